This design comes from an exercise in tuning for small area, a short achievable clock period and few clock cycles per item on the open sky130 flow, not from production work. RTL that was checked went through simulation tests only; none was proved equivalent to the original. The runs stand in the order in which they began. Some may have run side by side, so a run need not build on the results above it, and the first need not be the original design. The series may have gaps, and a smaller design here may also do less where the tests do not look. The RTL of runs 1 to 4, 6, 9, 17 and 28 was laid out without a check of its function. Power figures rest on the tool's default switching activity, not on a simulated workload.

**flow/config.mk**
```make
export PLATFORM = sky130hd
export DESIGN_NAME = tea_interface
export DESIGN_NICKNAME = tea_interface
export VERILOG_FILES = /design/flow/design.v
export SDC_FILE = /design/flow/constraint.sdc
export NUM_CORES = 4
export LEC_CHECK = 0
export CAP_MARGIN = 20
export CORE_MARGIN = 2
export CORE_UTILIZATION = 40
export SLEW_MARGIN = 20
```
**flow/constraint.sdc**
```tcl
create_clock -name core_clock -period 12.0 [get_ports {clk}]
set_input_delay 2.4000 -clock core_clock [delete_from_list [all_inputs] [get_ports {clk}]]
set_output_delay 2.4000 -clock core_clock [all_outputs]
set_load 0.01 [all_outputs]
```
**flow/design.v**
```verilog
module tea_enc_dec (
    input [63:0] in,
    input [127:0] key,
    input mode,
    input write,
    input clk,
    output reg [63:0] out,
    output reg out_ready
);
    parameter rounds = 32;
    reg[31:0] sum;
    reg[5:0] round_counter;
    localparam DELTA = 32'h9E3779B9;
    function [31:0] tea_round_func (input[31:0] vhalf, input[63:0] khalf, input[31:0] sum);
        begin
            tea_round_func = ((vhalf << 4) + khalf[63:32]) ^
                             (vhalf + sum) ^
                             ((vhalf >> 5) + khalf[31:0]);
        end
    endfunction
    function [63:0] encrypt_cycle(input[63:0] v, input[127:0] k, input[63:0] sum);
        begin
            encrypt_cycle = v;
            encrypt_cycle[63:32] += tea_round_func(encrypt_cycle[31:0] , k[127:64], sum);
            encrypt_cycle[31:0]  += tea_round_func(encrypt_cycle[63:32], k[63:0],   sum);
        end
    endfunction
    function [63:0] decrypt_cycle(input[63:0] v, input[127:0] k, input [63:0] sum);
        begin
            decrypt_cycle = v;
            decrypt_cycle[31:0]  -= tea_round_func(decrypt_cycle[63:32], k[63:0],   sum);
            decrypt_cycle[63:32] -= tea_round_func(decrypt_cycle[31:0],  k[127:64], sum);
        end
    endfunction
    always@(posedge clk) begin
        if (write) begin
            round_counter <= 0;
            out <= in;
            sum <= mode ? (rounds)*DELTA : DELTA;
            out_ready <= 0;
        end else if (round_counter < rounds) begin
            round_counter <= round_counter + 1;
            if(mode == 0) begin
                out <= encrypt_cycle(out, key, sum);
                sum <= sum + DELTA;
            end else begin
                out <= decrypt_cycle(out, key, sum);
                sum <= sum - DELTA;
            end
        end else  
            out_ready <= 1;
    end
endmodule
module tea_interface(
    input [63:0] in,
    input mode,
    input reset,
    input write,
    input clk,
    output [63:0] out,
    output out_ready
);
    parameter swapbytes = 1;
    wire [63:0] encdec_out;
    wire [63:0] unswapped_in;
    reg[127:0] key;
    reg waiting_key;
    assign unswapped_in = swapbytes ? byteswap32_64(in) : in;
    assign out = swapbytes ? byteswap32_64(encdec_out) : encdec_out;
    reg enable_output;
    wire out_ready_unmasked;
    assign out_ready = enable_output && out_ready_unmasked;
    tea_enc_dec encdec(unswapped_in, key, mode, write, clk, encdec_out, out_ready_unmasked);
    function [31:0] byteswap32(input[31:0] x);
        byteswap32 = {x[7:0], x[15:8], x[23:16], x[31:24]};
    endfunction
    function [63:0] byteswap32_64(input[63:0] x);
        byteswap32_64 = {
            byteswap32(x[63:32]),
            byteswap32(x[31:0])
        };
    endfunction
    always@(posedge clk) begin
        if (reset) begin
            key[127:64] <= unswapped_in;
            waiting_key <= 1;
            enable_output <= 0;
        end else if (waiting_key) begin
            key[63:0] <= unswapped_in;
            waiting_key <= 0;
        end else if (write) begin
            enable_output <= 1;
        end
    end
endmodule
```
**flow/run.sh**
```bash
#!/bin/bash
# synth_recipe.tcl (not shown) runs the flow's synth.tcl, then flattens the netlist and writes it again
# the make line also repeats each setting of config.mk as NAME=value (left out here)
make -C /OpenROAD-flow-scripts/flow DESIGN_CONFIG=/design/flow/config.mk WORK_HOME=/design/flow/orfs CLKGATE_MAP_FILE= SYNTH_SCRIPT=/design/flow/synth_recipe.tcl finish
```
==> impl_metrics.env, run 1 <==
export IMPL_cp_required_ns=12.36
export IMPL_syn_num_nets=4394
export IMPL_ys_warn_count=2
export IMPL_outcome="timing/DRC/antenna clean"
export IMPL_fin_tns_setup_ns=0
export IMPL_regToRegSetupSlack_ns=0.81
export IMPL_drc=0
export IMPL_die_area_mm2=0.08543
export IMPL_drtIter0Drc=3398
export IMPL_wl_per_cell_um=25.91
export IMPL_synth_top_flop_cell="edfxtp_1"
export IMPL_cts_setup_buffers=0
export IMPL_max_freq_mhz=89.39
export IMPL_drive_above_1_share_pct=3.337
export IMPL_grt_total_usage_pct=29.78
export IMPL_clock_skew_ns=0.01678
export IMPL_start_util_pct=40.42
export IMPL_worstSetupEndpoint="encdec.out[31]"
export IMPL_crit_type="flip-flop to flip-flop"
export IMPL_r2r_end="encdec.out[31]"
export IMPL_critical_path_endpoint_type="flip-flop"
export IMPL_grtUsageMet1_pct=43.23
export IMPL_ys_ff_latch=233
export IMPL_die_w_um=292.3
export IMPL_grt_util_met2_pct=45.37
export IMPL_chipHeight_um=292.3
export IMPL_tightestPinTransition_ns=1.049
export IMPL_finalCritPeriodShare_pct=93.23
export IMPL_synth_edf_count=224
export IMPL_finalHoldViolCount=0
export IMPL_area_growth_pct=11.69
export IMPL_io_buffers=132
export IMPL_path_clk_slew_ns=0.06
export IMPL_fin_area_mm2=0.03713
export IMPL_hpwl_um=107000
export IMPL_cts_buffer_depth=3
export IMPL_core_mm2=0.08224
export IMPL_hp_class="flip-flop to flip-flop"
export IMPL_timing_rr_start="encdec.out[1]"
export IMPL_nets=4569
export IMPL_cts_buffers=30
export IMPL_ys_seq_area_share_pct=20.78
export IMPL_critPathLaunch="encdec.out[1]"
export IMPL_multi_input_area_mm2=0.02569
export IMPL_rows=105
export IMPL_rsz0062_at_grt="false"
export IMPL_startpoint_type="flip-flop"
export IMPL_vias=31070
export IMPL_cts_root_buffer_cell="clkbuf_16"
export IMPL_syn_area_per_cell_um2=8.769
export IMPL_met3_usage_pct=5.349
export IMPL_grt_max_degree=65
export IMPL_maxSlewViolCount=0
export IMPL_ant_nets=0
export IMPL_grt_pass1_vias=29510
export IMPL_drt_first_pass_iters=6
export IMPL_cts_tree="built"
export IMPL_viasPerCell=6.137
export IMPL_syn_instance_count=3791
export IMPL_cts_hold_buf=0
export IMPL_antenna_found_initial=5
export IMPL_slew_headroom_pct=30.09
export IMPL_fillCellCount=8033
export IMPL_reg2reg_depth=42
export IMPL_cpMostUsedCell="a21oi_1"
export IMPL_clock_latency_ns=0.61
export IMPL_crit_fanout=9
export IMPL_cts_resized_gates=0
export IMPL_postPlaceCellArea_mm2=0.03614
export IMPL_grt_pass1_wl_um=188800
export IMPL_min_period_ns=11.19
export IMPL_seqCellArea_mm2=0.006907
export IMPL_worstPathArrival_ns=11.54
export IMPL_cp_slowest_stage_delay_ns=0.72
export IMPL_cap_viol_max_count=0
export IMPL_crit_slowest_cell="a2111oi_1"
export IMPL_routabilityCongestion=0.9832
export IMPL_cts_sink_count=233
export IMPL_htreeDepth=1
export IMPL_async_flop_share_pct=0
export IMPL_syn_area_mm2=0.03324
export IMPL_drt_total_wl_um=131200
export IMPL_setup_viol_count_final=0
export IMPL_grt_overflow=0
export IMPL_synth_cell_type_count=81
export IMPL_io_pins=133
export IMPL_top_usage_layer="met2"
[kinds of logic (layout without fill, tap and decap cells)]
logic type / count (synthesis) / in the layout / synth area share [%]
AND/OR/NAND/NOR: 775 / 775 / 11.21
XOR/XNOR: 740 / 740 / 19.71
other: 0 / 6 / 0
multiplexers: 21 / 21 / 0.6474
adder cells (fa/ha/maj): 535 / 535 / 20.52
flip-flops: 233 / 233 / 20.78
buffers and inverters: 178 / 373 / 2.014
AO/OA/AOI/OAI: 1309 / 1309 / 25.13
[Yosys cell counts, drive strengths merged (13+ instances only)]
cell	number	area (µm²)
nor2	172	645.6
o31ai	21	162.6
clkbuf	31	116.4
fa	17	340.3
a211o	14	122.6
edfxtp	224	6726
o21bai	68	510.5
and2	17	106.4
o21a	52	390.4
or3	22	137.6
and3	25	156.4
a211oi	49	367.9
a31oi	40	250.2
nor3	45	225.2
nand2b	59	369.1
mux2i	17	170.2
nand2	243	912.1
xnor2	613	5369
inv	138	518.0
a21o	261	1959
a41oi	13	113.9
a21oi	420	2110
o211ai	21	157.7
nand3	68	340.3
xor2	122	1069
nand4	32	200.2
ha	518	6481
nor2b	48	300.3
o21ai	233	1170
[per-layer routing]
layer	vias up	part of all wire [%]	routed length (µm)
met1	14990	45	58570
li1	14440	-	-
met5	-	0	0
met3	186	11	13960
met4	0	2.6	3349
met2	1455	42	55270
[per-stage QoR]
stage | hold slack, ns | worst slack, ns | cells | util, %
6_report | 0.4587 | 0.8127 | 5062 | 45.15
5_1_grt | 0.4863 | 0.05286 | 5056 | 45.13
4_1_cts | 0.4671 | 0.6548 | 5056 | 45.12
3_5_place_dp | 0.4532 | 0.7117 | 5004 | 43.94
3_3_place_gp | 0.4444 | 0.7219 | 5004 | 43.94
2_1_floorplan | 0.4292 | 2.944 | 3791 | -
[cell usage in the layout, fill, tap and decap left out, drive strengths merged, types with 21 or more instances in the layout]
cell           netlist  routed
a211oi              49      49
xnor2              613     613
nor2b               48      48
ha                 518     518
o21ai              233     233
edfxtp             224     224
clkdlybuf4s50        0     129
o211ai              21      21
a31oi               40      40
and3                25      25
o21a                52      52
inv                138     139
nand2              243     243
o31ai               21      21
buf                  8      53
o21bai              68      68
nand4               32      32
nor2               172     172
nand3               68      68
a21o               261     261
xor2               122     122
clkbuf              31      38
or3                 22      22
a21oi              420     420
nand2b              59      59
nor3                45      45
[registers in the layout, summed over array words and instances (netlist names)]
name and flops:
waiting_key 1, encdec.round_counter 6, encdec.out 64, encdec.sum 32
key 128, encdec.out_ready 1, enable_output 1
[final cells by class]
cell class,instances,area share [%]
diodes,6,0.04044
clock buffers,38,2.160
flip-flops and latches,233,18.60
repair buffers,182,4.549
clock inverters,14,0.4515
inverters,139,1.405
well taps,1070,3.606
multi-input cells,3380,69.19
[how the worst min path moves through the flow]
stage | slack [ns] | endpoint | cells past startpoint | from
2_1_floorplan | 0.43 | enable_output | 2 | enable_output
3_3_place_gp | 0.44 | encdec.out_ready | 2 | encdec.out_ready
3_5_place_dp | 0.45 | encdec.out_ready | 2 | encdec.out_ready
4_1_cts | 0.47 | encdec.out_ready | 2 | encdec.out_ready
5_1_grt | 0.49 | encdec.out_ready | 2 | encdec.out_ready
6_report | 0.46 | encdec.out_ready | 2 | encdec.out_ready
[worst max-delay path: cells and delay by family, from the launching register on]
kind                       cells  cell delay (ns)
and+or+nand+nor               10             1.57
adders and majority gates      4             1.48
xor gates and xnor gates       5             1.33
DFF                            1             0.60
AOI/OAI and AO/OA             23             5.93
Power of run 1 is left out: the tool's default activity adds up to more than one toggle a clock period on the data nets, which glitch-free logic cannot reach.
==> run 2: changes to the inputs <==
==> flow/design.v (replaced) <==
module tea_interface(
    input [63:0] in,
    input mode,
    input reset,
    input write,
    input clk,
    output [63:0] out,
    output out_ready
);
    localparam [31:0] DELTA = 32'h9E3779B9;
    localparam [31:0] SUM_DEC = 32'hC6EF3720;  
    function [31:0] bs(input [31:0] x);
        bs = {x[7:0], x[15:8], x[23:16], x[31:24]};
    endfunction
    wire [31:0] in_y = bs(in[63:32]);
    wire [31:0] in_z = bs(in[31:0]);
    reg [63:0] kp, kq;
    reg        qhi;       
    reg        wk;        
    reg [31:0] y, z, s;
    reg        m;         
    reg        t;         
    reg        ph;        
    reg        busy, rdy;
    always @(posedge clk) begin
        kq <= kp;
        kp <= (reset | wk) ? {in_y, in_z} : kq;
        qhi <= wk ? 1'b1 : ~qhi;
    end
    wire [31:0] x  = t ? y : z;
    wire [31:0] w  = t ? z : y;
    wire [31:0] f  = ((x << 4) + kq[63:32]) ^ (x + s) ^ ((x >> 5) + kq[31:0]);
    wire [32:0] r  = {w, m} + {f ^ {32{m}}, m};
    wire [31:0] nw = r[32:1];
    wire go   = busy & (qhi == ~t);
    wire last = ph & (s == (m ? DELTA : SUM_DEC));
    always @(posedge clk) begin
        if (reset) begin
            wk   <= 1'b1;
            busy <= 1'b0;
            rdy  <= 1'b0;
        end else begin
            wk <= 1'b0;
            if (write) begin
                busy <= 1'b1;
                rdy  <= 1'b0;
            end else if (go & last) begin
                busy <= 1'b0;
                rdy  <= 1'b1;
            end
        end
    end
    always @(posedge clk) begin
        if (write) begin
            y  <= in_y;
            z  <= in_z;
            s  <= mode ? SUM_DEC : DELTA;
            m  <= mode;
            t  <= mode;
            ph <= 1'b0;
        end else if (go) begin
            if (t) z <= nw; else y <= nw;
            t  <= ~t;
            ph <= ~ph;
            if (ph) s <= m ? s - DELTA : s + DELTA;
        end
    end
    assign out = {bs(y), bs(z)};
    assign out_ready = rdy;
endmodule
==> impl_metrics.env, run 2 <==
export IMPL_ys_ff_latch=231
export IMPL_cts_buffers=27
export IMPL_diodes=0
export IMPL_cts_root_buffer_cell="clkbuf_16"
export IMPL_place_ws_ns=5.406
export IMPL_start_util_pct=40.71
export IMPL_synth_cell_type_count=78
export IMPL_viasPerCell=5.615
export IMPL_dp_cells=2315
export IMPL_fin_tns_setup_ns=0
export IMPL_hp_start="kp[54]"
export IMPL_cp_slowest_stage_delay_ns=0.48
export IMPL_cts_setup_buffers=0
export IMPL_chipHeight_um=205.5
export IMPL_cts_hold_buf=0
export IMPL_slew_headroom_pct=27.13
export IMPL_synth_top_cells_by_count="nand2_1, xnor2_1, ha_1"
export IMPL_syn_instance_count=1692
export IMPL_ys_seq_area_share_pct=34.50
export IMPL_setup_viol_count_final=0
export IMPL_grt_pass1_wl_um=75590
export IMPL_critical_path_endpoint_type="flip-flop"
export IMPL_tightestPinTransition_ns=1.093
export IMPL_crit_family="compound AO/OA/AOI/OAI gates"
export IMPL_drive_above_1_share_pct=11.03
export IMPL_synth_edf_count=98
export IMPL_timing_rr_start="t"
export IMPL_grt_max_degree=79
export IMPL_clock_skew_ns=0.02006
export IMPL_outcome="timing/DRC/antenna clean"
export IMPL_cpMostUsedCell="a21o_1"
export IMPL_grt_overflow=0
export IMPL_hp_class="flip-flop to flip-flop"
export IMPL_cp_required_ns=12.36
export IMPL_grt_pass1_vias=12890
export IMPL_worstPathArrival_ns=7.05
export IMPL_fin_area_mm2=0.01899
export IMPL_finalCritPeriodShare_pct=55.79
export IMPL_path_buf_inv=1
export IMPL_async_flop_share_pct=0
export IMPL_htreeDepth=1
export IMPL_io_buffers=132
export IMPL_wl_per_cell_um=20.99
export IMPL_worst_slack_ns=5.306
export IMPL_fillCellCount=3750
export IMPL_reg2reg_depth=25
export IMPL_max_freq_mhz=149.4
export IMPL_yosysMostFrequentCell="nand2_1"
export IMPL_startpoint_type="flip-flop"
export IMPL_path_clk_slew_ns=0.06
export IMPL_drtIter0Drc=956
export IMPL_maxSlewViolCount=0
export IMPL_worstSetupEndpoint="y[31]"
export IMPL_routabilityCongestion=0.8947
export IMPL_grt_total_usage_pct=23.26
export IMPL_instances_no_fill=2365
export IMPL_ant_nets=0
export IMPL_largestRegisters="kp: 64 flops, kq: 64 flops"
export IMPL_regToRegSetupSlack_ns=5.31
export IMPL_r2r_end="y[31]"
export IMPL_cts_tree="built"
export IMPL_syn_num_nets=1913
export IMPL_finalHoldViolCount=0
export IMPL_postPlaceCellArea_mm2=0.01813
export IMPL_cap_viol_max_count=0
export IMPL_min_period_ns=6.694
export IMPL_area_growth_pct=16.86
export IMPL_final_common_cell="nand2_1"
export IMPL_die_w_um=205.5
export IMPL_hpwl_um=38670
export IMPL_syn_area_per_cell_um2=9.603
export IMPL_cts_resized_gates=0
export IMPL_crit_fanout=46
export IMPL_crit_slowest_cell="buf_4"
export IMPL_drc=0
export IMPL_cts_buffer_depth=3
export IMPL_cts_sink_count=231
export IMPL_critPathLaunch="t"
export IMPL_core_mm2=0.03991
export IMPL_rows=73
export IMPL_yosys_area_top_type="edfxtp_1"
export IMPL_synthTopCellsByArea="edfxtp_1, dfxtp_1, ha_1, xnor2_1, mux2_2"
export IMPL_synth_top_area_share_pct=18.11
export IMPL_final_cell_mix="nand2_1, xnor2_1, ha_1"
export IMPL_rsz0062_at_grt="false"
export IMPL_synth_top_flop_cell="dfxtp_1"
export IMPL_vias=13280
export IMPL_antenna_found_initial=0
export IMPL_crit_type="flip-flop to flip-flop"
export IMPL_ys_warn_count=1
export IMPL_die_area_mm2=0.04225
export IMPL_nets=2040
export IMPL_syn_area_mm2=0.01625
export IMPL_io_pins=133
export IMPL_drt_first_pass_iters=7
export IMPL_crit_cells=25
export IMPL_drt_total_wl_um=49650
export IMPL_clock_latency_ns=0.56
run 2: cell types whose count changed in the layout (fill, tap and decap cells not counted), moves of 75 or more:
cell | before | now
mux2_2 | 4 | 115
xor2_1 | 122 | 47
xnor2_1 | 613 | 174
dfxtp_1 | 9 | 133
ha_1 | 518 | 149
o21ai_0 | 227 | 88
nor2_1 | 171 | 63
edfxtp_1 | 224 | 98
inv_1 | 137 | 43
a21o_1 | 261 | 94
a21oi_1 | 418 | 128
run 2: worst min path at each step:
| stage | endpoint | slack, ns | cells past startpoint |
|---|---|---|---|
| CTS | kq[3] | 0.32 | 0 |
| global route | kq[14] | 0.33 | 0 |
| floorplan | kq[0] | 0.31 | 0 |
| detailed placement | kq[3] | 0.31 | 0 |
| global placement | kq[31] | 0.31 | 0 |
| finish | kq[54] | 0.32 | 0 |
run 2: per-layer routing:
| layer | vias up | wire [µm] | track usage, % |
|---|---|---|---|
| met5 | - | 0 | 0 |
| met4 | 0 | 1006 | 5.781 |
| met3 | 59 | 3009 | 2.978 |
| met2 | 398 | 21590 | 36.18 |
| met1 | 6389 | 24050 | 33.97 |
| li1 | 6434 | - | - |
run 2: area by class of cell:
cell class / count / area (µm²) / share of cell area [%]
Clock buffer: 34 / 721.9 / 3.802
Clock inverter: 16 / 132.6 / 0.6985
Inverter: 44 / 165.2 / 0.8698
Multi-Input combinational cell: 1371 / 10300 / 54.23
Sequential cell: 231 / 5605 / 29.52
Tap cell: 525 / 656.9 / 3.460
Timing Repair Buffer: 144 / 1409 / 7.420
run 2: through the flow:
step	hold WS, ns	util (%)
2_1_floorplan	0.3096	-
3_3_place_gp	0.3101	45.43
3_5_place_dp	0.3121	45.43
4_1_cts	0.3243	47.57
5_1_grt	0.3267	47.57
6_report	0.3222	47.57
run 2: cells by family (layout without fill, tap and decap cells):
group,count (synthesis),in the layout,share of synthesized area [%]
flip-flops,231,231,34.50
XOR/XNOR,226,226,12.63
AO/OA/AOI/OAI,456,456,18.24
AND/OR/NAND/NOR,414,414,11.95
multiplexers,122,122,8.455
adder cells (fa/ha/maj),153,153,11.97
buffers and inverters,90,238,2.256
Power of run 2 is left out for the same reason.
==> run 3: changes to the inputs <==
==> flow/design.v (replaced) <==
module tea_interface(
    input [63:0] in,
    input mode,
    input reset,
    input write,
    input clk,
    output [63:0] out,
    output out_ready
);
    parameter KS = 0;  
    localparam [31:0] DELTA   = 32'h9E3779B9;
    localparam [31:0] NDELTA  = 32'h61C88647;  
    localparam [31:0] SUM_DEC = 32'hC6EF3720;  
    function [31:0] bs(input [31:0] x);
        bs = {x[7:0], x[15:8], x[23:16], x[31:24]};
    endfunction
    wire [31:0] in_y = bs(in[63:32]);
    wire [31:0] in_z = bs(in[31:0]);
    reg [63:0] kp, kq;
    reg        qhi;        
    reg        wk;         
    reg [31:0] a, c, d, s;
    reg        m;          
    reg        ph;         
    reg        pre;        
    reg [1:0]  post;       
    reg        busy, rdy;
    always @(posedge clk) begin
        kp <= kq;
        kq <= (reset | wk) ? {in_y, in_z} : kp;
        qhi <= wk ? 1'b0 : ~qhi;
    end
    wire [31:0] mm = {32{m}};
    wire [31:0] bres;
    wire        ov;
    padd #(32, 0) add_b (c, d, m, bres, ov);
    wire [27:0] s1 = c[27:0] ^ d[27:0] ^ kq[63:36];
    wire [27:0] c1 = {(c[26:0] & d[26:0]) | (c[26:0] & kq[62:36]) | (d[26:0] & kq[62:36]), m};
    wire [27:0] t1h;
    padd #(28, KS) add_t1 (s1, c1, 1'b0, t1h, );
    wire [31:0] t1 = {t1h, kq[35:32]};
    wire [31:0] s2 = c ^ d ^ s;
    wire [31:0] c2 = {(c[30:0] & d[30:0]) | (c[30:0] & s[30:0]) | (d[30:0] & s[30:0]), m};
    wire [31:0] t2;
    padd #(32, KS) add_t2 (s2, c2, 1'b0, t2, );
    wire [4:0]  lo5;
    wire        cy5;
    padd #(5, 1) add_lo5 (c[4:0], d[4:0], m, lo5, cy5);
    wire [31:0] cs  = {{5{ov}}, c[31:5]};
    wire [31:0] ds  = {5'd0, d[31:5]};
    wire [31:0] s3  = cs ^ ds ^ kq[31:0];
    wire [31:0] c3  = {(cs[30:0] & ds[30:0]) | (cs[30:0] & kq[30:0]) | (ds[30:0] & kq[30:0]), cy5};
    wire [31:0] t3;
    padd #(32, KS) add_t3 (s3, c3, 1'b0, t3, );
    wire        swp = pre | (post != 2'd0);
    wire [31:0] f   = (t1 ^ t2 ^ t3) & {32{~swp}};
    wire go  = busy & (swp | (qhi == (m ~^ ph)));
    wire fin = ph & (s == (m ? DELTA : SUM_DEC));
    always @(posedge clk) begin
        if (reset) begin
            wk   <= 1'b1;
            busy <= 1'b0;
            rdy  <= 1'b0;
        end else begin
            wk <= 1'b0;
            if (write) begin
                busy <= 1'b1;
                rdy  <= 1'b0;
            end else if (go & (post == 2'd1)) begin
                busy <= 1'b0;
                rdy  <= 1'b1;
            end
        end
    end
    always @(posedge clk) begin
        if (write) begin
            a    <= in_y;
            c    <= in_z;
            d    <= {32{mode}};
            s    <= mode ? SUM_DEC : DELTA;
            m    <= mode;
            ph   <= 1'b0;
            pre  <= mode;
            post <= 2'd0;
        end else if (go) begin
            a <= bres;
            c <= a;
            d <= f ^ mm;
            if (pre) begin
                pre <= 1'b0;
            end else if (post != 2'd0) begin
                post <= post - 2'd1;
            end else begin
                ph <= ~ph;
                if (ph) s <= s + (m ? NDELTA : DELTA);
                if (fin) post <= m ? 2'd1 : 2'd2;
            end
        end
    end
    assign out = {bs(a), bs(c)};
    assign out_ready = rdy;
endmodule
module padd #(parameter W = 32, parameter KS = 0) (
    input  [W-1:0] a,
    input  [W-1:0] b,
    input          ci,
    output [W-1:0] s,
    output         co
);
    reg [W-1:0] p, g, gp, pp;
    integer l, i, j;
    always @* begin
        p = a ^ b;
        g = a & b;
        g[0] = g[0] | (p[0] & ci);
        gp = g;
        pp = p;
        for (l = 0; (1 << l) < W; l = l + 1) begin
            for (i = W - 1; i >= 0; i = i - 1) begin
                if (KS) j = i - (1 << l);
                else    j = ((i >> l) & 1) ? ((i >> l) << l) - 1 : -1;
                if (j >= 0) begin
                    gp[i] = gp[i] | (pp[i] & gp[j]);
                    pp[i] = pp[i] & pp[j];
                end
            end
        end
    end
    assign s  = p ^ {gp[W-2:0], ci};
    assign co = gp[W-1];
endmodule
==> impl_metrics.env, run 3 <==
export IMPL_synth_top_cells_by_count="xnor2_1, ha_1, dfxtp_1"
export IMPL_die_area_mm2=0.04564
export IMPL_yosys_area_top_type="edfxtp_1"
export IMPL_die_w_um=213.6
export IMPL_ys_ff_latch=265
export IMPL_ys_warn_count=4
export IMPL_grt_pass1_vias=12290
export IMPL_syn_instance_count=1535
export IMPL_async_flop_share_pct=0
export IMPL_rows=76
export IMPL_yosysMostFrequentCell="xnor2_1"
export IMPL_finalCritPeriodShare_pct=51.45
export IMPL_tightestPinTransition_ns=0.9740
export IMPL_fillCellCount=3971
export IMPL_routabilityCongestion=0.8562
export IMPL_syn_area_per_cell_um2=11.45
export IMPL_cp_required_ns=12.29
export IMPL_hp_class="flip-flop to flip-flop"
export IMPL_outcome="timing/DRC/antenna clean"
export IMPL_startpoint_type="flip-flop"
export IMPL_synth_edf_count=130
export IMPL_finalHoldViolCount=0
export IMPL_min_period_ns=6.173
export IMPL_grt_total_usage_pct=20.81
export IMPL_wl_per_cell_um=20.33
export IMPL_chipHeight_um=213.6
export IMPL_grt_max_degree=65
export IMPL_path_clk_slew_ns=0.07
export IMPL_drt_first_pass_iters=5
export IMPL_critical_path_endpoint_type="flip-flop"
export IMPL_clock_skew_ns=0.01895
export IMPL_drtIter0Drc=733
export IMPL_syn_area_mm2=0.01758
export IMPL_slew_headroom_pct=35.06
export IMPL_fin_tns_setup_ns=0
export IMPL_maxSlewViolCount=0
export IMPL_cts_buffers=30
export IMPL_crit_fanout=26
export IMPL_hpwl_um=34150
export IMPL_cts_tree="built"
export IMPL_final_cell_mix="xnor2_1, ha_1, dfxtp_1"
export IMPL_core_mm2=0.04327
export IMPL_synth_top_area_share_pct=22.21
export IMPL_htreeDepth=1
export IMPL_ant_nets=0
export IMPL_rsz0062_at_grt="false"
export IMPL_diodes=0
export IMPL_synth_top_flop_cell="dfxtp_1"
export IMPL_cts_root_buffer_cell="clkbuf_16"
export IMPL_cts_sink_count=265
export IMPL_ys_seq_area_share_pct=37.58
export IMPL_drive_above_1_share_pct=11.33
export IMPL_cts_buffer_depth=3
export IMPL_drc=0
export IMPL_final_common_cell="xnor2_1"
export IMPL_grt_overflow=0
export IMPL_cts_resized_gates=0
export IMPL_crit_type="flip-flop to flip-flop"
export IMPL_start_util_pct=40.63
export IMPL_largestRegisters="kp: 64 flops, kq: 64 flops"
export IMPL_io_buffers=132
export IMPL_syn_num_nets=1861
export IMPL_cts_setup_buffers=0
export IMPL_worstPathArrival_ns=6.46
export IMPL_antenna_found_initial=0
export IMPL_finish_utilization_pct=47.82
export IMPL_max_freq_mhz=162.0
export IMPL_setup_viol_count_final=0
export IMPL_grt_pass1_wl_um=72190
export IMPL_io_pins=133
export IMPL_cts_hold_buf=0
export IMPL_viasPerCell=5.311
export IMPL_synth_cell_type_count=69
export IMPL_nets=1996
export IMPL_area_growth_pct=17.70
export IMPL_drt_total_wl_um=46330
export IMPL_vias=12100
export IMPL_cap_viol_max_count=0
export IMPL_clock_latency_ns=0.58
export IMPL_synthTopCellsByArea="edfxtp_1, dfxtp_1, fa_1, ha_1, xnor2_1"
## run 3: changes by cell type in the layout (fill, tap and decap cells not counted), moves of 29 or more
| cell | change |
|---|---|
| a21oi_1 | -29 |
| o21ai_0 | -29 |
| fa_1 | +103 |
| edfxtp_1 | +32 |
| nand2_1 | -116 |
| a21o_1 | -33 |
## run 3: final cells by class
cell class	instances	area [µm²]	share of cell area, %
Multi-Input combinational cell	1180	10660	51.51
Sequential cell	265	6606	31.93
Timing Repair Buffer	139	1371	6.628
Clock buffer	41	915.9	4.426
Tap cell	585	732.0	3.538
Clock inverter	15	205.2	0.9917
Inverter	54	202.7	0.9796
## run 3: logic make-up (layout without fill, tap and decap cells)
kind of cell | after synthesis | count (layout) | share of synthesized area, %
buf+inv | 90 | 249 | 1.922
fa+ha+maj | 258 | 258 | 22.93
flops | 265 | 265 | 37.58
simple gates | 274 | 274 | 7.552
mux | 101 | 101 | 6.463
compound gates | 344 | 344 | 13.05
xor+xnor | 203 | 203 | 10.51
## run 3: worst paths after layout
kind,end,cells past startpoint,from,slack (ns)
setup / recovery,d[31],23,m,5.83
hold / removal,kp[32],0,kq[32],0.37
setup reg to reg,d[31],23,m,5.83
hold reg to reg,kp[32],0,kq[32],0.37
## run 3: per-layer routing
metal  wire length, µm  global-route usage (%)  part of all wire, %  vias to the layer above
li1                  -                       -                    -                     5824
met1             22480                   30.38                   49                     6036
met2             21340                   33.55                   46                      197
met3              1799                   2.124                  3.9                       46
met4               716                   4.310                  1.5                        0
met5                 0                       0                    0                        -
## run 3: through the flow
step / setup slack, ns / cell area (µm²) / instances / hold WS, ns
3_3_place_gp: 5.949 / 19570 / 2223 / 0.3563
2_1_floorplan: 6.194 / 17580 / 1535 / 0.3368
3_5_place_dp: 5.867 / 19570 / 2223 / 0.3564
6_report: 5.827 / 20690 / 2279 / 0.3687
4_1_cts: 5.831 / 20690 / 2279 / 0.3692
5_1_grt: 5.499 / 20690 / 2279 / 0.3794
## run 3: worst max-delay path, stage by stage (launching register included)
cell and delay, ns:
edfxtp_1 0.40, inv_2 0.48, fa_1 0.29, inv_1 0.07, fa_1 0.45, a211oi_2 0.35
o21ai_2 0.17, a41oi_4 0.31, a211oi_2 0.17, o2111a_2 0.35, o21a_4 0.24, a21oi_4 0.13
inv_1 0.10, ha_1 0.20, xnor2_1 0.17, xnor2_1 0.11, xnor2_1 0.34, nor4_1 0.09
a2111oi_0 0.37, o211ai_1 0.16, xnor3_1 0.27, or4_1 0.50, o2111ai_1 0.12, nor2_1 0.05
Power of run 3 is left out for the same reason.
==> run 4: changes to the inputs <==
--- a/flow/design.v
+++ b/flow/design.v
@@ -9,3 +9,3 @@
 );
-    parameter KS = 0;  
+    parameter KS = 1;  
     localparam [31:0] DELTA   = 32'h9E3779B9;
==> impl_metrics.env, run 4 <==
export IMPL_finalCritPeriodShare_pct=59.29
export IMPL_drive_above_1_share_pct=10.44
export IMPL_postPlaceCellArea_mm2=0.02038
export IMPL_hp_class="flip-flop to flip-flop"
export IMPL_outcome="timing/DRC/antenna clean"
export IMPL_die_area_mm2=0.04771
export IMPL_chipHeight_um=218.4
export IMPL_grt_pass1_wl_um=79810
export IMPL_crit_slowest_cell="a211oi_1"
export IMPL_ys_ff_latch=265
export IMPL_io_pins=133
export IMPL_synth_top_area_share_pct=21.23
export IMPL_crit_type="flip-flop to flip-flop"
export IMPL_synth_edf_count=130
export IMPL_cts_hold_buf=0
export IMPL_synthTopCellsByArea="edfxtp_1, dfxtp_1, ha_1, fa_1, xnor2_1"
export IMPL_syn_area_per_cell_um2=10.79
export IMPL_grtUsageMet1_pct=31.64
export IMPL_maxSlewViolCount=0
export IMPL_cap_viol_max_count=0
export IMPL_drt_first_pass_iters=5
export IMPL_tightestPinTransition_ns=1.065
export IMPL_min_period_ns=7.115
export IMPL_cp_slowest_stage_delay_ns=0.75
export IMPL_startpoint_type="flip-flop"
export IMPL_hpwl_um=39290
export IMPL_worstPathArrival_ns=7.39
export IMPL_crit_fanout=39
export IMPL_whs_ns=0.3659
export IMPL_synth_cell_type_count=79
export IMPL_diodes=0
export IMPL_drt_total_wl_um=51910
export IMPL_routabilityCongestion=0.8873
export IMPL_viasPerCell=5.528
export IMPL_area_growth_pct=16.23
export IMPL_wl_per_cell_um=21.12
export IMPL_cts_sink_count=265
export IMPL_clock_latency_ns=0.58
export IMPL_grt_overflow=0
export IMPL_grt_util_met2_pct=34.46
export IMPL_ant_nets=0
export IMPL_setup_viol_count_final=0
export IMPL_max_freq_mhz=140.5
export IMPL_top_usage_layer="met2"
export IMPL_cts_root_buffer_cell="clkbuf_16"
export IMPL_ys_warn_count=5
export IMPL_final_cell_mix="xnor2_1, ha_1, dfxtp_1"
export IMPL_grt_total_usage_pct=21.74
export IMPL_die_w_um=218.4
export IMPL_finalHoldViolCount=0
export IMPL_antenna_found_initial=0
export IMPL_syn_area_mm2=0.01839
export IMPL_cpMostUsedCell="a21oi_1"
export IMPL_clock_skew_ns=0.02959
export IMPL_core_mm2=0.04538
export IMPL_cp_required_ns=12.27
export IMPL_synth_top_cells_by_count="xnor2_1, ha_1, dfxtp_1"
export IMPL_final_common_cell="xnor2_1"
export IMPL_syn_instance_count=1704
export IMPL_drtIter0Drc=922
export IMPL_cts_resized_gates=0
export IMPL_synth_top_flop_cell="dfxtp_1"
export IMPL_cts_tree="built"
export IMPL_grt_max_degree=70
export IMPL_path_clk_slew_ns=0.06
export IMPL_vias=13590
export IMPL_fin_tns_setup_ns=0
export IMPL_rsz0062_at_grt="false"
export IMPL_cts_buffer_depth=3
export IMPL_grt_pass1_vias=13480
export IMPL_drc=0
export IMPL_cts_setup_buffers=0
export IMPL_cts_buffers=30
export IMPL_ys_seq_area_share_pct=35.92
export IMPL_htreeDepth=1
export IMPL_fillCellCount=4228
export IMPL_async_flop_share_pct=0
export IMPL_yosys_area_top_type="edfxtp_1"
export IMPL_regToRegSetupSlack_ns=4.89
export IMPL_largestRegisters="kp: 64 flops, kq: 64 flops"
export IMPL_nets=2151
export IMPL_syn_num_nets=2021
export IMPL_cp_cell_sequence="buf_4 > inv_2 > fa_1 > inv_1 > fa_1 > a211oi_1 > o21ai_0 > o311ai_1 > a211oi_1 > o21ai_0 > a31oi_1 > ha_1 > ha_1 > a21oi_1 > inv_1 > a21oi_1 > o31ai_1 > a21oi_1 > xor3_1 > mux2i_1"
export IMPL_met3_usage_pct=2.422
export IMPL_rows=78
export IMPL_yosysMostFrequentCell="xnor2_1"
export IMPL_fin_area_mm2=0.02138
export IMPL_start_util_pct=40.53
export IMPL_critical_path_endpoint_type="flip-flop"
export IMPL_slew_headroom_pct=28.98
export IMPL_io_buffers=132
-- run 4: per-stage QoR --
stage,std cells,utilization [%],worst slack (ns)
floorplan,1704,-,6.365
global placement,2402,44.91,5.064
detailed placement,2402,44.91,4.919
CTS,2458,47.11,4.877
global route,2458,47.11,4.414
finish,2458,47.11,4.885
-- run 4: cell type report --
class / count / area (µm²) / share of cell area (%)
Clock buffer: 40 / 869.6 / 4.068
Clock inverter: 16 / 126.4 / 0.5912
Inverter: 39 / 146.4 / 0.6848
Multi-Input combinational cell: 1356 / 11480 / 53.72
Sequential cell: 265 / 6606 / 30.90
Tap cell: 600 / 750.7 / 3.512
Timing Repair Buffer: 142 / 1394 / 6.520
-- run 4: kinds of logic after synthesis --
kind of cell	count (synthesis)	share of synthesized area [%]
flops	265	35.92
buf+inv	83	1.735
xor+xnor	208	10.29
fa+ha+maj	249	20.82
mux	105	6.388
simple gates	353	9.171
compound gates	441	15.68
-- run 4: critical path: cells and delay by family (launching register included) --
kind | cells | cell delay (ns)
buffers and inverters | 4 | 1.10
DFF | 1 | 0.32
muxes | 1 | 0.13
xor gates and xnor gates | 1 | 0.45
adders and majority gates | 4 | 1.47
AOI/OAI and AO/OA | 10 | 3.33
-- run 4: layer usage --
| metal | wire [µm] | vias to the layer above |
|---|---|---|
| li1 | - | 6501 |
| met1 | 24900 | 6704 |
| met2 | 23520 | 321 |
| met3 | 2437 | 62 |
| met4 | 1046 | 0 |
| met5 | 0 | - |
-- run 4: final timing paths --
check,startpoint,end,cells after the start
max reg2reg,m,d[31],20
min reg2reg,kq[33],kp[33],0
max,m,d[31],20
min,kq[33],kp[33],0
Power of run 4 is left out for the same reason.
==> run 5: changes to the inputs <==
==> flow/design.v (replaced) <==
module tea_interface(
    input [63:0] in,
    input mode,
    input reset,
    input write,
    input clk,
    output [63:0] out,
    output out_ready
);
    localparam [31:0] DELTA   = 32'h9E3779B9;
    localparam [31:0] NDELTA  = 32'h61C88647;  
    localparam [31:0] SUM_DEC = 32'hC6EF3720;  
    function [31:0] bs(input [31:0] x);
        bs = {x[7:0], x[15:8], x[23:16], x[31:24]};
    endfunction
    wire [31:0] in_y = bs(in[63:32]);
    wire [31:0] in_z = bs(in[31:0]);
    reg [63:0] kp, kq;
    reg        qhi;       
    reg        wk;        
    reg [31:0] a, b, s;
    reg        m;         
    reg        ph;        
    reg        pre, post;  
    reg        busy, rdy;
    always @(posedge clk) begin
        kq <= kp;
        kp <= (reset | wk) ? {in_y, in_z} : kq;
        qhi <= wk ? 1'b1 : ~qhi;
    end
    wire        swp = pre | post;
    wire [31:0] f   = ((b << 4) + kq[63:32]) ^ (b + s) ^ ((b >> 5) + kq[31:0]);
    wire [31:0] fe  = f & {32{~swp}};
    wire [31:0] mm  = {32{m}};
    wire [31:0] nb  = mm ^ ((mm ^ a) + fe);
    wire go   = busy & (swp | (qhi == (m ~^ ph)));
    wire fin  = ph & (s == (m ? DELTA : SUM_DEC));
    always @(posedge clk) begin
        if (reset) begin
            wk   <= 1'b1;
            busy <= 1'b0;
            rdy  <= 1'b0;
        end else begin
            wk <= 1'b0;
            if (write) begin
                busy <= 1'b1;
                rdy  <= 1'b0;
            end else if (go & (post | (~m & ~swp & fin))) begin
                busy <= 1'b0;
                rdy  <= 1'b1;
            end
        end
    end
    always @(posedge clk) begin
        if (write) begin
            a    <= in_y;
            b    <= in_z;
            s    <= mode ? SUM_DEC : DELTA;
            m    <= mode;
            ph   <= 1'b0;
            pre  <= mode;
            post <= 1'b0;
        end else if (go) begin
            a <= b;
            b <= nb;
            if (swp) begin
                pre  <= 1'b0;
                post <= 1'b0;
            end else begin
                ph <= ~ph;
                if (ph) s <= s + (m ? NDELTA : DELTA);
                if (m & fin) post <= 1'b1;
            end
        end
    end
    assign out = {bs(a), bs(b)};
    assign out_ready = rdy;
endmodule
==> impl_metrics.env, run 5 <==
export IMPL_outcome="timing/DRC/antenna clean"
export IMPL_top_usage_layer="met2"
export IMPL_reg2reg_depth=25
export IMPL_hold_path_depth=0
export IMPL_routabilityCongestion=0.8925
export IMPL_grtUsageMet1_pct=32.08
export IMPL_drtIter0Drc=763
export IMPL_drt_first_pass_iters=7
export IMPL_chipHeight_um=202.9
export IMPL_rows=72
export IMPL_nets=1926
export IMPL_synth_top_area_share_pct=18.60
export IMPL_finalCritPeriodShare_pct=52.70
export IMPL_area_growth_pct=17.32
export IMPL_io_pins=133
export IMPL_min_to="kq[6]"
export IMPL_final_common_cell="xnor2_1"
export IMPL_setup_viol_count_final=0
export IMPL_syn_area_per_cell_um2=10.01
export IMPL_min_period_ns=6.325
export IMPL_die_area_mm2=0.04116
export IMPL_slew_headroom_pct=27.91
export IMPL_regToRegSetupSlack_ns=5.68
export IMPL_maxSlewViolCount=0
export IMPL_viasPerCell=5.459
export IMPL_synth_top_flop_cell="dfxtp_1"
export IMPL_path_buf_inv=0
export IMPL_wl_per_cell_um=20.43
export IMPL_synth_edf_count=98
export IMPL_ys_seq_area_share_pct=35.56
export IMPL_cts_setup_buffers=0
export IMPL_synthTopCellsByArea="edfxtp_1, dfxtp_1, ha_1, xnor2_1, mux2_2"
export IMPL_rsz0062_at_grt="false"
export IMPL_hp_start="kp[6]"
export IMPL_hp_class="flip-flop to flip-flop"
export IMPL_final_cell_mix="xnor2_1, ha_1, dfxtp_1"
export IMPL_yosys_area_top_type="edfxtp_1"
export IMPL_ys_warn_count=1
export IMPL_vias=12260
export IMPL_critical_path_endpoint_type="flip-flop"
export IMPL_diodes=0
export IMPL_fillCellCount=3598
export IMPL_timing_rr_start="b[5]"
export IMPL_hpwl_um=34620
export IMPL_grt_max_degree=66
export IMPL_fin_tns_setup_ns=0
export IMPL_cts_root_buffer_cell="clkbuf_16"
export IMPL_cts_buffer_depth=3
export IMPL_cts_buffers=27
export IMPL_seqCellArea_mm2=0.005625
export IMPL_grt_pass1_wl_um=71040
export IMPL_crit_slowest_cell="edfxtp_1"
export IMPL_max_freq_mhz=158.1
export IMPL_critPathLaunch="b[5]"
export IMPL_drt_total_wl_um=45880
export IMPL_ys_ff_latch=232
export IMPL_htreeDepth=1
export IMPL_startpoint_type="flip-flop"
export IMPL_die_w_um=202.9
export IMPL_r2r_end="b[31]"
export IMPL_io_buffers=132
export IMPL_yosysMostFrequentCell="xnor2_1"
export IMPL_antenna_found_initial=0
export IMPL_core_mm2=0.03883
export IMPL_tightestPinTransition_ns=1.081
export IMPL_met3_usage_pct=2.327
export IMPL_cts_sink_count=232
export IMPL_crit_family="compound AO/OA/AOI/OAI gates"
export IMPL_async_flop_share_pct=0
export IMPL_syn_instance_count=1581
export IMPL_worstPathArrival_ns=6.64
export IMPL_drive_above_1_share_pct=11.23
export IMPL_grt_pass1_vias=12120
export IMPL_cap_viol_max_count=0
export IMPL_grt_util_met2_pct=35.13
export IMPL_start_util_pct=40.75
export IMPL_synth_cell_type_count=73
export IMPL_synth_top_cells_by_count="xnor2_1, ha_1, dfxtp_1"
export IMPL_syn_num_nets=1800
export IMPL_multi_input_area_mm2=0.009926
export IMPL_ant_nets=0
export IMPL_crit_fanout=5
export IMPL_clock_skew_ns=0.01061
export IMPL_grt_overflow=0
export IMPL_cts_tree="built"
export IMPL_largestRegisters="kp: 64 flops, kq: 64 flops"
export IMPL_drc=0
export IMPL_grt_total_usage_pct=22.16
export IMPL_cts_resized_gates=0
export IMPL_crit_type="flip-flop to flip-flop"
export IMPL_cpMostUsedCell="a21o_1"
export IMPL_clock_latency_ns=0.56
export IMPL_cp_slowest_stage_delay_ns=0.51
export IMPL_cts_hold_buf=0
export IMPL_syn_area_mm2=0.01582
export IMPL_cp_required_ns=12.31
export IMPL_finalHoldViolCount=0
export IMPL_path_clk_slew_ns=0.06
[run 5: cell types whose count changed after synthesis, sizes merged, moves of 8 or more]
cell,delta
a21o,+18
a21oi,+8
and3,-8
edfxtp,-32
fa,-90
ha,-8
mux2,+18
nand2,-35
nor2,+18
nor3,-14
o21a,-13
xor2,+47
[run 5: kinds of logic (layout without fill, tap and decap cells)]
logic type | Yosys count | in the layout | synth area share, %
compound gates | 422 | 422 | 17.46
simple gates | 322 | 322 | 9.696
xor+xnor | 260 | 260 | 14.83
flops | 232 | 232 | 35.56
fa+ha+maj | 151 | 151 | 12.18
mux | 120 | 120 | 8.518
buf+inv | 74 | 221 | 1.764
[run 5: worst max-delay path by stage]
stage,to,slack (ns),depth (start not counted)
finish,b[31],5.68,25
global route,b[31],5.34,25
CTS,b[31],5.68,25
detailed placement,b[31],5.74,25
global placement,b[31],5.78,25
floorplan,b[31],6.49,25
[run 5: area by class of cell]
cell class	count	share of cell area, %
clock buffers	37	4.058
clock inverters	13	0.6472
well taps	518	3.492
repair buffers	138	7.348
inverters	33	0.6674
flip-flops and latches	232	30.31
multi-input cells	1275	53.48
[run 5: layer usage]
| metal | part of all wire [%] | wire length [µm] |
|---|---|---|
| met2 | 44 | 20250 |
| met3 | 3.9 | 1808 |
| met5 | 0 | 0 |
| met4 | 2.1 | 962 |
| met1 | 50 | 22860 |
[run 5: stage by stage]
stage / util (%) / std cells / hold WS (ns) / area, µm² / setup slack, ns
floorplan: - / 1581 / 0.3096 / 15820 / 6.492
global placement: 45.55 / 2196 / 0.3103 / 17690 / 5.780
detailed placement: 45.55 / 2196 / 0.3121 / 17690 / 5.738
CTS: 47.80 / 2246 / 0.3224 / 18560 / 5.684
global route: 47.80 / 2246 / 0.3273 / 18560 / 5.337
finish: 47.80 / 2246 / 0.3195 / 18560 / 5.675
Testbench counts for the RTL of run 5, summed over its fixed seeds: cycles 68,736, items 1,024.
Power of run 5 is left out for the same reason.
==> run 6: changes to the inputs <==
==> flow/design.v (replaced) <==
module tea_interface(
    input [63:0] in,
    input mode,
    input reset,
    input write,
    input clk,
    output [63:0] out,
    output out_ready
);
    localparam [31:0] DELTA   = 32'h9E3779B9;
    localparam [31:0] NDELTA  = 32'h61C88647;  
    localparam [31:0] SUM_DEC = 32'hC6EF3720;  
    function [31:0] bs(input [31:0] x);
        bs = {x[7:0], x[15:8], x[23:16], x[31:24]};
    endfunction
    wire [31:0] in_y = bs(in[63:32]);
    wire [31:0] in_z = bs(in[31:0]);
    reg [63:0] kp, kq;
    reg        qhi;        
    reg        wk;         
    reg [31:0] a, c, d, s;
    reg        m;          
    reg        mi;         
    reg        ph;         
    reg        pre;        
    reg [1:0]  post;       
    reg        busy, rdy;
    always @(posedge clk) begin
        kp <= kq;
        kq <= (reset | wk) ? {in_y, in_z} : kp;
        qhi <= wk ? 1'b0 : ~qhi;
    end
    wire [32:0] bfull = {1'b0, c} + {1'b0, d} + {32'd0, mi};
    wire [31:0] bres  = bfull[31:0];
    wire        ov    = bfull[32];
    wire [27:0] s1 = c[27:0] ^ d[27:0] ^ kq[63:36];
    wire [27:0] c1 = {(c[26:0] & d[26:0]) | (c[26:0] & kq[62:36]) | (d[26:0] & kq[62:36]), mi};
    wire [27:0] t1h = s1 + c1;
    wire [31:0] t1 = {t1h, kq[35:32]};
    wire [31:0] s2 = c ^ d ^ s;
    wire [31:0] c2 = {(c[30:0] & d[30:0]) | (c[30:0] & s[30:0]) | (d[30:0] & s[30:0]), mi};
    wire [31:0] t2 = s2 + c2;
    wire [31:0] k5  = {kq[26:0], 5'd0};
    wire [31:0] s3  = c ^ d ^ k5;
    wire [31:0] mj3 = (c & d) | (c & k5) | (d & k5);
    wire [32:0] x3  = {1'b0, s3} + {mj3[30:0], mi};
    wire        c3p = x3[32];
    wire        c3c = mj3[31];
    wire        up3 = (c3c & c3p) | ((c3c ^ c3p) & ~ov);
    wire [4:0]  k1h = kq[31:27];
    wire [31:0] t3  = {up3 ? k1h + 5'd1 : k1h, x3[31:5]};
    wire        swp = pre | (post != 2'd0);
    wire        kok = qhi == (m ~^ ph);
    wire        go  = busy & (swp | kok);
    wire        rnd = busy & ~swp & kok;
    wire        fin = ph & (s == (m ? DELTA : SUM_DEC));
    wire [31:0] f  = (t1 ^ t2 ^ t3) & {32{rnd}};
    wire        mn = write ? mode : m;
    always @(posedge clk) begin
        if (reset) begin
            wk   <= 1'b1;
            busy <= 1'b0;
            rdy  <= 1'b0;
        end else begin
            wk <= 1'b0;
            if (write) begin
                busy <= 1'b1;
                rdy  <= 1'b0;
            end else if (go & (post == 2'd1)) begin
                busy <= 1'b0;
                rdy  <= 1'b1;
            end
        end
    end
    always @(posedge clk) begin
        d <= f ^ {32{mn}};
        if (write) begin
            a    <= in_y;
            c    <= in_z;
            s    <= mode ? SUM_DEC : DELTA;
            m    <= mode;
            mi   <= mode;
            ph   <= 1'b0;
            pre  <= mode;
            post <= 2'd0;
        end else if (go) begin
            a <= bres;
            c <= a;
            if (pre) begin
                pre <= 1'b0;
            end else if (post != 2'd0) begin
                post <= post - 2'd1;
            end else begin
                ph <= ~ph;
                if (ph) s <= s + (m ? NDELTA : DELTA);
                if (fin) post <= m ? 2'd1 : 2'd2;
            end
        end
    end
    assign out = {bs(a), bs(c)};
    assign out_ready = rdy;
endmodule
==> impl_metrics.env, run 6 <==
export IMPL_outcome="timing/DRC/antenna clean"
export IMPL_synth_cell_type_count=74
export IMPL_drc=0
export IMPL_area_growth_pct=16.84
export IMPL_final_cell_mix="xnor2_1, dfxtp_1, ha_1"
export IMPL_chipHeight_um=216.8
export IMPL_viasPerCell=5.454
export IMPL_drt_first_pass_iters=5
export IMPL_cts_setup_buffers=0
export IMPL_synth_top_flop_cell="dfxtp_1"
export IMPL_cts_buffers=31
export IMPL_drive_above_1_share_pct=9.807
export IMPL_start_util_pct=40.71
export IMPL_grt_max_degree=66
export IMPL_cts_sink_count=266
export IMPL_drt_total_wl_um=52110
export IMPL_nets=2158
export IMPL_die_w_um=216.8
export IMPL_postPlaceCellArea_mm2=0.02012
export IMPL_diodes=0
export IMPL_yosysMostFrequentCell="xnor2_1"
export IMPL_cts_tree="built"
export IMPL_htreeDepth=1
export IMPL_cts_root_buffer_cell="clkbuf_16"
export IMPL_synth_edf_count=98
export IMPL_crit_type="flip-flop to flip-flop"
export IMPL_final_common_cell="xnor2_1"
export IMPL_cap_viol_max_count=0
export IMPL_yosys_area_top_type="dfxtp_1"
export IMPL_clock_skew_ns=0.01250
export IMPL_async_flop_share_pct=0
export IMPL_synth_top_cells_by_count="xnor2_1, dfxtp_1, ha_1"
export IMPL_wl_per_cell_um=21.20
export IMPL_clock_latency_ns=0.58
export IMPL_ys_warn_count=1
export IMPL_crit_fanout=5
export IMPL_slew_headroom_pct=25.33
export IMPL_syn_area_mm2=0.01812
export IMPL_cts_hold_buf=0
export IMPL_cts_resized_gates=0
export IMPL_ys_ff_latch=266
export IMPL_min_period_ns=6.024
export IMPL_syn_instance_count=1710
export IMPL_grt_pass1_vias=13600
export IMPL_tightestPinTransition_ns=1.118
export IMPL_finalHoldViolCount=0
export IMPL_grt_total_usage_pct=22.30
export IMPL_syn_num_nets=2025
export IMPL_hpwl_um=40680
export IMPL_path_clk_slew_ns=0.06
export IMPL_worstPathArrival_ns=6.45
export IMPL_grt_overflow=0
export IMPL_max_freq_mhz=166.0
export IMPL_hp_class="flip-flop to flip-flop"
export IMPL_rsz0062_at_grt="false"
export IMPL_ant_nets=0
export IMPL_fin_tns_setup_ns=0
export IMPL_die_area_mm2=0.04702
export IMPL_setup_viol_count_final=0
export IMPL_io_buffers=132
export IMPL_cts_buffer_depth=3
export IMPL_critical_path_endpoint_type="flip-flop"
export IMPL_cp_required_ns=12.43
export IMPL_startpoint_type="flip-flop"
export IMPL_ys_seq_area_share_pct=34.80
export IMPL_maxSlewViolCount=0
export IMPL_synthTopCellsByArea="dfxtp_1, edfxtp_1, ha_1, fa_1, xnor2_1"
export IMPL_core_mm2=0.04451
export IMPL_rows=77
export IMPL_drtIter0Drc=844
export IMPL_synth_top_area_share_pct=18.56
export IMPL_grt_pass1_wl_um=80790
export IMPL_routabilityCongestion=0.9196
export IMPL_io_pins=133
export IMPL_largestRegisters="kp: 64 flops, kq: 64 flops"
export IMPL_finalCritPeriodShare_pct=50.20
export IMPL_vias=13410
export IMPL_antenna_found_initial=0
export IMPL_syn_area_per_cell_um2=10.60
export IMPL_fin_area_mm2=0.02117
-- run 6: cell count changes after synthesis, sizes merged, moves of 18 or more --
cell,previous run,this run
nand2,83,129
mux2,117,97
dfxtp,134,168
xor2,91,47
fa,5,93
a21oi,134,110
nor2,99,75
xnor2,164,182
-- run 6: per-layer routing --
layer / share of wire (%) / vias to the layer above / routed length (µm) / track usage [%]
li1: - / 6447 / - / -
met2: 46 / 336 / 24080 / 36.36
met1: 47 / 6554 / 24520 / 31.53
met3: 4.5 / 68 / 2368 / 2.879
met4: 2.2 / 0 / 1140 / 5.205
met5: 0 / - / 0 / 0
-- run 6: stage by stage --
step / cells / hold slack [ns] / setup slack [ns] / util, %
after floorplan: 1710 / 0.3487 / 6.984 / -
after global placement: 2401 / 0.3553 / 5.835 / 45.17
after detailed placement: 2402 / 0.3560 / 5.996 / 45.19
after CTS: 2458 / 0.3626 / 5.962 / 47.56
after global routing: 2458 / 0.3754 / 5.537 / 47.56
final: 2458 / 0.3647 / 5.976 / 47.56
-- run 6: critical path, cell delays in order, from the launching register on --
cell and delay (ns):
edfxtp_1 0.53, fa_1 0.55, ha_1 0.35, and3_1 0.21, and2_1 0.17, a221oi_1 0.45
a2111oi_1 0.16, clkdlybuf4s18_2 0.29, o21ai_0 0.20, o211ai_1 0.17, a21oi_1 0.26, o21bai_1 0.14
a21o_1 0.20, ha_1 0.18, nand3b_1 0.17, nor4_1 0.37, nand3_1 0.13, a211oi_1 0.32
nor3_2 0.14, mux2i_1 0.24, xnor2_1 0.17, xnor3_1 0.34, nand2_1 0.09, xnor2_1 0.06
-- run 6: final cells by class --
| type | count | area [µm²] |
|---|---|---|
| clock buffer | 35 | 832.0 |
| timing repair buffer | 139 | 1374 |
| inverter | 50 | 187.7 |
| clock inverter | 21 | 221.5 |
| tap | 592 | 740.7 |
| sequential | 266 | 6306 |
| fill | 4158 | 23340 |
| multi-input combinational | 1355 | 11510 |
-- run 6: worst paths after layout --
check	startpoint	to	slack, ns	depth (start not counted)
max	c[9]	d[28]	5.98	23
min	kq[3]	kp[3]	0.36	0
max reg2reg	c[9]	d[28]	5.98	23
min reg2reg	kq[3]	kp[3]	0.36	0
-- run 6: kinds of logic after synthesis --
family | after synthesis | share of synthesized area [%]
compound gates | 427 | 15.68
fa+ha+maj | 247 | 20.91
simple gates | 349 | 9.122
xor+xnor | 232 | 11.45
flops | 266 | 34.80
mux | 100 | 6.194
buf+inv | 89 | 1.844
Power of run 6 is not shown: the default activity estimate is doubtful for this run.
==> run 7: changes to the inputs <==
==> flow/design.v (replaced) <==
module tea_interface(
    input [63:0] in,
    input mode,
    input reset,
    input write,
    input clk,
    output [63:0] out,
    output out_ready
);
    localparam [31:0] DELTA   = 32'h9E3779B9;
    localparam [31:0] NDELTA  = 32'h61C88647;  
    localparam [31:0] SUM_DEC = 32'hC6EF3720;  
    function [31:0] bs(input [31:0] x);
        bs = {x[7:0], x[15:8], x[23:16], x[31:24]};
    endfunction
    wire [31:0] in_y = bs(in[63:32]);
    wire [31:0] in_z = bs(in[31:0]);
    reg [63:0] kp, kq;
    reg        qhi;       
    reg        wk;        
    reg [31:0] a, b, s;
    reg        m;         
    reg        ph;        
    reg        pre, post;  
    reg        busy, rdy;
    always @(posedge clk) begin
        kq <= kp;
        kp <= (reset | wk) ? {in_y, in_z} : kq;
        qhi <= wk ? 1'b1 : ~qhi;
    end
    wire        swp = pre | post;
    wire [31:0] f   = ((b << 4) + kq[63:32]) ^ (b + s) ^ ((b >> 5) + kq[31:0]);
    wire [31:0] fe  = f & {32{~swp}};
    wire [31:0] mm  = {32{m}};
    wire [31:0] nb  = mm ^ ((mm ^ a) + fe);
    wire go   = busy & (swp | (qhi == (m ~^ ph)));
    wire fin  = ph & (s == (m ? DELTA : SUM_DEC));
    always @(posedge clk) begin
        if (reset) begin
            wk   <= 1'b1;
            busy <= 1'b0;
            rdy  <= 1'b0;
        end else begin
            wk <= 1'b0;
            if (write) begin
                busy <= 1'b1;
                rdy  <= 1'b0;
            end else if (go & (post | (~m & ~swp & fin))) begin
                busy <= 1'b0;
                rdy  <= 1'b1;
            end
        end
    end
    always @(posedge clk) begin
        if (write) begin
            a    <= in_y;
            b    <= in_z;
            s    <= mode ? SUM_DEC : DELTA;
            m    <= mode;
            ph   <= 1'b0;
            pre  <= mode;
            post <= 1'b0;
        end else if (go) begin
            a <= b;
            b <= nb;
            if (swp) begin
                pre  <= 1'b0;
                post <= 1'b0;
            end else begin
                ph <= ~ph;
                if (ph) s <= s + (m ? NDELTA : DELTA);
                if (m & fin) post <= 1'b1;
            end
        end
    end
    assign out = {bs(a), bs(b)};
    assign out_ready = rdy;
endmodule
==> flow/flow/run.sh (new file) <==
#!/bin/bash
# The standard layout, with timing repair aiming below the clock period:
# repair_timing treats paths with less than MARGIN ns of slack as failing.
set -euo pipefail
MARGIN=7
bash standard.sh SETUP_SLACK_MARGIN=$MARGIN finish > standard_finish.log 2>&1
==> flow/standard.sh (new file) <==
#!/bin/bash
# synth_recipe.tcl (not shown) runs the flow's synth.tcl, then flattens the netlist and writes it again
# the make line also repeats each setting of config.mk as NAME=value (left out here)
make -C /OpenROAD-flow-scripts/flow DESIGN_CONFIG=/design/flow/config.mk WORK_HOME=/design/flow/orfs CLKGATE_MAP_FILE= SYNTH_SCRIPT=/design/flow/synth_recipe.tcl "${@:-finish}"
removed: flow/run.sh
==> impl_metrics.env, run 7 <==
export IMPL_syn_area_per_cell_um2=10.01
export IMPL_synth_top_cells_by_count="xnor2_1, ha_1, dfxtp_1"
export IMPL_viasPerCell=5.467
export IMPL_ys_ff_latch=232
export IMPL_crit_type="flip-flop to flip-flop"
export IMPL_cp_cell_sequence="buf_6 > ha_4 > fa_2 > a21o_1 > a21o_1 > a211oi_4 > o31ai_4 > a2111oi_4 > buf_4 > buf_6 > o31ai_4 > a21oi_2 > nor2b_1 > xnor3_1 > xor2_1 > nor2_1 > ha_1 > nand2_2 > o41ai_4 > a21o_1 > a21oi_2 > xnor2_1 > xnor2_1 > mux2_2"
export IMPL_syn_num_nets=1800
export IMPL_drtIter0Drc=822
export IMPL_path_clk_slew_ns=0.06
export IMPL_min_period_ns=5.460
export IMPL_wl_per_cell_um=20.62
export IMPL_grt_total_usage_pct=23.12
export IMPL_hpwl_um=35110
export IMPL_grt_pass1_wl_um=74210
export IMPL_synthTopCellsByArea="edfxtp_1, dfxtp_1, ha_1, xnor2_1, mux2_2"
export IMPL_final_common_cell="xnor2_1"
export IMPL_max_freq_mhz=183.1
export IMPL_maxSlewViolCount=0
export IMPL_drt_total_wl_um=48300
export IMPL_cts_buffers=26
export IMPL_worstPathArrival_ns=5.76
export IMPL_vias=12800
export IMPL_rsz0062_at_grt="true"
export IMPL_cts_buffer_depth=3
export IMPL_yosys_area_top_type="edfxtp_1"
export IMPL_io_buffers=132
export IMPL_hp_class="flip-flop to flip-flop"
export IMPL_synth_edf_count=98
export IMPL_final_cell_mix="xnor2_1, dfxtp_1, clkdlybuf4s50_1"
export IMPL_grt_max_degree=66
export IMPL_cpMostUsedCell="a21o_1"
export IMPL_antenna_found_initial=0
export IMPL_cp_required_ns=12.30
export IMPL_core_mm2=0.03883
export IMPL_routabilityCongestion=0.8823
export IMPL_slew_headroom_pct=28.82
export IMPL_drive_above_1_share_pct=22.26
export IMPL_drt_first_pass_iters=5
export IMPL_cts_sink_count=232
export IMPL_ys_warn_count=1
export IMPL_grt_pass1_vias=12530
export IMPL_cap_viol_max_count=0
export IMPL_htreeDepth=1
export IMPL_outcome="timing/DRC/antenna clean"
export IMPL_diodes=0
export IMPL_chipHeight_um=202.9
export IMPL_cts_tree="built"
export IMPL_start_util_pct=40.75
export IMPL_nets=2025
export IMPL_fin_tns_setup_ns=0
export IMPL_die_w_um=202.9
export IMPL_synth_top_area_share_pct=18.60
export IMPL_die_area_mm2=0.04116
export IMPL_area_growth_pct=27.19
export IMPL_setup_viol_count_final=0
export IMPL_clock_skew_ns=0.008705
export IMPL_async_flop_share_pct=0
export IMPL_crit_fanout=4
export IMPL_syn_area_mm2=0.01582
export IMPL_startpoint_type="flip-flop"
export IMPL_finalCritPeriodShare_pct=45.50
export IMPL_whs_ns=0.3194
export IMPL_finalHoldViolCount=0
export IMPL_ys_seq_area_share_pct=35.56
export IMPL_syn_instance_count=1581
export IMPL_cp_slowest_stage_delay_ns=0.46
export IMPL_drc=0
export IMPL_synth_cell_type_count=73
export IMPL_synth_top_flop_cell="dfxtp_1"
export IMPL_place_ws_ns=6.090
export IMPL_crit_slowest_cell="a2111oi_4"
export IMPL_worst_slack_ns=6.540
export IMPL_cts_root_buffer_cell="clkbuf_16"
export IMPL_clock_latency_ns=0.55
export IMPL_yosysMostFrequentCell="xnor2_1"
export IMPL_critical_path_endpoint_type="flip-flop"
export IMPL_largestRegisters="kp: 64 flops, kq: 64 flops"
export IMPL_cts_hold_buf=0
export IMPL_tightestPinTransition_ns=1.068
export IMPL_io_pins=133
export IMPL_rows=72
export IMPL_grt_overflow=0
export IMPL_ant_nets=0
==> run 7: cell count changes after synthesis, moves of 18 or more <==
| cell | delta |
|---|---|
| nand2_1 | -46 |
| xnor2_1 | -18 |
| xor2_1 | +44 |
| a21oi_1 | +21 |
| o21ai_0 | -27 |
| nor2_1 | +24 |
| fa_1 | -88 |
| dfxtp_1 | -34 |
| mux2_2 | +20 |
==> run 7: per-stage QoR <==
stage | cells | area [µm²] | util, %
2_1_floorplan | 1581 | 15920 | -
3_3_place_gp | 2197 | 17780 | 45.80
3_5_place_dp | 2197 | 17780 | 45.80
4_1_cts | 2297 | 19360 | 49.87
5_1_grt | 2342 | 20120 | 51.82
6_report | 2342 | 20120 | 51.82
==> run 7: path summary, 6_finish.rpt <==
kind              endpoint  slack [ns]    from  depth (start not counted)
setup / recovery     b[31]        6.54    b[5]                         24
hold / removal      kq[44]        0.32  kp[44]                          0
setup reg to reg     b[31]        6.54    b[5]                         24
hold reg to reg     kq[44]        0.32  kp[44]                          0
==> run 7: what timing repair did <==
| item | 4_1_cts | 5_1_grt |
|---|---|---|
| cloned | 0 | 1 |
| setup endpoints to repair | 14 | 18 |
| pin swaps | 47 | 86 |
| resized for setup | 60 | 94 |
| buffers inserted | 54 | 44 |
==> run 7: metal layers <==
| metal | track usage (%) | vias to the layer above | wire, µm |
|---|---|---|---|
| met5 | 0 | - | 0 |
| li1 | - | 6237 | - |
| met4 | 6.074 | 0 | 1107 |
| met3 | 1.878 | 71 | 1841 |
| met1 | 33.68 | 6234 | 23660 |
| met2 | 36.86 | 261 | 21690 |
==> run 7: logic make-up (layout without fill, tap and decap cells) <==
kind of cell | count (synthesis) | after routing | share of synthesized area (%)
and+or+nand+nor | 322 | 322 | 9.696
buffers and inverters | 74 | 317 | 1.764
AOI/OAI and AO/OA | 422 | 422 | 17.46
adders and majority gates | 151 | 151 | 12.18
DFF | 232 | 232 | 35.56
muxes | 120 | 120 | 8.518
xor gates and xnor gates | 260 | 260 | 14.83
==> run 7: layout make-up <==
class	instances	area (µm²)
clock buffer	37	765.7
clock inverter	9	105.1
fill	3432	18710
inverter	33	127.6
multi-input combinational	1275	10700
sequential	232	5625
tap	518	648.1
timing repair buffer	237	2145
timing repair inverter	1	5.005
==> run 7: critical path, delay by kind of cell, from the launching register on <==
family	cells	cell delay, ns
AO/OA/AOI/OAI	10	2.19
XOR/XNOR	4	0.77
adder cells (fa/ha/maj)	3	0.90
buffers and inverters	3	0.43
flip-flops	1	0.40
multiplexers	1	0.26
AND/OR/NAND/NOR	3	0.24
Testbench counts for the RTL of run 7, summed over its fixed seeds: cycles 68,736, items 1,024.
Power of run 7 is not shown: default switching activity piles up to over one toggle a cycle in this logic, so the estimate is an artifact.
==> run 8: changes to the inputs <==
==> flow/flow/run.sh (replaced) <==
#!/bin/bash
# The standard layout, with timing repair aiming below the clock period:
# repair_timing treats paths with less than MARGIN ns of slack as failing,
# and may resize cells to any footprint.
set -euo pipefail
MARGIN=8
bash standard.sh SETUP_SLACK_MARGIN=$MARGIN MATCH_CELL_FOOTPRINT=0 finish > standard_finish.log 2>&1
==> impl_metrics.env, run 8 <==
export IMPL_cp_required_ns=12.31
export IMPL_clock_skew_ns=0.01484
export IMPL_largestRegisters="kp: 64 flops, kq: 64 flops"
export IMPL_cts_buffers=26
export IMPL_hold_path_depth=0
export IMPL_drt_total_wl_um=51970
export IMPL_async_flop_share_pct=0
export IMPL_hp_class="flip-flop to flip-flop"
export IMPL_regToRegSetupSlack_ns=6.52
export IMPL_yosysMostFrequentCell="xnor2_1"
export IMPL_drt_first_pass_iters=5
export IMPL_tightestPinTransition_ns=1.103
export IMPL_drtIter0Drc=817
export IMPL_grt_overflow=0
export IMPL_syn_num_nets=1800
export IMPL_slew_headroom_pct=26.49
export IMPL_grt_pass1_wl_um=76970
export IMPL_die_area_mm2=0.04116
export IMPL_crit_slowest_cell="edfxtp_1"
export IMPL_crit_type="flip-flop to flip-flop"
export IMPL_final_cell_mix="xnor2_1, dfxtp_1, ha_1"
export IMPL_core_mm2=0.03883
export IMPL_syn_area_mm2=0.01582
export IMPL_rows=72
export IMPL_syn_area_per_cell_um2=10.01
export IMPL_yosys_area_top_type="edfxtp_1"
export IMPL_seqCellArea_mm2=0.005625
export IMPL_startpoint_type="flip-flop"
export IMPL_maxSlewViolCount=0
export IMPL_io_buffers=132
export IMPL_ys_seq_area_share_pct=35.56
export IMPL_cts_root_buffer_cell="clkbuf_16"
export IMPL_ys_warn_count=1
export IMPL_rsz0062_at_grt="true"
export IMPL_grt_total_usage_pct=24.39
export IMPL_fin_tns_setup_ns=0
export IMPL_grt_max_degree=66
export IMPL_nets=2048
export IMPL_r2r_end="b[31]"
export IMPL_cp_cell_sequence="ha_1 > a21o_1 > nand4_1 > nand3_2 > a31o_4 > a2111oi_4 > buf_4 > o41a_1 > buf_4 > xnor2_1 > xnor2_1 > nor2_1 > ha_1 > and3_4 > and4_1 > a221o_1 > nor3_4 > o41ai_4 > a21o_1 > a21oi_2 > xnor2_1 > xnor2_1 > mux2_2"
export IMPL_max_freq_mhz=182.5
export IMPL_diodes=0
export IMPL_hpwl_um=35270
export IMPL_path_clk_slew_ns=0.06
export IMPL_timing_rr_start="b[1]"
export IMPL_fillCellCount=3458
export IMPL_routabilityCongestion=0.9261
export IMPL_hp_start="kp[35]"
export IMPL_synth_top_flop_cell="dfxtp_1"
export IMPL_cts_sink_count=232
export IMPL_reg2reg_depth=23
export IMPL_multi_input_area_mm2=0.01076
export IMPL_drive_above_1_share_pct=23.55
export IMPL_synth_edf_count=98
export IMPL_setup_viol_count_final=0
export IMPL_drc=0
export IMPL_start_util_pct=40.75
export IMPL_synth_top_area_share_pct=18.60
export IMPL_worstPathArrival_ns=5.79
export IMPL_chipHeight_um=202.9
export IMPL_critical_path_endpoint_type="flip-flop"
export IMPL_area_growth_pct=29.17
export IMPL_final_common_cell="xnor2_1"
export IMPL_ys_ff_latch=232
export IMPL_cts_tree="built"
export IMPL_wl_per_cell_um=21.97
export IMPL_synth_top_cells_by_count="xnor2_1, ha_1, dfxtp_1"
export IMPL_finalCritPeriodShare_pct=45.67
export IMPL_synthTopCellsByArea="edfxtp_1, dfxtp_1, ha_1, xnor2_1, mux2_2"
export IMPL_cap_viol_max_count=0
export IMPL_crit_fanout=7
export IMPL_min_to="kq[35]"
export IMPL_outcome="timing/DRC/antenna clean"
export IMPL_grt_pass1_vias=12820
export IMPL_cts_buffer_depth=3
export IMPL_cpMostUsedCell="xnor2_1"
export IMPL_antenna_found_initial=2
export IMPL_min_period_ns=5.481
export IMPL_ant_nets=0
export IMPL_io_pins=133
export IMPL_cts_hold_buf=0
export IMPL_syn_instance_count=1581
export IMPL_die_w_um=202.9
export IMPL_clock_latency_ns=0.57
export IMPL_vias=13150
export IMPL_finalHoldViolCount=0
export IMPL_viasPerCell=5.562
export IMPL_cp_slowest_stage_delay_ns=0.51
export IMPL_htreeDepth=1
export IMPL_synth_cell_type_count=73
[run 8: cell types whose count changed in the layout (fill, tap and decap cells not counted), moves of 3 or more]
cell / before / now
clkdlybuf4s50_1: 131 / 100
dlymetal6s2s_1: 0 / 31
buf_6: 10 / 25
ha_1: 120 / 128
ha_2: 15 / 7
buf_4: 96 / 103
nor2_1: 90 / 86
nor2_2: 7 / 11
inv_4: 0 / 3
[run 8: worst max-delay path by stage]
stage	slack [ns]	start	to
2_1_floorplan	6.99	b[5]	b[31]
3_3_place_gp	6.33	b[11]	b[31]
3_5_place_dp	6.25	b[11]	b[31]
4_1_cts	6.48	b[1]	b[31]
5_1_grt	6.30	b[5]	b[31]
6_report	6.52	b[1]	b[31]
[run 8: through the flow]
step / instances / instance area [µm²] / setup WS, ns / utilization (%) / hold WS, ns
final: 2365 / 20430 / 6.519 / 52.63 / 0.3172
after global routing: 2365 / 20430 / 6.302 / 52.63 / 0.3304
after CTS: 2329 / 19750 / 6.481 / 50.87 / 0.3183
after detailed placement: 2196 / 17880 / 6.247 / 46.06 / 0.3121
after global placement: 2196 / 17870 / 6.328 / 46.04 / 0.3104
after floorplan: 1581 / 16020 / 6.989 / - / 0.3096
[run 8: metal layers]
layer,vias to the layer above,GRT usage [%],wire length (µm),part of all wire [%]
met5,-,0,0,0
met4,0,7.143,1454,2.8
met3,70,2.135,2336,4.5
met2,360,38.93,23160,45
met1,6437,35.15,25020,48
li1,6287,-,-,-
[run 8: worst max-delay path, delay by kind of cell (launching register included)]
family                     cells  cell delay (ns)
muxes                          1             0.26
AOI/OAI and AO/OA              8             1.77
buffers and inverters          2             0.34
DFF                            1             0.51
adders and majority gates      2             0.76
xor gates and xnor gates       4             0.59
and+or+nand+nor                6             0.96
[run 8: layout make-up]
cell class,count,share of cell area (%)
Multi-Input combinational cell,1275,52.65
Sequential cell,232,27.53
Timing Repair Buffer,260,12.08
Clock buffer,34,3.533
Tap cell,518,3.172
Inverter,33,0.6368
Clock inverter,12,0.3796
Timing Repair inverter,1,0.02449
[run 8: timing repair]
action | 4_1_cts | 5_1_grt
pin swaps | 27 | 68
cloned | 3 | 1
endpoints found under the setup margin | 71 | 32
buffers inserted | 84 | 35
gates resized for setup | 100 | 87
[run 8: cells by family (layout without fill, tap and decap cells)]
group | after synthesis | after routing | share of synthesized area (%)
xor+xnor | 260 | 260 | 14.83
compound gates | 422 | 422 | 17.46
buf+inv | 74 | 340 | 1.764
mux | 120 | 120 | 8.518
simple gates | 322 | 322 | 9.696
fa+ha+maj | 151 | 151 | 12.18
flops | 232 | 232 | 35.56
Power of run 8 is left out for the same reason.
==> run 9: changes to the inputs <==
==> flow/design.v: back to that of run 6 <==
==> impl_metrics.env, run 9 <==
export IMPL_syn_area_per_cell_um2=10.60
export IMPL_nets=2236
export IMPL_finalHoldViolCount=0
export IMPL_slew_headroom_pct=19.63
export IMPL_min_period_ns=4.943
export IMPL_rsz0062_at_grt="true"
export IMPL_synth_edf_count=98
export IMPL_area_growth_pct=24.05
export IMPL_worstSetupEndpoint="d[28]"
export IMPL_diodes=0
export IMPL_clock_latency_ns=0.55
export IMPL_place_ws_ns=6.651
export IMPL_crit_type="flip-flop to flip-flop"
export IMPL_syn_instance_count=1710
export IMPL_largestRegisters="kp: 64 flops, kq: 64 flops"
export IMPL_drt_total_wl_um=56080
export IMPL_cp_slowest_stage_delay_ns=0.56
export IMPL_ant_nets=0
export IMPL_setup_viol_count_final=0
export IMPL_critical_path_endpoint_type="flip-flop"
export IMPL_dp_cells=2401
export IMPL_die_w_um=216.8
export IMPL_hp_class="flip-flop to flip-flop"
export IMPL_reg2reg_depth=23
export IMPL_die_area_mm2=0.04702
export IMPL_synth_top_flop_cell="dfxtp_1"
export IMPL_htreeDepth=2
export IMPL_routabilityCongestion=0.9075
export IMPL_final_common_cell="xnor2_1"
export IMPL_yosysMostFrequentCell="xnor2_1"
export IMPL_drc=0
export IMPL_hpwl_um=42010
export IMPL_synthTopCellsByArea="dfxtp_1, edfxtp_1, ha_1, fa_1, xnor2_1"
export IMPL_rows=77
export IMPL_grt_pass1_wl_um=84950
export IMPL_worst_slack_ns=7.057
export IMPL_fin_tns_setup_ns=0
export IMPL_ys_seq_area_share_pct=34.80
export IMPL_cp_required_ns=12.40
export IMPL_chipHeight_um=216.8
export IMPL_finalCritPeriodShare_pct=41.20
export IMPL_core_mm2=0.04451
export IMPL_synth_cell_type_count=74
export IMPL_clock_skew_ns=0.03195
export IMPL_finish_utilization_pct=50.49
export IMPL_vias=13940
export IMPL_cts_buffers=34
export IMPL_grt_total_usage_pct=23.80
export IMPL_cp_cell_sequence="fa_1 > ha_4 > and3_4 > and2_4 > a221oi_4 > a2111oi_4 > o21ai_1 > o211ai_1 > a21oi_2 > o21bai_1 > a21o_1 > ha_2 > nand3b_1 > nor4_2 > nand3_1 > a211oi_2 > nor3_4 > buf_6 > mux2i_1 > xnor2_1 > xnor3_1 > nand2_1 > xnor2_1"
export IMPL_drive_above_1_share_pct=17.83
export IMPL_drtIter0Drc=1009
export IMPL_syn_area_mm2=0.01812
export IMPL_start_util_pct=40.71
export IMPL_startpoint_type="flip-flop"
export IMPL_final_cell_mix="xnor2_1, dfxtp_1, ha_1"
export IMPL_drt_first_pass_iters=5
export IMPL_outcome="timing/DRC/antenna clean"
export IMPL_fillCellCount=4107
export IMPL_antenna_found_initial=0
export IMPL_wl_per_cell_um=22.10
export IMPL_timing_rr_start="c[10]"
export IMPL_grt_max_degree=69
export IMPL_synth_top_cells_by_count="xnor2_1, dfxtp_1, ha_1"
export IMPL_cap_viol_max_count=0
export IMPL_tightestPinTransition_ns=1.203
export IMPL_cpMostUsedCell="xnor2_1"
export IMPL_crit_fanout=4
export IMPL_ys_warn_count=1
export IMPL_grt_pass1_vias=14100
export IMPL_worstPathArrival_ns=5.34
export IMPL_instances_no_fill=2538
export IMPL_syn_num_nets=2025
export IMPL_max_freq_mhz=202.3
export IMPL_ys_ff_latch=266
export IMPL_io_pins=133
export IMPL_async_flop_share_pct=0
export IMPL_viasPerCell=5.494
export IMPL_critPathLaunch="c[10]"
export IMPL_io_buffers=132
export IMPL_cts_sink_count=266
export IMPL_yosys_area_top_type="dfxtp_1"
export IMPL_maxSlewViolCount=0
export IMPL_r2r_end="d[28]"
export IMPL_path_clk_slew_ns=0.06
export IMPL_regToRegSetupSlack_ns=7.06
export IMPL_cts_root_buffer_cell="clkbuf_16"
export IMPL_cts_tree="built"
export IMPL_grt_overflow=0
export IMPL_crit_slowest_cell="fa_1"
export IMPL_synth_top_area_share_pct=18.56
export IMPL_cts_buffer_depth=3
## run 9: changes by cell type in the layout (fill, tap and decap cells not counted), sizes merged, moves of 18 or more
| cell | delta |
|---|---|
| fa | +88 |
| buf | -47 |
| nand2 | +46 |
| xor2 | -44 |
| dfxtp | +34 |
| a21oi | -24 |
| nor2 | -23 |
| mux2 | -20 |
| xnor2 | +18 |
## run 9: how the worst min path moves through the flow
stage,startpoint,to,slack (ns),cells past startpoint
after global placement,kq[63],kp[63],0.36,0
after CTS,kq[62],kp[62],0.36,0
after detailed placement,kq[31],kp[31],0.36,0
after global routing,kq[32],kp[32],0.37,0
after floorplan,kq[31],kp[31],0.35,0
final,kq[62],kp[62],0.36,0
## run 9: metrics by stage
| step | hold WS [ns] | instance area, µm² |
|---|---|---|
| after floorplan | 0.3487 | 18240 |
| after global placement | 0.3562 | 20220 |
| after detailed placement | 0.3556 | 20220 |
| after CTS | 0.3607 | 22050 |
| after global routing | 0.3721 | 22480 |
| final | 0.3589 | 22480 |
## run 9: logic make-up after synthesis
group	count (synthesis)	share of synthesized area, %
xor+xnor	232	11.45
mux	100	6.194
flops	266	34.80
simple gates	349	9.122
compound gates	427	15.68
fa+ha+maj	247	20.91
buf+inv	89	1.844
## run 9: cell type report
| cell class | count | area, µm² | area share (%) |
|---|---|---|---|
| inverters | 50 | 200.2 | 0.8907 |
| multi-input cells | 1356 | 12090 | 53.79 |
| clock buffers | 46 | 967.2 | 4.303 |
| clock inverters | 15 | 115.1 | 0.5122 |
| flip-flops and latches | 266 | 6320 | 28.12 |
| repair buffers | 212 | 2037 | 9.063 |
| repair inverters | 1 | 5.005 | 0.02227 |
| well taps | 592 | 740.7 | 3.296 |
## run 9: layer usage
layer	part of all wire [%]	wire length, µm	vias up	global-route usage [%]
met5	0	0	-	0
met4	2.5	1430	0	6.530
met3	6.0	3366	92	4.864
met2	46	25900	416	38.38
met1	45	25390	6824	32.52
li1	-	-	6612	-
## run 9: what timing repair did
item	4_1_cts	5_1_grt
cloned	2	0
endpoints found under the setup margin	185	44
pin swaps	29	40
gates resized for setup	84	59
endpoints found under the hold margin	0	0
hold buffers	0	0
setup buffers	54	20
## run 9: worst max-delay path, delay by kind of cell (launching register included)
family | cells | cell delay (ns)
and+or+nand+nor | 7 | 1.09
xor gates and xnor gates | 3 | 0.44
DFF | 1 | 0.41
AOI/OAI and AO/OA | 8 | 1.60
buffers and inverters | 1 | 0.14
adders and majority gates | 3 | 0.96
muxes | 1 | 0.16
Power of run 9 is not shown: the default activity estimate is doubtful for this run.
==> run 10: changes to the inputs <==
==> flow/design.v (replaced) <==
module tea_interface(
    input [63:0] in,
    input mode,
    input reset,
    input write,
    input clk,
    output [63:0] out,
    output out_ready
);
    localparam [31:0] DELTA   = 32'h9E3779B9;
    localparam [31:0] NDELTA  = 32'h61C88647;  
    localparam [31:0] SUM_DEC = 32'hC6EF3720;  
    function [31:0] bs(input [31:0] x);
        bs = {x[7:0], x[15:8], x[23:16], x[31:24]};
    endfunction
    wire [31:0] in_y = bs(in[63:32]);
    wire [31:0] in_z = bs(in[31:0]);
    reg [63:0] kp, kq;
    reg        qhi;       
    reg        wk;        
    reg [31:0] a, b, s;
    reg        m;         
    reg        ph;        
    reg        pre, post;  
    reg        busy, rdy;
    always @(posedge clk) begin
        kq <= kp;
        kp <= (reset | wk) ? {in_y, in_z} : kq;
        qhi <= wk ? 1'b1 : ~qhi;
    end
    wire        swp = pre | post;
    wire [31:0] f   = ((b << 4) + kq[63:32]) ^ (b + s) ^ ((b >> 5) + kq[31:0]);
    wire [31:0] fe  = f & {32{~swp}};
    wire [31:0] mm  = {32{m}};
    wire [31:0] nb  = mm ^ ((mm ^ a) + fe);
    wire go   = busy & (swp | (qhi == (m ~^ ph)));
    wire fin  = ph & (s == (m ? DELTA : SUM_DEC));
    always @(posedge clk) begin
        if (reset) begin
            wk   <= 1'b1;
            busy <= 1'b0;
            rdy  <= 1'b0;
        end else begin
            wk <= 1'b0;
            if (write) begin
                busy <= 1'b1;
                rdy  <= 1'b0;
            end else if (go & (post | (~m & ~swp & fin))) begin
                busy <= 1'b0;
                rdy  <= 1'b1;
            end
        end
    end
    always @(posedge clk) begin
        if (write) begin
            a    <= in_y;
            b    <= in_z;
            s    <= mode ? SUM_DEC : DELTA;
            m    <= mode;
            ph   <= 1'b0;
            pre  <= mode;
            post <= 1'b0;
        end else if (go) begin
            a <= b;
            b <= nb;
            if (swp) begin
                pre  <= 1'b0;
                post <= 1'b0;
            end else begin
                ph <= ~ph;
                if (ph) s <= s + (m ? NDELTA : DELTA);
                if (m & fin) post <= 1'b1;
            end
        end
    end
    assign out = {bs(a), bs(b)};
    assign out_ready = rdy;
endmodule
==> flow/flow/run.sh (replaced) <==
#!/bin/bash
set -euo pipefail
bash standard.sh SETUP_SLACK_MARGIN=7 ADDER_MAP_FILE= finish > standard_finish.log 2>&1
==> impl_metrics.env, run 10 <==
export IMPL_grt_max_degree=80
export IMPL_synth_top_cells_by_count="xnor2_1, nand2_1, nor2_1"
export IMPL_grt_pass1_wl_um=90210
export IMPL_finalCritPeriodShare_pct=45.05
export IMPL_finish_utilization_pct=51.91
export IMPL_crit_fanout=7
export IMPL_syn_area_per_cell_um2=8.674
export IMPL_drt_first_pass_iters=8
export IMPL_finalHoldViolCount=0
export IMPL_ys_seq_area_share_pct=31.84
export IMPL_synth_cell_type_count=91
export IMPL_slew_headroom_pct=43.65
export IMPL_outcome="timing/DRC/antenna clean"
export IMPL_critical_path_endpoint_type="flip-flop"
export IMPL_wl_per_cell_um=20.88
export IMPL_clock_latency_ns=0.56
export IMPL_viasPerCell=5.820
export IMPL_tightestPinTransition_ns=0.8432
export IMPL_worstPathArrival_ns=5.72
export IMPL_crit_type="flip-flop to flip-flop"
export IMPL_yosysMostFrequentCell="xnor2_1"
export IMPL_syn_area_mm2=0.01767
export IMPL_nets=2282
export IMPL_chipHeight_um=214.2
export IMPL_grt_pass1_vias=15730
export IMPL_startpoint_type="flip-flop"
export IMPL_top_usage_layer="met2"
export IMPL_cap_viol_max_count=0
export IMPL_drtIter0Drc=1326
export IMPL_cts_tree="built"
export IMPL_drt_total_wl_um=59010
export IMPL_io_buffers=132
export IMPL_clock_skew_ns=0.01532
export IMPL_htreeDepth=1
export IMPL_synth_edf_count=98
export IMPL_grt_overflow=0
export IMPL_synth_top_area_share_pct=16.65
export IMPL_hpwl_um=37910
export IMPL_die_w_um=214.2
export IMPL_met3_usage_pct=2.596
export IMPL_min_period_ns=5.406
export IMPL_die_area_mm2=0.04587
export IMPL_cts_sink_count=232
export IMPL_synth_top_flop_cell="dfxtp_1"
export IMPL_max_freq_mhz=185.0
export IMPL_cts_root_buffer_cell="clkbuf_16"
export IMPL_ys_ff_latch=232
export IMPL_maxSlewViolCount=0
export IMPL_final_common_cell="xnor2_1"
export IMPL_path_clk_slew_ns=0.06
export IMPL_final_cell_mix="xnor2_1, nand2_1, nor2_1"
export IMPL_grt_util_met2_pct=43.35
export IMPL_io_pins=133
export IMPL_setup_viol_count_final=0
export IMPL_fin_tns_setup_ns=0
export IMPL_drc=0
export IMPL_antenna_found_initial=0
export IMPL_grt_total_usage_pct=24.63
export IMPL_ys_warn_count=1
export IMPL_cts_buffer_depth=3
export IMPL_yosys_area_top_type="edfxtp_1"
export IMPL_cts_buffers=27
export IMPL_area_growth_pct=29.08
export IMPL_largestRegisters="kp: 64 flops, kq: 64 flops"
export IMPL_routabilityCongestion=0.8958
export IMPL_syn_instance_count=2037
export IMPL_regToRegSetupSlack_ns=6.59
export IMPL_syn_num_nets=2105
export IMPL_synthTopCellsByArea="edfxtp_1, dfxtp_1, xnor2_1, mux2_2, xor2_1"
export IMPL_ant_nets=0
export IMPL_rsz0062_at_grt="true"
export IMPL_async_flop_share_pct=0
export IMPL_cts_hold_buf=0
export IMPL_drive_above_1_share_pct=24.75
export IMPL_grtUsageMet1_pct=32.21
export IMPL_start_util_pct=40.22
export IMPL_hp_class="flip-flop to flip-flop"
export IMPL_vias=16450
export IMPL_core_mm2=0.04393
export IMPL_rows=77
export IMPL_cp_required_ns=12.31
[run 10: cell types whose count changed in the layout (fill, tap and decap cells not counted), moves of 33 or more]
cell	before	now
xnor2_1	179	219
ha_1	137	0
nand2_1	126	160
a21o_1	74	17
maj3_1	0	36
fa_1	87	0
nor2_1	73	145
buf_4	69	140
dfxtp_1	159	126
[run 10: cell type report]
class | instances | area, µm²
well taps | 592 | 740.7
inverters | 41 | 158.9
clock buffers | 37 | 763.2
diodes | 1 | 2.502
fillers | 4063 | 21130
repair buffers | 301 | 2779
multi-input cells | 1611 | 12620
clock inverters | 12 | 103.9
flip-flops and latches | 232 | 5635
[run 10: kinds of logic (layout without fill, tap and decap cells)]
group	count (synthesis)	after routing	synth area share [%]
flops	232	232	31.84
compound gates	549	549	20.39
xor+xnor	345	345	18.44
simple gates	552	552	14.79
mux	122	122	7.697
buf+inv	194	391	4.397
fa+ha+maj	43	43	2.457
other cells	0	1	0
[run 10: worst paths after layout]
check               from      to  cells after the start
setup / recovery    b[5]   b[28]                     21
hold / removal    kp[42]  kq[42]                      0
hold reg to reg   kp[42]  kq[42]                      0
setup reg to reg    b[5]   b[28]                     21
[run 10: per-layer routing]
layer / vias up / routed length, µm
met5: - / 0
met4: 0 / 1243
met3: 71 / 3510
met2: 542 / 28980
met1: 8119 / 25280
li1: 7720 / -
[run 10: worst max-delay path, stage by stage, from the launching register on]
cell	delay (ns)
edfxtp_1	0.46
buf_4	0.20
buf_4	0.17
xor2_2	0.20
o2111a_2	0.27
buf_6	0.15
o31ai_4	0.33
nand2_1	0.10
maj3_2	0.33
xnor3_2	0.28
mux2i_4	0.37
buf_6	0.16
o21ai_2	0.05
a32o_2	0.30
o22ai_1	0.17
o211ai_1	0.24
a31oi_4	0.31
a22oi_2	0.14
a2111oi_4	0.38
nor2_1	0.12
xnor2_1	0.15
mux2_4	0.26
[run 10: repair_timing]
| action | CTS | global route |
|---|---|---|
| setup endpoints to repair | 18 | 16 |
| cloned | 2 | 0 |
| gates resized for setup | 171 | 66 |
| pin swaps | 88 | 33 |
| buffers inserted | 138 | 17 |
[run 10: stage by stage]
stage / instance area (µm²) / setup WS (ns) / instances / hold WS [ns]
finish: 22810 / 6.594 / 2827 / 0.3226
global route: 22800 / 6.391 / 2826 / 0.3311
CTS: 22300 / 6.616 / 2807 / 0.3255
detailed placement: 19430 / 5.364 / 2618 / 0.3121
global placement: 19430 / 5.543 / 2618 / 0.3101
floorplan: 17910 / 6.997 / 2037 / 0.3096
Testbench counts for the RTL of run 10, summed over its fixed seeds: cycles 68,736, items 1,024.
Power of run 10 is not shown: the default activity estimate is doubtful for this run.
==> run 11: changes to the inputs <==
==> flow/flow/run.sh (replaced) <==
#!/bin/bash
set -euo pipefail
bash standard.sh SETUP_SLACK_MARGIN=7 finish > standard_finish.log 2>&1
--- a/flow/config.mk
+++ b/flow/config.mk
@@ -9,3 +9,4 @@
 export CORE_MARGIN = 2
-export CORE_UTILIZATION = 40
+export CORE_UTILIZATION = 65
+export PLACE_DENSITY = 0.8
 export SLEW_MARGIN = 20
==> impl_metrics.env, run 11 <==
export IMPL_area_growth_pct=23.99
export IMPL_synth_top_cells_by_count="xnor2_1, ha_1, dfxtp_1"
export IMPL_crit_fanout=3
export IMPL_die_w_um=160.0
export IMPL_fin_tns_setup_ns=0
export IMPL_drc=0
export IMPL_clock_skew_ns=0.01176
export IMPL_grt_pass1_wl_um=73550
export IMPL_critPathLaunch="b[5]"
export IMPL_chipHeight_um=160.0
export IMPL_dp_cells=2002
export IMPL_fillCellCount=1546
export IMPL_cts_sink_count=232
export IMPL_worstSetupEndpoint="b[31]"
export IMPL_yosysMostFrequentCell="xnor2_1"
export IMPL_place_ws_ns=6.061
export IMPL_drt_first_pass_iters=5
export IMPL_cap_viol_max_count=0
export IMPL_diodes=0
export IMPL_final_cell_mix="xnor2_1, dfxtp_1, clkdlybuf4s50_1"
export IMPL_synth_compound_area_share_pct=17.45
export IMPL_vias=13420
export IMPL_grt_total_usage_pct=36.47
export IMPL_antenna_found_initial=0
export IMPL_htreeDepth=1
export IMPL_syn_num_nets=1800
export IMPL_viasPerCell=6.288
export IMPL_synthTopCellsByArea="edfxtp_1, dfxtp_1, ha_1, xnor2_1, mux2_2"
export IMPL_crit_type="flip-flop to flip-flop"
export IMPL_critical_path_endpoint_type="flip-flop"
export IMPL_path_clk_slew_ns=0.06
export IMPL_hp_class="flip-flop to flip-flop"
export IMPL_io_pins=133
export IMPL_wl_per_cell_um=22.85
export IMPL_max_freq_mhz=178.4
export IMPL_ys_warn_count=1
export IMPL_rows=57
export IMPL_cts_tree="built"
export IMPL_synth_edf_count=98
export IMPL_cts_buffers=25
export IMPL_worstPathArrival_ns=5.89
export IMPL_cp_required_ns=12.29
export IMPL_instances_no_fill=2134
export IMPL_largestRegisters="kp: 64 flops, kq: 64 flops"
export IMPL_cts_hold_buf=0
export IMPL_finalCritPeriodShare_pct=46.71
export IMPL_outcome="timing/DRC/antenna clean"
export IMPL_grt_pass1_vias=13160
export IMPL_ant_nets=0
export IMPL_min_period_ns=5.606
export IMPL_drtIter0Drc=1368
export IMPL_cts_root_buffer_cell="clkbuf_16"
export IMPL_ys_seq_area_share_pct=35.56
export IMPL_async_flop_share_pct=0
export IMPL_worst_slack_ns=6.394
export IMPL_final_common_cell="xnor2_1"
export IMPL_regToRegSetupSlack_ns=6.39
export IMPL_io_buffers=132
export IMPL_synth_top_flop_cell="dfxtp_1"
export IMPL_syn_instance_count=1581
export IMPL_routabilityCongestion=0.9294
export IMPL_ys_ff_latch=232
export IMPL_muxShareOfSynthArea_pct=8.518
export IMPL_cts_buffer_depth=3
export IMPL_yosys_area_top_type="edfxtp_1"
export IMPL_drt_total_wl_um=48770
export IMPL_synth_fa_ha_area_share_pct=12.18
export IMPL_core_mm2=0.02411
export IMPL_rsz0062_at_grt="true"
export IMPL_grt_max_degree=73
export IMPL_grt_overflow=0
export IMPL_synth_top_area_share_pct=18.60
export IMPL_synth_xor_area_share_pct=14.83
export IMPL_finalHoldViolCount=0
export IMPL_slew_headroom_pct=27.11
export IMPL_tightestPinTransition_ns=1.093
export IMPL_die_area_mm2=0.02560
export IMPL_nets=2011
export IMPL_start_util_pct=65.63
export IMPL_timing_rr_start="b[5]"
export IMPL_synth_cell_type_count=73
export IMPL_syn_area_mm2=0.01582
export IMPL_startpoint_type="flip-flop"
export IMPL_hpwl_um=33280
export IMPL_synth_top_family_by_area="compound AO/OA/AOI/OAI gates"
export IMPL_syn_area_per_cell_um2=10.01
export IMPL_clock_latency_ns=0.54
export IMPL_maxSlewViolCount=0
export IMPL_drive_above_1_share_pct=20.50
export IMPL_synth_simple_area_share_pct=9.696
export IMPL_r2r_end="b[31]"
export IMPL_reg2reg_depth=23
export IMPL_setup_viol_count_final=0
run 11: cell count changes in the layout (fill, tap and decap cells not counted), moves of 36 or more:
cell / change
ha_1: +127
a21o_1: +75
maj3_1: -36
buf_4: -57
nor2_1: -54
xnor2_1: -62
nand2_1: -78
o21ai_0: -53
run 11: critical path, cell delays in order (launching register included):
cell and delay, ns:
edfxtp_1 0.44, buf_6 0.16, ha_4 0.17, fa_2 0.34
a21o_1 0.20, a21o_1 0.20, a211oi_4 0.30, o31ai_4 0.12
a2111oi_4 0.48, buf_4 0.19, o31ai_2 0.11, a21oi_2 0.20
nor2b_1 0.09, xnor3_1 0.35, xor2_1 0.16, nor2_1 0.07
ha_1 0.38, nand2_1 0.13, o41ai_4 0.47, a21o_1 0.19
a21oi_2 0.06, xnor2_1 0.18, xnor2_1 0.08, mux2_2 0.26
run 11: cell families (layout without fill, tap and decap cells):
logic type / after synthesis / after routing
adder cells (fa/ha/maj): 151 / 151
buffers and inverters: 74 / 303
multiplexers: 120 / 120
AO/OA/AOI/OAI: 422 / 422
AND/OR/NAND/NOR: 322 / 322
flip-flops: 232 / 232
XOR/XNOR: 260 / 260
run 11: repair_timing:
| item | in CTS | in global routing |
|---|---|---|
| gates cloned | 1 | 0 |
| setup buffers | 35 | 51 |
| endpoints found under the setup margin | 15 | 20 |
| pin swaps | 35 | 60 |
| resized for setup | 47 | 73 |
run 11: layout make-up:
| class | count | area, µm² | area share, % |
|---|---|---|---|
| clock buffers | 31 | 710.7 | 3.623 |
| clock inverters | 14 | 151.4 | 0.7718 |
| inverters | 33 | 127.6 | 0.6506 |
| multi-input cells | 1275 | 10540 | 53.75 |
| flip-flops and latches | 232 | 5625 | 28.68 |
| well taps | 324 | 405.4 | 2.067 |
| repair buffers | 224 | 2047 | 10.44 |
| repair inverters | 1 | 5.005 | 0.02552 |
run 11: worst min-delay path by stage:
stage            from  slack [ns]  endpoint  depth (start not counted)
3_3_place_gp   kp[14]        0.31    kq[14]                          0
5_1_grt        kp[23]        0.33    kq[23]                          0
2_1_floorplan   kp[0]        0.31     kq[0]                          0
4_1_cts        kp[28]        0.32    kq[28]                          0
6_report       kp[28]        0.32    kq[28]                          0
3_5_place_dp   kp[50]        0.31    kq[50]                          0
run 11: per-stage QoR:
step / area [µm²] / util [%] / hold WS, ns
final: 19620 / 81.37 / 0.3202
after detailed placement: 17530 / 72.72 / 0.3121
after CTS: 18920 / 78.48 / 0.3224
after global routing: 19620 / 81.37 / 0.3276
after global placement: 17530 / 72.72 / 0.3097
after floorplan: 15920 / - / 0.3096
run 11: per-layer routing:
| metal | vias up | GRT usage [%] | wire [µm] |
|---|---|---|---|
| met4 | 0 | 11.79 | 1637 |
| met3 | 125 | 6.468 | 4183 |
| met2 | 626 | 57.91 | 22330 |
| met1 | 6457 | 50.93 | 20620 |
| met5 | - | 0 | 0 |
| li1 | 6210 | - | - |
Power of run 11 is not shown: default switching activity piles up to over one toggle a cycle in this logic, so the estimate is an artifact.
==> run 12: changes to the inputs <==
==> flow/flow/run.sh (replaced) <==
#!/bin/bash
set -euo pipefail
bash standard.sh SETUP_SLACK_MARGIN=7.5 finish > standard_finish.log 2>&1
--- a/flow/config.mk
+++ b/flow/config.mk
@@ -7,6 +7,6 @@
 export LEC_CHECK = 0
+export ABC_AREA = 1
 export CAP_MARGIN = 20
 export CORE_MARGIN = 2
-export CORE_UTILIZATION = 65
-export PLACE_DENSITY = 0.8
+export CORE_UTILIZATION = 40
 export SLEW_MARGIN = 20
==> impl_metrics.env, run 12 <==
export IMPL_start_util_pct=40.55
export IMPL_fin_tns_setup_ns=0
export IMPL_htreeDepth=1
export IMPL_grt_max_degree=111
export IMPL_crit_fanout=5
export IMPL_io_pins=133
export IMPL_cpMostUsedCell="nand2_1"
export IMPL_synth_top_area_share_pct=17.26
export IMPL_cp_slowest_stage_delay_ns=0.41
export IMPL_cap_viol_max_count=0
export IMPL_drtIter0Drc=1069
export IMPL_wl_per_cell_um=20.24
export IMPL_crit_family="simple AND/OR/NAND/NOR gates"
export IMPL_antenna_found_initial=1
export IMPL_yosys_area_top_type="edfxtp_1"
export IMPL_drc=0
export IMPL_synth_edf_count=98
export IMPL_nets=2665
export IMPL_fillCellCount=4173
export IMPL_ant_nets=0
export IMPL_die_w_um=210.4
export IMPL_syn_area_mm2=0.01705
export IMPL_cp_required_ns=12.29
export IMPL_cts_sink_count=232
export IMPL_grt_pass1_wl_um=89980
export IMPL_synth_top_flop_cell="dfxtp_1"
export IMPL_yosysMostFrequentCell="nand2_1"
export IMPL_ys_seq_area_share_pct=33.00
export IMPL_crit_type="flip-flop to flip-flop"
export IMPL_vias=16230
export IMPL_finalCritPeriodShare_pct=37.26
export IMPL_largestRegisters="kp: 64 flops, kq: 64 flops"
export IMPL_ys_ff_latch=232
export IMPL_drt_total_wl_um=60850
export IMPL_synth_cell_type_count=56
export IMPL_crit_slowest_cell="edfxtp_1"
export IMPL_diodes=0
export IMPL_syn_instance_count=2235
export IMPL_cts_root_buffer_cell="clkbuf_16"
export IMPL_grt_overflow=0
export IMPL_grt_total_usage_pct=26.72
export IMPL_ys_warn_count=1
export IMPL_cts_buffer_depth=3
export IMPL_syn_num_nets=2454
export IMPL_cts_tree="built"
export IMPL_io_buffers=132
export IMPL_path_clk_slew_ns=0.06
export IMPL_tightestPinTransition_ns=0.9179
export IMPL_outcome="timing/DRC/antenna clean"
export IMPL_fin_area_mm2=0.02149
export IMPL_area_growth_pct=26.07
export IMPL_hpwl_um=47020
export IMPL_critical_path_endpoint_type="flip-flop"
export IMPL_async_flop_share_pct=0
export IMPL_slew_headroom_pct=38.80
export IMPL_drt_first_pass_iters=6
export IMPL_seqCellArea_mm2=0.005625
export IMPL_setup_viol_count_final=0
export IMPL_drive_above_1_share_pct=15.97
export IMPL_finalHoldViolCount=0
export IMPL_worstPathArrival_ns=4.77
export IMPL_die_area_mm2=0.04429
export IMPL_multi_input_area_mm2=0.01132
export IMPL_final_common_cell="nand2_1"
export IMPL_rows=75
export IMPL_path_buf_inv=2
export IMPL_clock_skew_ns=0.01812
export IMPL_final_cell_mix="nand2_1, inv_1, o21ai_0"
export IMPL_max_freq_mhz=223.7
export IMPL_synthTopCellsByArea="edfxtp_1, dfxtp_1, nand2_1, ha_1, xor2_1"
export IMPL_hp_class="flip-flop to flip-flop"
export IMPL_syn_area_per_cell_um2=7.628
export IMPL_grt_pass1_vias=15570
export IMPL_min_period_ns=4.471
export IMPL_clock_latency_ns=0.59
export IMPL_routabilityCongestion=0.9326
export IMPL_core_mm2=0.04204
export IMPL_maxSlewViolCount=0
export IMPL_synth_top_cells_by_count="nand2_1, inv_1, a21oi_1"
export IMPL_cp_cell_sequence="buf_6 > ha_4 > fa_2 > nand2_2 > nand2_2 > o21ai_4 > o21ai_4 > a21oi_4 > buf_4 > o21ai_2 > nand2_1 > nand2_1 > or2_1 > nand2_1 > nand2_1 > a21oi_1 > nor2_2 > ha_4 > nand4_1 > nor3_1 > nand4_1 > nand2_1 > xnor2_2 > o21ai_0"
export IMPL_cts_buffers=27
export IMPL_startpoint_type="flip-flop"
export IMPL_viasPerCell=5.399
export IMPL_chipHeight_um=210.4
export IMPL_rsz0062_at_grt="true"
export IMPL_postPlaceCellArea_mm2=0.01895
==> run 12: cell types whose count changed after synthesis, moves of 60 or more <==
cell,previous run,this run
nand2_1,83,492
inv_1,32,238
o21ai_0,64,180
xnor2_1,164,59
mux2_2,117,17
a21o_1,92,18
nor2_1,99,165
nand3_1,27,88
a21oi_1,131,191
==> run 12: worst paths after layout <==
kind | startpoint | to | slack, ns | cells after the start
max | b[0] | b[28] | 7.53 | 24
max reg2reg | b[0] | b[28] | 7.53 | 24
min reg2reg | kp[16] | kq[16] | 0.31 | 0
min | kp[16] | kq[16] | 0.31 | 0
==> run 12: cells by family after synthesis <==
logic type	Yosys count	share of synthesized area (%)
flops	232	33.00
fa+ha+maj	151	11.30
buf+inv	281	6.261
xor+xnor	195	10.02
simple gates	850	20.95
compound gates	509	17.34
mux	17	1.123
==> run 12: layer usage <==
| metal | track usage, % | vias up | wire (µm) |
|---|---|---|---|
| met4 | 5.901 | 2 | 1299 |
| met2 | 44.87 | 456 | 28060 |
| met3 | 3.561 | 81 | 3545 |
| met1 | 36.64 | 7743 | 27930 |
| met5 | 0 | - | 13 |
| li1 | - | 7947 | - |
==> run 12: stage by stage <==
step | worst slack [ns] | hold slack (ns) | utilization (%) | std cells
2_1_floorplan | 7.579 | 0.3096 | - | 2235
3_3_place_gp | 6.400 | 0.3099 | 45.08 | 2872
3_5_place_dp | 6.321 | 0.3121 | 45.08 | 2872
4_1_cts | 7.458 | 0.3172 | 48.50 | 2960
5_1_grt | 7.353 | 0.3190 | 51.12 | 3006
6_report | 7.529 | 0.3123 | 51.12 | 3006
==> run 12: final cells by class <==
class                   count  share of cell area [%]
repair buffers            224                   9.466
inverters                 239                   4.197
clock inverters             7                  0.3901
well taps                 539                   3.138
flip-flops and latches    232                   26.17
multi-input cells        1722                   52.69
clock buffers              43                   3.947
==> run 12: what timing repair did <==
item                                    4_1_cts  5_1_grt
hold buffers                                  0        0
buffers inserted                             38       46
resized for setup                            48      164
endpoints found under the setup margin       93       82
pin swaps                                    19       46
==> run 12: worst register-to-register path: cells and delay by family, from the launching register on <==
kind | cells | cell delay, ns
XOR/XNOR | 1 | 0.18
AO/OA/AOI/OAI | 6 | 0.77
adder cells (fa/ha/maj) | 3 | 0.87
buffers and inverters | 2 | 0.32
flip-flops | 1 | 0.41
AND/OR/NAND/NOR | 12 | 1.63
Power of run 12 is not shown: the default activity estimate is doubtful for this run.
==> run 13: changes to the inputs <==
==> flow/run.sh (new file) <==
#!/bin/bash
# synth_recipe.tcl (not shown) runs the flow's synth.tcl, then flattens the netlist and writes it again
# the make line also repeats each setting of config.mk as NAME=value (left out here)
make -C /OpenROAD-flow-scripts/flow DESIGN_CONFIG=/design/flow/config.mk WORK_HOME=/design/flow/orfs CLKGATE_MAP_FILE= SYNTH_SCRIPT=/design/flow/synth_recipe.tcl finish
removed: flow/flow/run.sh
removed: flow/standard.sh
==> impl_metrics.env, run 13 <==
export IMPL_max_freq_mhz=197.7
export IMPL_diodes=0
export IMPL_synthTopCellsByArea="edfxtp_1, dfxtp_1, nand2_1, ha_1, xor2_1"
export IMPL_worstPathArrival_ns=5.37
export IMPL_hp_class="flip-flop to flip-flop"
export IMPL_vias=15680
export IMPL_final_cell_mix="nand2_1, inv_1, a21oi_1"
export IMPL_rows=75
export IMPL_synth_top_cells_by_count="nand2_1, inv_1, a21oi_1"
export IMPL_syn_instance_count=2235
export IMPL_outcome="timing/DRC/antenna clean"
export IMPL_grt_overflow=0
export IMPL_area_growth_pct=17.15
export IMPL_hpwl_um=46600
export IMPL_cts_hold_buf=0
export IMPL_ys_warn_count=1
export IMPL_finalHoldViolCount=0
export IMPL_ant_nets=0
export IMPL_routabilityCongestion=0.9674
export IMPL_drive_above_1_share_pct=6.494
export IMPL_cts_sink_count=232
export IMPL_crit_fanout=5
export IMPL_synth_edf_count=98
export IMPL_htreeDepth=1
export IMPL_synth_cell_type_count=56
export IMPL_grt_pass1_vias=15520
export IMPL_cts_resized_gates=0
export IMPL_critical_path_endpoint_type="flip-flop"
export IMPL_antenna_found_initial=0
export IMPL_grt_pass1_wl_um=89700
export IMPL_drt_total_wl_um=59310
export IMPL_fin_area_mm2=0.01997
export IMPL_maxSlewViolCount=0
export IMPL_cap_viol_max_count=0
export IMPL_yosysMostFrequentCell="nand2_1"
export IMPL_drtIter0Drc=1115
export IMPL_tightestPinTransition_ns=1.114
export IMPL_setup_viol_count_final=0
export IMPL_startpoint_type="flip-flop"
export IMPL_synth_top_flop_cell="dfxtp_1"
export IMPL_cts_buffer_depth=3
export IMPL_path_clk_slew_ns=0.06
export IMPL_ys_seq_area_share_pct=33.00
export IMPL_crit_type="flip-flop to flip-flop"
export IMPL_rsz0062_at_grt="false"
export IMPL_io_pins=133
export IMPL_ys_ff_latch=232
export IMPL_drt_first_pass_iters=5
export IMPL_drc=0
export IMPL_syn_area_per_cell_um2=7.628
export IMPL_cts_buffers=29
export IMPL_grt_total_usage_pct=26.64
export IMPL_postPlaceCellArea_mm2=0.01896
export IMPL_die_w_um=210.4
export IMPL_die_area_mm2=0.04429
export IMPL_syn_num_nets=2454
export IMPL_async_flop_share_pct=0
export IMPL_clock_skew_ns=0.01310
export IMPL_final_common_cell="nand2_1"
export IMPL_core_mm2=0.04204
export IMPL_yosys_area_top_type="edfxtp_1"
export IMPL_start_util_pct=40.55
export IMPL_finalCritPeriodShare_pct=42.14
export IMPL_cts_root_buffer_cell="clkbuf_16"
export IMPL_largestRegisters="kp: 64 flops, kq: 64 flops"
export IMPL_syn_area_mm2=0.01705
export IMPL_min_period_ns=5.057
export IMPL_cp_required_ns=12.32
export IMPL_clock_latency_ns=0.59
export IMPL_nets=2583
export IMPL_regToRegSetupSlack_ns=6.94
export IMPL_chipHeight_um=210.4
export IMPL_slew_headroom_pct=25.26
export IMPL_synth_top_area_share_pct=17.26
export IMPL_fin_tns_setup_ns=0
export IMPL_viasPerCell=5.357
export IMPL_cts_tree="built"
export IMPL_io_buffers=132
export IMPL_cts_setup_buffers=0
export IMPL_grt_max_degree=66
export IMPL_wl_per_cell_um=20.27
==> run 13: cell types whose count changed in the layout (fill, tap and decap cells not counted), moves of 21 or more <==
| cell | delta |
|---|---|
| nand2_1 | +27 |
| a21oi_2 | -26 |
| buf_4 | -80 |
| a21oi_1 | +35 |
| ha_1 | +24 |
| xor2_1 | +22 |
| nand2_2 | -21 |
==> run 13: final timing paths <==
check,start,endpoint,cells after the start
max reg2reg,b[5],b[29],24
max,b[5],b[29],24
min reg2reg,kp[10],kq[10],0
min,kp[10],kq[10],0
==> run 13: critical path, cell delays in order (launching register included) <==
cell and delay (ns):
edfxtp_1 0.56, ha_1 0.31, fa_1 0.41, nand3_1 0.09
nand2_1 0.12, a21oi_2 0.26, o21ai_2 0.16, nand2_1 0.08
nand2_1 0.10, a21oi_1 0.19, xor2_1 0.34, o21ai_1 0.12
a21oi_1 0.14, ha_1 0.30, a21oi_1 0.32, o21ai_0 0.15
a21oi_1 0.15, nand3_1 0.22, nand2_1 0.14, nand2_1 0.09
nand3_1 0.08, nand3_1 0.08, or2_1 0.21, nand3_1 0.06
o21ai_0 0.08
==> run 13: cell families (layout without fill, tap and decap cells) <==
group | Yosys count | count (layout) | synth area share (%)
xor+xnor | 195 | 195 | 10.02
simple gates | 850 | 850 | 20.95
buf+inv | 281 | 433 | 6.261
fa+ha+maj | 151 | 151 | 11.30
mux | 17 | 17 | 1.123
flops | 232 | 232 | 33.00
compound gates | 509 | 509 | 17.34
==> run 13: per-layer routing <==
layer / vias to the layer above / share of wire, % / global-route usage [%]
met4: 0 / 2.4 / 6.727
met1: 7388 / 47 / 37.46
met3: 77 / 5.7 / 2.831
met2: 426 / 45 / 43.79
li1: 7785 / - / -
met5: - / 0 / 0
==> run 13: cell type report <==
| class | count | area (µm²) |
|---|---|---|
| fill | 4177 | 22070 |
| multi-input combinational | 1722 | 10380 |
| clock inverter | 15 | 182.7 |
| sequential | 232 | 5625 |
| tap | 539 | 674.4 |
| timing repair buffer | 140 | 1389 |
| clock buffer | 39 | 825.8 |
| inverter | 239 | 898.4 |
==> run 13: through the flow <==
step | util, % | worst slack, ns | instances | hold WS, ns
after floorplan | - | 6.950 | 2235 | 0.3096
after global placement | 45.06 | 6.608 | 2871 | 0.3102
after detailed placement | 45.11 | 6.535 | 2872 | 0.3121
after CTS | 47.51 | 6.984 | 2926 | 0.3224
after global routing | 47.51 | 6.554 | 2926 | 0.3299
final | 47.51 | 6.943 | 2926 | 0.3181
Power of run 13 is not shown: the default activity estimate is doubtful for this run.
==> run 14: changes to the inputs <==
==> flow/flow/run.sh (new file) <==
#!/bin/bash
# The standard layout, with two changes:
# - timing repair treats paths with less than MARGIN ns of slack as failing,
#   so it speeds up the design below the clock period;
# - the buffer on each input and output port is the smallest buffer.
set -euo pipefail
MARGIN=7.5
bash standard.sh SETUP_SLACK_MARGIN=$MARGIN \
  "BUFFER_PORTS_ARGS=-buffer_cell sky130_fd_sc_hd__buf_1" \
  finish > standard_finish.log 2>&1
==> flow/standard.sh (new file) <==
#!/bin/bash
# synth_recipe.tcl (not shown) runs the flow's synth.tcl, then flattens the netlist and writes it again
# the make line also repeats each setting of config.mk as NAME=value (left out here)
make -C /OpenROAD-flow-scripts/flow DESIGN_CONFIG=/design/flow/config.mk WORK_HOME=/design/flow/orfs CLKGATE_MAP_FILE= SYNTH_SCRIPT=/design/flow/synth_recipe.tcl "${@:-finish}"
--- a/flow/config.mk
+++ b/flow/config.mk
@@ -11,2 +11,3 @@
 export CORE_UTILIZATION = 40
+export CTS_BUF_LIST = sky130_fd_sc_hd__clkbuf_4
 export SLEW_MARGIN = 20
removed: flow/run.sh
==> impl_metrics.env, run 14 <==
export IMPL_cp_slowest_stage_delay_ns=0.55
export IMPL_crit_type="flip-flop to flip-flop"
export IMPL_io_pins=133
export IMPL_crit_slowest_cell="edfxtp_1"
export IMPL_drive_above_1_share_pct=14.97
export IMPL_critical_path_endpoint_type="flip-flop"
export IMPL_grt_max_degree=65
export IMPL_crit_fanout=5
export IMPL_syn_instance_count=2235
export IMPL_rows=75
export IMPL_hpwl_um=45960
export IMPL_synth_edf_count=98
export IMPL_ant_nets=0
export IMPL_final_common_cell="nand2_1"
export IMPL_nets=2681
export IMPL_cap_viol_max_count=0
export IMPL_viasPerCell=5.336
export IMPL_cts_buffer_depth=3
export IMPL_wl_per_cell_um=19.37
export IMPL_hold_path_depth=0
export IMPL_syn_area_mm2=0.01705
export IMPL_ys_ff_latch=232
export IMPL_largestRegisters="kp: 64 flops, kq: 64 flops"
export IMPL_slew_headroom_pct=47.33
export IMPL_clock_skew_ns=0.08814
export IMPL_startpoint_type="flip-flop"
export IMPL_synth_top_flop_cell="dfxtp_1"
export IMPL_hp_class="flip-flop to flip-flop"
export IMPL_grt_pass1_vias=15910
export IMPL_syn_area_per_cell_um2=7.628
export IMPL_yosys_area_top_type="edfxtp_1"
export IMPL_finalHoldViolCount=0
export IMPL_vias=16340
export IMPL_ys_warn_count=1
export IMPL_cp_required_ns=12.55
export IMPL_drt_total_wl_um=59310
export IMPL_synth_top_area_share_pct=17.26
export IMPL_drtIter0Drc=1207
export IMPL_drt_first_pass_iters=5
export IMPL_maxSlewViolCount=0
export IMPL_tightestPinTransition_ns=0.7900
export IMPL_antenna_found_initial=2
export IMPL_area_growth_pct=17.97
export IMPL_fin_tns_setup_ns=0
export IMPL_cts_tree="built"
export IMPL_max_freq_mhz=218.1
export IMPL_grt_total_usage_pct=26.53
export IMPL_reg2reg_depth=22
export IMPL_io_buffers=132
export IMPL_cts_root_buffer_cell="clkbuf_4"
export IMPL_synthTopCellsByArea="edfxtp_1, dfxtp_1, nand2_1, ha_1, xor2_1"
export IMPL_htreeDepth=3
export IMPL_start_util_pct=40.55
export IMPL_die_area_mm2=0.04429
export IMPL_cts_hold_buf=0
export IMPL_synth_top_cells_by_count="nand2_1, inv_1, a21oi_1"
export IMPL_ys_seq_area_share_pct=33.00
export IMPL_worstPathArrival_ns=5.14
export IMPL_rsz0062_at_grt="true"
export IMPL_cpMostUsedCell="a21oi_1"
export IMPL_yosysMostFrequentCell="nand2_1"
export IMPL_chipHeight_um=210.4
export IMPL_synth_cell_type_count=56
export IMPL_cts_buffers=69
export IMPL_final_cell_mix="nand2_1, inv_1, o21ai_0"
export IMPL_cp_cell_sequence="ha_1 > a21o_1 > a31oi_1 > o21ai_0 > a21oi_2 > o21ai_2 > xor2_2 > inv_1 > nand2_1 > a21oi_1 > nor2_1 > ha_1 > a21oi_1 > inv_1 > a21oi_1 > o21ai_0 > a21oi_1 > nand2_1 > xor2_1 > nand3_1 > nand3_1 > nand2_1"
export IMPL_finalCritPeriodShare_pct=38.21
export IMPL_min_period_ns=4.586
export IMPL_syn_num_nets=2454
export IMPL_outcome="timing/DRC/antenna clean"
export IMPL_grt_overflow=0
export IMPL_grt_pass1_wl_um=88600
export IMPL_async_flop_share_pct=0
export IMPL_routabilityCongestion=1.009
export IMPL_die_w_um=210.4
export IMPL_setup_viol_count_final=0
export IMPL_cts_sink_count=232
export IMPL_path_clk_slew_ns=0.07
export IMPL_clock_latency_ns=0.83
export IMPL_core_mm2=0.04204
export IMPL_drc=0
==> run 14: cell counts after synthesis <==
Identical to the previous run, type by type.
==> run 14: final timing paths <==
| kind | startpoint | to | slack (ns) |
|---|---|---|---|
| max reg2reg | b[15] | b[31] | 7.41 |
| min | kp[9] | kq[9] | 0.29 |
| max | b[15] | b[31] | 7.41 |
| min reg2reg | kp[9] | kq[9] | 0.29 |
==> run 14: critical path, delay by kind of cell, from the launching register on <==
kind	cells	cell delay, ns
AND/OR/NAND/NOR	6	0.51
flip-flops	1	0.55
adder cells (fa/ha/maj)	2	0.85
AO/OA/AOI/OAI	10	1.89
buffers and inverters	2	0.14
XOR/XNOR	2	0.37
==> run 14: area by class of cell <==
class | instances | area, µm²
tap | 539 | 674.4
fill | 4266 | 21930
clock inverter | 27 | 231.5
clock buffer | 100 | 750.7
sequential | 232 | 5625
timing repair buffer | 198 | 1012
inverter | 239 | 903.4
antenna | 5 | 12.51
multi-input combinational | 1722 | 10900
==> run 14: repair_timing <==
action / in CTS / in global routing
resized for setup: 42 / 85
pin swaps: 15 / 31
buffers inserted: 27 / 31
endpoints found under the setup margin: 53 / 40
==> run 14: through the flow <==
| step | instance area, µm² | std cells | hold WS, ns | util [%] | setup slack [ns] |
|---|---|---|---|---|---|
| final | 20110 | 3062 | 0.2920 | 47.84 | 7.414 |
| after detailed placement | 18130 | 2872 | 0.3121 | 43.13 | 6.604 |
| after global placement | 18130 | 2872 | 0.3098 | 43.13 | 6.681 |
| after global routing | 20110 | 3062 | 0.3004 | 47.84 | 7.174 |
| after floorplan | 17050 | 2235 | 0.3096 | - | 7.579 |
| after CTS | 19520 | 3026 | 0.2931 | 46.43 | 7.430 |
==> run 14: logic make-up (layout without fill, tap and decap cells) <==
logic type | after synthesis | count (layout) | share of synthesized area [%]
XOR/XNOR | 195 | 195 | 10.02
buffers and inverters | 281 | 564 | 6.261
flip-flops | 232 | 232 | 33.00
AND/OR/NAND/NOR | 850 | 850 | 20.95
other | 0 | 5 | 0
adder cells (fa/ha/maj) | 151 | 151 | 11.30
AO/OA/AOI/OAI | 509 | 509 | 17.34
multiplexers | 17 | 17 | 1.123
==> run 14: metal layers <==
layer	vias to the layer above	share of wire (%)	GRT usage, %
met5	-	0	0
met1	7664	46	35.65
li1	8023	-	-
met2	530	45	43.17
met3	123	6.2	4.172
met4	0	3.1	9.713
Power of run 14 is not shown: the default activity estimate is doubtful for this run.
==> run 15: changes to the inputs <==
--- a/flow/config.mk
+++ b/flow/config.mk
@@ -11,3 +11,4 @@
 export CORE_UTILIZATION = 40
-export CTS_BUF_LIST = sky130_fd_sc_hd__clkbuf_4
+export CTS_CLUSTER_DIAMETER = 100
+export CTS_CLUSTER_SIZE = 30
 export SLEW_MARGIN = 20
==> impl_metrics.env, run 15 <==
export IMPL_outcome="timing/DRC/antenna clean"
export IMPL_worstPathArrival_ns=4.76
export IMPL_yosysMostFrequentCell="nand2_1"
export IMPL_synth_edf_count=98
export IMPL_rsz0062_at_grt="true"
export IMPL_cpMostUsedCell="nand3_1"
export IMPL_whs_ns=0.3278
export IMPL_syn_area_mm2=0.01705
export IMPL_regToRegSetupSlack_ns=7.50
export IMPL_critical_path_endpoint_type="flip-flop"
export IMPL_grt_overflow=0
export IMPL_final_common_cell="nand2_1"
export IMPL_clock_skew_ns=0.03156
export IMPL_final_cell_mix="nand2_1, inv_1, o21ai_0"
export IMPL_hpwl_um=45960
export IMPL_htreeDepth=1
export IMPL_drive_above_1_share_pct=14.62
export IMPL_start_util_pct=40.55
export IMPL_finalHoldViolCount=0
export IMPL_postPlaceCellArea_mm2=0.01813
export IMPL_place_ws_ns=6.604
export IMPL_viasPerCell=5.438
export IMPL_drt_total_wl_um=59180
export IMPL_reg2reg_depth=25
export IMPL_crit_family="compound AO/OA/AOI/OAI gates"
export IMPL_drt_first_pass_iters=5
export IMPL_fillCellCount=4201
export IMPL_syn_instance_count=2235
export IMPL_path_buf_inv=1
export IMPL_cts_tree="built"
export IMPL_finalCritPeriodShare_pct=37.49
export IMPL_max_freq_mhz=222.3
export IMPL_hp_start="kp[35]"
export IMPL_rows=75
export IMPL_largestRegisters="kp: 64 flops, kq: 64 flops"
export IMPL_cp_required_ns=12.26
export IMPL_die_area_mm2=0.04429
export IMPL_chipHeight_um=210.4
export IMPL_fin_tns_setup_ns=0
export IMPL_grt_total_usage_pct=25.93
export IMPL_fin_area_mm2=0.02006
export IMPL_syn_num_nets=2454
export IMPL_vias=16140
export IMPL_syn_area_per_cell_um2=7.628
export IMPL_die_w_um=210.4
export IMPL_antenna_found_initial=0
export IMPL_setup_viol_count_final=0
export IMPL_grt_max_degree=65
export IMPL_ys_seq_area_share_pct=33.00
export IMPL_clock_latency_ns=0.53
export IMPL_wl_per_cell_um=19.95
export IMPL_slew_headroom_pct=47.87
export IMPL_crit_fanout=4
export IMPL_synth_top_area_share_pct=17.26
export IMPL_grt_pass1_wl_um=87500
export IMPL_yosys_area_top_type="edfxtp_1"
export IMPL_core_mm2=0.04204
export IMPL_cts_buffers=14
export IMPL_ys_ff_latch=232
export IMPL_crit_slowest_cell="edfxtp_1"
export IMPL_cp_slowest_stage_delay_ns=0.51
export IMPL_cap_viol_max_count=0
export IMPL_startpoint_type="flip-flop"
export IMPL_path_clk_slew_ns=0.11
export IMPL_cts_hold_buf=0
export IMPL_io_pins=133
export IMPL_io_buffers=132
export IMPL_synth_top_flop_cell="dfxtp_1"
export IMPL_area_growth_pct=17.68
export IMPL_tightestPinTransition_ns=0.7818
export IMPL_diodes=0
export IMPL_nets=2639
export IMPL_synth_cell_type_count=56
export IMPL_drtIter0Drc=1148
export IMPL_cts_sink_count=232
export IMPL_cts_root_buffer_cell="clkbuf_16"
export IMPL_worst_slack_ns=7.501
export IMPL_timing_rr_start="b[0]"
export IMPL_synthTopCellsByArea="edfxtp_1, dfxtp_1, nand2_1, ha_1, xor2_1"
export IMPL_async_flop_share_pct=0
export IMPL_ys_warn_count=1
export IMPL_hp_class="flip-flop to flip-flop"
export IMPL_min_to="kq[35]"
export IMPL_crit_type="flip-flop to flip-flop"
export IMPL_ant_nets=0
export IMPL_cts_buffer_depth=3
export IMPL_min_period_ns=4.499
export IMPL_r2r_end="b[29]"
export IMPL_maxSlewViolCount=0
export IMPL_synth_top_cells_by_count="nand2_1, inv_1, a21oi_1"
export IMPL_hold_path_depth=0
export IMPL_routabilityCongestion=1.009
export IMPL_grt_pass1_vias=15340
export IMPL_drc=0
run 15: cell counts after synthesis:
No cell type changed its count.
run 15: final cells by class:
cell class                      instances  area (µm²)  area share, %
Multi-Input combinational cell       1722       11260          56.12
Sequential cell                       232        5625          28.04
Timing Repair Buffer                  211        1106          5.513
Inverter                              239       905.9          4.515
Clock buffer                           16       389.1          1.940
Clock inverter                          8       102.6         0.5114
Tap cell                              539       674.4          3.362
run 15: cells by family after synthesis:
| kind of cell | after synthesis | synth area share [%] |
|---|---|---|
| adder cells (fa/ha/maj) | 151 | 11.30 |
| buffers and inverters | 281 | 6.261 |
| multiplexers | 17 | 1.123 |
| XOR/XNOR | 195 | 10.02 |
| AO/OA/AOI/OAI | 509 | 17.34 |
| AND/OR/NAND/NOR | 850 | 20.95 |
| flip-flops | 232 | 33.00 |
run 15: worst register-to-register path, delay by kind of cell, from the launching register on:
kind / cells / cell delay (ns)
buffers and inverters: 1 / 0.15
DFF: 1 / 0.51
xor gates and xnor gates: 1 / 0.22
adders and majority gates: 3 / 0.92
and+or+nand+nor: 11 / 1.16
AOI/OAI and AO/OA: 9 / 1.27
run 15: routing by layer:
layer	vias up	GRT usage, %	share of wire (%)
met3	78	2.622	5.6
met2	524	43.57	46
met1	7658	35.97	46
met5	-	0	0
met4	0	5.949	2.4
li1	7876	-	-
run 15: worst max-delay path by stage:
stage,startpoint,end,cells past startpoint
CTS,b[0],b[29],25
global placement,write,a[23],4
floorplan,write,a[0],5
global route,b[7],b[29],22
finish,b[0],b[29],25
detailed placement,write,a[24],4
run 15: repair_timing:
item                       4_1_cts  5_1_grt
gates cloned                     0        0
setup endpoints to repair      103       18
pin swaps                       12       47
hold endpoints to repair         0        0
resized for setup               24      173
setup buffers                   30       41
run 15: metrics by stage:
| step | utilization [%] | cells |
|---|---|---|
| 2_1_floorplan | - | 2235 |
| 3_3_place_gp | 43.13 | 2872 |
| 3_5_place_dp | 43.13 | 2872 |
| 4_1_cts | 45.12 | 2926 |
| 5_1_grt | 47.72 | 2967 |
| 6_report | 47.72 | 2967 |
Power of run 15 is not shown: the default activity estimate is doubtful for this run.
==> run 16: changes to the inputs <==
--- a/flow/flow/run.sh
+++ b/flow/flow/run.sh
@@ -6,3 +6,3 @@
 set -euo pipefail
-MARGIN=7.5
+MARGIN=8
 bash standard.sh SETUP_SLACK_MARGIN=$MARGIN \
--- a/flow/config.mk
+++ b/flow/config.mk
@@ -11,4 +11,3 @@
 export CORE_UTILIZATION = 40
-export CTS_CLUSTER_DIAMETER = 100
-export CTS_CLUSTER_SIZE = 30
+export CTS_BUF_LIST = sky130_fd_sc_hd__clkbuf_8
 export SLEW_MARGIN = 20
==> impl_metrics.env, run 16 <==
export IMPL_outcome="timing/DRC/antenna clean"
export IMPL_crit_fanout=4
export IMPL_cts_sink_count=232
export IMPL_tightestPinTransition_ns=0.6773
export IMPL_diodes=0
export IMPL_clock_latency_ns=0.64
export IMPL_ys_ff_latch=232
export IMPL_synth_top_flop_cell="dfxtp_1"
export IMPL_final_cell_mix="nand2_1, inv_1, o21ai_0"
export IMPL_die_w_um=210.4
export IMPL_io_buffers=132
export IMPL_synth_edf_count=98
export IMPL_synthTopCellsByArea="edfxtp_1, dfxtp_1, nand2_1, ha_1, xor2_1"
export IMPL_hpwl_um=47910
export IMPL_hp_class="flip-flop to flip-flop"
export IMPL_drt_first_pass_iters=6
export IMPL_worst_slack_ns=7.436
export IMPL_wl_per_cell_um=20.56
export IMPL_place_ws_ns=6.595
export IMPL_routabilityCongestion=0.9873
export IMPL_synth_top_area_share_pct=17.26
export IMPL_crit_slowest_cell="edfxtp_1"
export IMPL_io_pins=133
export IMPL_die_area_mm2=0.04429
export IMPL_antenna_found_initial=0
export IMPL_synth_cell_type_count=56
export IMPL_drc=0
export IMPL_cpMostUsedCell="a21oi_4"
export IMPL_async_flop_share_pct=0
export IMPL_nets=2709
export IMPL_cts_buffers=43
export IMPL_cts_hold_buf=0
export IMPL_vias=16600
export IMPL_synth_top_cells_by_count="nand2_1, inv_1, a21oi_1"
export IMPL_path_buf_inv=5
export IMPL_cp_required_ns=12.33
export IMPL_syn_area_per_cell_um2=7.628
export IMPL_crit_type="flip-flop to flip-flop"
export IMPL_cp_slowest_stage_delay_ns=0.43
export IMPL_min_period_ns=4.564
export IMPL_core_mm2=0.04204
export IMPL_setup_viol_count_final=0
export IMPL_clock_skew_ns=0.03560
export IMPL_cts_buffer_depth=3
export IMPL_ys_seq_area_share_pct=33.00
export IMPL_startpoint_type="flip-flop"
export IMPL_yosysMostFrequentCell="nand2_1"
export IMPL_grt_max_degree=65
export IMPL_cts_tree="built"
export IMPL_grt_overflow=0
export IMPL_start_util_pct=40.55
export IMPL_htreeDepth=2
export IMPL_drtIter0Drc=1268
export IMPL_drt_total_wl_um=63000
export IMPL_ys_warn_count=1
export IMPL_yosys_area_top_type="edfxtp_1"
export IMPL_grt_pass1_vias=15860
export IMPL_rsz0062_at_grt="true"
export IMPL_viasPerCell=5.416
export IMPL_area_growth_pct=24.73
export IMPL_syn_instance_count=2235
export IMPL_cap_viol_max_count=0
export IMPL_cts_root_buffer_cell="clkbuf_8"
export IMPL_finalCritPeriodShare_pct=38.04
export IMPL_maxSlewViolCount=0
export IMPL_grt_pass1_wl_um=92360
export IMPL_syn_num_nets=2454
export IMPL_path_clk_slew_ns=0.06
export IMPL_crit_family="compound AO/OA/AOI/OAI gates"
export IMPL_slew_headroom_pct=54.52
export IMPL_critical_path_endpoint_type="flip-flop"
export IMPL_grt_total_usage_pct=27.73
export IMPL_max_freq_mhz=219.1
export IMPL_final_common_cell="nand2_1"
export IMPL_ant_nets=0
export IMPL_worstPathArrival_ns=4.90
export IMPL_rows=75
export IMPL_finalHoldViolCount=0
export IMPL_chipHeight_um=210.4
export IMPL_drive_above_1_share_pct=19.25
export IMPL_largestRegisters="kp: 64 flops, kq: 64 flops"
export IMPL_fin_tns_setup_ns=0
export IMPL_syn_area_mm2=0.01705
[run 16: changes by cell type in the layout (fill, tap and decap cells not counted), moves of 15 or more]
cell       before  now
inv_1         234  249
clkbuf_16      15    0
ha_4           11   33
buf_4          77  109
clkbuf_8        1   51
ha_1          119  103
[run 16: per-layer routing]
layer	GRT usage (%)	vias up	part of all wire [%]
li1	-	8029	-
met1	37.80	7871	44
met2	45.55	565	46
met3	3.829	130	7.0
met4	8.694	0	3.1
met5	0	-	0
[run 16: timing repair]
action | 4_1_cts | 5_1_grt
buffers inserted | 71 | 41
resized for setup | 131 | 159
endpoints found under the setup margin | 148 | 20
pin swaps | 35 | 68
[run 16: layout make-up]
class | count | area (µm²)
Fill cell | 4092 | 20780
Multi-Input combinational cell | 1722 | 11720
Sequential cell | 232 | 5625
Timing Repair Buffer | 252 | 1451
Inverter | 239 | 913.4
Clock buffer | 51 | 701.9
Tap cell | 539 | 674.4
Clock inverter | 29 | 178.9
[run 16: worst paths after layout]
check | end | depth (start not counted) | startpoint | slack (ns)
worst max register to register | b[21] | 25 | b[0] | 7.44
worst min register to register | kq[13] | 0 | kp[13] | 0.31
worst min-delay path | kq[13] | 0 | kp[13] | 0.31
worst max-delay path | b[21] | 25 | b[0] | 7.44
[run 16: metrics by stage]
| step | area [µm²] | utilization, % | hold WS (ns) | instances |
|---|---|---|---|---|
| final | 21260 | 50.58 | 0.3079 | 3064 |
| after global placement | 18140 | 43.15 | 0.3098 | 2872 |
| after global routing | 21260 | 50.58 | 0.3240 | 3064 |
| after detailed placement | 18140 | 43.15 | 0.3121 | 2872 |
| after CTS | 20190 | 48.03 | 0.3041 | 3023 |
| after floorplan | 17070 | - | 0.3096 | 2235 |
[run 16: cell families after synthesis]
family	after synthesis	synth area share, %
DFF	232	33.00
adders and majority gates	151	11.30
AOI/OAI and AO/OA	509	17.34
muxes	17	1.123
buffers and inverters	281	6.261
xor gates and xnor gates	195	10.02
and+or+nand+nor	850	20.95
[run 16: worst register-to-register path, stage by stage (launching register included)]
cell and delay [ns]:
edfxtp_1 0.43, buf_6 0.15, ha_4 0.17, fa_2 0.41
nand2_2 0.08, nand2_2 0.06, o21ai_4 0.08, o21ai_4 0.09
a21oi_4 0.30, inv_2 0.12, a21oi_4 0.15, xor2_2 0.23
xnor2_2 0.16, o21ai_1 0.10, a21oi_2 0.18, ha_4 0.25
a21oi_4 0.15, o21ai_2 0.08, a21oi_2 0.12, nand3_2 0.17
buf_4 0.18, buf_4 0.13, buf_6 0.11, or2_4 0.22
nand3_2 0.05, o21ai_1 0.07
Power of run 16 is not shown: default switching activity piles up to over one toggle a cycle in this logic, so the estimate is an artifact.
==> run 17: changes to the inputs <==
--- a/flow/design.v
+++ b/flow/design.v
@@ -31,6 +31,12 @@
     wire        swp = pre | post;
-    wire [31:0] f   = ((b << 4) + kq[63:32]) ^ (b + s) ^ ((b >> 5) + kq[31:0]);
+    wire [31:0] t1, t2, t3;
+    padd #(32) u1 (b << 4, kq[63:32], 1'b0, t1, );
+    padd #(32) u2 (b, s, 1'b0, t2, );
+    padd #(32) u3 (b >> 5, kq[31:0], 1'b0, t3, );
+    wire [31:0] f   = t1 ^ t2 ^ t3;
     wire [31:0] fe  = f & {32{~swp}};
     wire [31:0] mm  = {32{m}};
-    wire [31:0] nb  = mm ^ ((mm ^ a) + fe);
+    wire [31:0] nbr;
+    padd #(32) u4 (mm ^ a, fe, 1'b0, nbr, );
+    wire [31:0] nb  = mm ^ nbr;
     wire go   = busy & (swp | (qhi == (m ~^ ph)));
@@ -78 +84,29 @@
 endmodule
+module padd #(parameter W = 32) (
+    input  [W-1:0] a,
+    input  [W-1:0] b,
+    input          ci,
+    output [W-1:0] s,
+    output         co
+);
+    reg [W-1:0] p, g, gp, pp;
+    integer l, i, j;
+    always @* begin
+        p = a ^ b;
+        g = a & b;
+        g[0] = g[0] | (p[0] & ci);
+        gp = g;
+        pp = p;
+        for (l = 0; (1 << l) < W; l = l + 1) begin
+            for (i = W - 1; i >= 0; i = i - 1) begin
+                j = i - (1 << l);
+                if (j >= 0) begin
+                    gp[i] = gp[i] | (pp[i] & gp[j]);
+                    pp[i] = pp[i] & pp[j];
+                end
+            end
+        end
+    end
+    assign s  = p ^ {gp[W-2:0], ci};
+    assign co = gp[W-1];
+endmodule
--- a/flow/flow/run.sh
+++ b/flow/flow/run.sh
@@ -6,3 +6,3 @@
 set -euo pipefail
-MARGIN=8
+MARGIN=7.5
 bash standard.sh SETUP_SLACK_MARGIN=$MARGIN \
--- a/flow/config.mk
+++ b/flow/config.mk
@@ -11,3 +11,4 @@
 export CORE_UTILIZATION = 40
-export CTS_BUF_LIST = sky130_fd_sc_hd__clkbuf_8
+export CTS_CLUSTER_DIAMETER = 60
+export CTS_CLUSTER_SIZE = 20
 export SLEW_MARGIN = 20
==> impl_metrics.env, run 17 <==
export IMPL_syn_area_per_cell_um2=7.462
export IMPL_fin_area_mm2=0.02049
export IMPL_hpwl_um=49150
export IMPL_slew_headroom_pct=44.60
export IMPL_crit_fanout=5
export IMPL_min_period_ns=4.411
export IMPL_antenna_found_initial=2
export IMPL_routabilityCongestion=0.9803
export IMPL_crit_family="simple AND/OR/NAND/NOR gates"
export IMPL_cts_buffer_depth=3
export IMPL_die_area_mm2=0.04484
export IMPL_largestRegisters="kp: 64 flops, kq: 64 flops"
export IMPL_startpoint_type="flip-flop"
export IMPL_cap_viol_max_count=0
export IMPL_synth_top_cells_by_count="nand2_1, inv_1, a21oi_1"
export IMPL_grt_total_usage_pct=26.96
export IMPL_nets=2711
export IMPL_clock_latency_ns=0.60
export IMPL_outcome="timing/DRC/antenna clean"
export IMPL_final_cell_mix="nand2_1, inv_1, a21oi_1"
export IMPL_yosys_area_top_type="edfxtp_1"
export IMPL_drtIter0Drc=1269
export IMPL_finalHoldViolCount=0
export IMPL_maxSlewViolCount=0
export IMPL_ys_ff_latch=232
export IMPL_async_flop_share_pct=0
export IMPL_ant_nets=0
export IMPL_final_common_cell="nand2_1"
export IMPL_r2r_end="b[28]"
export IMPL_regToRegSetupSlack_ns=7.59
export IMPL_timing_rr_start="b[20]"
export IMPL_grt_max_degree=66
export IMPL_area_growth_pct=18.68
export IMPL_viasPerCell=5.328
export IMPL_hp_start="kp[11]"
export IMPL_yosysMostFrequentCell="nand2_1"
export IMPL_rows=76
export IMPL_drive_above_1_share_pct=13.42
export IMPL_fin_tns_setup_ns=0
export IMPL_start_util_pct=40.26
export IMPL_rsz0062_at_grt="true"
export IMPL_cts_sink_count=232
export IMPL_die_w_um=211.8
export IMPL_syn_num_nets=2533
export IMPL_io_pins=133
export IMPL_syn_area_mm2=0.01727
export IMPL_grt_pass1_vias=15400
export IMPL_max_freq_mhz=226.7
export IMPL_cts_tree="built"
export IMPL_reg2reg_depth=21
export IMPL_wl_per_cell_um=19.88
export IMPL_ys_seq_area_share_pct=32.58
export IMPL_cpMostUsedCell="nand2_1"
export IMPL_finalCritPeriodShare_pct=36.76
export IMPL_io_buffers=132
export IMPL_syn_instance_count=2314
export IMPL_cts_hold_buf=0
export IMPL_cp_slowest_stage_delay_ns=0.57
export IMPL_crit_type="flip-flop to flip-flop"
export IMPL_cts_buffers=25
export IMPL_instances_no_fill=3098
export IMPL_drc=0
export IMPL_whs_ns=0.3147
export IMPL_hp_class="flip-flop to flip-flop"
export IMPL_drt_total_wl_um=61580
export IMPL_chipHeight_um=211.8
export IMPL_tightestPinTransition_ns=0.8310
export IMPL_hold_path_depth=0
export IMPL_synth_top_area_share_pct=17.04
export IMPL_worstPathArrival_ns=4.75
export IMPL_grt_pass1_wl_um=90210
export IMPL_core_mm2=0.04289
export IMPL_crit_slowest_cell="edfxtp_1"
export IMPL_postPlaceCellArea_mm2=0.01841
export IMPL_synth_edf_count=98
export IMPL_dp_cells=2999
export IMPL_critical_path_endpoint_type="flip-flop"
export IMPL_setup_viol_count_final=0
export IMPL_cp_required_ns=12.34
export IMPL_path_clk_slew_ns=0.08
export IMPL_ys_warn_count=2
export IMPL_drt_first_pass_iters=5
export IMPL_htreeDepth=1
export IMPL_cts_root_buffer_cell="clkbuf_16"
export IMPL_cp_cell_sequence="ha_1 > nand2_1 > nor2_1 > inv_1 > o21ai_0 > nand2_1 > nand3_1 > a21boi_1 > xor2_1 > nand3_1 > nand2_1 > nor2_4 > ha_2 > nand2_2 > o21ai_0 > a21oi_1 > o21ai_0 > o21bai_2 > or2_2 > nand3_1 > nand2_1"
export IMPL_min_to="kq[11]"
export IMPL_path_buf_inv=1
export IMPL_clock_skew_ns=0.02720
export IMPL_synthTopCellsByArea="edfxtp_1, dfxtp_1, nand2_1, ha_1, xor2_1"
export IMPL_grt_overflow=0
export IMPL_synth_cell_type_count=55
export IMPL_vias=16510
export IMPL_synth_top_flop_cell="dfxtp_1"
[run 17: changes by cell type after synthesis, moves of 11 or more]
| cell | previous run | this run |
|---|---|---|
| nand2_1 | 492 | 527 |
| a21oi_1 | 191 | 203 |
| nand3_1 | 88 | 115 |
| o21ai_1 | 10 | 23 |
| inv_1 | 238 | 227 |
| nor2_1 | 165 | 184 |
| xor2_1 | 136 | 122 |
[run 17: final cells by class]
class	count	area (µm²)
multi-input cells	1804	11370
flip-flops and latches	232	5625
fillers	4332	22390
clock inverters	19	264.0
inverters	237	897.1
clock buffers	27	643.1
well taps	585	732.0
diodes	2	5.005
repair buffers	192	954.7
[run 17: logic make-up (layout without fill, tap and decap cells)]
| group | count (synthesis) | count (layout) | share of synthesized area [%] |
|---|---|---|---|
| AOI/OAI and AO/OA | 512 | 512 | 16.72 |
| xor gates and xnor gates | 182 | 182 | 9.232 |
| adders and majority gates | 151 | 151 | 11.16 |
| buffers and inverters | 278 | 475 | 6.152 |
| DFF | 232 | 232 | 32.58 |
| muxes | 18 | 18 | 1.174 |
| other | 0 | 2 | 0 |
| and+or+nand+nor | 941 | 941 | 22.99 |
[run 17: through the flow]
step,utilization [%],worst slack [ns]
2_1_floorplan,-,7.597
3_3_place_gp,42.93,6.443
3_5_place_dp,42.93,6.383
4_1_cts,45.45,7.502
5_1_grt,47.77,7.325
6_report,47.78,7.589
[run 17: how the worst max path moves through the flow]
stage	from	end	slack, ns	cells after the start
floorplan	write	a[0]	7.60	5
global placement	write	s[26]	6.44	6
detailed placement	write	s[25]	6.38	6
CTS	b[5]	b[28]	7.50	26
global route	b[5]	b[27]	7.33	22
finish	b[20]	b[28]	7.59	21
[run 17: worst register-to-register path, delay by kind of cell (launching register included)]
kind / cells / cell delay, ns
xor+xnor: 1 / 0.17
simple gates: 11 / 1.51
buf+inv: 1 / 0.08
flops: 1 / 0.57
compound gates: 6 / 1.04
fa+ha+maj: 2 / 0.80
[run 17: what timing repair did]
action                                  in CTS  in global routing
pin swaps                                    0                 22
gates resized for setup                     22                156
setup buffers                               12                 39
hold endpoints to repair                     0                  0
endpoints found under the setup margin     135                 51
[run 17: metal layers]
layer	track usage (%)	share of wire [%]
met1	36.72	46
met2	43.49	45
met3	4.851	6.3
met4	8.111	3.3
met5	0	0.045
Power of run 17 is not shown: the default activity estimate is doubtful for this run.
==> run 18: changes to the inputs <==
--- a/flow/design.v
+++ b/flow/design.v
@@ -101,3 +101,3 @@
             for (i = W - 1; i >= 0; i = i - 1) begin
-                j = i - (1 << l);
+                j = ((i >> l) & 1) ? ((i >> l) << l) - 1 : -1;
                 if (j >= 0) begin
==> impl_metrics.env, run 18 <==
export IMPL_final_cell_mix="nand2_1, inv_1, dfxtp_1"
export IMPL_synth_top_flop_cell="dfxtp_1"
export IMPL_ys_warn_count=2
export IMPL_vias=13690
export IMPL_routabilityCongestion=0.9092
export IMPL_r2r_end="b[16]"
export IMPL_max_freq_mhz=222.7
export IMPL_yosysMostFrequentCell="nand2_1"
export IMPL_ys_ff_latch=232
export IMPL_drc=0
export IMPL_grt_max_degree=74
export IMPL_finalHoldViolCount=0
export IMPL_cts_buffer_depth=3
export IMPL_synth_top_cells_by_count="nand2_1, inv_1, ha_1"
export IMPL_synth_edf_count=98
export IMPL_cts_buffers=26
export IMPL_critPathLaunch="write"
export IMPL_wl_per_cell_um=16.99
export IMPL_regToRegSetupSlack_ns=7.53
export IMPL_io_buffers=132
export IMPL_cpMostUsedCell="buf_4"
export IMPL_start_util_pct=40.71
export IMPL_io_pins=133
export IMPL_diodes=0
export IMPL_grt_total_usage_pct=21.68
export IMPL_cts_hold_buf=0
export IMPL_htreeDepth=1
export IMPL_final_common_cell="nand2_1"
export IMPL_cp_cell_sequence="clkbuf_2 > buf_4 > buf_4 > nor2_1 > clkinvlp_4 > buf_4"
export IMPL_die_w_um=202.8
export IMPL_setup_viol_count_final=0
export IMPL_cp_slowest_stage_delay_ns=0.60
export IMPL_hpwl_um=33470
export IMPL_slew_headroom_pct=43.74
export IMPL_rows=72
export IMPL_cap_viol_max_count=0
export IMPL_drive_above_1_share_pct=12.89
export IMPL_synthTopCellsByArea="edfxtp_1, dfxtp_1, ha_1, nand2_1, inv_1"
export IMPL_whs_ns=0.3267
export IMPL_timing_rr_start="b[5]"
export IMPL_largestRegisters="kp: 64 flops, kq: 64 flops"
export IMPL_finish_utilization_pct=48.08
export IMPL_hp_class="flip-flop to flip-flop"
export IMPL_grt_pass1_vias=13080
export IMPL_die_area_mm2=0.04112
export IMPL_outcome="timing/DRC/antenna clean"
export IMPL_drt_total_wl_um=45580
export IMPL_viasPerCell=5.101
export IMPL_syn_num_nets=2191
export IMPL_fin_tns_setup_ns=0
export IMPL_synth_top_area_share_pct=18.62
export IMPL_ant_nets=0
export IMPL_path_clk_slew_ns=0.07
export IMPL_rsz0062_at_grt="true"
export IMPL_core_mm2=0.03883
export IMPL_syn_area_mm2=0.01581
export IMPL_syn_area_per_cell_um2=8.060
export IMPL_crit_type="primary input to flip-flop"
export IMPL_nets=2375
export IMPL_tightestPinTransition_ns=0.8422
export IMPL_cts_sink_count=232
export IMPL_cts_tree="built"
export IMPL_crit_slowest_cell="clkinvlp_4"
export IMPL_drt_first_pass_iters=5
export IMPL_clock_skew_ns=0.01436
export IMPL_synth_cell_type_count=54
export IMPL_ys_seq_area_share_pct=35.59
export IMPL_finalCritPeriodShare_pct=37.42
export IMPL_startpoint_type="primary input"
export IMPL_worstPathArrival_ns=4.69
export IMPL_async_flop_share_pct=0
export IMPL_worstSetupEndpoint="b[1]"
export IMPL_drtIter0Drc=1014
export IMPL_area_growth_pct=18.11
export IMPL_chipHeight_um=202.8
export IMPL_syn_instance_count=1961
export IMPL_maxSlewViolCount=0
export IMPL_clock_latency_ns=0.57
export IMPL_yosys_area_top_type="edfxtp_1"
export IMPL_crit_fanout=37
export IMPL_critical_path_endpoint_type="flip-flop"
export IMPL_reg2reg_depth=24
export IMPL_cts_root_buffer_cell="clkbuf_16"
export IMPL_cp_required_ns=12.20
export IMPL_grt_pass1_wl_um=70190
export IMPL_grt_overflow=0
export IMPL_antenna_found_initial=0
export IMPL_min_period_ns=4.491
## run 18: worst min-delay path by stage
stage,from,to,slack [ns],cells after the start
after floorplan,kp[0],kq[0],0.31,0
after global placement,kp[60],kq[60],0.31,0
after detailed placement,kp[63],kq[63],0.31,0
after CTS,kp[10],kq[10],0.33,0
after global routing,kp[51],kq[51],0.33,0
final,kp[20],kq[20],0.33,0
## run 18: repair_timing
item	CTS	global route
gates resized for setup	16	92
pin swaps	9	45
setup buffers	19	33
setup endpoints to repair	45	54
## run 18: final cells by class
| type | count | area [µm²] |
|---|---|---|
| tap | 518 | 648.1 |
| clock buffer | 29 | 704.4 |
| clock inverter | 19 | 249.0 |
| multi-input combinational | 1440 | 9477 |
| timing repair buffer | 196 | 1020 |
| fill | 3784 | 20160 |
| sequential | 232 | 5625 |
| inverter | 249 | 943.4 |
## run 18: logic make-up (layout without fill, tap and decap cells)
| group | Yosys count | count (layout) | share of synthesized area, % |
|---|---|---|---|
| buf+inv | 289 | 493 | 6.943 |
| flops | 232 | 232 | 35.59 |
| xor+xnor | 148 | 148 | 8.249 |
| compound gates | 377 | 377 | 14.23 |
| fa+ha+maj | 162 | 162 | 13.77 |
| mux | 19 | 19 | 1.354 |
| simple gates | 734 | 734 | 19.86 |
## run 18: metal layers
layer | vias to the layer above | share of wire, % | global-route usage, %
met1 | 6387 | 46 | 29.40
met5 | - | 0 | 0
met3 | 60 | 5.4 | 2.697
met2 | 341 | 46 | 36.47
met4 | 0 | 2.4 | 5.787
li1 | 6898 | - | -
## run 18: critical path, delay by kind of cell
kind,cells,cell delay [ns]
buf+inv,5,2.05
simple gates,1,0.17
## run 18: stage by stage
step	worst slack [ns]	instances	instance area, µm²
after floorplan	7.636	1961	15810
after global placement	6.909	2583	16900
after detailed placement	6.887	2583	16900
after CTS	7.491	2650	18050
after global routing	7.310	2683	18670
final	7.509	2683	18670
Testbench counts for the RTL of run 18, summed over its fixed seeds: cycles 68,736, items 1,024.
Power of run 18 is not shown: the default activity estimate is doubtful for this run.
==> run 19: changes to the inputs <==
--- a/flow/flow/run.sh
+++ b/flow/flow/run.sh
@@ -6,3 +6,3 @@
 set -euo pipefail
-MARGIN=7.5
+MARGIN=8
 bash standard.sh SETUP_SLACK_MARGIN=$MARGIN \
==> impl_metrics.env, run 19 <==
export IMPL_io_buffers=132
export IMPL_drc=0
export IMPL_syn_instance_count=1961
export IMPL_cts_buffer_depth=3
export IMPL_vias=13870
export IMPL_synth_top_flop_cell="dfxtp_1"
export IMPL_ys_seq_area_share_pct=35.59
export IMPL_async_flop_share_pct=0
export IMPL_fin_tns_setup_ns=0
export IMPL_slew_headroom_pct=27.44
export IMPL_chipHeight_um=202.8
export IMPL_die_w_um=202.8
export IMPL_grt_pass1_vias=13330
export IMPL_cts_buffers=26
export IMPL_grt_overflow=0
export IMPL_critical_path_endpoint_type="flip-flop"
export IMPL_drt_total_wl_um=46890
export IMPL_cts_tree="built"
export IMPL_maxSlewViolCount=0
export IMPL_regToRegSetupSlack_ns=7.53
export IMPL_hp_class="flip-flop to flip-flop"
export IMPL_cts_root_buffer_cell="clkbuf_16"
export IMPL_drtIter0Drc=995
export IMPL_path_clk_slew_ns=0.08
export IMPL_htreeDepth=1
export IMPL_outcome="timing/DRC/antenna clean"
export IMPL_rows=72
export IMPL_final_common_cell="nand2_1"
export IMPL_cp_required_ns=12.29
export IMPL_cp_slowest_stage_delay_ns=0.52
export IMPL_routabilityCongestion=0.9011
export IMPL_tightestPinTransition_ns=1.083
export IMPL_hold_path_depth=0
export IMPL_clock_latency_ns=0.57
export IMPL_syn_area_mm2=0.01581
export IMPL_synth_cell_type_count=54
export IMPL_synthTopCellsByArea="edfxtp_1, dfxtp_1, ha_1, nand2_1, inv_1"
export IMPL_setup_viol_count_final=0
export IMPL_cap_viol_max_count=0
export IMPL_drt_first_pass_iters=7
export IMPL_syn_area_per_cell_um2=8.060
export IMPL_viasPerCell=5.150
export IMPL_crit_type="flip-flop to flip-flop"
export IMPL_cpMostUsedCell="fa_2"
export IMPL_io_pins=133
export IMPL_cts_hold_buf=0
export IMPL_nets=2385
export IMPL_finish_utilization_pct=48.51
export IMPL_startpoint_type="flip-flop"
export IMPL_grt_total_usage_pct=22.37
export IMPL_reg2reg_depth=21
export IMPL_synth_top_area_share_pct=18.62
export IMPL_drive_above_1_share_pct=14.02
export IMPL_hpwl_um=34420
export IMPL_min_period_ns=4.469
export IMPL_ant_nets=0
export IMPL_area_growth_pct=19.17
export IMPL_start_util_pct=40.71
export IMPL_cts_sink_count=232
export IMPL_finalHoldViolCount=0
export IMPL_final_cell_mix="nand2_1, inv_1, ha_1"
export IMPL_grt_pass1_wl_um=72260
export IMPL_synth_top_cells_by_count="nand2_1, inv_1, ha_1"
export IMPL_finalCritPeriodShare_pct=37.24
export IMPL_cp_cell_sequence="ha_2 > inv_2 > fa_2 > nand3b_1 > nand2_2 > nand3_2 > nand2_4 > inv_4 > fa_2 > xor2_2 > o21ai_1 > a21oi_1 > ha_1 > nand2_1 > nor2_2 > nand3_2 > nand2_4 > inv_2 > fa_2 > xor2_1 > o21ai_1"
export IMPL_diodes=0
export IMPL_syn_num_nets=2191
export IMPL_crit_slowest_cell="fa_2"
export IMPL_wl_per_cell_um=17.41
export IMPL_worstPathArrival_ns=4.76
export IMPL_die_area_mm2=0.04112
export IMPL_core_mm2=0.03883
export IMPL_crit_fanout=3
export IMPL_rsz0062_at_grt="true"
export IMPL_antenna_found_initial=0
export IMPL_ys_ff_latch=232
export IMPL_yosys_area_top_type="edfxtp_1"
export IMPL_grt_max_degree=70
export IMPL_yosysMostFrequentCell="nand2_1"
export IMPL_largestRegisters="kp: 64 flops, kq: 64 flops"
export IMPL_synth_edf_count=98
export IMPL_max_freq_mhz=223.7
export IMPL_ys_warn_count=2
export IMPL_clock_skew_ns=0.02781
run 19: metrics by stage:
step,instances,hold WS [ns],instance area [µm²],setup slack [ns]
2_1_floorplan,1961,0.3096,15890,7.921
3_3_place_gp,2583,0.3100,16940,7.011
3_5_place_dp,2583,0.3121,16940,6.943
4_1_cts,2671,0.3177,18450,7.597
5_1_grt,2693,0.3160,18840,7.341
6_report,2693,0.3160,18840,7.531
run 19: area by class of cell:
cell class | instances | area, µm²
clock buffer | 32 | 735.7
clock inverter | 16 | 200.2
fill | 3752 | 19990
inverter | 249 | 947.2
multi-input combinational | 1440 | 9590
sequential | 232 | 5625
tap | 518 | 648.1
timing repair buffer | 205 | 1084
timing repair inverter | 1 | 5.005
run 19: layer usage:
| metal | GRT usage, % | share of wire (%) | vias up |
|---|---|---|---|
| met3 | 3.114 | 5.2 | 73 |
| met1 | 29.89 | 45 | 6515 |
| met2 | 37.81 | 47 | 360 |
| met5 | 0 | 0 | - |
| li1 | - | - | 6921 |
| met4 | 6.204 | 2.6 | 0 |
run 19: critical path, delay by kind of cell (launching register included):
| kind | cells | cell delay, ns |
|---|---|---|
| AOI/OAI and AO/OA | 3 | 0.30 |
| xor gates and xnor gates | 2 | 0.33 |
| adders and majority gates | 5 | 1.82 |
| buffers and inverters | 3 | 0.13 |
| DFF | 1 | 0.50 |
| and+or+nand+nor | 8 | 1.11 |
run 19: timing repair:
action / in CTS / in global routing
endpoints found under the setup margin: 107 / 67
gates resized for setup: 80 / 48
setup buffers: 39 / 22
pin swaps: 42 / 47
cloned: 1 / 0
run 19: cell families after synthesis:
logic type	share of synthesized area [%]
AO/OA/AOI/OAI	14.23
AND/OR/NAND/NOR	19.86
buffers and inverters	6.943
XOR/XNOR	8.249
adder cells (fa/ha/maj)	13.77
flip-flops	35.59
multiplexers	1.354
run 19: worst paths after layout:
kind | end | start
min reg2reg | kq[50] | kp[50]
max | b[16] | b[5]
min | kq[50] | kp[50]
max reg2reg | b[16] | b[5]
Power of run 19 is not shown: the default activity estimate is doubtful for this run.
==> run 20: changes to the inputs <==
--- a/flow/flow/run.sh
+++ b/flow/flow/run.sh
@@ -6,3 +6,3 @@
 set -euo pipefail
-MARGIN=8
+MARGIN=7.5
 bash standard.sh SETUP_SLACK_MARGIN=$MARGIN \
--- a/flow/config.mk
+++ b/flow/config.mk
@@ -11,4 +11,4 @@
 export CORE_UTILIZATION = 40
-export CTS_CLUSTER_DIAMETER = 60
-export CTS_CLUSTER_SIZE = 20
+export CTS_CLUSTER_DIAMETER = 80
+export CTS_CLUSTER_SIZE = 30
 export SLEW_MARGIN = 20
==> impl_metrics.env, run 20 <==
export IMPL_outcome="timing/DRC/antenna clean"
export IMPL_chipHeight_um=202.8
export IMPL_routabilityCongestion=0.9092
export IMPL_synth_cell_type_count=54
export IMPL_cts_root_buffer_cell="clkbuf_16"
export IMPL_ant_nets=0
export IMPL_wl_per_cell_um=17.19
export IMPL_whs_ns=0.3227
export IMPL_crit_type="primary input to flip-flop"
export IMPL_drtIter0Drc=994
export IMPL_reg2reg_depth=26
export IMPL_clock_latency_ns=0.54
export IMPL_cap_viol_max_count=0
export IMPL_diodes=0
export IMPL_worstPathArrival_ns=4.69
export IMPL_critical_path_endpoint_type="flip-flop"
export IMPL_cp_cell_sequence="clkbuf_2 > buf_4 > buf_4 > nor2_1 > clkinvlp_4 > buf_4"
export IMPL_drt_total_wl_um=45660
export IMPL_syn_area_per_cell_um2=8.060
export IMPL_synth_top_area_share_pct=18.62
export IMPL_grt_overflow=0
export IMPL_startpoint_type="primary input"
export IMPL_max_freq_mhz=221.2
export IMPL_finalCritPeriodShare_pct=37.67
export IMPL_rows=72
export IMPL_syn_area_mm2=0.01581
export IMPL_rsz0062_at_grt="true"
export IMPL_cp_required_ns=12.17
export IMPL_grt_pass1_wl_um=70170
export IMPL_r2r_end="b[31]"
export IMPL_yosys_area_top_type="edfxtp_1"
export IMPL_synth_top_cells_by_count="nand2_1, inv_1, ha_1"
export IMPL_crit_slowest_cell="clkinvlp_4"
export IMPL_setup_viol_count_final=0
export IMPL_nets=2357
export IMPL_drive_above_1_share_pct=11.97
export IMPL_tightestPinTransition_ns=0.8436
export IMPL_die_area_mm2=0.04112
export IMPL_ys_seq_area_share_pct=35.59
export IMPL_cts_tree="built"
export IMPL_hp_class="flip-flop to flip-flop"
export IMPL_hpwl_um=33470
export IMPL_min_period_ns=4.520
export IMPL_start_util_pct=40.71
export IMPL_async_flop_share_pct=0
export IMPL_grt_pass1_vias=13020
export IMPL_vias=13680
export IMPL_cts_sink_count=232
export IMPL_cpMostUsedCell="buf_4"
export IMPL_largestRegisters="kp: 64 flops, kq: 64 flops"
export IMPL_final_common_cell="nand2_1"
export IMPL_ys_warn_count=2
export IMPL_ys_ff_latch=232
export IMPL_htreeDepth=1
export IMPL_finalHoldViolCount=0
export IMPL_syn_num_nets=2191
export IMPL_final_cell_mix="nand2_1, inv_1, ha_1"
export IMPL_hold_path_depth=0
export IMPL_crit_fanout=37
export IMPL_die_w_um=202.8
export IMPL_viasPerCell=5.148
export IMPL_regToRegSetupSlack_ns=7.51
export IMPL_path_clk_slew_ns=0.08
export IMPL_io_pins=133
export IMPL_synthTopCellsByArea="edfxtp_1, dfxtp_1, ha_1, nand2_1, inv_1"
export IMPL_maxSlewViolCount=0
export IMPL_cp_slowest_stage_delay_ns=0.60
export IMPL_timing_rr_start="b[5]"
export IMPL_syn_instance_count=1961
export IMPL_cts_buffer_depth=3
export IMPL_grt_total_usage_pct=21.70
export IMPL_fin_tns_setup_ns=0
export IMPL_antenna_found_initial=0
export IMPL_min_to="kq[59]"
export IMPL_cts_buffers=19
export IMPL_drc=0
export IMPL_area_growth_pct=15.87
export IMPL_slew_headroom_pct=43.64
export IMPL_drt_first_pass_iters=5
export IMPL_io_buffers=132
export IMPL_synth_top_flop_cell="dfxtp_1"
export IMPL_hp_start="kp[59]"
export IMPL_synth_edf_count=98
export IMPL_grt_max_degree=74
export IMPL_yosysMostFrequentCell="nand2_1"
export IMPL_core_mm2=0.03883
export IMPL_clock_skew_ns=0.02110
-- run 20: cell counts after synthesis --
Identical to the previous run, type by type.
-- run 20: kinds of logic (layout without fill, tap and decap cells) --
| logic type | count (synthesis) | in the layout | share of synthesized area [%] |
|---|---|---|---|
| adders and majority gates | 162 | 162 | 13.77 |
| buffers and inverters | 289 | 467 | 6.943 |
| AOI/OAI and AO/OA | 377 | 377 | 14.23 |
| DFF | 232 | 232 | 35.59 |
| xor gates and xnor gates | 148 | 148 | 8.249 |
| muxes | 19 | 19 | 1.354 |
| and+or+nand+nor | 734 | 734 | 19.86 |
-- run 20: how the worst max path moves through the flow --
| stage | slack, ns | cells after the start | from | endpoint |
|---|---|---|---|---|
| CTS | 7.45 | 6 | write | b[1] |
| global placement | 6.91 | 6 | write | a[4] |
| detailed placement | 6.89 | 6 | write | a[13] |
| floorplan | 7.64 | 4 | write | a[0] |
| global route | 7.31 | 29 | b[0] | b[31] |
| finish | 7.48 | 6 | write | b[12] |
-- run 20: metrics by stage --
step                setup slack [ns]  util [%]  instance area [µm²]  std cells
finish                         7.480     47.17                18310       2657
global route                   7.307     47.17                18310       2657
CTS                            7.453     45.80                17780       2636
detailed placement             6.887     43.51                16900       2583
global placement               6.909     43.51                16900       2583
floorplan                      7.636         -                15810       1961
-- run 20: cell type report --
| cell class | count | area, µm² |
|---|---|---|
| Fill cell | 3827 | 20510 |
| Multi-Input combinational cell | 1440 | 9495 |
| Sequential cell | 232 | 5625 |
| Tap cell | 518 | 648.1 |
| Clock buffer | 22 | 496.7 |
| Timing Repair Buffer | 185 | 922.1 |
| Inverter | 249 | 943.4 |
| Clock inverter | 11 | 182.7 |
-- run 20: per-layer routing --
metal | part of all wire, % | track usage, % | up-vias
met3 | 5.1 | 2.713 | 66
met4 | 2.9 | 6.309 | 0
met1 | 46 | 29.31 | 6385
li1 | - | - | 6846
met5 | 0 | 0 | -
met2 | 46 | 36.41 | 380
-- run 20: what timing repair did --
| action | CTS | global route |
|---|---|---|
| hold buffers | 0 | 0 |
| endpoints found under the setup margin | 55 | 55 |
| hold endpoints to repair | 0 | 0 |
| gates resized for setup | 17 | 91 |
| pin swaps | 10 | 54 |
| setup buffers | 20 | 21 |
-- run 20: worst max-delay path: cells and delay by family --
kind / cells / cell delay, ns
buf+inv: 5 / 2.07
simple gates: 1 / 0.17
Power of run 20 is not shown: the default activity estimate is doubtful for this run.
==> run 21: changes to the inputs <==
--- a/flow/flow/run.sh
+++ b/flow/flow/run.sh
@@ -6,3 +6,3 @@
 set -euo pipefail
-MARGIN=7.5
+MARGIN=7
 bash standard.sh SETUP_SLACK_MARGIN=$MARGIN \
--- a/flow/config.mk
+++ b/flow/config.mk
@@ -11,4 +11,4 @@
 export CORE_UTILIZATION = 40
-export CTS_CLUSTER_DIAMETER = 80
-export CTS_CLUSTER_SIZE = 30
+export CTS_CLUSTER_DIAMETER = 60
+export CTS_CLUSTER_SIZE = 20
 export SLEW_MARGIN = 20
==> impl_metrics.env, run 21 <==
export IMPL_cts_sink_count=232
export IMPL_reg2reg_depth=22
export IMPL_crit_fanout=57
export IMPL_vias=13500
export IMPL_grt_overflow=0
export IMPL_ys_warn_count=2
export IMPL_outcome="timing/DRC/antenna clean"
export IMPL_rsz0062_at_grt="false"
export IMPL_largestRegisters="kp: 64 flops, kq: 64 flops"
export IMPL_clock_latency_ns=0.56
export IMPL_crit_type="primary input to flip-flop"
export IMPL_synth_edf_count=98
export IMPL_finalCritPeriodShare_pct=39.25
export IMPL_rows=72
export IMPL_cap_viol_max_count=0
export IMPL_syn_instance_count=1961
export IMPL_chipHeight_um=202.8
export IMPL_min_period_ns=4.710
export IMPL_grt_total_usage_pct=21.55
export IMPL_drive_above_1_share_pct=7.783
export IMPL_start_util_pct=40.71
export IMPL_final_cell_mix="nand2_1, inv_1, ha_1"
export IMPL_critPathLaunch="write"
export IMPL_cp_slowest_stage_delay_ns=0.66
export IMPL_grt_pass1_vias=12910
export IMPL_drt_first_pass_iters=5
export IMPL_grt_pass1_wl_um=69500
export IMPL_whs_ns=0.3200
export IMPL_io_pins=133
export IMPL_die_w_um=202.8
export IMPL_drt_total_wl_um=44810
export IMPL_cts_buffer_depth=3
export IMPL_syn_area_mm2=0.01581
export IMPL_die_area_mm2=0.04112
export IMPL_yosysMostFrequentCell="nand2_1"
export IMPL_diodes=0
export IMPL_place_ws_ns=6.710
export IMPL_routabilityCongestion=0.8913
export IMPL_drc=0
export IMPL_viasPerCell=5.119
export IMPL_tightestPinTransition_ns=0.9359
export IMPL_worstPathArrival_ns=4.93
export IMPL_grt_max_degree=60
export IMPL_area_growth_pct=13.71
export IMPL_nets=2330
export IMPL_synthTopCellsByArea="edfxtp_1, dfxtp_1, ha_1, nand2_1, inv_1"
export IMPL_cp_required_ns=12.22
export IMPL_drtIter0Drc=812
export IMPL_ys_ff_latch=232
export IMPL_io_buffers=132
export IMPL_synth_top_flop_cell="dfxtp_1"
export IMPL_syn_num_nets=2191
export IMPL_max_freq_mhz=212.3
export IMPL_ys_seq_area_share_pct=35.59
export IMPL_async_flop_share_pct=0
export IMPL_multi_input_area_mm2=0.009130
export IMPL_clock_skew_ns=0.01974
export IMPL_path_clk_slew_ns=0.08
export IMPL_fin_tns_setup_ns=0
export IMPL_worst_slack_ns=7.290
export IMPL_antenna_found_initial=0
export IMPL_regToRegSetupSlack_ns=7.32
export IMPL_final_common_cell="nand2_1"
export IMPL_cts_root_buffer_cell="clkbuf_16"
export IMPL_setup_viol_count_final=0
export IMPL_worstSetupEndpoint="s[25]"
export IMPL_synth_top_area_share_pct=18.62
export IMPL_cp_cell_sequence="clkbuf_2 > buf_4 > clkinv_2 > buf_4 > o21ai_2 > buf_4"
export IMPL_cts_tree="built"
export IMPL_slew_headroom_pct=37.61
export IMPL_cts_hold_buf=0
export IMPL_hp_class="flip-flop to flip-flop"
export IMPL_maxSlewViolCount=0
export IMPL_finalHoldViolCount=0
export IMPL_startpoint_type="primary input"
export IMPL_core_mm2=0.03883
export IMPL_fillCellCount=3825
export IMPL_cpMostUsedCell="buf_4"
export IMPL_syn_area_per_cell_um2=8.060
export IMPL_timing_rr_start="b[5]"
export IMPL_hpwl_um=33530
export IMPL_synth_cell_type_count=54
export IMPL_ant_nets=0
export IMPL_seqCellArea_mm2=0.005625
export IMPL_crit_slowest_cell="clkinv_2"
export IMPL_yosys_area_top_type="edfxtp_1"
export IMPL_cts_buffers=27
export IMPL_htreeDepth=1
export IMPL_synth_top_cells_by_count="nand2_1, inv_1, ha_1"
export IMPL_wl_per_cell_um=16.99
export IMPL_r2r_end="b[16]"
export IMPL_critical_path_endpoint_type="flip-flop"
-- run 21: cell count changes in the layout (fill, tap and decap cells not counted), sizes merged --
cell      delta
clkbuf       +7
clkinvlp     -1
inv          +7
bufinv       +2
clkinv       +1
buf         -35
-- run 21: kinds of logic (layout without fill, tap and decap cells) --
kind of cell | count (synthesis) | in the layout | synth area share [%]
adders and majority gates | 162 | 162 | 13.77
xor gates and xnor gates | 148 | 148 | 8.249
buffers and inverters | 289 | 448 | 6.943
AOI/OAI and AO/OA | 377 | 377 | 14.23
and+or+nand+nor | 734 | 734 | 19.86
DFF | 232 | 232 | 35.59
muxes | 19 | 19 | 1.354
-- run 21: timing repair --
| action | in CTS | in global routing |
|---|---|---|
| endpoints found under the setup margin | 2 | 16 |
| setup buffers | 0 | 6 |
| pin swaps | 0 | 2 |
| gates resized for setup | 1 | 10 |
-- run 21: critical path, delay by kind of cell --
| kind | cells | cell delay [ns] |
|---|---|---|
| buffers and inverters | 5 | 2.07 |
| AOI/OAI and AO/OA | 1 | 0.41 |
-- run 21: metal layers --
metal | GRT usage [%] | wire [µm] | up-vias
met5 | 0 | 0 | -
met4 | 7.169 | 1521 | 0
met3 | 3.050 | 2487 | 90
met2 | 35.38 | 20080 | 377
met1 | 29.18 | 20730 | 6200
li1 | - | - | 6836
-- run 21: how the worst min path moves through the flow --
stage,startpoint,endpoint,cells after the start
2_1_floorplan,kp[0],kq[0],0
3_3_place_gp,kp[38],kq[38],0
3_5_place_dp,kp[0],kq[0],0
4_1_cts,kp[9],kq[9],0
5_1_grt,kp[9],kq[9],0
6_report,kp[27],kq[27],0
-- run 21: per-stage QoR --
step,instance area [µm²],util (%),std cells
after detailed placement,16900,43.54,2583
after CTS,17890,46.08,2632
after global routing,17970,46.29,2638
after global placement,16880,43.48,2582
after floorplan,15810,-,1961
final,17970,46.29,2638
-- run 21: final cells by class --
type / count / area share (%)
clock buffers: 29 / 3.857
clock inverters: 20 / 1.636
inverters: 249 / 5.214
multi-input cells: 1440 / 50.80
flip-flops and latches: 232 / 31.30
well taps: 518 / 3.606
repair buffers: 150 / 3.585
Power of run 21 is not shown: the default activity estimate is doubtful for this run.
==> run 22: changes to the inputs <==
--- a/flow/flow/run.sh
+++ b/flow/flow/run.sh
@@ -6,3 +6,3 @@
 set -euo pipefail
-MARGIN=7
+MARGIN=7.5
 bash standard.sh SETUP_SLACK_MARGIN=$MARGIN \
--- a/flow/config.mk
+++ b/flow/config.mk
@@ -11,4 +11,5 @@
 export CORE_UTILIZATION = 40
-export CTS_CLUSTER_DIAMETER = 60
-export CTS_CLUSTER_SIZE = 20
+export CTS_CLUSTER_DIAMETER = 80
+export CTS_CLUSTER_SIZE = 30
+export PLACE_DENSITY = 0.75
 export SLEW_MARGIN = 20
==> impl_metrics.env, run 22 <==
export IMPL_outcome="timing/DRC/antenna clean"
export IMPL_grt_total_usage_pct=21.45
export IMPL_cts_root_buffer_cell="clkbuf_16"
export IMPL_syn_instance_count=1961
export IMPL_synth_top_cells_by_count="nand2_1, inv_1, ha_1"
export IMPL_tightestPinTransition_ns=1.041
export IMPL_wl_per_cell_um=16.84
export IMPL_synth_top_flop_cell="dfxtp_1"
export IMPL_cp_slowest_stage_delay_ns=0.46
export IMPL_grt_max_degree=90
export IMPL_vias=13940
export IMPL_min_period_ns=4.499
export IMPL_start_util_pct=40.71
export IMPL_cts_sink_count=232
export IMPL_final_cell_mix="nand2_1, inv_1, ha_1"
export IMPL_grt_pass1_vias=13350
export IMPL_largestRegisters="kp: 64 flops, kq: 64 flops"
export IMPL_worstPathArrival_ns=4.78
export IMPL_yosysMostFrequentCell="nand2_1"
export IMPL_io_buffers=132
export IMPL_crit_type="flip-flop to flip-flop"
export IMPL_drive_above_1_share_pct=13.20
export IMPL_async_flop_share_pct=0
export IMPL_slew_headroom_pct=30.61
export IMPL_crit_slowest_cell="edfxtp_1"
export IMPL_final_common_cell="nand2_1"
export IMPL_cap_viol_max_count=0
export IMPL_cpMostUsedCell="nand2_1"
export IMPL_critical_path_endpoint_type="flip-flop"
export IMPL_nets=2378
export IMPL_core_mm2=0.03883
export IMPL_cts_buffer_depth=3
export IMPL_die_area_mm2=0.04112
export IMPL_crit_fanout=3
export IMPL_cp_required_ns=12.28
export IMPL_fillCellCount=3643
export IMPL_htreeDepth=1
export IMPL_finalCritPeriodShare_pct=37.49
export IMPL_clock_latency_ns=0.55
export IMPL_cts_tree="built"
export IMPL_clock_skew_ns=0.03744
export IMPL_io_pins=133
export IMPL_drt_first_pass_iters=6
export IMPL_viasPerCell=5.208
export IMPL_synthTopCellsByArea="edfxtp_1, dfxtp_1, ha_1, nand2_1, inv_1"
export IMPL_hpwl_um=32550
export IMPL_maxSlewViolCount=0
export IMPL_chipHeight_um=202.8
export IMPL_startpoint_type="flip-flop"
export IMPL_drc=0
export IMPL_area_growth_pct=17.20
export IMPL_syn_area_per_cell_um2=8.060
export IMPL_setup_viol_count_final=0
export IMPL_cts_buffers=17
export IMPL_synth_edf_count=98
export IMPL_path_clk_slew_ns=0.11
export IMPL_ys_warn_count=2
export IMPL_drtIter0Drc=1005
export IMPL_synth_cell_type_count=54
export IMPL_synth_top_area_share_pct=18.62
export IMPL_yosys_area_top_type="edfxtp_1"
export IMPL_max_freq_mhz=222.3
export IMPL_rsz0062_at_grt="true"
export IMPL_ys_ff_latch=232
export IMPL_routabilityCongestion=0.9270
export IMPL_grt_overflow=0
export IMPL_ys_seq_area_share_pct=35.59
export IMPL_grt_pass1_wl_um=70030
export IMPL_ant_nets=0
export IMPL_syn_area_mm2=0.01581
export IMPL_die_w_um=202.8
export IMPL_syn_num_nets=2191
export IMPL_hp_class="flip-flop to flip-flop"
export IMPL_finalHoldViolCount=0
export IMPL_drt_total_wl_um=45090
export IMPL_rows=72
export IMPL_diodes=0
export IMPL_fin_tns_setup_ns=0
export IMPL_antenna_found_initial=0
==> run 22: timing repair <==
item,in CTS,in global routing
setup buffers,25,41
pin swaps,24,75
hold buffers,0,0
endpoints found under the hold margin,0,0
setup endpoints to repair,39,32
resized for setup,47,85
==> run 22: path summary, 6_finish.rpt <==
check,from,to,slack [ns],depth (start not counted)
worst max-delay path,b[0],b[31],7.50,28
worst min-delay path,kp[35],kq[35],0.31,0
worst max register to register,b[0],b[31],7.50,28
worst min register to register,kp[35],kq[35],0.31,0
==> run 22: critical path: cells and delay by family, from the launching register on <==
| family | cells | cell delay [ns] |
|---|---|---|
| xor gates and xnor gates | 2 | 0.42 |
| buffers and inverters | 1 | 0.06 |
| and+or+nand+nor | 17 | 1.34 |
| AOI/OAI and AO/OA | 5 | 1.00 |
| DFF | 1 | 0.46 |
| adders and majority gates | 3 | 0.90 |
==> run 22: area by class of cell <==
type | count | area (µm²) | share of cell area (%)
multi-input cells | 1440 | 9567 | 51.64
flip-flops and latches | 232 | 5625 | 30.37
repair buffers | 208 | 1101 | 5.944
inverters | 249 | 947.2 | 5.113
well taps | 518 | 648.1 | 3.499
clock buffers | 17 | 425.4 | 2.297
clock inverters | 13 | 210.2 | 1.135
==> run 22: cell families after synthesis <==
logic type / count (synthesis) / share of synthesized area (%)
adders and majority gates: 162 / 13.77
AOI/OAI and AO/OA: 377 / 14.23
buffers and inverters: 289 / 6.943
and+or+nand+nor: 734 / 19.86
muxes: 19 / 1.354
DFF: 232 / 35.59
xor gates and xnor gates: 148 / 8.249
==> run 22: routing by layer <==
metal  global-route usage, %  wire length (µm)  vias up
met5                       0                 0        -
met3                   2.873              2680       82
met2                   35.96             21120      407
li1                        -                 -     6888
met1                   28.52             19910     6564
met4                   7.247              1374        0
==> run 22: metrics by stage <==
step / hold WS [ns] / instance area [µm²] / util [%] / cells / setup slack (ns)
2_1_floorplan: 0.3096 / 15810 / - / 1961 / 7.636
3_3_place_gp: 0.3100 / 16880 / 43.47 / 2581 / 6.827
3_5_place_dp: 0.3121 / 16880 / 43.47 / 2581 / 6.755
4_1_cts: 0.3063 / 17860 / 45.99 / 2636 / 7.373
5_1_grt: 0.3138 / 18520 / 47.71 / 2677 / 7.280
6_report: 0.3102 / 18520 / 47.71 / 2677 / 7.501
Power of run 22 is not shown: the default activity estimate is doubtful for this run.
==> run 23: changes to the inputs <==
--- a/flow/design.v
+++ b/flow/design.v
@@ -59,2 +59,5 @@
     end
+    wire        sup = go & ~swp & ph;
+    always @(posedge clk)
+        s <= write ? (mode ? SUM_DEC : DELTA) : s + ((m ? NDELTA : DELTA) & {32{sup}});
     always @(posedge clk) begin
@@ -63,3 +66,2 @@
             b    <= in_z;
-            s    <= mode ? SUM_DEC : DELTA;
             m    <= mode;
@@ -76,3 +78,2 @@
                 ph <= ~ph;
-                if (ph) s <= s + (m ? NDELTA : DELTA);
                 if (m & fin) post <= 1'b1;
--- a/flow/config.mk
+++ b/flow/config.mk
@@ -11,5 +11,4 @@
 export CORE_UTILIZATION = 40
-export CTS_CLUSTER_DIAMETER = 80
-export CTS_CLUSTER_SIZE = 30
-export PLACE_DENSITY = 0.75
+export CTS_CLUSTER_DIAMETER = 60
+export CTS_CLUSTER_SIZE = 20
 export SLEW_MARGIN = 20
==> impl_metrics.env, run 23 <==
export IMPL_drive_above_1_share_pct=16.41
export IMPL_min_to="kq[13]"
export IMPL_maxSlewViolCount=0
export IMPL_cts_sink_count=232
export IMPL_path_clk_slew_ns=0.08
export IMPL_regToRegSetupSlack_ns=7.61
export IMPL_crit_family="compound AO/OA/AOI/OAI gates"
export IMPL_finalCritPeriodShare_pct=36.59
export IMPL_synth_top_cells_by_count="nand2_1, inv_1, dfxtp_1"
export IMPL_setup_viol_count_final=0
export IMPL_postPlaceCellArea_mm2=0.01668
export IMPL_crit_fanout=4
export IMPL_place_ws_ns=6.838
export IMPL_critical_path_endpoint_type="flip-flop"
export IMPL_ant_nets=0
export IMPL_chipHeight_um=201.7
export IMPL_hp_start="kp[13]"
export IMPL_tightestPinTransition_ns=0.9064
export IMPL_grt_pass1_vias=13180
export IMPL_synthTopCellsByArea="dfxtp_1, edfxtp_1, ha_1, nand2_1, inv_1"
export IMPL_ys_warn_count=2
export IMPL_synth_xor_area_share_pct=8.675
export IMPL_finish_utilization_pct=48.98
export IMPL_die_w_um=201.7
export IMPL_fillCellCount=3753
export IMPL_grt_pass1_wl_um=71080
export IMPL_multi_input_area_mm2=0.01008
export IMPL_area_growth_pct=21.09
export IMPL_grt_total_usage_pct=21.98
export IMPL_clock_latency_ns=0.59
export IMPL_rows=72
export IMPL_reg2reg_depth=25
export IMPL_cts_buffer_depth=3
export IMPL_drtIter0Drc=830
export IMPL_clock_skew_ns=0.03886
export IMPL_die_area_mm2=0.04068
export IMPL_outcome="timing/DRC/antenna clean"
export IMPL_yosys_area_top_type="dfxtp_1"
export IMPL_synth_fa_ha_area_share_pct=14.01
export IMPL_crit_type="flip-flop to flip-flop"
export IMPL_synth_cell_type_count=55
export IMPL_final_common_cell="nand2_1"
export IMPL_hp_class="flip-flop to flip-flop"
export IMPL_hpwl_um=33840
export IMPL_ys_ff_latch=232
export IMPL_core_mm2=0.03865
export IMPL_synth_top_flop_cell="dfxtp_1"
export IMPL_drc=0
export IMPL_cts_hold_buf=0
export IMPL_synth_simple_area_share_pct=22.06
export IMPL_antenna_found_initial=0
export IMPL_synth_compound_area_share_pct=12.68
export IMPL_startpoint_type="flip-flop"
export IMPL_start_util_pct=40.45
export IMPL_fin_area_mm2=0.01893
export IMPL_max_freq_mhz=227.7
export IMPL_largestRegisters="kp: 64 flops, kq: 64 flops"
export IMPL_viasPerCell=5.036
export IMPL_hold_path_depth=0
export IMPL_synth_edf_count=66
export IMPL_timing_rr_start="b[5]"
export IMPL_io_buffers=132
export IMPL_cp_slowest_stage_delay_ns=0.50
export IMPL_seqCellArea_mm2=0.005305
export IMPL_grt_max_degree=78
export IMPL_async_flop_share_pct=0
export IMPL_finalHoldViolCount=0
export IMPL_io_pins=133
export IMPL_muxShareOfSynthArea_pct=1.729
export IMPL_syn_num_nets=2215
export IMPL_rsz0062_at_grt="true"
export IMPL_synth_top_area_share_pct=21.26
export IMPL_slew_headroom_pct=39.57
export IMPL_min_period_ns=4.391
export IMPL_syn_area_per_cell_um2=7.880
export IMPL_final_cell_mix="nand2_1, inv_1, dfxtp_1"
export IMPL_worstPathArrival_ns=4.71
export IMPL_routabilityCongestion=0.8755
export IMPL_syn_instance_count=1984
export IMPL_cts_buffers=26
export IMPL_yosysMostFrequentCell="nand2_1"
export IMPL_cp_required_ns=12.32
export IMPL_cap_viol_max_count=0
export IMPL_grt_overflow=0
export IMPL_crit_slowest_cell="edfxtp_1"
export IMPL_drt_first_pass_iters=5
export IMPL_worst_slack_ns=7.609
export IMPL_r2r_end="b[27]"
export IMPL_nets=2399
export IMPL_drt_total_wl_um=45900
export IMPL_wl_per_cell_um=16.96
export IMPL_htreeDepth=1
export IMPL_diodes=0
export IMPL_vias=13630
export IMPL_path_buf_inv=1
export IMPL_syn_area_mm2=0.01563
export IMPL_fin_tns_setup_ns=0
export IMPL_ys_seq_area_share_pct=33.93
export IMPL_synth_top_family_by_area="simple AND/OR/NAND/NOR gates"
export IMPL_cts_tree="built"
export IMPL_cts_root_buffer_cell="clkbuf_16"
[run 23: cell types whose count changed in the layout (fill, tap and decap cells not counted), sizes merged, moves of 8 or more]
cell and delta:
nand2 +23, edfxtp -32, buf -11, dfxtp +32, xnor2 +9, a21oi -15
nand3 +18, clkbuf +8, o21ai -19
[run 23: stage by stage]
stage	hold slack, ns	std cells
after floorplan	0.3096	1984
after global placement	0.3100	2600
after detailed placement	0.3121	2600
after CTS	0.3196	2667
after global routing	0.3262	2706
final	0.3191	2706
[run 23: repair_timing]
item / CTS / global route
pin swaps: 18 / 73
setup endpoints to repair: 22 / 24
buffers inserted: 19 / 39
resized for setup: 25 / 155
endpoints found under the hold margin: 0 / 0
[run 23: cell families after synthesis]
| logic type | after synthesis |
|---|---|
| and+or+nand+nor | 791 |
| AOI/OAI and AO/OA | 335 |
| buffers and inverters | 285 |
| DFF | 232 |
| adders and majority gates | 163 |
| xor gates and xnor gates | 154 |
| muxes | 24 |
[run 23: metal layers]
layer / GRT usage, % / up-vias / wire length, µm
met5: 0 / - / 0
met3: 3.353 / 65 / 2389
met2: 35.65 / 303 / 20790
met4: 6.486 / 0 / 1039
li1: - / 6920 / -
met1: 30.22 / 6339 / 21690
[run 23: cell type report]
cell class	instances	share of cell area, %
Multi-Input combinational cell	1467	53.23
Sequential cell	232	28.02
Timing Repair Buffer	196	5.433
Inverter	245	4.911
Clock buffer	26	3.437
Tap cell	518	3.424
Clock inverter	22	1.547
[run 23: worst max path at each step]
stage               startpoint  endpoint  slack (ns)  cells past startpoint
detailed placement        b[5]     b[16]        6.84                     22
global route              b[0]     b[29]        7.34                     25
finish                    b[5]     b[27]        7.61                     25
floorplan                 b[5]     b[16]        7.76                     22
CTS                       b[0]     b[16]        7.48                     22
global placement         write     a[19]        6.92                      4
Testbench counts for the RTL of run 23, summed over its fixed seeds: cycles 68,736, items 1,024.
Power of run 23 is not shown: the default activity estimate is doubtful for this run.
==> run 24: changes to the inputs <==
--- a/flow/config.mk
+++ b/flow/config.mk
@@ -11,4 +11,4 @@
 export CORE_UTILIZATION = 40
-export CTS_CLUSTER_DIAMETER = 60
-export CTS_CLUSTER_SIZE = 20
+export CTS_CLUSTER_DIAMETER = 70
+export CTS_CLUSTER_SIZE = 25
 export SLEW_MARGIN = 20
==> impl_metrics.env, run 24 <==
export IMPL_grt_total_usage_pct=21.97
export IMPL_cts_sink_count=232
export IMPL_chipHeight_um=201.7
export IMPL_synth_top_area_share_pct=21.26
export IMPL_regToRegSetupSlack_ns=7.56
export IMPL_viasPerCell=5.024
export IMPL_drt_first_pass_iters=5
export IMPL_io_buffers=132
export IMPL_wl_per_cell_um=16.91
export IMPL_start_util_pct=40.45
export IMPL_top_usage_layer="met2"
export IMPL_cts_root_buffer_cell="clkbuf_16"
export IMPL_drt_total_wl_um=45730
export IMPL_fillCellCount=3760
export IMPL_nets=2402
export IMPL_hold_path_depth=0
export IMPL_rows=72
export IMPL_ys_warn_count=2
export IMPL_finalCritPeriodShare_pct=36.97
export IMPL_maxSlewViolCount=0
export IMPL_cts_buffers=22
export IMPL_grt_pass1_vias=13200
export IMPL_final_common_cell="nand2_1"
export IMPL_yosys_area_top_type="dfxtp_1"
export IMPL_finalHoldViolCount=0
export IMPL_tightestPinTransition_ns=0.9182
export IMPL_io_pins=133
export IMPL_core_mm2=0.03865
export IMPL_grt_max_degree=78
export IMPL_clock_skew_ns=0.03234
export IMPL_ant_nets=0
export IMPL_cts_tree="built"
export IMPL_grt_pass1_wl_um=71070
export IMPL_largestRegisters="kp: 64 flops, kq: 64 flops"
export IMPL_hpwl_um=33840
export IMPL_synth_top_cells_by_count="nand2_1, inv_1, dfxtp_1"
export IMPL_syn_area_mm2=0.01563
export IMPL_vias=13590
export IMPL_cap_viol_max_count=0
export IMPL_drc=0
export IMPL_antenna_found_initial=0
export IMPL_cts_buffer_depth=3
export IMPL_min_period_ns=4.437
export IMPL_yosysMostFrequentCell="nand2_1"
export IMPL_reg2reg_depth=22
export IMPL_async_flop_share_pct=0
export IMPL_worstSetupEndpoint="b[16]"
export IMPL_ys_seq_area_share_pct=33.93
export IMPL_syn_area_per_cell_um2=7.880
export IMPL_cts_hold_buf=0
export IMPL_met3_usage_pct=3.191
export IMPL_critPathLaunch="b[5]"
export IMPL_outcome="timing/DRC/antenna clean"
export IMPL_synth_cell_type_count=55
export IMPL_crit_fanout=3
export IMPL_max_freq_mhz=225.4
export IMPL_syn_num_nets=2215
export IMPL_drtIter0Drc=790
export IMPL_slew_headroom_pct=38.79
export IMPL_synth_top_flop_cell="dfxtp_1"
export IMPL_rsz0062_at_grt="true"
export IMPL_startpoint_type="flip-flop"
export IMPL_grt_overflow=0
export IMPL_synth_edf_count=66
export IMPL_timing_rr_start="b[5]"
export IMPL_crit_type="flip-flop to flip-flop"
export IMPL_grtUsageMet1_pct=30.33
export IMPL_final_cell_mix="nand2_1, inv_1, dfxtp_1"
export IMPL_diodes=0
export IMPL_synthTopCellsByArea="dfxtp_1, edfxtp_1, ha_1, nand2_1, inv_1"
export IMPL_grt_util_met2_pct=35.80
export IMPL_clock_latency_ns=0.56
export IMPL_critical_path_endpoint_type="flip-flop"
export IMPL_fin_tns_setup_ns=0
export IMPL_hp_class="flip-flop to flip-flop"
export IMPL_routabilityCongestion=0.8755
export IMPL_drive_above_1_share_pct=15.73
export IMPL_cp_required_ns=12.29
export IMPL_setup_viol_count_final=0
export IMPL_seqCellArea_mm2=0.005305
export IMPL_htreeDepth=1
export IMPL_ys_ff_latch=232
export IMPL_syn_instance_count=1984
export IMPL_die_area_mm2=0.04068
export IMPL_worstPathArrival_ns=4.73
export IMPL_r2r_end="b[16]"
export IMPL_path_clk_slew_ns=0.09
export IMPL_area_growth_pct=20.16
export IMPL_die_w_um=201.7
export IMPL_multi_input_area_mm2=0.01000
==> run 24: cell counts after synthesis <==
Identical to the previous run, type by type.
==> run 24: worst max-delay path, cell delays in order, from the launching register on <==
cell and delay (ns):
edfxtp_1 0.48, ha_2 0.22, inv_2 0.04, fa_2 0.41, inv_2 0.06, nand3_2 0.07
nand2_4 0.10, nand3_4 0.07, nand2_4 0.11, inv_4 0.06, fa_2 0.37, xor2_2 0.16
o21ai_1 0.12, a21oi_1 0.06, ha_1 0.33, a21oi_2 0.21, o21ai_2 0.11, a221oi_2 0.29
nand2_2 0.15, inv_2 0.08, fa_2 0.43, xor2_1 0.14, o21ai_1 0.07
==> run 24: area by class of cell <==
class	instances	share of cell area, %
clock buffers	22	2.931
clock inverters	18	1.552
inverters	245	4.949
multi-input cells	1467	53.23
flip-flops and latches	232	28.24
well taps	518	3.450
repair buffers	203	5.648
==> run 24: worst min path at each step <==
| stage | slack [ns] | start | end |
|---|---|---|---|
| after floorplan | 0.31 | kp[0] | kq[0] |
| after global routing | 0.32 | kp[12] | kq[12] |
| after detailed placement | 0.31 | kp[36] | kq[36] |
| final | 0.32 | kp[20] | kq[20] |
| after CTS | 0.32 | kp[20] | kq[20] |
| after global placement | 0.31 | kp[31] | kq[31] |
==> run 24: per-layer routing <==
layer,vias to the layer above,wire length (µm)
li1,6928,-
met1,6302,21840
met2,299,20740
met3,60,2190
met4,0,959
met5,-,0
==> run 24: kinds of logic (layout without fill, tap and decap cells) <==
logic type	Yosys count	in the layout	synth area share, %
compound gates	335	335	12.68
xor+xnor	154	154	8.676
fa+ha+maj	163	163	14.01
buf+inv	285	488	6.923
flops	232	232	33.93
mux	24	24	1.729
simple gates	791	791	22.06
==> run 24: timing repair <==
action | CTS | global route
setup endpoints to repair | 66 | 24
buffers inserted | 21 | 44
pin swaps | 19 | 81
resized for setup | 26 | 138
gates cloned | 0 | 0
==> run 24: metrics by stage <==
stage | util (%) | hold slack (ns) | worst slack (ns) | area (µm²) | cells
2_1_floorplan | - | 0.3096 | 7.761 | 15640 | 1984
3_3_place_gp | 43.16 | 0.3100 | 6.917 | 16680 | 2600
3_5_place_dp | 43.16 | 0.3121 | 6.838 | 16680 | 2600
4_1_cts | 46.03 | 0.3220 | 7.501 | 17790 | 2661
5_1_grt | 48.61 | 0.3224 | 7.328 | 18790 | 2705
6_report | 48.61 | 0.3218 | 7.563 | 18790 | 2705
Power of run 24 is not shown: the default activity estimate is doubtful for this run.
==> run 25: changes to the inputs <==
--- a/flow/config.mk
+++ b/flow/config.mk
@@ -11,4 +11,4 @@
 export CORE_UTILIZATION = 40
-export CTS_CLUSTER_DIAMETER = 70
-export CTS_CLUSTER_SIZE = 25
+export CTS_CLUSTER_DIAMETER = 80
+export CTS_CLUSTER_SIZE = 30
 export SLEW_MARGIN = 20
==> impl_metrics.env, run 25 <==
export IMPL_syn_area_per_cell_um2=7.880
export IMPL_start_util_pct=40.45
export IMPL_cts_buffers=18
export IMPL_drtIter0Drc=901
export IMPL_syn_instance_count=1984
export IMPL_seqCellArea_mm2=0.005305
export IMPL_synth_top_flop_cell="dfxtp_1"
export IMPL_core_mm2=0.03865
export IMPL_worstPathArrival_ns=4.63
export IMPL_grt_max_degree=78
export IMPL_critical_path_endpoint_type="flip-flop"
export IMPL_yosys_area_top_type="dfxtp_1"
export IMPL_grt_pass1_vias=13120
export IMPL_io_pins=133
export IMPL_vias=13570
export IMPL_min_period_ns=4.383
export IMPL_postPlaceCellArea_mm2=0.01668
export IMPL_async_flop_share_pct=0
export IMPL_grt_pass1_wl_um=70810
export IMPL_place_ws_ns=6.838
export IMPL_crit_fanout=5
export IMPL_largestRegisters="kp: 64 flops, kq: 64 flops"
export IMPL_rows=72
export IMPL_setup_viol_count_final=0
export IMPL_drt_total_wl_um=45540
export IMPL_cts_tree="built"
export IMPL_io_buffers=132
export IMPL_synth_cell_type_count=55
export IMPL_ys_warn_count=2
export IMPL_die_area_mm2=0.04068
export IMPL_worst_slack_ns=7.617
export IMPL_regToRegSetupSlack_ns=7.62
export IMPL_cts_buffer_depth=3
export IMPL_cp_required_ns=12.24
export IMPL_ant_nets=0
export IMPL_syn_area_mm2=0.01563
export IMPL_syn_num_nets=2215
export IMPL_antenna_found_initial=0
export IMPL_drive_above_1_share_pct=15.14
export IMPL_synth_top_area_share_pct=21.26
export IMPL_fillCellCount=3806
export IMPL_clock_latency_ns=0.54
export IMPL_ys_ff_latch=232
export IMPL_wl_per_cell_um=16.96
export IMPL_grt_total_usage_pct=21.90
export IMPL_chipHeight_um=201.7
export IMPL_diodes=0
export IMPL_startpoint_type="flip-flop"
export IMPL_timing_rr_start="b[0]"
export IMPL_hpwl_um=33840
export IMPL_area_growth_pct=18.60
export IMPL_path_clk_slew_ns=0.11
export IMPL_synthTopCellsByArea="dfxtp_1, edfxtp_1, ha_1, nand2_1, inv_1"
export IMPL_outcome="timing/DRC/antenna clean"
export IMPL_synth_top_cells_by_count="nand2_1, inv_1, dfxtp_1"
export IMPL_critPathLaunch="b[0]"
export IMPL_ys_seq_area_share_pct=33.93
export IMPL_cts_sink_count=232
export IMPL_multi_input_area_mm2=0.01002
export IMPL_maxSlewViolCount=0
export IMPL_routabilityCongestion=0.8755
export IMPL_tightestPinTransition_ns=0.9222
export IMPL_die_w_um=201.7
export IMPL_final_cell_mix="nand2_1, inv_1, dfxtp_1"
export IMPL_max_freq_mhz=228.1
export IMPL_synth_edf_count=66
export IMPL_whs_ns=0.3215
export IMPL_hp_class="flip-flop to flip-flop"
export IMPL_htreeDepth=1
export IMPL_slew_headroom_pct=38.52
export IMPL_reg2reg_depth=20
export IMPL_final_common_cell="nand2_1"
export IMPL_grt_overflow=0
export IMPL_drt_first_pass_iters=5
export IMPL_finalCritPeriodShare_pct=36.53
export IMPL_rsz0062_at_grt="true"
export IMPL_hp_start="kp[38]"
export IMPL_fin_area_mm2=0.01854
export IMPL_drc=0
export IMPL_yosysMostFrequentCell="nand2_1"
export IMPL_finalHoldViolCount=0
export IMPL_clock_skew_ns=0.03687
export IMPL_crit_type="flip-flop to flip-flop"
export IMPL_viasPerCell=5.054
export IMPL_fin_tns_setup_ns=0
export IMPL_cap_viol_max_count=0
export IMPL_cts_root_buffer_cell="clkbuf_16"
export IMPL_hold_path_depth=0
export IMPL_nets=2386
## run 25: cell families (layout without fill, tap and decap cells)
| family | count (synthesis) | count (layout) | synth area share [%] |
|---|---|---|---|
| simple gates | 791 | 791 | 22.06 |
| compound gates | 335 | 335 | 12.68 |
| buf+inv | 285 | 468 | 6.923 |
| flops | 232 | 232 | 33.93 |
| fa+ha+maj | 163 | 163 | 14.01 |
| xor+xnor | 154 | 154 | 8.676 |
| mux | 24 | 24 | 1.729 |
## run 25: critical path, cell delays in order, from the launching register on
cell	delay, ns
edfxtp_1	0.42
ha_2	0.21
fa_2	0.37
buf_4	0.15
fa_1	0.38
xnor2_1	0.22
xor2_1	0.18
nor2_1	0.06
ha_1	0.33
inv_1	0.05
o211a_1	0.26
o21ai_2	0.19
nand3_2	0.12
nand2_4	0.13
nand3_2	0.08
nand2_2	0.12
inv_2	0.05
fa_2	0.36
xnor2_2	0.16
xor2_1	0.15
o21ai_0	0.09
## run 25: cell type report
cell class	count	share of cell area [%]
Clock buffer	21	2.719
Clock inverter	11	0.9110
Inverter	245	5.027
Multi-Input combinational cell	1467	54.05
Sequential cell	232	28.61
Tap cell	518	3.496
Timing Repair Buffer	191	5.189
## run 25: worst paths after layout
| path | endpoint |
|---|---|
| setup / recovery | b[17] |
| hold / removal | kq[38] |
| setup reg to reg | b[17] |
| hold reg to reg | kq[38] |
## run 25: timing repair
| action | in CTS | in global routing |
|---|---|---|
| setup endpoints to repair | 78 | 24 |
| hold buffers | 0 | 0 |
| gates resized for setup | 27 | 140 |
| setup buffers | 20 | 33 |
| pin swaps | 19 | 72 |
## run 25: per-layer routing
layer / share of wire, % / track usage (%) / up-vias
met3: 4.2 / 2.446 / 63
met1: 48 / 30.57 / 6342
met4: 2.4 / 6.171 / 0
met5: 0 / 0 / -
met2: 45 / 35.79 / 278
li1: - / - / 6888
## run 25: through the flow
step / util [%] / instances
after global routing: 47.98 / 2685
after detailed placement: 43.16 / 2600
after global placement: 43.16 / 2600
after CTS: 45.54 / 2652
after floorplan: - / 1984
final: 47.98 / 2685
Power of run 25 is not shown: the default activity estimate is doubtful for this run.
==> run 26: changes to the inputs <==
==> flow/flow/run.sh (replaced) <==
#!/bin/bash
# The standard layout, with three changes:
# - timing repair treats paths with less than MARGIN ns of slack as failing,
#   so it speeds up the design below the clock period;
# - the buffer on each input and output port is the smallest buffer;
# - clock tree synthesis adds no dummy loads.
set -euo pipefail
MARGIN=7.5
bash standard.sh SETUP_SLACK_MARGIN=$MARGIN \
  "BUFFER_PORTS_ARGS=-buffer_cell sky130_fd_sc_hd__buf_1" \
  "CTS_ARGS=-sink_clustering_enable -repair_clock_nets -sink_clustering_size 30 -sink_clustering_max_diameter 80 -dont_use_dummy_load" \
  finish > standard_finish.log 2>&1
==> impl_metrics.env, run 26 <==
export IMPL_clock_latency_ns=0.54
export IMPL_syn_area_per_cell_um2=7.880
export IMPL_yosysMostFrequentCell="nand2_1"
export IMPL_ant_nets=0
export IMPL_multi_input_area_mm2=0.009844
export IMPL_nets=2379
export IMPL_cts_sink_count=232
export IMPL_cts_buffer_depth=3
export IMPL_outcome="timing/DRC/antenna clean"
export IMPL_ys_seq_area_share_pct=33.93
export IMPL_hp_class="flip-flop to flip-flop"
export IMPL_grt_pass1_vias=13090
export IMPL_die_area_mm2=0.04068
export IMPL_final_cell_mix="nand2_1, inv_1, dfxtp_1"
export IMPL_cp_required_ns=12.22
export IMPL_reg2reg_depth=21
export IMPL_worstPathArrival_ns=4.64
export IMPL_htreeDepth=1
export IMPL_crit_type="flip-flop to flip-flop"
export IMPL_routabilityCongestion=0.8755
export IMPL_whs_ns=0.3035
export IMPL_cts_tree="built"
export IMPL_critical_path_endpoint_type="flip-flop"
export IMPL_ys_ff_latch=232
export IMPL_die_w_um=201.7
export IMPL_synth_top_cells_by_count="nand2_1, inv_1, dfxtp_1"
export IMPL_io_pins=133
export IMPL_synthTopCellsByArea="dfxtp_1, edfxtp_1, ha_1, nand2_1, inv_1"
export IMPL_synth_top_flop_cell="dfxtp_1"
export IMPL_diodes=0
export IMPL_io_buffers=132
export IMPL_dp_cells=2600
export IMPL_area_growth_pct=15.68
export IMPL_slew_headroom_pct=38.92
export IMPL_yosys_area_top_type="dfxtp_1"
export IMPL_synth_edf_count=66
export IMPL_max_freq_mhz=226.5
export IMPL_grt_max_degree=78
export IMPL_antenna_found_initial=0
export IMPL_finalHoldViolCount=0
export IMPL_cts_hold_buf=0
export IMPL_worst_slack_ns=7.584
export IMPL_seqCellArea_mm2=0.005306
export IMPL_fin_tns_setup_ns=0
export IMPL_drive_above_1_share_pct=13.23
export IMPL_grt_overflow=0
export IMPL_viasPerCell=5.046
export IMPL_drtIter0Drc=764
export IMPL_cts_root_buffer_cell="clkbuf_16"
export IMPL_drt_total_wl_um=45120
export IMPL_final_common_cell="nand2_1"
export IMPL_syn_num_nets=2215
export IMPL_fillCellCount=3840
export IMPL_crit_fanout=3
export IMPL_synth_top_area_share_pct=21.26
export IMPL_maxSlewViolCount=0
export IMPL_largestRegisters="kp: 64 flops, kq: 64 flops"
export IMPL_hpwl_um=33840
export IMPL_grt_total_usage_pct=21.83
export IMPL_rsz0062_at_grt="true"
export IMPL_grt_pass1_wl_um=70530
export IMPL_instances_no_fill=2664
export IMPL_min_period_ns=4.416
export IMPL_cap_viol_max_count=0
export IMPL_startpoint_type="flip-flop"
export IMPL_async_flop_share_pct=0
export IMPL_ys_warn_count=2
export IMPL_wl_per_cell_um=16.94
export IMPL_syn_area_mm2=0.01563
export IMPL_syn_instance_count=1984
export IMPL_place_ws_ns=6.838
export IMPL_synth_cell_type_count=55
export IMPL_core_mm2=0.03865
export IMPL_cts_buffers=18
export IMPL_start_util_pct=40.45
export IMPL_chipHeight_um=201.7
export IMPL_tightestPinTransition_ns=0.9162
export IMPL_hold_path_depth=0
export IMPL_path_clk_slew_ns=0.10
export IMPL_vias=13440
export IMPL_rows=72
export IMPL_drc=0
export IMPL_setup_viol_count_final=0
export IMPL_finalCritPeriodShare_pct=36.80
export IMPL_drt_first_pass_iters=6
export IMPL_clock_skew_ns=0.06746
-- run 26: cell counts after synthesis --
Identical to the previous run, type by type.
-- run 26: logic make-up (layout without fill, tap and decap cells) --
group                    count (synthesis)  count (layout)  share of synthesized area (%)
flip-flops                             232             232                          33.93
multiplexers                            24              24                          1.729
XOR/XNOR                               154             154                          8.676
buffers and inverters                  285             447                          6.923
AND/OR/NAND/NOR                        791             791                          22.06
AO/OA/AOI/OAI                          335             335                          12.68
adder cells (fa/ha/maj)                163             163                          14.01
-- run 26: final timing paths --
| path | to | startpoint | slack (ns) |
|---|---|---|---|
| min | kq[60] | kp[60] | 0.30 |
| max reg2reg | b[16] | b[5] | 7.58 |
| min reg2reg | kq[60] | kp[60] | 0.30 |
| max | b[16] | b[5] | 7.58 |
-- run 26: metrics by stage --
stage | util, % | cell area [µm²]
floorplan | - | 15640
detailed placement | 43.16 | 16680
finish | 46.79 | 18080
global route | 46.79 | 18080
CTS | 45.01 | 17390
global placement | 43.16 | 16680
-- run 26: final cells by class --
type	instances	share of cell area, %
clock buffer	18	2.491
sequential	232	29.34
inverter	245	5.140
tap	518	3.584
timing repair buffer	184	5.009
multi-input combinational	1467	54.43
-- run 26: worst max-delay path, cell delays in order (launching register included) --
cell	delay, ns
edfxtp_1	0.50
buf_6	0.19
ha_4	0.27
nand2_1	0.06
nor2_1	0.12
nand2_2	0.09
nand2_4	0.12
inv_4	0.04
fa_1	0.37
xnor2_1	0.15
xnor2_1	0.23
o21ai_1	0.09
a21oi_1	0.14
ha_1	0.28
a21oi_2	0.20
o21ai_2	0.10
a221oi_2	0.29
nand2_2	0.14
inv_2	0.07
fa_2	0.43
xor2_1	0.14
o21ai_1	0.07
-- run 26: what timing repair did --
action | in CTS | in global routing
pin swaps | 20 | 71
gates resized for setup | 29 | 110
setup endpoints to repair | 80 | 25
buffers inserted | 20 | 26
-- run 26: routing by layer --
layer  share of wire (%)  global-route usage [%]
met5                   0                       0
met4                 2.3                   5.909
met1                  48                   30.53
met3                 4.9                   2.608
met2                  45                   35.58
Power of run 26 is not shown: the default activity estimate is doubtful for this run.
==> run 27: changes to the inputs <==
==> flow/flow/run.sh (replaced) <==
#!/bin/bash
# The standard layout, with three changes:
# - synthesis leaves adders to ABC instead of mapping them to half- and
#   full-adder cells first (ADDER_MAP_FILE empty); registers are unchanged;
# - timing repair treats paths with less than MARGIN ns of slack as failing,
#   so it speeds up the design below the clock period;
# - the buffer on each input and output port is the smallest buffer.
set -euo pipefail
MARGIN=7.5
bash standard.sh SETUP_SLACK_MARGIN=$MARGIN ADDER_MAP_FILE= \
  "BUFFER_PORTS_ARGS=-buffer_cell sky130_fd_sc_hd__buf_1" \
  finish > standard_finish.log 2>&1
==> impl_metrics.env, run 27 <==
export IMPL_outcome="timing/DRC/antenna clean"
export IMPL_drt_total_wl_um=53360
export IMPL_setup_viol_count_final=0
export IMPL_cp_cell_sequence="clkbuf_4 > buf_4 > inv_2 > buf_4 > nand2_8"
export IMPL_vias=17090
export IMPL_syn_instance_count=2702
export IMPL_cts_sink_count=232
export IMPL_final_cell_mix="nand2_1, inv_1, nor2_1"
export IMPL_cts_buffers=19
export IMPL_cp_slowest_stage_delay_ns=0.64
export IMPL_grt_overflow=0
export IMPL_grt_pass1_vias=15790
export IMPL_critical_path_endpoint_type="flip-flop"
export IMPL_p_per_area_mw_per_mm2=262.4
export IMPL_area_growth_pct=9.843
export IMPL_grt_pass1_wl_um=84100
export IMPL_largestRegisters="kp: 64 flops, kq: 64 flops"
export IMPL_diodes=0
export IMPL_timing_rr_start="m"
export IMPL_regToRegSetupSlack_ns=7.92
export IMPL_crit_family="buffers and inverters"
export IMPL_fillCellCount=4449
export IMPL_path_buf_inv=4
export IMPL_grtUsageMet1_pct=34.45
export IMPL_path_clk_slew_ns=0.07
export IMPL_grt_util_met2_pct=38.99
export IMPL_async_flop_share_pct=0
export IMPL_postPlaceCellArea_mm2=0.01801
export IMPL_tightestPinTransition_ns=0.8832
export IMPL_ys_ff_latch=232
export IMPL_cts_tree="built"
export IMPL_maxSlewViolCount=0
export IMPL_min_to="kq[18]"
export IMPL_fin_tns_setup_ns=0
export IMPL_hp_start="kp[18]"
export IMPL_die_w_um=210.1
export IMPL_routabilityCongestion=0.9127
export IMPL_drt_first_pass_iters=5
export IMPL_cp_required_ns=12.10
export IMPL_crit_type="primary input to flip-flop"
export IMPL_hpwl_um=41420
export IMPL_crit_slowest_cell="buf_4"
export IMPL_r2r_end="s[20]"
export IMPL_cap_viol_max_count=0
export IMPL_slew_headroom_pct=41.12
export IMPL_htreeDepth=1
export IMPL_synth_cell_type_count=53
export IMPL_chipHeight_um=210.1
export IMPL_met3_usage_pct=2.324
export IMPL_ant_nets=0
export IMPL_hp_class="flip-flop to flip-flop"
export IMPL_cpMostUsedCell="buf_4"
export IMPL_fin_area_mm2=0.01867
export IMPL_start_util_pct=40.52
export IMPL_p_leak_uw=0.009758
export IMPL_synth_top_cells_by_count="nand2_1, inv_1, nor2_1"
export IMPL_cts_buffer_depth=3
export IMPL_ys_warn_count=2
export IMPL_hold_path_depth=0
export IMPL_max_freq_mhz=242.2
export IMPL_synth_top_flop_cell="dfxtp_1"
export IMPL_final_common_cell="nand2_1"
export IMPL_whs_ns=0.3242
export IMPL_instances_no_fill=3365
export IMPL_yosysMostFrequentCell="nand2_1"
export IMPL_drtIter0Drc=1274
export IMPL_clock_latency_ns=0.54
export IMPL_crit_fanout=67
export IMPL_ir_drop_mv=0.09447
export IMPL_finalCritPeriodShare_pct=34.41
export IMPL_rows=75
export IMPL_synthTopCellsByArea="dfxtp_1, nand2_1, edfxtp_1, inv_1, nand3_1"
export IMPL_ys_seq_area_share_pct=31.22
export IMPL_syn_num_nets=2770
export IMPL_grt_total_usage_pct=24.02
export IMPL_dp_cells=3331
export IMPL_cts_root_buffer_cell="clkbuf_16"
export IMPL_finalHoldViolCount=0
export IMPL_antenna_found_initial=1
export IMPL_drc=0
export IMPL_worstPathArrival_ns=4.23
export IMPL_syn_area_per_cell_um2=6.290
export IMPL_yosys_area_top_type="dfxtp_1"
export IMPL_min_period_ns=4.129
export IMPL_grt_max_degree=71
export IMPL_core_mm2=0.04195
export IMPL_nets=2882
export IMPL_top_usage_layer="met2"
export IMPL_io_buffers=132
export IMPL_startpoint_type="primary input"
export IMPL_rsz0062_at_grt="false"
export IMPL_reg2reg_depth=23
export IMPL_io_pins=133
export IMPL_drive_above_1_share_pct=7.077
export IMPL_syn_area_mm2=0.01700
export IMPL_viasPerCell=5.078
export IMPL_die_area_mm2=0.04415
export IMPL_wl_per_cell_um=15.86
export IMPL_synth_top_area_share_pct=19.55
export IMPL_clock_skew_ns=0.02373
export IMPL_synth_edf_count=66
[run 27: changes by cell type in the layout (fill, tap and decap cells not counted), moves of 38 or more]
cell / delta
nand2_1: +439
nor2_1: +161
inv_1: +159
ha_1: -130
nand3_1: +119
buf_4: -38
nand4_1: +38
[run 27: cell type report]
| cell class | count | area (µm²) | area share (%) |
|---|---|---|---|
| clock inverters | 13 | 142.6 | 0.7641 |
| repair buffers | 142 | 578.1 | 3.097 |
| inverters | 410 | 1541 | 8.257 |
| multi-input cells | 2009 | 9947 | 53.28 |
| flip-flops and latches | 232 | 5305 | 28.42 |
| well taps | 539 | 674.4 | 3.613 |
| clock buffers | 20 | 479.2 | 2.567 |
[run 27: worst max path at each step]
stage,start,endpoint,slack [ns],cells past startpoint
final,write,b[26],7.87,5
after global routing,b[9],b[22],7.51,24
after CTS,write,b[18],7.59,5
after detailed placement,write,a[29],7.03,5
after global placement,write,b[29],7.04,5
after floorplan,write,a[0],7.61,5
[run 27: routing by layer]
metal  up-vias  share of wire, %
li1       8800                 -
met1      7845                49
met2       393                44
met3        48               5.3
met4         0               1.8
met5         -                 0
[run 27: stage by stage]
stage	utilization (%)	total power [µW]	setup slack (ns)
2_1_floorplan	-	3531	7.612
3_3_place_gp	42.94	4155	7.043
3_5_place_dp	42.94	4226	7.027
4_1_cts	44.42	4901	7.591
5_1_grt	44.50	5407	7.513
6_report	44.50	4898	7.871
[run 27: report_power, final]
group | internal [µW] | switching, µW
registers | 967 | 224
clock network | 327 | 332
logic | 1050 | 2000
total | 2340 | 2550
[run 27: what timing repair did]
action	4_1_cts	5_1_grt
resized for setup	0	6
hold buffers	0	0
setup buffers	0	1
setup endpoints to repair	0	19
[run 27: cells by family (layout without fill, tap and decap cells)]
group / count (synthesis) / in the layout / share of synthesized area, %
flip-flops: 232 / 232 / 31.22
buffers and inverters: 461 / 585 / 10.49
AO/OA/AOI/OAI: 289 / 289 / 9.446
XOR/XNOR: 128 / 128 / 6.641
multiplexers: 45 / 45 / 2.982
AND/OR/NAND/NOR: 1547 / 1547 / 39.23
[run 27: worst register-to-register path, cell delays in order, from the launching register on]
cell      delay, ns
edfxtp_1       0.50
inv_4          0.32
nand2_1        0.13
nand2_1        0.07
nand2_1        0.05
nand2_1        0.07
nand3_1        0.15
nor2_2         0.19
nand2_1        0.07
buf_4          0.26
inv_1          0.29
nand2_1        0.13
nand2_1        0.08
nor2_1         0.05
a21oi_1        0.20
inv_1          0.08
nand3_1        0.11
o21ai_0        0.18
nand3_1        0.14
nand3_1        0.15
a21oi_1        0.32
o21bai_1       0.12
or2_1          0.22
a31oi_1        0.11
==> run 28: changes to the inputs <==
--- a/flow/design.v
+++ b/flow/design.v
@@ -61,7 +61,5 @@
     always @(posedge clk)
-        s <= write ? (mode ? SUM_DEC : DELTA) : s + ((m ? NDELTA : DELTA) & {32{sup}});
+        s <= busy ? s + ((m ? NDELTA : DELTA) & {32{sup}}) : (mode ? SUM_DEC : DELTA);
     always @(posedge clk) begin
-        if (write) begin
-            a    <= in_y;
-            b    <= in_z;
+        if (!busy) begin
             m    <= mode;
@@ -71,4 +69,2 @@
         end else if (go) begin
-            a <= b;
-            b <= nb;
             if (swp) begin
@@ -82,2 +78,7 @@
     end
+    always @(posedge clk)
+        if (write | go) begin
+            a <= busy ? b  : in_y;
+            b <= busy ? nb : in_z;
+        end
     assign out = {bs(a), bs(b)};
@@ -92,16 +93,18 @@
 );
-    reg [W-1:0] p, g, gp, pp;
-    integer l, i, j;
-    always @* begin
-        p = a ^ b;
-        g = a & b;
-        g[0] = g[0] | (p[0] & ci);
-        gp = g;
-        pp = p;
-        for (l = 0; (1 << l) < W; l = l + 1) begin
-            for (i = W - 1; i >= 0; i = i - 1) begin
-                j = ((i >> l) & 1) ? ((i >> l) << l) - 1 : -1;
-                if (j >= 0) begin
-                    gp[i] = gp[i] | (pp[i] & gp[j]);
-                    pp[i] = pp[i] & pp[j];
+    localparam L = $clog2(W);
+    wire [(L+1)*W-1:0] G, P;
+    wire [W-1:0] p0 = a ^ b;
+    assign G[W-1:0] = (a & b) | {{(W-1){1'b0}}, p0[0] & ci};
+    assign P[W-1:0] = p0;
+    genvar l, i;
+    generate
+        for (l = 0; l < L; l = l + 1) begin : lvl
+            for (i = 0; i < W; i = i + 1) begin : bit_
+                if ((i >> l) & 1) begin : join_
+                    localparam integer J = ((i >> l) << l) - 1;
+                    assign G[(l+1)*W+i] = G[l*W+i] | (P[l*W+i] & G[l*W+J]);
+                    assign P[(l+1)*W+i] = P[l*W+i] & P[l*W+J];
+                end else begin : pass_
+                    assign G[(l+1)*W+i] = G[l*W+i];
+                    assign P[(l+1)*W+i] = P[l*W+i];
                 end
@@ -109,5 +112,5 @@
         end
-    end
-    assign s  = p ^ {gp[W-2:0], ci};
-    assign co = gp[W-1];
+    endgenerate
+    assign s  = p0 ^ {G[L*W+W-2:L*W], ci};
+    assign co = G[L*W+W-1];
 endmodule
--- a/flow/flow/run.sh
+++ b/flow/flow/run.sh
@@ -1,3 +1,3 @@
 #!/bin/bash
-# The standard layout, with three changes:
+# The standard layout, with four changes:
 # - synthesis leaves adders to ABC instead of mapping them to half- and
@@ -6,3 +6,4 @@
 #   so it speeds up the design below the clock period;
-# - the buffer on each input and output port is the smallest buffer.
+# - the buffer on each input and output port is the smallest buffer;
+# - clock tree synthesis adds no dummy loads.
 set -euo pipefail
@@ -11,2 +12,3 @@
   "BUFFER_PORTS_ARGS=-buffer_cell sky130_fd_sc_hd__buf_1" \
+  "CTS_ARGS=-sink_clustering_enable -repair_clock_nets -sink_clustering_size 30 -sink_clustering_max_diameter 80 -dont_use_dummy_load" \
   finish > standard_finish.log 2>&1
==> impl_metrics.env, run 28 <==
export IMPL_routabilityCongestion=0.9351
export IMPL_worst_slack_ns=7.921
export IMPL_io_pins=133
export IMPL_finalCritPeriodShare_pct=33.99
export IMPL_grt_total_usage_pct=23.70
export IMPL_io_buffers=132
export IMPL_die_w_um=210.5
export IMPL_area_growth_pct=9.070
export IMPL_largestRegisters="kp: 64 flops, kq: 64 flops"
export IMPL_cts_root_buffer_cell="clkbuf_16"
export IMPL_cts_buffer_depth=3
export IMPL_cap_viol_max_count=0
export IMPL_vias=17290
export IMPL_ys_ff_latch=232
export IMPL_worstPathArrival_ns=4.37
export IMPL_start_util_pct=40.59
export IMPL_power_total_uw=3597
export IMPL_die_area_mm2=0.04433
export IMPL_grt_max_degree=74
export IMPL_path_clk_slew_ns=0.09
export IMPL_finalHoldViolCount=0
export IMPL_wl_per_cell_um=15.64
export IMPL_crit_type="flip-flop to flip-flop"
export IMPL_hp_class="flip-flop to flip-flop"
export IMPL_drt_total_wl_um=53190
export IMPL_syn_num_nets=2817
export IMPL_synth_cell_type_count=55
export IMPL_maxSlewViolCount=0
export IMPL_whs_ns=0.2730
export IMPL_fillCellCount=4411
export IMPL_ys_warn_count=1
export IMPL_antenna_found_initial=0
export IMPL_rsz0062_at_grt="false"
export IMPL_grt_overflow=0
export IMPL_cts_buffers=20
export IMPL_synth_top_area_share_pct=19.47
export IMPL_synth_edf_count=66
export IMPL_place_ws_ns=7.321
export IMPL_syn_area_per_cell_um2=6.207
export IMPL_synth_top_flop_cell="dfxtp_1"
export IMPL_cp_required_ns=12.29
export IMPL_grt_pass1_wl_um=83100
export IMPL_fin_tns_setup_ns=0
export IMPL_synth_top_cells_by_count="nand2_1, inv_1, nor2_1"
export IMPL_drive_above_1_share_pct=5.868
export IMPL_core_mm2=0.04204
export IMPL_ys_seq_area_share_pct=31.09
export IMPL_syn_instance_count=2749
export IMPL_grt_pass1_vias=15740
export IMPL_drc=0
export IMPL_ant_nets=0
export IMPL_postPlaceCellArea_mm2=0.01799
export IMPL_setup_viol_count_final=0
export IMPL_critical_path_endpoint_type="flip-flop"
export IMPL_viasPerCell=5.083
export IMPL_diodes=0
export IMPL_nets=2933
export IMPL_clock_skew_ns=0.07338
export IMPL_final_cell_mix="nand2_1, inv_1, nor2_1"
export IMPL_tightestPinTransition_ns=0.8814
export IMPL_max_freq_mhz=245.2
export IMPL_outcome="timing/DRC/antenna clean"
export IMPL_p_leak_uw=0.009778
export IMPL_htreeDepth=1
export IMPL_crit_fanout=37
export IMPL_clock_latency_ns=0.55
export IMPL_drt_first_pass_iters=8
export IMPL_p_per_area_mw_per_mm2=193.3
export IMPL_slew_headroom_pct=41.18
export IMPL_synthTopCellsByArea="dfxtp_1, nand2_1, edfxtp_1, inv_1, nand3_1"
export IMPL_rows=75
export IMPL_hpwl_um=40590
export IMPL_yosys_area_top_type="dfxtp_1"
export IMPL_async_flop_share_pct=0
export IMPL_fin_area_mm2=0.01861
export IMPL_drtIter0Drc=1237
export IMPL_cts_sink_count=232
export IMPL_cts_tree="built"
export IMPL_startpoint_type="flip-flop"
export IMPL_min_period_ns=4.079
export IMPL_ir_drop_mv=0.1132
export IMPL_chipHeight_um=210.5
export IMPL_final_common_cell="nand2_1"
export IMPL_yosysMostFrequentCell="nand2_1"
export IMPL_syn_area_mm2=0.01706
export IMPL_cts_hold_buf=0
run 28: changes by cell type after synthesis, sizes merged, moves of 6 or more:
cell	previous run	this run
inv	409	418
o21ai	126	169
nand3	232	239
a21oi	110	100
nor4	6	14
xnor2	65	59
mux2	45	19
run 28: timing repair:
item,in CTS,in global routing
gates resized for setup,1,2
cloned,1,0
endpoints found under the setup margin,11,32
pin swaps,1,2
hold endpoints to repair,0,0
setup buffers,0,11
run 28: stage by stage:
step           instances  util [%]
2_1_floorplan       2749         -
3_3_place_gp        3370     42.79
3_5_place_dp        3370     42.79
4_1_cts             3391     44.01
5_1_grt             3402     44.27
6_report            3402     44.27
run 28: cells by family after synthesis:
logic type	after synthesis	share of synthesized area, %
AOI/OAI and AO/OA	324	10.40
DFF	232	31.09
xor gates and xnor gates	122	6.262
buffers and inverters	480	11.20
muxes	19	1.254
and+or+nand+nor	1572	39.79
run 28: final timing paths:
kind	startpoint	end	slack (ns)	cells after the start
setup reg to reg	m	b[18]	7.92	20
hold / removal	kp[17]	kq[17]	0.27	0
setup / recovery	m	b[18]	7.92	20
hold reg to reg	kp[17]	kq[17]	0.27	0
run 28: report_power, final:
part           switching (µW)  internal [µW]
registers                 147            917
clock network             289            294
logic                    1280            669
run 28: worst max-delay path, stage by stage, from the launching register on:
cell	delay, ns
edfxtp_1	0.35
buf_4	0.35
buf_4	0.67
xnor2_1	0.18
inv_1	0.08
nand4_1	0.12
nand2_1	0.13
inv_1	0.05
nand3_1	0.08
nand2_1	0.11
nand2_1	0.14
nand2_1	0.08
nand2_1	0.07
nand2_1	0.16
nand3_1	0.15
nand3_2	0.42
nand2_1	0.18
nand2_1	0.09
or2_2	0.28
nand3_1	0.06
o21ai_0	0.08
run 28: layer usage:
metal / vias to the layer above / GRT usage [%] / part of all wire, %
li1: 8971 / - / -
met1: 7782 / 33.15 / 48
met3: 75 / 3.054 / 5.9
met5: - / 0 / 0
met2: 466 / 37.90 / 43
met4: 0 / 7.552 / 2.7
run 28: final cells by class:
class	instances	area, µm²	share of cell area [%]
multi-input cells	2038	9897	53.18
flip-flops and latches	232	5309	28.52
inverters	423	1588	8.531
well taps	539	674.4	3.624
repair buffers	150	643.1	3.455
clock buffers	20	500.5	2.689
==> run 29: changes to the inputs <==
--- a/flow/design.v
+++ b/flow/design.v
@@ -25,2 +25,27 @@
     reg        busy, rdy;
+    localparam [159:0] TOP = {32'h00008000, 32'h00800080, 32'h08080808, 32'h22222222, 32'h55555555};
+    localparam [159:0] HI  = {32'hFFFF0000, 32'hFF00FF00, 32'hF0F0F0F0, 32'hCCCCCCCC, 32'hAAAAAAAA};
+    function [31:0] skl_spread(input [31:0] x, input integer l);
+        reg [31:0] t;
+        integer k;
+        begin
+            t = x << 1;
+            for (k = 0; k < l; k = k + 1)
+                t = t | (t << (1 << k));
+            skl_spread = t;
+        end
+    endfunction
+    function [31:0] skl_add(input [31:0] x, input [31:0] y);
+        reg [31:0] g, p;
+        integer l;
+        begin
+            g = x & y;
+            p = x ^ y;
+            for (l = 0; l < 5; l = l + 1) begin
+                g = g | (p & skl_spread(g & TOP[l*32 +: 32], l));
+                p = p & (skl_spread(p & TOP[l*32 +: 32], l) | ~HI[l*32 +: 32]);
+            end
+            skl_add = (x ^ y) ^ {g[30:0], 1'b0};
+        end
+    endfunction
     always @(posedge clk) begin
@@ -31,6 +56,5 @@
     wire        swp = pre | post;
-    wire [31:0] t1, t2, t3;
-    padd #(32) u1 (b << 4, kq[63:32], 1'b0, t1, );
-    padd #(32) u2 (b, s, 1'b0, t2, );
-    padd #(32) u3 (b >> 5, kq[31:0], 1'b0, t3, );
+    wire [31:0] t1 = skl_add(b << 4, kq[63:32]);
+    wire [31:0] t2 = skl_add(b, s);
+    wire [31:0] t3 = skl_add(b >> 5, kq[31:0]);
     wire [31:0] f   = t1 ^ t2 ^ t3;
@@ -38,4 +62,3 @@
     wire [31:0] mm  = {32{m}};
-    wire [31:0] nbr;
-    padd #(32) u4 (mm ^ a, fe, 1'b0, nbr, );
+    wire [31:0] nbr = skl_add(mm ^ a, fe);
     wire [31:0] nb  = mm ^ nbr;
@@ -86,31 +109 @@
 endmodule
-module padd #(parameter W = 32) (
-    input  [W-1:0] a,
-    input  [W-1:0] b,
-    input          ci,
-    output [W-1:0] s,
-    output         co
-);
-    localparam L = $clog2(W);
-    wire [(L+1)*W-1:0] G, P;
-    wire [W-1:0] p0 = a ^ b;
-    assign G[W-1:0] = (a & b) | {{(W-1){1'b0}}, p0[0] & ci};
-    assign P[W-1:0] = p0;
-    genvar l, i;
-    generate
-        for (l = 0; l < L; l = l + 1) begin : lvl
-            for (i = 0; i < W; i = i + 1) begin : bit_
-                if ((i >> l) & 1) begin : join_
-                    localparam integer J = ((i >> l) << l) - 1;
-                    assign G[(l+1)*W+i] = G[l*W+i] | (P[l*W+i] & G[l*W+J]);
-                    assign P[(l+1)*W+i] = P[l*W+i] & P[l*W+J];
-                end else begin : pass_
-                    assign G[(l+1)*W+i] = G[l*W+i];
-                    assign P[(l+1)*W+i] = P[l*W+i];
-                end
-            end
-        end
-    endgenerate
-    assign s  = p0 ^ {G[L*W+W-2:L*W], ci};
-    assign co = G[L*W+W-1];
-endmodule
==> impl_metrics.env, run 29 <==
export IMPL_outcome="timing/DRC/antenna clean"
export IMPL_hp_class="flip-flop to flip-flop"
export IMPL_io_buffers=132
export IMPL_yosysMostFrequentCell="nand2_1"
export IMPL_finalCritPeriodShare_pct=33.75
export IMPL_drtIter0Drc=1338
export IMPL_place_ws_ns=6.757
export IMPL_ant_nets=0
export IMPL_grt_pass1_vias=15580
export IMPL_final_common_cell="nand2_1"
export IMPL_grt_overflow=0
export IMPL_finalHoldViolCount=0
export IMPL_cp_required_ns=12.39
export IMPL_die_area_mm2=0.04499
export IMPL_fillCellCount=4554
export IMPL_cts_hold_buf=0
export IMPL_core_mm2=0.04289
export IMPL_start_util_pct=40.40
export IMPL_cap_viol_max_count=0
export IMPL_tightestPinTransition_ns=1.076
export IMPL_maxSlewViolCount=0
export IMPL_regToRegSetupSlack_ns=7.95
export IMPL_async_flop_share_pct=0
export IMPL_drt_first_pass_iters=5
export IMPL_htreeDepth=1
export IMPL_synth_top_flop_cell="dfxtp_1"
export IMPL_crit_fanout=35
export IMPL_clock_latency_ns=0.57
export IMPL_crit_family="simple AND/OR/NAND/NOR gates"
export IMPL_die_w_um=212.1
export IMPL_power_total_uw=3680
export IMPL_p_leak_uw=0.01005
export IMPL_cp_slowest_stage_delay_ns=0.41
export IMPL_ys_seq_area_share_pct=30.62
export IMPL_syn_instance_count=2792
export IMPL_startpoint_type="flip-flop"
export IMPL_syn_area_mm2=0.01732
export IMPL_nets=2971
export IMPL_routabilityCongestion=0.9300
export IMPL_grt_max_degree=66
export IMPL_synth_top_area_share_pct=19.26
export IMPL_crit_type="flip-flop to flip-flop"
export IMPL_antenna_found_initial=1
export IMPL_slew_headroom_pct=28.16
export IMPL_met3_usage_pct=3.353
export IMPL_drt_total_wl_um=54250
export IMPL_final_cell_mix="nand2_1, inv_1, nor2_1"
export IMPL_cts_buffers=20
export IMPL_yosys_area_top_type="nand2_1"
export IMPL_viasPerCell=5.015
export IMPL_grt_total_usage_pct=23.74
export IMPL_crit_slowest_cell="buf_6"
export IMPL_rows=76
export IMPL_area_growth_pct=9.129
export IMPL_cts_tree="built"
export IMPL_min_period_ns=4.050
export IMPL_wl_per_cell_um=15.56
export IMPL_largestRegisters="kp: 64 flops, kq: 64 flops"
export IMPL_io_pins=133
export IMPL_clock_skew_ns=0.09567
export IMPL_ys_warn_count=1
export IMPL_rsz0062_at_grt="false"
export IMPL_path_buf_inv=3
export IMPL_hpwl_um=41290
export IMPL_drive_above_1_share_pct=5.757
export IMPL_ys_ff_latch=232
export IMPL_top_usage_layer="met2"
export IMPL_ir_drop_mv=0.1025
export IMPL_cts_root_buffer_cell="clkbuf_16"
export IMPL_cts_sink_count=232
export IMPL_cp_cell_sequence="buf_6 > inv_6 > nand2_1 > nand3b_1 > nand3_1 > nand3_1 > nor2_2 > nand2_2 > inv_1 > nand2_1 > a21oi_1 > a21oi_1 > o21ai_1 > nand3_1 > nand2_1 > a21boi_1 > o21ai_0 > xor2_1 > o21ai_1"
export IMPL_vias=17490
export IMPL_synth_edf_count=66
export IMPL_chipHeight_um=212.1
export IMPL_p_per_area_mw_per_mm2=194.6
export IMPL_critical_path_endpoint_type="flip-flop"
export IMPL_fin_tns_setup_ns=0
export IMPL_drc=0
export IMPL_grt_util_met2_pct=37.18
export IMPL_synth_cell_type_count=56
export IMPL_cts_buffer_depth=3
export IMPL_grtUsageMet1_pct=34.12
export IMPL_grt_pass1_wl_um=83320
export IMPL_synth_top_cells_by_count="nand2_1, inv_1, nor2_1"
export IMPL_syn_num_nets=2860
export IMPL_path_clk_slew_ns=0.09
export IMPL_worstPathArrival_ns=4.44
export IMPL_syn_area_per_cell_um2=6.205
export IMPL_setup_viol_count_final=0
export IMPL_max_freq_mhz=246.9
export IMPL_synthTopCellsByArea="nand2_1, dfxtp_1, edfxtp_1, inv_1, nand3_1"
export IMPL_worst_slack_ns=7.950
## run 29: path summary, 6_finish.rpt
| check | start | to | depth (start not counted) |
|---|---|---|---|
| max | m | s[22] | 19 |
| min | kp[6] | kq[6] | 0 |
| max reg2reg | m | s[22] | 19 |
| min reg2reg | kp[6] | kq[6] | 0 |
## run 29: per-stage QoR
stage / utilization (%) / hold slack (ns) / instances / instance area, µm²
after floorplan: - / 0.3096 / 2792 / 17320
after global placement: 42.79 / 0.3100 / 3462 / 18350
after detailed placement: 42.79 / 0.3121 / 3462 / 18350
after CTS: 44.01 / 0.2974 / 3485 / 18870
after global routing: 44.08 / 0.2951 / 3487 / 18910
final: 44.08 / 0.2920 / 3487 / 18910
## run 29: repair_timing
| action | 4_1_cts | 5_1_grt |
|---|---|---|
| pin swaps | 1 | 0 |
| gates resized for setup | 1 | 2 |
| setup buffers | 2 | 0 |
| gates cloned | 1 | 0 |
| endpoints found under the setup margin | 27 | 4 |
## run 29: layer usage
layer / part of all wire (%) / vias up / wire length (µm)
li1: - / 9034 / -
met1: 48 / 7892 / 26260
met2: 43 / 492 / 23130
met3: 6.5 / 68 / 3517
met4: 2.5 / 0 / 1336
met5: 0 / - / 0
## run 29: kinds of logic after synthesis
kind of cell	after synthesis	share of synthesized area [%]
adders and majority gates	1	0.05778
AOI/OAI and AO/OA	319	10.26
muxes	23	1.495
xor gates and xnor gates	124	6.269
buffers and inverters	499	11.27
DFF	232	30.62
and+or+nand+nor	1594	40.03
## run 29: where the power goes
part,internal [µW],switching [µW]
clock,293,285
combinational,687,1330
sequential,918,165
## run 29: cell type report
type                    count  area (µm²)  share of cell area (%)
clock buffers              20       500.5                   2.647
inverters                 446        1679                   8.882
repair buffers            141       579.3                   3.064
flip-flops and latches    232        5309                   28.08
diodes                      1       2.502                 0.01324
well taps                 585       732.0                   3.872
multi-input cells        2062       10100                   53.44
## run 29: worst register-to-register path, cell delays in order, from the launching register on
cell	delay [ns]
edfxtp_1	0.38
buf_6	0.41
inv_6	0.17
nand2_1	0.12
nand3b_1	0.08
nand3_1	0.10
nand3_1	0.11
nor2_2	0.24
nand2_2	0.33
inv_1	0.41
nand2_1	0.22
a21oi_1	0.20
a21oi_1	0.10
o21ai_1	0.21
nand3_1	0.11
nand2_1	0.17
a21boi_1	0.11
o21ai_0	0.25
xor2_1	0.17
o21ai_1	0.06
Testbench counts for the RTL of run 29, summed over its fixed seeds: cycles 68,736, items 1,024.
==> run 30: changes to the inputs <==
--- a/flow/flow/run.sh
+++ b/flow/flow/run.sh
@@ -9,3 +9,3 @@
 set -euo pipefail
-MARGIN=7.5
+MARGIN=8
 bash standard.sh SETUP_SLACK_MARGIN=$MARGIN ADDER_MAP_FILE= \
==> impl_metrics.env, run 30 <==
export IMPL_power_total_uw=3778
export IMPL_worstPathArrival_ns=1.46
export IMPL_seqCellArea_mm2=0.005309
export IMPL_viasPerCell=5.028
export IMPL_ant_nets=0
export IMPL_ys_seq_area_share_pct=30.62
export IMPL_p_per_area_mw_per_mm2=195.0
export IMPL_yosys_area_top_type="nand2_1"
export IMPL_final_common_cell="nand2_1"
export IMPL_area_growth_pct=11.85
export IMPL_setup_viol_count_final=0
export IMPL_synth_top_flop_cell="dfxtp_1"
export IMPL_syn_area_mm2=0.01732
export IMPL_largestRegisters="kp: 64 flops, kq: 64 flops"
export IMPL_io_buffers=132
export IMPL_ys_ff_latch=232
export IMPL_slew_headroom_pct=30.28
export IMPL_syn_num_nets=2860
export IMPL_regToRegSetupSlack_ns=8.25
export IMPL_synth_top_family_by_area="simple AND/OR/NAND/NOR gates"
export IMPL_tightestPinTransition_ns=1.046
export IMPL_crit_cells=2
export IMPL_startpoint_type="flip-flop"
export IMPL_fillCellCount=4469
export IMPL_finalHoldViolCount=0
export IMPL_finalCritPeriodShare_pct=32.18
export IMPL_clock_skew_ns=0.05450
export IMPL_multi_input_area_mm2=0.01025
export IMPL_cap_viol_max_count=0
export IMPL_hpwl_um=41870
export IMPL_cts_sink_count=232
export IMPL_drtIter0Drc=1371
export IMPL_htreeDepth=1
export IMPL_core_mm2=0.04289
export IMPL_path_clk_slew_ns=0.10
export IMPL_final_cell_mix="nand2_1, inv_1, nor2_1"
export IMPL_synth_top_cells_by_count="nand2_1, inv_1, nor2_1"
export IMPL_crit_slowest_cell="edfxtp_1"
export IMPL_grt_pass1_vias=16020
export IMPL_grt_overflow=0
export IMPL_min_period_ns=3.862
export IMPL_rsz0062_at_grt="false"
export IMPL_critPathLaunch="b[17]"
export IMPL_worstSetupEndpoint="out[9]"
export IMPL_chipHeight_um=212.1
export IMPL_cts_buffers=19
export IMPL_synth_cell_type_count=56
export IMPL_muxShareOfSynthArea_pct=1.495
export IMPL_fin_tns_setup_ns=0
export IMPL_max_freq_mhz=259.0
export IMPL_drt_first_pass_iters=5
export IMPL_crit_type="flip-flop to primary output"
export IMPL_cp_cell_sequence="buf_4 > buf_1"
export IMPL_hp_class="flip-flop to flip-flop"
export IMPL_ys_warn_count=1
export IMPL_nets=3012
export IMPL_rows=76
export IMPL_hold_path_depth=0
export IMPL_synth_simple_area_share_pct=40.03
export IMPL_antenna_found_initial=0
export IMPL_postPlaceCellArea_mm2=0.01835
export IMPL_yosysMostFrequentCell="nand2_1"
export IMPL_crit_family="flip-flops"
export IMPL_cp_slowest_stage_delay_ns=0.58
export IMPL_wl_per_cell_um=15.45
export IMPL_clock_latency_ns=0.54
export IMPL_synthTopCellsByArea="nand2_1, dfxtp_1, edfxtp_1, inv_1, nand3_1"
export IMPL_synth_fa_ha_area_share_pct=0.05778
export IMPL_r2r_end="b[26]"
export IMPL_dp_cells=3462
export IMPL_crit_fanout=7
export IMPL_die_w_um=212.1
export IMPL_drc=0
export IMPL_synth_top_area_share_pct=19.26
export IMPL_routabilityCongestion=0.9610
export IMPL_async_flop_share_pct=0
export IMPL_outcome="timing/DRC/antenna clean"
export IMPL_vias=17730
export IMPL_diodes=0
export IMPL_ir_drop_mv=0.1247
export IMPL_cts_root_buffer_cell="clkbuf_16"
export IMPL_synth_xor_area_share_pct=6.269
export IMPL_synth_compound_area_share_pct=10.26
export IMPL_cts_tree="built"
export IMPL_synth_edf_count=66
export IMPL_die_area_mm2=0.04499
export IMPL_cts_buffer_depth=3
export IMPL_grt_total_usage_pct=23.90
export IMPL_syn_instance_count=2792
export IMPL_drive_above_1_share_pct=8.022
export IMPL_grt_max_degree=76
export IMPL_io_pins=133
export IMPL_syn_area_per_cell_um2=6.205
export IMPL_critical_path_endpoint_type="primary output"
export IMPL_fin_area_mm2=0.01938
export IMPL_reg2reg_depth=24
export IMPL_start_util_pct=40.40
export IMPL_p_leak_uw=0.01025
export IMPL_grt_pass1_wl_um=84590
export IMPL_cp_required_ns=9.60
export IMPL_instances_no_fill=3527
export IMPL_drt_total_wl_um=54490
export IMPL_maxSlewViolCount=0
export IMPL_hp_start="kp[53]"
export IMPL_cts_hold_buf=0
export IMPL_path_buf_inv=2
export IMPL_timing_rr_start="b[13]"
-- run 30: cell count changes in the layout (fill, tap and decap cells not counted), sizes merged --
cell	change
inv	-2
clkbuf	-1
clkinvlp	+2
buf	+43
nor2	-1
diode	-1
-- run 30: cell type report --
cell class / count / area share, %
Clock buffer: 19 / 2.454
Inverter: 446 / 8.717
Multi-Input combinational cell: 2061 / 52.88
Sequential cell: 232 / 27.40
Tap cell: 585 / 3.777
Timing Repair Buffer: 184 / 4.778
-- run 30: what timing repair did --
| item | 4_1_cts | 5_1_grt |
|---|---|---|
| gates resized for setup | 3 | 46 |
| setup buffers | 9 | 37 |
| pin swaps | 1 | 5 |
| gates cloned | 0 | 0 |
| setup endpoints to repair | 40 | 37 |
-- run 30: how the worst min path moves through the flow --
stage | endpoint | slack (ns)
5_1_grt | kq[53] | 0.30
4_1_cts | kq[53] | 0.29
3_5_place_dp | kq[36] | 0.31
3_3_place_gp | kq[33] | 0.31
6_report | kq[53] | 0.29
2_1_floorplan | kq[0] | 0.31
-- run 30: per-layer routing --
layer,GRT usage [%],share of wire [%]
met2,37.67,43
met1,34.34,49
met3,2.866,5.9
met5,0,0
met4,6.605,2.2
-- run 30: cell families after synthesis --
logic type	after synthesis
flops	232
simple gates	1594
fa+ha+maj	1
mux	23
buf+inv	499
compound gates	319
xor+xnor	124
-- run 30: worst reg2reg max path, stage by stage (launching register included) --
cell and delay [ns]:
edfxtp_1 0.50, buf_4 0.24, or2_2 0.32, nand2_1 0.09, o21ai_0 0.15, a21oi_4 0.23, nand2_8 0.13, nand2_2 0.10
nand2_1 0.07, nand2_1 0.06, nand3_1 0.08, nand3_1 0.14, nand3_1 0.10, nand2_1 0.11, nand2_1 0.13, nor2_2 0.16
nand2_1 0.11, nand2_2 0.13, nand2_2 0.11, nand2_4 0.13, nand2_1 0.08, nand3_1 0.07, nand2_1 0.05, nand3_1 0.14
nand2_1 0.07
-- run 30: per-stage QoR --
step | setup slack (ns) | utilization (%) | hold WS (ns)
finish | 8.138 | 45.18 | 0.2920
global route | 7.965 | 45.18 | 0.2957
CTS | 8.033 | 44.11 | 0.2916
detailed placement | 7.381 | 42.79 | 0.3121
global placement | 7.468 | 42.79 | 0.3098
floorplan | 8.392 | - | 0.3096
-- run 30: power by group --
part	internal (µW)	leakage, µW	total (µW)	switching [µW]
Sequential	917	0.00206	1030	114
Clock	280	0.000234	563	283
Combinational	767	0.00796	2180	1420
==> run 31: changes to the inputs <==
--- a/flow/flow/run.sh
+++ b/flow/flow/run.sh
@@ -9,3 +9,3 @@
 set -euo pipefail
-MARGIN=8
+MARGIN=8.5
 bash standard.sh SETUP_SLACK_MARGIN=$MARGIN ADDER_MAP_FILE= \
==> impl_metrics.env, run 31 <==
export IMPL_outcome="timing/DRC/antenna clean"
export IMPL_chipHeight_um=212.1
export IMPL_vias=18960
export IMPL_viasPerCell=5.117
export IMPL_syn_area_per_cell_um2=6.205
export IMPL_tightestPinTransition_ns=1.112
export IMPL_grt_pass1_vias=17040
export IMPL_drt_first_pass_iters=5
export IMPL_io_pins=133
export IMPL_die_w_um=212.1
export IMPL_wl_per_cell_um=16.80
export IMPL_clock_latency_ns=0.56
export IMPL_ys_seq_area_share_pct=30.62
export IMPL_hp_start="kp[19]"
export IMPL_drc=0
export IMPL_regToRegSetupSlack_ns=8.35
export IMPL_timing_rr_start="b[11]"
export IMPL_area_growth_pct=31.53
export IMPL_highest_layer="met4"
export IMPL_crit_slowest_cell="edfxtp_1"
export IMPL_wl_met3_um=4145
export IMPL_drt_total_wl_um=62250
export IMPL_htreeDepth=1
export IMPL_cp_cell_sequence="buf_4 > buf_6 > buf_6"
export IMPL_rsz0062_at_grt="true"
export IMPL_rows=76
export IMPL_routabilityCongestion=0.9466
export IMPL_wl_met1_um=27970
export IMPL_crit_type="flip-flop to primary output"
export IMPL_cts_buffers=21
export IMPL_crit_fanout=4
export IMPL_finish_utilization_pct=53.13
export IMPL_drtIter0Drc=1443
export IMPL_die_area_mm2=0.04499
export IMPL_cp_required_ns=9.60
export IMPL_hp_class="flip-flop to flip-flop"
export IMPL_fin_tns_setup_ns=0
export IMPL_wl_met2_um=28400
export IMPL_hold_path_depth=0
export IMPL_slew_headroom_pct=25.80
export IMPL_synth_top_area_share_pct=19.26
export IMPL_drive_above_1_share_pct=24.29
export IMPL_nets=3191
export IMPL_largestRegisters="kp: 64 flops, kq: 64 flops"
export IMPL_ys_ff_latch=232
export IMPL_clock_skew_ns=0.05394
export IMPL_cpMostUsedCell="buf_6"
export IMPL_cp_slowest_stage_delay_ns=0.39
export IMPL_maxSlewViolCount=0
export IMPL_cts_sink_count=232
export IMPL_min_to="kq[19]"
export IMPL_syn_instance_count=2792
export IMPL_p_per_area_mw_per_mm2=203.1
export IMPL_syn_num_nets=2860
export IMPL_cap_viol_max_count=0
export IMPL_synth_cell_type_count=56
export IMPL_critical_path_endpoint_type="primary output"
export IMPL_async_flop_share_pct=0
export IMPL_yosysMostFrequentCell="nand2_1"
export IMPL_ant_nets=0
export IMPL_r2r_end="b[19]"
export IMPL_synth_edf_count=66
export IMPL_ys_warn_count=1
export IMPL_synthTopCellsByArea="nand2_1, dfxtp_1, edfxtp_1, inv_1, nand3_1"
export IMPL_setup_viol_count_final=0
export IMPL_grt_pass1_wl_um=91190
export IMPL_max_freq_mhz=267.9
export IMPL_cts_root_buffer_cell="clkbuf_16"
export IMPL_p_leak_uw=0.01180
export IMPL_worstPathArrival_ns=1.33
export IMPL_syn_area_mm2=0.01732
export IMPL_core_mm2=0.04289
export IMPL_min_period_ns=3.733
export IMPL_final_cell_mix="nand2_1, inv_1, nor2_1"
export IMPL_reg2reg_depth=27
export IMPL_path_clk_slew_ns=0.07
export IMPL_ir_drop_mv=0.1109
export IMPL_grt_overflow=0
export IMPL_final_common_cell="nand2_1"
export IMPL_diodes=0
export IMPL_hpwl_um=41710
export IMPL_grt_total_usage_pct=26.13
export IMPL_synth_top_cells_by_count="nand2_1, inv_1, nor2_1"
export IMPL_yosys_area_top_type="nand2_1"
export IMPL_startpoint_type="flip-flop"
export IMPL_cts_tree="built"
export IMPL_antenna_found_initial=0
export IMPL_synth_top_flop_cell="dfxtp_1"
export IMPL_io_buffers=132
export IMPL_finalHoldViolCount=0
export IMPL_grt_max_degree=73
export IMPL_finalCritPeriodShare_pct=31.11
export IMPL_start_util_pct=40.40
export IMPL_cts_buffer_depth=3
-- run 31: how the worst max path moves through the flow --
stage               start  endpoint  slack (ns)  cells after the start
finish               b[5]   out[29]        8.27                      3
global route        b[11]     b[19]        8.15                     27
CTS                  b[5]   out[29]        8.30                      2
detailed placement    pre     s[31]        7.08                     19
global placement      pre     s[17]        7.26                     20
floorplan           reset    kp[10]        8.55                      3
-- run 31: stage by stage --
step / hold slack, ns / std cells / instance area (µm²) / setup WS, ns / total power [µW]
floorplan: 0.3096 / 2792 / 17330 / 8.546 / 2620
global placement: 0.3099 / 3461 / 18340 / 7.258 / 3054
detailed placement: 0.3121 / 3461 / 18340 / 7.077 / 3097
CTS: 0.3210 / 3626 / 20740 / 8.303 / 4048
global route: 0.3259 / 3706 / 22790 / 8.153 / 4965
finish: 0.3210 / 3706 / 22790 / 8.267 / 4627
-- run 31: cell families (layout without fill, tap and decap cells) --
logic type | Yosys count | after routing | share of synthesized area (%)
XOR/XNOR | 124 | 124 | 6.269
AO/OA/AOI/OAI | 319 | 319 | 10.26
flip-flops | 232 | 232 | 30.62
adder cells (fa/ha/maj) | 1 | 1 | 0.05778
AND/OR/NAND/NOR | 1594 | 1600 | 40.03
multiplexers | 23 | 23 | 1.495
buffers and inverters | 499 | 822 | 11.27
-- run 31: layer usage --
layer	global-route usage [%]	up-vias
li1	-	9510
met1	35.72	8796
met2	42.05	568
met3	3.959	90
met5	0	-
met4	8.718	0
-- run 31: final cells by class --
class                   count  area (µm²)
multi-input cells        2067       11880
repair buffers            355        2640
flip-flops and latches    232        5309
inverters                 446        1703
clock buffers              21       525.5
fillers                  4177       20100
well taps                 585       732.0
-- run 31: critical path, delay by kind of cell, from the launching register on --
family / cells / cell delay, ns
buf+inv: 3 / 0.40
flops: 1 / 0.39
-- run 31: timing repair --
item / CTS / global route
endpoints found under the setup margin: 170 / 102
pin swaps: 29 / 118
buffers inserted: 137 / 78
hold buffers: 0 / 0
gates cloned: 7 / 2
resized for setup: 181 / 403
-- run 31: power breakdown --
group / switching (µW) / leakage [µW] / total (µW) / internal, µW
sequential: 76.5 / 0.00206 / 993 / 916
clock: 296 / 0.000259 / 603 / 307
combinational: 1850 / 0.00948 / 3030 / 1180
total: 2230 / 0.0118 / 4630 / 2400
==> run 32: changes to the inputs <==
--- a/flow/flow/run.sh
+++ b/flow/flow/run.sh
@@ -9,3 +9,3 @@
 set -euo pipefail
-MARGIN=8.5
+MARGIN=8.25
 bash standard.sh SETUP_SLACK_MARGIN=$MARGIN ADDER_MAP_FILE= \
==> impl_metrics.env, run 32 <==
export IMPL_outcome="timing/DRC/antenna clean"
export IMPL_start_util_pct=40.40
export IMPL_crit_type="flip-flop to primary output"
export IMPL_grt_total_usage_pct=24.04
export IMPL_postPlaceCellArea_mm2=0.01835
export IMPL_reg2reg_depth=23
export IMPL_drc=0
export IMPL_synth_cell_type_count=56
export IMPL_largestRegisters="kp: 64 flops, kq: 64 flops"
export IMPL_vias=18170
export IMPL_die_w_um=212.1
export IMPL_cp_required_ns=9.60
export IMPL_crit_fanout=3
export IMPL_drive_above_1_share_pct=13.06
export IMPL_diodes=0
export IMPL_die_area_mm2=0.04499
export IMPL_rsz0062_at_grt="true"
export IMPL_setup_viol_count_final=0
export IMPL_syn_num_nets=2860
export IMPL_yosys_area_top_type="nand2_1"
export IMPL_cap_viol_max_count=0
export IMPL_final_cell_mix="nand2_1, inv_1, nor2_1"
export IMPL_p_leak_uw=0.01067
export IMPL_hpwl_um=41870
export IMPL_yosysMostFrequentCell="nand2_1"
export IMPL_wl_per_cell_um=16.01
export IMPL_finalCritPeriodShare_pct=31.98
export IMPL_area_growth_pct=18.13
export IMPL_finalHoldViolCount=0
export IMPL_finish_utilization_pct=47.72
export IMPL_p_per_area_mw_per_mm2=198.8
export IMPL_cts_root_buffer_cell="clkbuf_16"
export IMPL_ant_nets=0
export IMPL_max_freq_mhz=260.6
export IMPL_ys_ff_latch=232
export IMPL_hold_path_depth=0
export IMPL_syn_area_mm2=0.01732
export IMPL_cts_tree="built"
export IMPL_grt_pass1_vias=16200
export IMPL_multi_input_area_mm2=0.01079
export IMPL_hp_start="kp[53]"
export IMPL_drtIter0Drc=1355
export IMPL_fin_area_mm2=0.02046
export IMPL_syn_area_per_cell_um2=6.205
export IMPL_core_mm2=0.04289
export IMPL_fillCellCount=4374
export IMPL_htreeDepth=1
export IMPL_nets=3063
export IMPL_antenna_found_initial=0
export IMPL_cts_buffers=19
export IMPL_async_flop_share_pct=0
export IMPL_viasPerCell=5.077
export IMPL_cts_buffer_depth=3
export IMPL_ys_seq_area_share_pct=30.62
export IMPL_cts_sink_count=232
export IMPL_clock_latency_ns=0.54
export IMPL_drt_first_pass_iters=5
export IMPL_path_clk_slew_ns=0.10
export IMPL_min_period_ns=3.837
export IMPL_synth_top_flop_cell="dfxtp_1"
export IMPL_timing_rr_start="b[10]"
export IMPL_routabilityCongestion=0.9610
export IMPL_power_total_uw=4069
export IMPL_critPathLaunch="b[10]"
export IMPL_final_common_cell="nand2_1"
export IMPL_io_buffers=132
export IMPL_startpoint_type="flip-flop"
export IMPL_clock_skew_ns=0.05655
export IMPL_grt_overflow=0
export IMPL_slew_headroom_pct=26.71
export IMPL_ir_drop_mv=0.1250
export IMPL_grt_max_degree=76
export IMPL_synth_top_cells_by_count="nand2_1, inv_1, nor2_1"
export IMPL_rows=76
export IMPL_hp_class="flip-flop to flip-flop"
export IMPL_cts_hold_buf=0
export IMPL_syn_instance_count=2792
export IMPL_tightestPinTransition_ns=1.099
export IMPL_io_pins=133
export IMPL_seqCellArea_mm2=0.005309
export IMPL_drt_total_wl_um=57290
export IMPL_ys_warn_count=1
export IMPL_critical_path_endpoint_type="primary output"
export IMPL_worstPathArrival_ns=1.44
export IMPL_maxSlewViolCount=0
export IMPL_synth_top_area_share_pct=19.26
export IMPL_synth_edf_count=66
export IMPL_chipHeight_um=212.1
export IMPL_whs_ns=0.2902
export IMPL_grt_pass1_wl_um=85040
export IMPL_synthTopCellsByArea="nand2_1, dfxtp_1, edfxtp_1, inv_1, nand3_1"
export IMPL_fin_tns_setup_ns=0
-- run 32: power by group --
part	internal (µW)	switching, µW
sequential	917	90.0
combinational	926	1570
clock	280	287
total	2120	1950
-- run 32: worst paths after layout --
| path | slack, ns | endpoint |
|---|---|---|
| setup / recovery | 8.16 | out[18] |
| hold reg to reg | 0.29 | kq[53] |
| setup reg to reg | 8.38 | b[26] |
| hold / removal | 0.29 | kq[53] |
-- run 32: worst max-delay path: stages, from the launching register on --
cell      delay [ns]
edfxtp_1        0.43
buf_6           0.16
buf_6           0.11
buf_6           0.10
buf_6           0.11
-- run 32: what timing repair did --
item | in CTS | in global routing
endpoints found under the setup margin | 84 | 52
buffers inserted | 44 | 48
pin swaps | 4 | 51
cloned | 0 | 5
gates resized for setup | 21 | 192
-- run 32: final cells by class --
type | count | share of cell area, %
multi-input cells | 2065 | 52.72
flip-flops and latches | 232 | 25.94
inverters | 446 | 8.291
repair buffers | 231 | 7.147
well taps | 585 | 3.577
clock buffers | 19 | 2.323
-- run 32: stage by stage --
| stage | setup WS [ns] | std cells |
|---|---|---|
| 2_1_floorplan | 8.392 | 2792 |
| 3_3_place_gp | 7.468 | 3462 |
| 3_5_place_dp | 7.381 | 3462 |
| 4_1_cts | 8.234 | 3525 |
| 5_1_grt | 8.126 | 3578 |
| 6_report | 8.163 | 3578 |
-- run 32: routing by layer --
layer | global-route usage (%) | up-vias | wire length (µm) | part of all wire, %
met5 | 0 | - | 0 | 0
met1 | 34.33 | 8340 | 26860 | 47
met4 | 7.334 | 0 | 1777 | 3.1
met3 | 3.013 | 91 | 3453 | 6.0
met2 | 37.73 | 508 | 25200 | 44
li1 | - | 9226 | - | -
-- run 32: kinds of logic (layout without fill, tap and decap cells) --
logic type	after synthesis	after routing	share of synthesized area (%)
adders and majority gates	1	1	0.05778
AOI/OAI and AO/OA	319	319	10.26
buffers and inverters	499	696	11.27
xor gates and xnor gates	124	124	6.269
and+or+nand+nor	1594	1598	40.03
DFF	232	232	30.62
muxes	23	23	1.495
==> run 33: changes to the inputs <==
--- a/flow/flow/run.sh
+++ b/flow/flow/run.sh
@@ -9,4 +9,4 @@
 set -euo pipefail
-MARGIN=8.25
-bash standard.sh SETUP_SLACK_MARGIN=$MARGIN ADDER_MAP_FILE= \
+MARGIN=8
+bash standard.sh SETUP_SLACK_MARGIN=$MARGIN ADDER_MAP_FILE= MATCH_CELL_FOOTPRINT=0 \
   "BUFFER_PORTS_ARGS=-buffer_cell sky130_fd_sc_hd__buf_1" \
==> impl_metrics.env, run 33 <==
export IMPL_start_util_pct=40.40
export IMPL_finalHoldViolCount=0
export IMPL_syn_area_per_cell_um2=6.205
export IMPL_hp_class="flip-flop to flip-flop"
export IMPL_viasPerCell=5.028
export IMPL_io_pins=133
export IMPL_grtUsageMet1_pct=34.34
export IMPL_drive_above_1_share_pct=8.022
export IMPL_synth_edf_count=66
export IMPL_synthTopCellsByArea="nand2_1, dfxtp_1, edfxtp_1, inv_1, nand3_1"
export IMPL_clock_latency_ns=0.54
export IMPL_worst_slack_ns=8.138
export IMPL_met3_usage_pct=2.866
export IMPL_synth_cell_type_count=56
export IMPL_drt_total_wl_um=54490
export IMPL_synth_top_flop_cell="dfxtp_1"
export IMPL_place_ws_ns=7.381
export IMPL_antenna_found_initial=0
export IMPL_syn_area_mm2=0.01732
export IMPL_p_leak_uw=0.01025
export IMPL_area_growth_pct=11.85
export IMPL_internal_power_uw=1965
export IMPL_cap_viol_max_count=0
export IMPL_core_mm2=0.04289
export IMPL_critical_path_endpoint_type="primary output"
export IMPL_fin_tns_setup_ns=0
export IMPL_routabilityCongestion=0.9610
export IMPL_pwr_share_comb_pct=57.8
export IMPL_cts_buffer_depth=3
export IMPL_max_freq_mhz=259.0
export IMPL_crit_type="flip-flop to primary output"
export IMPL_syn_num_nets=2860
export IMPL_cts_tree="built"
export IMPL_final_cell_mix="nand2_1, inv_1, nor2_1"
export IMPL_io_buffers=132
export IMPL_final_common_cell="nand2_1"
export IMPL_ys_seq_area_share_pct=30.62
export IMPL_hpwl_um=41870
export IMPL_htreeDepth=1
export IMPL_async_flop_share_pct=0
export IMPL_top_usage_layer="met2"
export IMPL_p_per_area_mw_per_mm2=195.0
export IMPL_rsz0062_at_grt="false"
export IMPL_cts_buffers=19
export IMPL_drtIter0Drc=1371
export IMPL_maxSlewViolCount=0
export IMPL_crit_fanout=7
export IMPL_cp_slowest_stage_delay_ns=0.58
export IMPL_crit_slowest_cell="edfxtp_1"
export IMPL_die_w_um=212.1
export IMPL_min_period_ns=3.862
export IMPL_cts_hold_buf=0
export IMPL_cts_root_buffer_cell="clkbuf_16"
export IMPL_tightestPinTransition_ns=1.046
export IMPL_multi_input_area_mm2=0.01025
export IMPL_ir_drop_mv=0.1247
export IMPL_ys_warn_count=1
export IMPL_yosys_area_top_type="nand2_1"
export IMPL_fillCellCount=4469
export IMPL_grt_util_met2_pct=37.67
export IMPL_chipHeight_um=212.1
export IMPL_finalCritPeriodShare_pct=32.18
export IMPL_path_buf_inv=2
export IMPL_largestRegisters="kp: 64 flops, kq: 64 flops"
export IMPL_seqCellArea_mm2=0.005309
export IMPL_pwr_share_clk_pct=14.9
export IMPL_grt_max_degree=76
export IMPL_diodes=0
export IMPL_worstPathArrival_ns=1.46
export IMPL_grt_pass1_vias=16020
export IMPL_synth_top_cells_by_count="nand2_1, inv_1, nor2_1"
export IMPL_crit_family="flip-flops"
export IMPL_switching_power_uw=1814
export IMPL_syn_instance_count=2792
export IMPL_ant_nets=0
export IMPL_slew_headroom_pct=30.28
export IMPL_rows=76
export IMPL_grt_pass1_wl_um=84590
export IMPL_p_seq_share_pct=27.3
export IMPL_wl_per_cell_um=15.45
export IMPL_setup_viol_count_final=0
export IMPL_power_total_uw=3778
export IMPL_cp_required_ns=9.60
export IMPL_vias=17730
export IMPL_drc=0
export IMPL_outcome="timing/DRC/antenna clean"
export IMPL_drt_first_pass_iters=5
export IMPL_nets=3012
export IMPL_path_clk_slew_ns=0.10
export IMPL_yosysMostFrequentCell="nand2_1"
export IMPL_die_area_mm2=0.04499
export IMPL_cp_cell_sequence="buf_4 > buf_1"
export IMPL_startpoint_type="flip-flop"
export IMPL_synth_top_area_share_pct=19.26
export IMPL_clock_skew_ns=0.05450
export IMPL_ys_ff_latch=232
export IMPL_switching_share_pct=48.01
export IMPL_grt_overflow=0
export IMPL_grt_total_usage_pct=23.90
export IMPL_cts_sink_count=232
[run 33: path summary, 6_finish.rpt]
| kind | endpoint | slack (ns) | startpoint | cells past startpoint |
|---|---|---|---|---|
| hold / removal | kq[53] | 0.29 | kp[53] | 0 |
| setup / recovery | out[9] | 8.14 | b[17] | 2 |
| setup reg to reg | b[26] | 8.25 | b[13] | 24 |
| hold reg to reg | kq[53] | 0.29 | kp[53] | 0 |
[run 33: timing repair]
item                       CTS  global route
gates resized for setup      3            46
setup endpoints to repair   40            37
pin swaps                    1             5
buffers inserted             9            37
[run 33: layout make-up]
type | instances | share of cell area (%)
clock buffers | 19 | 2.454
repair buffers | 184 | 4.778
flip-flops and latches | 232 | 27.40
well taps | 585 | 3.777
multi-input cells | 2061 | 52.88
inverters | 446 | 8.717
[run 33: power groups by stage]
| stage | Combinational (µW) | Sequential (µW) | Clock [µW] |
|---|---|---|---|
| final | 2180 | 1030 | 563 |
| after global routing | 2490 | 1040 | 600 |
| after CTS | 2040 | 1070 | 580 |
| after detailed placement | 2000 | 1100 | 0 |
| after global placement | 1960 | 1090 | 0 |
| after floorplan | 1590 | 1030 | 0 |
[run 33: per-layer routing]
metal,routed length (µm),vias to the layer above
met3,3203,74
li1,-,9115
met5,0,-
met2,23620,445
met4,1197,0
met1,26460,8099
[run 33: metrics by stage]
| step | util, % | instances | hold slack (ns) | cell area [µm²] |
|---|---|---|---|---|
| floorplan | - | 2792 | 0.3096 | 17330 |
| global placement | 42.79 | 3462 | 0.3098 | 18350 |
| detailed placement | 42.79 | 3462 | 0.3121 | 18350 |
| CTS | 44.11 | 3490 | 0.2916 | 18920 |
| global route | 45.18 | 3527 | 0.2957 | 19380 |
| finish | 45.18 | 3527 | 0.2920 | 19380 |
[run 33: logic make-up (layout without fill, tap and decap cells)]
kind of cell	count (synthesis)	after routing	share of synthesized area, %
adders and majority gates	1	1	0.05778
AOI/OAI and AO/OA	319	319	10.26
xor gates and xnor gates	124	124	6.269
muxes	23	23	1.495
buffers and inverters	499	649	11.27
and+or+nand+nor	1594	1594	40.03
DFF	232	232	30.62
==> run 34: changes to the inputs <==
--- a/flow/flow/run.sh
+++ b/flow/flow/run.sh
@@ -9,4 +9,4 @@
 set -euo pipefail
-MARGIN=8
-bash standard.sh SETUP_SLACK_MARGIN=$MARGIN ADDER_MAP_FILE= MATCH_CELL_FOOTPRINT=0 \
+MARGIN=7.75
+bash standard.sh SETUP_SLACK_MARGIN=$MARGIN ADDER_MAP_FILE= \
   "BUFFER_PORTS_ARGS=-buffer_cell sky130_fd_sc_hd__buf_1" \
==> impl_metrics.env, run 34 <==
export IMPL_syn_area_per_cell_um2=6.205
export IMPL_yosys_area_top_type="nand2_1"
export IMPL_synth_top_area_share_pct=19.26
export IMPL_drive_above_1_share_pct=6.181
export IMPL_yosysMostFrequentCell="nand2_1"
export IMPL_drtIter0Drc=1513
export IMPL_hold_path_depth=0
export IMPL_worstPathArrival_ns=4.27
export IMPL_grt_pass1_wl_um=83320
export IMPL_setup_viol_count_final=0
export IMPL_crit_type="flip-flop to flip-flop"
export IMPL_outcome="timing/DRC/antenna clean"
export IMPL_synth_simple_area_share_pct=40.03
export IMPL_synth_cell_type_count=56
export IMPL_cts_sink_count=232
export IMPL_crit_fanout=34
export IMPL_path_clk_slew_ns=0.09
export IMPL_worstSetupEndpoint="s[22]"
export IMPL_hpwl_um=41290
export IMPL_ys_warn_count=1
export IMPL_dp_cells=3462
export IMPL_drc=0
export IMPL_muxShareOfSynthArea_pct=1.495
export IMPL_fin_tns_setup_ns=0
export IMPL_synth_xor_area_share_pct=6.269
export IMPL_min_period_ns=3.883
export IMPL_chipHeight_um=212.1
export IMPL_final_cell_mix="nand2_1, inv_1, nor2_1"
export IMPL_cts_root_buffer_cell="clkbuf_16"
export IMPL_async_flop_share_pct=0
export IMPL_cts_buffer_depth=3
export IMPL_routabilityCongestion=0.9300
export IMPL_finalCritPeriodShare_pct=32.36
export IMPL_io_pins=133
export IMPL_antenna_found_initial=1
export IMPL_synth_top_cells_by_count="nand2_1, inv_1, nor2_1"
export IMPL_clock_latency_ns=0.57
export IMPL_start_util_pct=40.40
export IMPL_synth_fa_ha_area_share_pct=0.05778
export IMPL_place_ws_ns=6.757
export IMPL_grt_pass1_vias=15580
export IMPL_die_w_um=212.1
export IMPL_htreeDepth=1
export IMPL_cts_buffers=20
export IMPL_finalHoldViolCount=0
export IMPL_cap_viol_max_count=0
export IMPL_rsz0062_at_grt="false"
export IMPL_drt_first_pass_iters=6
export IMPL_cp_required_ns=12.39
export IMPL_cts_tree="built"
export IMPL_drt_total_wl_um=54370
export IMPL_ys_seq_area_share_pct=30.62
export IMPL_synth_compound_area_share_pct=10.26
export IMPL_synth_top_flop_cell="dfxtp_1"
export IMPL_syn_num_nets=2860
export IMPL_synth_top_family_by_area="simple AND/OR/NAND/NOR gates"
export IMPL_largestRegisters="kp: 64 flops, kq: 64 flops"
export IMPL_slew_headroom_pct=27.07
export IMPL_area_growth_pct=9.764
export IMPL_reg2reg_depth=18
export IMPL_grt_overflow=0
export IMPL_p_per_area_mw_per_mm2=194.6
export IMPL_viasPerCell=5.005
export IMPL_syn_area_mm2=0.01732
export IMPL_vias=17510
export IMPL_critical_path_endpoint_type="flip-flop"
export IMPL_max_freq_mhz=257.5
export IMPL_ant_nets=0
export IMPL_io_buffers=132
export IMPL_clock_skew_ns=0.09651
export IMPL_core_mm2=0.04289
export IMPL_timing_rr_start="pre"
export IMPL_r2r_end="s[22]"
export IMPL_regToRegSetupSlack_ns=8.12
export IMPL_ir_drop_mv=0.1028
export IMPL_final_common_cell="nand2_1"
export IMPL_syn_instance_count=2792
export IMPL_startpoint_type="flip-flop"
export IMPL_tightestPinTransition_ns=1.093
export IMPL_ys_ff_latch=232
export IMPL_wl_per_cell_um=15.54
export IMPL_p_leak_uw=0.01010
export IMPL_maxSlewViolCount=0
export IMPL_instances_no_fill=3498
export IMPL_die_area_mm2=0.04499
export IMPL_nets=2982
export IMPL_grt_total_usage_pct=23.74
export IMPL_grt_max_degree=66
export IMPL_critPathLaunch="pre"
export IMPL_worst_slack_ns=8.117
export IMPL_rows=76
export IMPL_synthTopCellsByArea="nand2_1, dfxtp_1, edfxtp_1, inv_1, nand3_1"
export IMPL_synth_edf_count=66
export IMPL_hp_class="flip-flop to flip-flop"
-- run 34: cell counts after synthesis --
No cell type changed its count.
-- run 34: layout make-up --
cell class | count | area (µm²)
fill | 4538 | 23870
multi-input combinational | 2062 | 10120
sequential | 232 | 5309
inverter | 446 | 1683
tap | 585 | 732.0
timing repair buffer | 152 | 664.4
clock buffer | 20 | 500.5
antenna | 1 | 2.502
-- run 34: timing repair --
action	CTS	global route
pin swaps	1	0
buffers inserted	2	11
resized for setup	2	9
cloned	1	0
endpoints found under the setup margin	39	24
hold buffers	0	0
-- run 34: logic make-up after synthesis --
logic type	after synthesis
buffers and inverters	499
adder cells (fa/ha/maj)	1
multiplexers	23
AND/OR/NAND/NOR	1594
flip-flops	232
XOR/XNOR	124
AO/OA/AOI/OAI	319
-- run 34: per-layer routing --
metal / vias up / track usage, % / share of wire [%]
li1: 9053 / - / -
met1: 7916 / 34.12 / 49
met2: 471 / 37.18 / 43
met3: 66 / 3.353 / 6.3
met4: 0 / 6.119 / 2.4
met5: - / 0 / 0
-- run 34: metrics by stage --
stage	total power (µW)	util, %	instance area [µm²]	hold WS (ns)
after floorplan	2620	-	17320	0.3096
after detailed placement	3094	42.79	18350	0.3121
final	3701	44.34	19020	0.2914
after CTS	3683	44.02	18880	0.2974
after global placement	3054	42.79	18350	0.3100
after global routing	4042	44.34	19020	0.2951
-- run 34: critical path: stages, from the launching register on --
cell and delay [ns]:
edfxtp_1 0.51, nor2_4 0.17, buf_4 0.36, nand3_1 0.15, nand3_1 0.12, nor2_2 0.09
nand2_4 0.30, inv_1 0.24, nand2_1 0.13, nand2_1 0.13, nor2_1 0.16, nand4_1 0.13
o21ai_1 0.33, nand3_1 0.11, nand2_1 0.17, a21boi_1 0.12, o21ai_0 0.25, xor2_1 0.17
o21ai_1 0.06
-- run 34: worst min-delay path by stage --
stage / start / end / slack [ns]
after global placement: kp[36] / kq[36] / 0.31
after detailed placement: kp[13] / kq[13] / 0.31
final: kp[6] / kq[6] / 0.29
after CTS: kp[6] / kq[6] / 0.30
after floorplan: kp[0] / kq[0] / 0.31
after global routing: kp[61] / kq[61] / 0.30
-- run 34: power by group --
group          internal (µW)  total, µW  leakage (µW)  switching, µW
clock                    293        579      0.000246            286
sequential               918       1070       0.00206            151
combinational            703       2050       0.00780           1350
total                   1910       3700        0.0101           1790
==> run 35: changes to the inputs <==
--- a/flow/flow/run.sh
+++ b/flow/flow/run.sh
@@ -9,6 +9,6 @@
 set -euo pipefail
-MARGIN=7.75
+MARGIN=8
 bash standard.sh SETUP_SLACK_MARGIN=$MARGIN ADDER_MAP_FILE= \
   "BUFFER_PORTS_ARGS=-buffer_cell sky130_fd_sc_hd__buf_1" \
-  "CTS_ARGS=-sink_clustering_enable -repair_clock_nets -sink_clustering_size 30 -sink_clustering_max_diameter 80 -dont_use_dummy_load" \
+  "CTS_ARGS=-sink_clustering_enable -repair_clock_nets -dont_use_dummy_load" \
   finish > standard_finish.log 2>&1
--- a/flow/config.mk
+++ b/flow/config.mk
@@ -11,4 +11,2 @@
 export CORE_UTILIZATION = 40
-export CTS_CLUSTER_DIAMETER = 80
-export CTS_CLUSTER_SIZE = 30
 export SLEW_MARGIN = 20
==> impl_metrics.env, run 35 <==
export IMPL_path_buf_inv=1
export IMPL_grt_pass1_wl_um=84990
export IMPL_area_growth_pct=12.59
export IMPL_ys_seq_area_share_pct=30.62
export IMPL_internal_power_uw=2073
export IMPL_grt_max_degree=76
export IMPL_outcome="timing/DRC/antenna clean"
export IMPL_chipHeight_um=212.1
export IMPL_whs_ns=0.3147
export IMPL_critical_path_endpoint_type="primary output"
export IMPL_drc=0
export IMPL_ant_nets=0
export IMPL_startpoint_type="flip-flop"
export IMPL_cts_sink_count=232
export IMPL_yosysMostFrequentCell="nand2_1"
export IMPL_fin_tns_setup_ns=0
export IMPL_finish_utilization_pct=45.48
export IMPL_hpwl_um=41870
export IMPL_max_freq_mhz=260.0
export IMPL_clock_skew_ns=0.01980
export IMPL_grt_pass1_vias=16150
export IMPL_place_ws_ns=7.381
export IMPL_hp_class="flip-flop to flip-flop"
export IMPL_start_util_pct=40.40
export IMPL_synth_top_area_share_pct=19.26
export IMPL_htreeDepth=1
export IMPL_slew_headroom_pct=30.03
export IMPL_finalHoldViolCount=0
export IMPL_synth_cell_type_count=56
export IMPL_synth_top_flop_cell="dfxtp_1"
export IMPL_min_period_ns=3.847
export IMPL_drt_total_wl_um=54450
export IMPL_crit_fanout=7
export IMPL_yosys_area_top_type="nand2_1"
export IMPL_rows=76
export IMPL_die_w_um=212.1
export IMPL_io_pins=133
export IMPL_cp_cell_sequence="buf_1"
export IMPL_ir_drop_mv=0.1175
export IMPL_io_buffers=132
export IMPL_p_leak_uw=0.01035
export IMPL_syn_num_nets=2860
export IMPL_final_cell_mix="nand2_1, inv_1, nor2_1"
export IMPL_synth_top_cells_by_count="nand2_1, inv_1, nor2_1"
export IMPL_rsz0062_at_grt="true"
export IMPL_worst_slack_ns=8.153
export IMPL_async_flop_share_pct=0
export IMPL_crit_family="flip-flops"
export IMPL_synthTopCellsByArea="nand2_1, dfxtp_1, edfxtp_1, inv_1, nand3_1"
export IMPL_final_common_cell="nand2_1"
export IMPL_grt_overflow=0
export IMPL_die_area_mm2=0.04499
export IMPL_pwr_share_comb_pct=55.1
export IMPL_syn_area_mm2=0.01732
export IMPL_p_per_area_mw_per_mm2=200.3
export IMPL_antenna_found_initial=0
export IMPL_drtIter0Drc=1344
export IMPL_diodes=0
export IMPL_routabilityCongestion=0.9610
export IMPL_tightestPinTransition_ns=1.050
export IMPL_path_clk_slew_ns=0.06
export IMPL_cts_buffers=28
export IMPL_cts_buffer_depth=3
export IMPL_pwr_share_clk_pct=18.5
export IMPL_viasPerCell=5.031
export IMPL_switching_power_uw=1834
export IMPL_drive_above_1_share_pct=7.862
export IMPL_nets=3021
export IMPL_drt_first_pass_iters=6
export IMPL_largestRegisters="kp: 64 flops, kq: 64 flops"
export IMPL_cap_viol_max_count=0
export IMPL_clock_latency_ns=0.57
export IMPL_syn_area_per_cell_um2=6.205
export IMPL_cts_tree="built"
export IMPL_worstPathArrival_ns=1.45
export IMPL_crit_slowest_cell="edfxtp_1"
export IMPL_cts_root_buffer_cell="clkbuf_16"
export IMPL_vias=17790
export IMPL_setup_viol_count_final=0
export IMPL_wl_per_cell_um=15.40
export IMPL_syn_instance_count=2792
export IMPL_cp_slowest_stage_delay_ns=0.67
export IMPL_core_mm2=0.04289
export IMPL_cp_required_ns=9.60
export IMPL_finalCritPeriodShare_pct=32.06
export IMPL_power_total_uw=3906
export IMPL_crit_type="flip-flop to primary output"
export IMPL_grt_total_usage_pct=24.03
export IMPL_maxSlewViolCount=0
export IMPL_ys_ff_latch=232
export IMPL_synth_edf_count=66
export IMPL_ys_warn_count=1
export IMPL_p_seq_share_pct=26.4
export IMPL_switching_share_pct=46.94
## run 35: final cells by class
| type | count | area [µm²] |
|---|---|---|
| fill | 4454 | 23380 |
| tap | 585 | 732.0 |
| inverter | 446 | 1683 |
| multi-input combinational | 2061 | 10180 |
| timing repair buffer | 184 | 897.1 |
| clock buffer | 28 | 700.7 |
| sequential | 232 | 5309 |
## run 35: timing repair
| action | 4_1_cts | 5_1_grt |
|---|---|---|
| gates resized for setup | 4 | 26 |
| setup endpoints to repair | 41 | 32 |
| hold buffers | 0 | 0 |
| pin swaps | 1 | 1 |
| buffers inserted | 5 | 41 |
## run 35: metal layers
layer  vias to the layer above  routed length (µm)  part of all wire, %  track usage, %
li1                       9131                   -                    -               -
met4                         0                1385                  2.5           7.115
met5                         -                   0                    0               0
met2                       478               23520                   43           37.92
met1                      8092               26030                   48           34.11
met3                        88                3512                  6.5           3.205
## run 35: worst register-to-register path: stages (launching register included)
cell and delay (ns):
edfxtp_1 0.35, buf_4 0.25, inv_6 0.26, nand2_1 0.11, nand2_1 0.06, nand2_1 0.05
nand3_1 0.08, nand3_1 0.14, nor2_4 0.25, nand2_8 0.20, nor2_1 0.21, inv_1 0.08
nand2_1 0.16, o21ai_0 0.16, nand2_1 0.10, nand3b_1 0.14, or2_1 0.26, a21oi_1 0.16
nand2_1 0.10, nand2_1 0.09, nand2_2 0.08, nand3_2 0.07, nor2_1 0.04, nor2_1 0.11
nand2_1 0.06, nand2_1 0.05, nor2_1 0.04
## run 35: final timing paths
check,startpoint,endpoint,slack (ns),cells after the start
min,kp[18],kq[18],0.31,0
min reg2reg,kp[18],kq[18],0.31,0
max,b[27],out[3],8.15,1
max reg2reg,m,s[29],8.24,26
## run 35: metrics by stage
step / instance area (µm²) / std cells
after global placement: 18350 / 3462
after CTS: 19110 / 3495
final: 19510 / 3536
after floorplan: 17330 / 2792
after detailed placement: 18350 / 3462
after global routing: 19510 / 3536
## run 35: power groups by stage
stage	clock (µW)	combinational (µW)	sequential, µW
after global placement	0	1960	1090
after detailed placement	0	2000	1100
after global routing	764	2460	1040
after floorplan	0	1590	1030
after CTS	738	2020	1080
final	722	2150	1030
## run 35: cells by family (layout without fill, tap and decap cells)
group | after synthesis | after routing | synth area share [%]
multiplexers | 23 | 23 | 1.495
adder cells (fa/ha/maj) | 1 | 1 | 0.05778
XOR/XNOR | 124 | 124 | 6.269
AO/OA/AOI/OAI | 319 | 319 | 10.26
buffers and inverters | 499 | 658 | 11.27
AND/OR/NAND/NOR | 1594 | 1594 | 40.03
flip-flops | 232 | 232 | 30.62

static timing again, ports no longer ideal:
In the flow no input, the clock included, has a driving cell. The finished layouts below were timed again as built, in two steps.
Step 1 (the two cells are an assumption about what drives the block):
set clk [get_ports {clk}]
set_driving_cell -lib_cell sky130_fd_sc_hd__clkbuf_16 $clk
set_driving_cell -lib_cell sky130_fd_sc_hd__buf_2 [delete_from_list [all_inputs] $clk]
Step 2 adds t to the input delays and takes it off the output delays; t is the mean of the earliest and latest rising clock arrival at the registers after step 1. Input paths then give back, and output paths get back, about the clock's delay inside the block.
Slacks: ideal / step 1 / step 2; pairs: ideal / step 1.
run | t (ns) | setup WS [ns] | worst hold slack (ns) | worst setup path at the end | latest minus earliest clock arrival (ns)
run 1 | 0.661 | 0.813 / 0.813 / 0.813 | 0.459 / 0.459 / 0.459 | register to register | 0.018 / 0.017
run 2 | 0.612 | 5.306 / 5.306 / 5.306 | 0.322 / 0.322 / 0.322 | register to register | 0.020 / 0.020
run 3 | 0.623 | 5.827 / 5.827 / 5.827 | 0.369 / 0.369 / 0.369 | register to register | 0.019 / 0.019
run 4 | 0.629 | 4.885 / 4.885 / 4.885 | 0.366 / 0.366 / 0.366 | register to register | 0.029 / 0.029
run 5 | 0.615 | 5.675 / 5.675 / 5.675 | 0.319 / 0.319 / 0.319 | register to register | 0.011 / 0.011
run 6 | 0.632 | 5.976 / 5.976 / 5.976 | 0.365 / 0.365 / 0.365 | register to register | 0.013 / 0.012
run 7 | 0.603 | 6.540 / 6.540 / 6.540 | 0.319 / 0.319 / 0.319 | register to register | 0.010 / 0.009
run 8 | 0.611 | 6.519 / 6.519 / 6.519 | 0.317 / 0.317 / 0.317 | register to register | 0.014 / 0.015
run 9 | 0.591 | 7.057 / 7.057 / 7.057 | 0.359 / 0.359 / 0.359 | register to register | 0.032 / 0.032
run 10 | 0.612 | 6.594 / 6.594 / 6.594 | 0.323 / 0.323 / 0.323 | register to register | 0.016 / 0.016
run 11 | 0.585 | 6.394 / 6.394 / 6.394 | 0.320 / 0.320 / 0.320 | register to register | 0.011 / 0.012
run 12 | 0.633 | 7.529 / 7.529 / 6.987 | 0.312 / 0.312 / 0.312 | input to register | 0.019 / 0.020
run 13 | 0.637 | 6.943 / 6.943 / 6.528 | 0.318 / 0.318 / 0.318 | input to register | 0.013 / 0.013
run 14 | 0.840 | 7.414 / 7.414 / 7.277 | 0.292 / 0.292 / 0.292 | input to register | 0.088 / 0.088
run 15 | 0.578 | 7.501 / 7.501 / 7.139 | 0.328 / 0.328 / 0.328 | input to register | 0.033 / 0.033
run 16 | 0.679 | 7.436 / 7.436 / 7.436 | 0.308 / 0.308 / 0.308 | register to register | 0.037 / 0.037
run 17 | 0.639 | 7.589 / 7.589 / 7.230 | 0.315 / 0.315 / 0.315 | input to register | 0.028 / 0.029
run 18 | 0.617 | 7.509 / 7.533 / 6.925 | 0.327 / 0.327 / 0.327 | input to register | 0.015 / 0.014
run 19 | 0.609 | 7.531 / 7.531 / 7.531 | 0.316 / 0.316 / 0.316 | register to register | 0.029 / 0.030
run 20 | 0.583 | 7.480 / 7.508 / 6.925 | 0.323 / 0.323 / 0.323 | input to register | 0.021 / 0.022
run 21 | 0.601 | 7.290 / 7.317 / 6.716 | 0.320 / 0.320 / 0.320 | input to register | 0.020 / 0.021
run 22 | 0.584 | 7.501 / 7.501 / 7.341 | 0.310 / 0.310 / 0.310 | input to register | 0.038 / 0.038
run 23 | 0.619 | 7.609 / 7.609 / 7.173 | 0.319 / 0.319 / 0.319 | input to register | 0.039 / 0.039
run 24 | 0.599 | 7.563 / 7.563 / 7.155 | 0.322 / 0.322 / 0.322 | input to register | 0.036 / 0.037
run 25 | 0.573 | 7.617 / 7.617 / 7.157 | 0.322 / 0.322 / 0.322 | input to register | 0.037 / 0.037
run 26 | 0.556 | 7.584 / 7.584 / 7.160 | 0.303 / 0.303 / 0.303 | input to register | 0.068 / 0.068
run 27 | 0.581 | 7.871 / 7.902 / 7.322 | 0.324 / 0.324 / 0.324 | input to register | 0.025 / 0.025
run 28 | 0.573 | 7.921 / 7.921 / 7.436 | 0.273 / 0.273 / 0.273 | input to register | 0.074 / 0.074
run 29 | 0.577 | 7.950 / 7.950 / 7.950 | 0.292 / 0.292 / 0.292 | register to register | 0.095 / 0.096
run 30 | 0.569 | 8.138 / 8.083 / 7.747 | 0.292 / 0.292 / 0.292 | input to register | 0.054 / 0.055
run 31 | 0.587 | 8.267 / 8.210 / 8.195 | 0.321 / 0.321 / 0.321 | input to register | 0.054 / 0.054
run 32 | 0.569 | 8.163 / 8.107 / 7.853 | 0.290 / 0.290 / 0.290 | input to register | 0.057 / 0.057
run 33 | 0.569 | 8.138 / 8.083 / 7.747 | 0.292 / 0.292 / 0.292 | input to register | 0.054 / 0.055
run 34 | 0.577 | 8.117 / 8.078 / 8.072 | 0.291 / 0.291 / 0.291 | input to register | 0.096 / 0.096
run 35 | 0.613 | 8.153 / 8.097 / 7.738 | 0.315 / 0.315 / 0.315 | input to register | 0.021 / 0.021
After both steps setup and hold are still met in every run listed. For run 18, which loses most, drivers alone change the setup slack by +0.024 ns; drivers and shift together by -0.584 ns.
